What follows belongs to an exercise in optimizing a design on an open flow for small area, a short achievable clock period and few clock cycles; a production flow would make more cautious choices. At most, simulation tests tie the RTL to the original design; equivalence was not proved. Order is by start time. A run may have started before the one above it ended, and the first run may already hold edits. Some runs may be left out. An edit can pass the tests and still lose a function that they never use. The RTL of runs 7 to 9 and 16 was laid out without a check of its function.

## flow/run.sh

```bash
#!/bin/bash
# synth_recipe.tcl (not shown) runs the flow's synth.tcl, then flattens the netlist and writes it again
# the make line also repeats each setting of config.mk as NAME=value (left out here)
make -C /OpenROAD-flow-scripts/flow DESIGN_CONFIG=/design/flow/config.mk WORK_HOME=/design/flow/orfs CLKGATE_MAP_FILE= SYNTH_SCRIPT=/design/flow/synth_recipe.tcl finish
```

## flow/config.mk

```make
export PLATFORM = sky130hd
export DESIGN_NAME = calc_ops
export DESIGN_NICKNAME = calc_ops
export VERILOG_FILES = /design/flow/design.v
export SDC_FILE = /design/flow/constraint.sdc
export NUM_CORES = 4
export LEC_CHECK = 0
export CAP_MARGIN = 20
export CORE_MARGIN = 2
export CORE_UTILIZATION = 40
export SLEW_MARGIN = 20
```

## flow/constraint.sdc

```tcl
create_clock -name core_clock -period 11.0 [get_ports {clk}]
set_input_delay 2.2000 -clock core_clock [delete_from_list [all_inputs] [get_ports {clk}]]
set_output_delay 2.2000 -clock core_clock [all_outputs]
set_load 0.01 [all_outputs]
```

## flow/design.v

```verilog
module adder (
    input                               clk,
    input                               rst,
    input [RAH_PACKET_WIDTH-1:0]        a,
    input                               empty,
    output reg [RAH_PACKET_WIDTH-1:0]   c,
    output reg                          rden,
    output reg                          wren
);
parameter RAH_PACKET_WIDTH = 48;
localparam IDLE = 2'd0;
localparam NEXT = 2'd1;
localparam LB = 2'd2;
localparam ADD = 2'd3;
reg [RAH_PACKET_WIDTH-1:0] da;
reg [RAH_PACKET_WIDTH-1:0] db;
reg r_wait;
reg [1:0] state;
always @(posedge clk) begin
    if (rst) begin
        state <= IDLE;
        r_wait <= 0;
        rden <= 0;
        wren <= 0;
    end else
    case(state)
        IDLE:begin
            wren <= 0;
            if (~empty) begin
               rden <= 1;
               state <= NEXT;
            end else begin
               rden <= 0;
            end
        end
        NEXT:begin
            if (r_wait) begin
                da <= a;
                rden <= 0;
                state <= LB;
                r_wait <= 0;
            end else begin
                r_wait <= ~r_wait;
            end
        end
        LB: begin
            db <= a;
            rden <= 0;
            state <= ADD;
        end
        ADD: begin
            c <= da + db;
            wren <= 1;
            state <= IDLE;
        end
    endcase
end
endmodule
module shift (
    input                               clk,
    input                               rst,
    input [RAH_PACKET_WIDTH-1:0]        a,
    input                               empty,
    output reg [RAH_PACKET_WIDTH-1:0]   c,
    output reg                          rden,
    output reg                          wren
);
parameter RAH_PACKET_WIDTH = 48;
localparam IDLE = 2'd0;
localparam NEXT = 2'd1;
localparam LB = 2'd2;
localparam ADD = 2'd3;
reg [RAH_PACKET_WIDTH-1:0] da;
reg [RAH_PACKET_WIDTH-1:0] db;
reg r_wait;
reg [1:0] state;
always @(posedge clk) begin
    if (rst) begin
        state <= IDLE;
        r_wait <= 0;
        rden <= 0;
        wren <= 0;
    end else
    case (state)
        IDLE: begin
            wren <= 0;
            rden <= 0;
            if (!empty) begin
               rden <= 1;
               state <= NEXT;
            end
        end
        NEXT: begin
            if (r_wait) begin
                da <= a;
                rden <= 0;
                state <= LB;
                r_wait <= 0;
            end else begin
                r_wait <= ~r_wait;
            end
        end
        LB: begin
            db <= a;
            rden <= 0;
            state <= ADD;
        end
        ADD: begin
            c <= (da << db);
            wren <= 1;
            state <= IDLE;
        end
    endcase
end
endmodule
module mul (
    input                               clk,
    input                               rst,
    input [RAH_PACKET_WIDTH-1:0]        a,
    input                               empty,
    output reg [RAH_PACKET_WIDTH-1:0]   c,
    output reg                          rden,
    output reg                          wren
);
parameter RAH_PACKET_WIDTH = 48;
localparam IDLE = 3'd0;
localparam NEXT = 3'd1;
localparam LB = 3'd2;
localparam ADD = 3'd3;
localparam WRITE = 3'd4;
reg [RAH_PACKET_WIDTH-1:0] da;
reg [RAH_PACKET_WIDTH-1:0] db;
reg [(2*RAH_PACKET_WIDTH)-1:0] temp_a;
reg r_wait;
reg [1:0] i;
reg [2:0] state;
always @(posedge clk) begin
    if (rst) begin
        state <= IDLE;
        r_wait <= 0;
        i <= 2'd2;
        rden <= 0;
        wren <= 0;
    end else
    case(state)
        IDLE: begin
            wren <= 0;
            rden <= 0;
            if (~empty) begin
               rden <= 1;
               state <= NEXT;
            end
        end
        NEXT: begin
            if (r_wait) begin
                da <= a;
                rden <= 0;
                state <= LB;
                r_wait <= 0;
            end else begin
                r_wait <= ~r_wait;
            end
        end
        LB: begin
            db <= a;
            rden <= 0;
            state <= ADD;
        end
        ADD: begin
            temp_a <= da * db;
            state <= WRITE;
        end
        WRITE: begin
            c <= temp_a[(i * 48) - 1 -: 48];
            wren <= 1;
            if (i == 1) begin
                state <= IDLE;
                i <= 2'd2;
            end else begin
                i <= i - 1;
            end
        end
    endcase
end
endmodule
module calc_ops (
    input           clk,
    input           rst,
    input  [47:0]   add_a,
    input           add_empty,
    output          add_rden,
    output [47:0]   add_c,
    output          add_wren,
    input  [47:0]   shl_a,
    input           shl_empty,
    output          shl_rden,
    output [47:0]   shl_c,
    output          shl_wren,
    input  [47:0]   mul_a,
    input           mul_empty,
    output          mul_rden,
    output [47:0]   mul_c,
    output          mul_wren
);
adder #(
    .RAH_PACKET_WIDTH(48)
) u_adder (
    .clk    (clk),
    .rst    (rst),
    .a      (add_a),
    .empty  (add_empty),
    .c      (add_c),
    .rden   (add_rden),
    .wren   (add_wren)
);
shift #(
    .RAH_PACKET_WIDTH(48)
) u_shift (
    .clk    (clk),
    .rst    (rst),
    .a      (shl_a),
    .empty  (shl_empty),
    .c      (shl_c),
    .rden   (shl_rden),
    .wren   (shl_wren)
);
mul #(
    .RAH_PACKET_WIDTH(48)
) u_mul (
    .clk    (clk),
    .rst    (rst),
    .a      (mul_a),
    .empty  (mul_empty),
    .c      (mul_c),
    .rden   (mul_rden),
    .wren   (mul_wren)
);
endmodule
```

==> results of run 1 <==
cell usage in the layout (no fill, tap or decap), drive strengths merged, types with 7 or more instances in the layout:
master,instances
a211oi,29
a21o,82
a21oi,232
a221oi,9
a31oi,28
a41oi,7
and2,1008
and3,26
buf,183
bufinv,8
clkbuf,87
clkdlybuf4s50,297
clkinv,30
dfxtp,18
edfxtp,528
fa,2113
ha,492
inv,2169
mux2,12
mux2i,105
mux4,31
nand2,1469
nand2b,16
nand3,34
nand4,35
nor2,234
nor2b,30
nor3,40
nor4,17
o211ai,13
o21a,13
o21ai,119
o21bai,24
o31ai,7
or3,10
xnor2,87
xor2,50
logic make-up (layout without fill, tap and decap cells):
kind of cell	Yosys count	in the layout	synth area share, %
buffers and inverters	2761	2777	10.8
AOI/OAI and AO/OA	625	625	4.21
other	0	3	0
xor gates and xnor gates	137	137	1.25
adders and majority gates	2605	2605	50.3
and+or+nand+nor	2937	2937	14.6
muxes	148	148	1.96
DFF	546	546	16.8
area by class of cell:
cell class | instances | area (µm²)
antenna | 3 | 7.51
clock inverter | 45 | 604
inverter | 2165 | 8130
fill | 22900 | 135000
multi-input combinational | 6452 | 69700
clock buffer | 87 | 1870
tap | 3185 | 3990
timing repair buffer | 480 | 4520
sequential | 546 | 16200
worst paths after layout:
path	start	end	slack, ns	cells past startpoint
worst max-delay path	u_mul.db[8]	u_mul.temp_a[94]	0.70	28
worst min-delay path	u_adder.rden	u_adder.rden	0.48	2
worst min register to register	u_adder.rden	u_adder.rden	0.48	2
worst max register to register	u_mul.db[8]	u_mul.temp_a[94]	0.70	28
routing by layer:
| layer | up-vias | routed length, µm | part of all wire (%) | GRT usage (%) |
|---|---|---|---|---|
| met4 | 0 | 12900 | 4.6 | 9.49 |
| met3 | 562 | 15900 | 5.6 | 2.81 |
| met1 | 35600 | 112000 | 40 | 30.2 |
| met2 | 2307 | 141000 | 50 | 40.8 |
| met5 | - | 0 | 0 | 0 |
| li1 | 28900 | - | - | - |
flip-flops by register name (all words and copies together) (netlist names), 2 cells and up:
signal and cells:
u_mul.db 48, u_adder.da 48, u_shift.db 48, u_mul.state 3, u_mul.temp_a 96, u_adder.db 48, u_adder.state 2, u_adder.c 48
u_mul.da 48, u_shift.state 2, u_mul.i 2, u_mul.c 48, u_shift.c 48, u_shift.da 48
critical path, delay by kind of cell (launching register included):
family,cells,cell delay (ns)
adders and majority gates,10,4.89
AOI/OAI and AO/OA,9,2.45
DFF,1,1.15
buffers and inverters,6,0.72
and+or+nand+nor,2,0.67
xor gates and xnor gates,1,0.15
per-stage QoR:
step / worst slack [ns] / area [µm²] / hold slack [ns]
floorplan: 2.62 / 96300 / 0.463
global placement: 0.883 / 102000 / 0.460
detailed placement: 0.753 / 102000 / 0.478
CTS: 0.684 / 105000 / 0.488
global route: 0.188 / 105000 / 0.525
finish: 0.697 / 105000 / 0.480
==> flow_summary_export.csv, run 1 <==
group,metric,value,unit
die,dieArea,245000,µm²
die,fp.dieH,495,µm
clock_tree,clockRootBuffer,"clkbuf_16",
synthesis,synth-seq-cells,546,
final_layout,nets,12500,
clock_tree,post_cts_buffers,0,
detailed_routing,routedWlPerCell,21.8,µm
min_path,hold_class,"reg -> reg",
synthesis,netlist_instances,9759,
sta,period_minus_slack,10.30,ns
sta,maxSlewHeadroom,19.8,%
synthesis,seq_area_frac_synth,16.8,%
placed_design,gp_congestion,0.929,
detailed_routing,drtPass1Iterations,6,
clock_tree,path_clk_slew,0.07,ns
synthesis,synth_edf_count,528,
sta,tightest_slew,1.20,ns
synthesis,synth_nets,12500,
placed_design,place_hpwl,231000,µm
grt,grt-ovfl-total,0,
clock_tree,clk_latency,0.71,ns
detailed_routing,viasPerCell,5.20,
final_layout,synthToLayoutAreaGrowth,9.12,%
clock_tree,cts_max_level,3,
synthesis,avgSynthCellArea,9.87,µm²
critical_path,end_kind,"flip-flop",
synthesis,synth_area_leaders,"fa_1, edfxtp_1, inv_1, and2_1, ha_1",
die,rows,180,
detailed_routing,drc,0,
placed_design,dp_cells,12800,
grt,grt_pass1_wl,442000,µm
sta,tns,0,ns
sta,min_period_over_period,93.7,%
final_layout,finalNonFillerCells,13000,
detailed_routing,routed_wl,282000,µm
critical_path,cp_common_cell,"fa_1",
synthesis,synth_top_cell_area_share,43.9,%
clock_tree,cts_buffer_depth,3,
grt,grtUsageTotal,23.6,%
synthesis,yosysWarnings,3,
clock_tree,cts_resized,0,
critical_path,cpPeakStageDelay,1.15,ns
critical_path,cp-start-kind,"flip-flop",
grt,grt_pass1_vias,74600,
sta,max_freq,97.1,MHz
grt,antenna_found_initial,8,
critical_path,path_max_fanout,27,
die,fp.coreArea,240000,µm²
synthesis,syn_area,96300,µm²
critical_path,critical_path_arrival,10.74,ns
grt,grt_max_degree,73,
detailed_routing,detail-route-antenna-nets,0,
die,ios,299,
sta,report.final.slew_viol_count,0,
synthesis,yosys_most_used_dff,"edfxtp_1",
die,die_w,495,µm
final_layout,layout-drive-gt1-share,3.87,%
sta,final-hold-violation-count,0,
synthesis,synth_top_cells_by_count,"inv_1, fa_1, nand2_1",
clock_tree,cts_tree,"built",
sta,finalSetupViolCount,0,
clock_tree,cts_sinks,546,
run_status,status,"finished clean",
critical_path,worstSetupPathType,"reg -> reg",
synthesis,async_flop_share,0,%
final_layout,final_util,43.8,%
job,maxCapViolations,0,
clock_tree,cts_buffers,72,
synthesis,ys_types,88,
sta,skew,0.0613,ns
detailed_routing,drtIter0Drc,4223,
critical_path,slowest_stage,"edfxtp_1",
placed_design,io_buffers,298,
die,initial_core_util,40.1,%
critical_path,crit_required,11.44,ns
synthesis,yosysMostFrequentCell,"inv_1",
synthesis,synthDominantAreaCellType,"fa_1",
detailed_routing,vias,67400,
clock_tree,cts_hold_buf,0,
sta,grt_setup_unrepaired,"no",
Testbench counts, summed over its fixed seeds: cycles 12,726.
Power of run 1 is not shown: the default activity estimate is doubtful for this run.
==> inputs of run 2 (changes only) <==
==> flow/design.v (replaced) <==
module adder (
    input  [55:0] a,
    input  [55:0] b,
    input         ci,
    output [55:0] sum
);
    assign sum = a + b + {55'd0, ci};
endmodule
module shift (
    input  [47:0] a,
    input  [47:0] b,
    output [47:0] c
);
    wire big = (|b[47:6]) | (b[5] & b[4]);
    assign c = big ? 48'd0 : (a << b[5:0]);
endmodule
module mul (
    input  [47:0] x,         
    input  [9:0]  yd,        
    input         it0,       
    input         negp,      
    input  [51:0] s,
    input  [51:0] c,
    output [51:0] s_n,       
    output [51:0] c_n,
    output [7:0]  sb,        
    output [7:0]  cb,
    output        negp_n
);
    function [2:0] benc(input y2, input y1, input y0);
        benc = {y2 & ~(y1 & y0),                        
                (y2 & ~y1 & ~y0) | (~y2 & y1 & y0),     
                y1 ^ y0};                               
    endfunction
    function [49:0] brow(input [2:0] e, input [47:0] xx);
        brow = {~e[2], ({49{e[0]}} & {1'b0, xx} | {49{e[1]}} & {xx, 1'b0}) ^ {49{e[2]}}};
    endfunction
    wire [2:0] e0 = benc(yd[1], yd[0], 1'b0);
    wire [2:0] e1 = benc(yd[3], yd[2], yd[1]);
    wire [2:0] e2 = benc(yd[5], yd[4], yd[3]);
    wire [2:0] e3 = benc(yd[7], yd[6], yd[5]);
    wire [2:0] e4 = benc(yd[9], yd[8], yd[7]);
    wire [49:0] r0 = brow(e0, x);
    wire [49:0] r1 = brow(e1, x);
    wire [49:0] r2 = brow(e2, x);
    wire [49:0] r3 = brow(e3, x);
    wire [49:0] r4 = brow(e4, x);
    wire [51:0] a_s = it0 ? {2'b00, r0} : s;
    wire [51:0] b_s = it0 ? (52'd3 << 49) : c;
    wire nb0 = it0 ? e0[2] : negp;
    wire n1 = e1[2];
    wire n2 = e2[2];
    wire n3 = e3[2];
    assign negp_n = e4[2];
    wire hs0;
    wire hc0;
    wire hs1;
    wire hc1;
    wire fs2;
    wire fc2;
    wire hs3;
    wire hc3;
    wire fs4;
    wire fc4;
    wire hs5;
    wire hc5;
    wire fs6;
    wire fc6;
    wire fs7;
    wire fc7;
    wire fs8;
    wire fc8;
    wire fs9;
    wire fc9;
    wire fs10;
    wire fc10;
    wire fs11;
    wire fc11;
    wire fs12;
    wire fc12;
    wire fs13;
    wire fc13;
    wire fs14;
    wire fc14;
    wire fs15;
    wire fc15;
    wire fs16;
    wire fc16;
    wire fs17;
    wire fc17;
    wire fs18;
    wire fc18;
    wire fs19;
    wire fc19;
    wire fs20;
    wire fc20;
    wire fs21;
    wire fc21;
    wire fs22;
    wire fc22;
    wire fs23;
    wire fc23;
    wire fs24;
    wire fc24;
    wire fs25;
    wire fc25;
    wire fs26;
    wire fc26;
    wire fs27;
    wire fc27;
    wire fs28;
    wire fc28;
    wire fs29;
    wire fc29;
    wire fs30;
    wire fc30;
    wire fs31;
    wire fc31;
    wire fs32;
    wire fc32;
    wire fs33;
    wire fc33;
    wire fs34;
    wire fc34;
    wire fs35;
    wire fc35;
    wire fs36;
    wire fc36;
    wire fs37;
    wire fc37;
    wire fs38;
    wire fc38;
    wire fs39;
    wire fc39;
    wire fs40;
    wire fc40;
    wire fs41;
    wire fc41;
    wire fs42;
    wire fc42;
    wire fs43;
    wire fc43;
    wire fs44;
    wire fc44;
    wire fs45;
    wire fc45;
    wire fs46;
    wire fc46;
    wire fs47;
    wire fc47;
    wire fs48;
    wire fc48;
    wire fs49;
    wire fc49;
    wire fs50;
    wire fc50;
    wire fs51;
    wire fc51;
    wire fs52;
    wire fc52;
    wire fs53;
    wire fc53;
    wire fs54;
    wire fc54;
    wire fs55;
    wire fc55;
    wire fs56;
    wire fc56;
    wire fs57;
    wire fc57;
    wire fs58;
    wire fc58;
    wire fs59;
    wire fc59;
    wire fs60;
    wire fc60;
    wire fs61;
    wire fc61;
    wire fs62;
    wire fc62;
    wire fs63;
    wire fc63;
    wire fs64;
    wire fc64;
    wire fs65;
    wire fc65;
    wire fs66;
    wire fc66;
    wire fs67;
    wire fc67;
    wire fs68;
    wire fc68;
    wire fs69;
    wire fc69;
    wire fs70;
    wire fc70;
    wire fs71;
    wire fc71;
    wire fs72;
    wire fc72;
    wire fs73;
    wire fc73;
    wire fs74;
    wire fc74;
    wire fs75;
    wire fc75;
    wire fs76;
    wire fc76;
    wire fs77;
    wire fc77;
    wire fs78;
    wire fc78;
    wire fs79;
    wire fc79;
    wire fs80;
    wire fc80;
    wire fs81;
    wire fc81;
    wire fs82;
    wire fc82;
    wire fs83;
    wire fc83;
    wire fs84;
    wire fc84;
    wire fs85;
    wire fc85;
    wire fs86;
    wire fc86;
    wire fs87;
    wire fc87;
    wire fs88;
    wire fc88;
    wire fs89;
    wire fc89;
    wire fs90;
    wire fc90;
    wire fs91;
    wire fc91;
    wire fs92;
    wire fc92;
    wire fs93;
    wire fc93;
    wire fs94;
    wire fc94;
    wire hs95;
    wire hc95;
    wire hs96;
    wire hc96;
    wire fs97;
    wire fc97;
    wire fs98;
    wire fc98;
    wire fs99;
    wire fc99;
    wire fs100;
    wire fc100;
    wire fs101;
    wire fc101;
    wire fs102;
    wire fc102;
    wire fs103;
    wire fc103;
    wire fs104;
    wire fc104;
    wire fs105;
    wire fc105;
    wire fs106;
    wire fc106;
    wire fs107;
    wire fc107;
    wire fs108;
    wire fc108;
    wire fs109;
    wire fc109;
    wire fs110;
    wire fc110;
    wire fs111;
    wire fc111;
    wire fs112;
    wire fc112;
    wire fs113;
    wire fc113;
    wire fs114;
    wire fc114;
    wire fs115;
    wire fc115;
    wire fs116;
    wire fc116;
    wire fs117;
    wire fc117;
    wire fs118;
    wire fc118;
    wire fs119;
    wire fc119;
    wire fs120;
    wire fc120;
    wire fs121;
    wire fc121;
    wire fs122;
    wire fc122;
    wire fs123;
    wire fc123;
    wire fs124;
    wire fc124;
    wire fs125;
    wire fc125;
    wire fs126;
    wire fc126;
    wire fs127;
    wire fc127;
    wire fs128;
    wire fc128;
    wire fs129;
    wire fc129;
    wire fs130;
    wire fc130;
    wire fs131;
    wire fc131;
    wire fs132;
    wire fc132;
    wire fs133;
    wire fc133;
    wire fs134;
    wire fc134;
    wire fs135;
    wire fc135;
    wire fs136;
    wire fc136;
    wire fs137;
    wire fc137;
    wire fs138;
    wire fc138;
    wire fs139;
    wire fc139;
    wire fs140;
    wire fc140;
    wire fs141;
    wire fc141;
    wire fs142;
    wire fc142;
    wire fs143;
    wire fc143;
    wire fs144;
    wire fc144;
    wire fs145;
    wire fc145;
    wire fs146;
    wire fc146;
    wire hs147;
    wire hc147;
    wire hs148;
    wire hc148;
    wire hs149;
    wire hc149;
    wire fs150;
    wire fc150;
    wire fs151;
    wire fc151;
    wire fs152;
    wire fc152;
    wire fs153;
    wire fc153;
    wire fs154;
    wire fc154;
    wire fs155;
    wire fc155;
    wire fs156;
    wire fc156;
    wire fs157;
    wire fc157;
    wire fs158;
    wire fc158;
    wire fs159;
    wire fc159;
    wire fs160;
    wire fc160;
    wire fs161;
    wire fc161;
    wire fs162;
    wire fc162;
    wire fs163;
    wire fc163;
    wire fs164;
    wire fc164;
    wire fs165;
    wire fc165;
    wire fs166;
    wire fc166;
    wire fs167;
    wire fc167;
    wire fs168;
    wire fc168;
    wire fs169;
    wire fc169;
    wire fs170;
    wire fc170;
    wire fs171;
    wire fc171;
    wire fs172;
    wire fc172;
    wire fs173;
    wire fc173;
    wire fs174;
    wire fc174;
    wire fs175;
    wire fc175;
    wire fs176;
    wire fc176;
    wire fs177;
    wire fc177;
    wire fs178;
    wire fc178;
    wire fs179;
    wire fc179;
    wire fs180;
    wire fc180;
    wire fs181;
    wire fc181;
    wire fs182;
    wire fc182;
    wire fs183;
    wire fc183;
    wire fs184;
    wire fc184;
    wire fs185;
    wire fc185;
    wire fs186;
    wire fc186;
    wire fs187;
    wire fc187;
    wire fs188;
    wire fc188;
    wire fs189;
    wire fc189;
    wire fs190;
    wire fc190;
    wire fs191;
    wire fc191;
    wire fs192;
    wire fc192;
    wire fs193;
    wire fc193;
    wire fs194;
    wire fc194;
    wire fs195;
    wire fc195;
    wire fs196;
    wire fc196;
    wire fs197;
    wire fc197;
    wire fs198;
    wire fc198;
    wire fs199;
    wire fc199;
    wire fs200;
    wire fc200;
    wire fs201;
    wire fc201;
    wire fs202;
    wire fc202;
    wire fs203;
    wire fc203;
    wire hs204;
    wire hc204;
    assign hs0 = a_s[4] ^ b_s[4];
    assign hc0 = a_s[4] & b_s[4];
    assign hs1 = a_s[5] ^ b_s[5];
    assign hc1 = a_s[5] & b_s[5];
    assign fs2 = a_s[6] ^ b_s[6] ^ n3;
    assign fc2 = (a_s[6] & b_s[6]) | (a_s[6] & n3) | (b_s[6] & n3);
    assign hs3 = r1[4] ^ r2[2];
    assign hc3 = r1[4] & r2[2];
    assign fs4 = a_s[7] ^ b_s[7] ^ r1[5];
    assign fc4 = (a_s[7] & b_s[7]) | (a_s[7] & r1[5]) | (b_s[7] & r1[5]);
    assign hs5 = r2[3] ^ r3[1];
    assign hc5 = r2[3] & r3[1];
    assign fs6 = a_s[8] ^ b_s[8] ^ r1[6];
    assign fc6 = (a_s[8] & b_s[8]) | (a_s[8] & r1[6]) | (b_s[8] & r1[6]);
    assign fs7 = r2[4] ^ r3[2] ^ r4[0];
    assign fc7 = (r2[4] & r3[2]) | (r2[4] & r4[0]) | (r3[2] & r4[0]);
    assign fs8 = a_s[9] ^ b_s[9] ^ r1[7];
    assign fc8 = (a_s[9] & b_s[9]) | (a_s[9] & r1[7]) | (b_s[9] & r1[7]);
    assign fs9 = r2[5] ^ r3[3] ^ r4[1];
    assign fc9 = (r2[5] & r3[3]) | (r2[5] & r4[1]) | (r3[3] & r4[1]);
    assign fs10 = a_s[10] ^ b_s[10] ^ r1[8];
    assign fc10 = (a_s[10] & b_s[10]) | (a_s[10] & r1[8]) | (b_s[10] & r1[8]);
    assign fs11 = r2[6] ^ r3[4] ^ r4[2];
    assign fc11 = (r2[6] & r3[4]) | (r2[6] & r4[2]) | (r3[4] & r4[2]);
    assign fs12 = a_s[11] ^ b_s[11] ^ r1[9];
    assign fc12 = (a_s[11] & b_s[11]) | (a_s[11] & r1[9]) | (b_s[11] & r1[9]);
    assign fs13 = r2[7] ^ r3[5] ^ r4[3];
    assign fc13 = (r2[7] & r3[5]) | (r2[7] & r4[3]) | (r3[5] & r4[3]);
    assign fs14 = a_s[12] ^ b_s[12] ^ r1[10];
    assign fc14 = (a_s[12] & b_s[12]) | (a_s[12] & r1[10]) | (b_s[12] & r1[10]);
    assign fs15 = r2[8] ^ r3[6] ^ r4[4];
    assign fc15 = (r2[8] & r3[6]) | (r2[8] & r4[4]) | (r3[6] & r4[4]);
    assign fs16 = a_s[13] ^ b_s[13] ^ r1[11];
    assign fc16 = (a_s[13] & b_s[13]) | (a_s[13] & r1[11]) | (b_s[13] & r1[11]);
    assign fs17 = r2[9] ^ r3[7] ^ r4[5];
    assign fc17 = (r2[9] & r3[7]) | (r2[9] & r4[5]) | (r3[7] & r4[5]);
    assign fs18 = a_s[14] ^ b_s[14] ^ r1[12];
    assign fc18 = (a_s[14] & b_s[14]) | (a_s[14] & r1[12]) | (b_s[14] & r1[12]);
    assign fs19 = r2[10] ^ r3[8] ^ r4[6];
    assign fc19 = (r2[10] & r3[8]) | (r2[10] & r4[6]) | (r3[8] & r4[6]);
    assign fs20 = a_s[15] ^ b_s[15] ^ r1[13];
    assign fc20 = (a_s[15] & b_s[15]) | (a_s[15] & r1[13]) | (b_s[15] & r1[13]);
    assign fs21 = r2[11] ^ r3[9] ^ r4[7];
    assign fc21 = (r2[11] & r3[9]) | (r2[11] & r4[7]) | (r3[9] & r4[7]);
    assign fs22 = a_s[16] ^ b_s[16] ^ r1[14];
    assign fc22 = (a_s[16] & b_s[16]) | (a_s[16] & r1[14]) | (b_s[16] & r1[14]);
    assign fs23 = r2[12] ^ r3[10] ^ r4[8];
    assign fc23 = (r2[12] & r3[10]) | (r2[12] & r4[8]) | (r3[10] & r4[8]);
    assign fs24 = a_s[17] ^ b_s[17] ^ r1[15];
    assign fc24 = (a_s[17] & b_s[17]) | (a_s[17] & r1[15]) | (b_s[17] & r1[15]);
    assign fs25 = r2[13] ^ r3[11] ^ r4[9];
    assign fc25 = (r2[13] & r3[11]) | (r2[13] & r4[9]) | (r3[11] & r4[9]);
    assign fs26 = a_s[18] ^ b_s[18] ^ r1[16];
    assign fc26 = (a_s[18] & b_s[18]) | (a_s[18] & r1[16]) | (b_s[18] & r1[16]);
    assign fs27 = r2[14] ^ r3[12] ^ r4[10];
    assign fc27 = (r2[14] & r3[12]) | (r2[14] & r4[10]) | (r3[12] & r4[10]);
    assign fs28 = a_s[19] ^ b_s[19] ^ r1[17];
    assign fc28 = (a_s[19] & b_s[19]) | (a_s[19] & r1[17]) | (b_s[19] & r1[17]);
    assign fs29 = r2[15] ^ r3[13] ^ r4[11];
    assign fc29 = (r2[15] & r3[13]) | (r2[15] & r4[11]) | (r3[13] & r4[11]);
    assign fs30 = a_s[20] ^ b_s[20] ^ r1[18];
    assign fc30 = (a_s[20] & b_s[20]) | (a_s[20] & r1[18]) | (b_s[20] & r1[18]);
    assign fs31 = r2[16] ^ r3[14] ^ r4[12];
    assign fc31 = (r2[16] & r3[14]) | (r2[16] & r4[12]) | (r3[14] & r4[12]);
    assign fs32 = a_s[21] ^ b_s[21] ^ r1[19];
    assign fc32 = (a_s[21] & b_s[21]) | (a_s[21] & r1[19]) | (b_s[21] & r1[19]);
    assign fs33 = r2[17] ^ r3[15] ^ r4[13];
    assign fc33 = (r2[17] & r3[15]) | (r2[17] & r4[13]) | (r3[15] & r4[13]);
    assign fs34 = a_s[22] ^ b_s[22] ^ r1[20];
    assign fc34 = (a_s[22] & b_s[22]) | (a_s[22] & r1[20]) | (b_s[22] & r1[20]);
    assign fs35 = r2[18] ^ r3[16] ^ r4[14];
    assign fc35 = (r2[18] & r3[16]) | (r2[18] & r4[14]) | (r3[16] & r4[14]);
    assign fs36 = a_s[23] ^ b_s[23] ^ r1[21];
    assign fc36 = (a_s[23] & b_s[23]) | (a_s[23] & r1[21]) | (b_s[23] & r1[21]);
    assign fs37 = r2[19] ^ r3[17] ^ r4[15];
    assign fc37 = (r2[19] & r3[17]) | (r2[19] & r4[15]) | (r3[17] & r4[15]);
    assign fs38 = a_s[24] ^ b_s[24] ^ r1[22];
    assign fc38 = (a_s[24] & b_s[24]) | (a_s[24] & r1[22]) | (b_s[24] & r1[22]);
    assign fs39 = r2[20] ^ r3[18] ^ r4[16];
    assign fc39 = (r2[20] & r3[18]) | (r2[20] & r4[16]) | (r3[18] & r4[16]);
    assign fs40 = a_s[25] ^ b_s[25] ^ r1[23];
    assign fc40 = (a_s[25] & b_s[25]) | (a_s[25] & r1[23]) | (b_s[25] & r1[23]);
    assign fs41 = r2[21] ^ r3[19] ^ r4[17];
    assign fc41 = (r2[21] & r3[19]) | (r2[21] & r4[17]) | (r3[19] & r4[17]);
    assign fs42 = a_s[26] ^ b_s[26] ^ r1[24];
    assign fc42 = (a_s[26] & b_s[26]) | (a_s[26] & r1[24]) | (b_s[26] & r1[24]);
    assign fs43 = r2[22] ^ r3[20] ^ r4[18];
    assign fc43 = (r2[22] & r3[20]) | (r2[22] & r4[18]) | (r3[20] & r4[18]);
    assign fs44 = a_s[27] ^ b_s[27] ^ r1[25];
    assign fc44 = (a_s[27] & b_s[27]) | (a_s[27] & r1[25]) | (b_s[27] & r1[25]);
    assign fs45 = r2[23] ^ r3[21] ^ r4[19];
    assign fc45 = (r2[23] & r3[21]) | (r2[23] & r4[19]) | (r3[21] & r4[19]);
    assign fs46 = a_s[28] ^ b_s[28] ^ r1[26];
    assign fc46 = (a_s[28] & b_s[28]) | (a_s[28] & r1[26]) | (b_s[28] & r1[26]);
    assign fs47 = r2[24] ^ r3[22] ^ r4[20];
    assign fc47 = (r2[24] & r3[22]) | (r2[24] & r4[20]) | (r3[22] & r4[20]);
    assign fs48 = a_s[29] ^ b_s[29] ^ r1[27];
    assign fc48 = (a_s[29] & b_s[29]) | (a_s[29] & r1[27]) | (b_s[29] & r1[27]);
    assign fs49 = r2[25] ^ r3[23] ^ r4[21];
    assign fc49 = (r2[25] & r3[23]) | (r2[25] & r4[21]) | (r3[23] & r4[21]);
    assign fs50 = a_s[30] ^ b_s[30] ^ r1[28];
    assign fc50 = (a_s[30] & b_s[30]) | (a_s[30] & r1[28]) | (b_s[30] & r1[28]);
    assign fs51 = r2[26] ^ r3[24] ^ r4[22];
    assign fc51 = (r2[26] & r3[24]) | (r2[26] & r4[22]) | (r3[24] & r4[22]);
    assign fs52 = a_s[31] ^ b_s[31] ^ r1[29];
    assign fc52 = (a_s[31] & b_s[31]) | (a_s[31] & r1[29]) | (b_s[31] & r1[29]);
    assign fs53 = r2[27] ^ r3[25] ^ r4[23];
    assign fc53 = (r2[27] & r3[25]) | (r2[27] & r4[23]) | (r3[25] & r4[23]);
    assign fs54 = a_s[32] ^ b_s[32] ^ r1[30];
    assign fc54 = (a_s[32] & b_s[32]) | (a_s[32] & r1[30]) | (b_s[32] & r1[30]);
    assign fs55 = r2[28] ^ r3[26] ^ r4[24];
    assign fc55 = (r2[28] & r3[26]) | (r2[28] & r4[24]) | (r3[26] & r4[24]);
    assign fs56 = a_s[33] ^ b_s[33] ^ r1[31];
    assign fc56 = (a_s[33] & b_s[33]) | (a_s[33] & r1[31]) | (b_s[33] & r1[31]);
    assign fs57 = r2[29] ^ r3[27] ^ r4[25];
    assign fc57 = (r2[29] & r3[27]) | (r2[29] & r4[25]) | (r3[27] & r4[25]);
    assign fs58 = a_s[34] ^ b_s[34] ^ r1[32];
    assign fc58 = (a_s[34] & b_s[34]) | (a_s[34] & r1[32]) | (b_s[34] & r1[32]);
    assign fs59 = r2[30] ^ r3[28] ^ r4[26];
    assign fc59 = (r2[30] & r3[28]) | (r2[30] & r4[26]) | (r3[28] & r4[26]);
    assign fs60 = a_s[35] ^ b_s[35] ^ r1[33];
    assign fc60 = (a_s[35] & b_s[35]) | (a_s[35] & r1[33]) | (b_s[35] & r1[33]);
    assign fs61 = r2[31] ^ r3[29] ^ r4[27];
    assign fc61 = (r2[31] & r3[29]) | (r2[31] & r4[27]) | (r3[29] & r4[27]);
    assign fs62 = a_s[36] ^ b_s[36] ^ r1[34];
    assign fc62 = (a_s[36] & b_s[36]) | (a_s[36] & r1[34]) | (b_s[36] & r1[34]);
    assign fs63 = r2[32] ^ r3[30] ^ r4[28];
    assign fc63 = (r2[32] & r3[30]) | (r2[32] & r4[28]) | (r3[30] & r4[28]);
    assign fs64 = a_s[37] ^ b_s[37] ^ r1[35];
    assign fc64 = (a_s[37] & b_s[37]) | (a_s[37] & r1[35]) | (b_s[37] & r1[35]);
    assign fs65 = r2[33] ^ r3[31] ^ r4[29];
    assign fc65 = (r2[33] & r3[31]) | (r2[33] & r4[29]) | (r3[31] & r4[29]);
    assign fs66 = a_s[38] ^ b_s[38] ^ r1[36];
    assign fc66 = (a_s[38] & b_s[38]) | (a_s[38] & r1[36]) | (b_s[38] & r1[36]);
    assign fs67 = r2[34] ^ r3[32] ^ r4[30];
    assign fc67 = (r2[34] & r3[32]) | (r2[34] & r4[30]) | (r3[32] & r4[30]);
    assign fs68 = a_s[39] ^ b_s[39] ^ r1[37];
    assign fc68 = (a_s[39] & b_s[39]) | (a_s[39] & r1[37]) | (b_s[39] & r1[37]);
    assign fs69 = r2[35] ^ r3[33] ^ r4[31];
    assign fc69 = (r2[35] & r3[33]) | (r2[35] & r4[31]) | (r3[33] & r4[31]);
    assign fs70 = a_s[40] ^ b_s[40] ^ r1[38];
    assign fc70 = (a_s[40] & b_s[40]) | (a_s[40] & r1[38]) | (b_s[40] & r1[38]);
    assign fs71 = r2[36] ^ r3[34] ^ r4[32];
    assign fc71 = (r2[36] & r3[34]) | (r2[36] & r4[32]) | (r3[34] & r4[32]);
    assign fs72 = a_s[41] ^ b_s[41] ^ r1[39];
    assign fc72 = (a_s[41] & b_s[41]) | (a_s[41] & r1[39]) | (b_s[41] & r1[39]);
    assign fs73 = r2[37] ^ r3[35] ^ r4[33];
    assign fc73 = (r2[37] & r3[35]) | (r2[37] & r4[33]) | (r3[35] & r4[33]);
    assign fs74 = a_s[42] ^ b_s[42] ^ r1[40];
    assign fc74 = (a_s[42] & b_s[42]) | (a_s[42] & r1[40]) | (b_s[42] & r1[40]);
    assign fs75 = r2[38] ^ r3[36] ^ r4[34];
    assign fc75 = (r2[38] & r3[36]) | (r2[38] & r4[34]) | (r3[36] & r4[34]);
    assign fs76 = a_s[43] ^ b_s[43] ^ r1[41];
    assign fc76 = (a_s[43] & b_s[43]) | (a_s[43] & r1[41]) | (b_s[43] & r1[41]);
    assign fs77 = r2[39] ^ r3[37] ^ r4[35];
    assign fc77 = (r2[39] & r3[37]) | (r2[39] & r4[35]) | (r3[37] & r4[35]);
    assign fs78 = a_s[44] ^ b_s[44] ^ r1[42];
    assign fc78 = (a_s[44] & b_s[44]) | (a_s[44] & r1[42]) | (b_s[44] & r1[42]);
    assign fs79 = r2[40] ^ r3[38] ^ r4[36];
    assign fc79 = (r2[40] & r3[38]) | (r2[40] & r4[36]) | (r3[38] & r4[36]);
    assign fs80 = a_s[45] ^ b_s[45] ^ r1[43];
    assign fc80 = (a_s[45] & b_s[45]) | (a_s[45] & r1[43]) | (b_s[45] & r1[43]);
    assign fs81 = r2[41] ^ r3[39] ^ r4[37];
    assign fc81 = (r2[41] & r3[39]) | (r2[41] & r4[37]) | (r3[39] & r4[37]);
    assign fs82 = a_s[46] ^ b_s[46] ^ r1[44];
    assign fc82 = (a_s[46] & b_s[46]) | (a_s[46] & r1[44]) | (b_s[46] & r1[44]);
    assign fs83 = r2[42] ^ r3[40] ^ r4[38];
    assign fc83 = (r2[42] & r3[40]) | (r2[42] & r4[38]) | (r3[40] & r4[38]);
    assign fs84 = a_s[47] ^ b_s[47] ^ r1[45];
    assign fc84 = (a_s[47] & b_s[47]) | (a_s[47] & r1[45]) | (b_s[47] & r1[45]);
    assign fs85 = r2[43] ^ r3[41] ^ r4[39];
    assign fc85 = (r2[43] & r3[41]) | (r2[43] & r4[39]) | (r3[41] & r4[39]);
    assign fs86 = a_s[48] ^ b_s[48] ^ r1[46];
    assign fc86 = (a_s[48] & b_s[48]) | (a_s[48] & r1[46]) | (b_s[48] & r1[46]);
    assign fs87 = r2[44] ^ r3[42] ^ r4[40];
    assign fc87 = (r2[44] & r3[42]) | (r2[44] & r4[40]) | (r3[42] & r4[40]);
    assign fs88 = a_s[49] ^ b_s[49] ^ r1[47];
    assign fc88 = (a_s[49] & b_s[49]) | (a_s[49] & r1[47]) | (b_s[49] & r1[47]);
    assign fs89 = r2[45] ^ r3[43] ^ r4[41];
    assign fc89 = (r2[45] & r3[43]) | (r2[45] & r4[41]) | (r3[43] & r4[41]);
    assign fs90 = a_s[50] ^ b_s[50] ^ r1[48];
    assign fc90 = (a_s[50] & b_s[50]) | (a_s[50] & r1[48]) | (b_s[50] & r1[48]);
    assign fs91 = r2[46] ^ r3[44] ^ r4[42];
    assign fc91 = (r2[46] & r3[44]) | (r2[46] & r4[42]) | (r3[44] & r4[42]);
    assign fs92 = a_s[51] ^ b_s[51] ^ r1[49];
    assign fc92 = (a_s[51] & b_s[51]) | (a_s[51] & r1[49]) | (b_s[51] & r1[49]);
    assign fs93 = r2[47] ^ r3[45] ^ r4[43];
    assign fc93 = (r2[47] & r3[45]) | (r2[47] & r4[43]) | (r3[45] & r4[43]);
    assign fs94 = 1'b1 ^ r2[48] ^ r3[46];
    assign fc94 = (1'b1 & r2[48]) | (1'b1 & r3[46]) | (r2[48] & r3[46]);
    assign hs95 = a_s[2] ^ b_s[2];
    assign hc95 = a_s[2] & b_s[2];
    assign hs96 = a_s[3] ^ b_s[3];
    assign hc96 = a_s[3] & b_s[3];
    assign fs97 = n2 ^ hs0 ^ r1[2];
    assign fc97 = (n2 & hs0) | (n2 & r1[2]) | (hs0 & r1[2]);
    assign fs98 = hc0 ^ hs1 ^ r1[3];
    assign fc98 = (hc0 & hs1) | (hc0 & r1[3]) | (hs1 & r1[3]);
    assign fs99 = hc1 ^ r3[0] ^ fs2;
    assign fc99 = (hc1 & r3[0]) | (hc1 & fs2) | (r3[0] & fs2);
    assign fs100 = fc2 ^ hc3 ^ hs5;
    assign fc100 = (fc2 & hc3) | (fc2 & hs5) | (hc3 & hs5);
    assign fs101 = hc5 ^ fc4 ^ fs6;
    assign fc101 = (hc5 & fc4) | (hc5 & fs6) | (fc4 & fs6);
    assign fs102 = fc6 ^ fc7 ^ fs8;
    assign fc102 = (fc6 & fc7) | (fc6 & fs8) | (fc7 & fs8);
    assign fs103 = fc8 ^ fc9 ^ fs10;
    assign fc103 = (fc8 & fc9) | (fc8 & fs10) | (fc9 & fs10);
    assign fs104 = fc10 ^ fc11 ^ fs12;
    assign fc104 = (fc10 & fc11) | (fc10 & fs12) | (fc11 & fs12);
    assign fs105 = fc12 ^ fc13 ^ fs14;
    assign fc105 = (fc12 & fc13) | (fc12 & fs14) | (fc13 & fs14);
    assign fs106 = fc14 ^ fc15 ^ fs16;
    assign fc106 = (fc14 & fc15) | (fc14 & fs16) | (fc15 & fs16);
    assign fs107 = fc16 ^ fc17 ^ fs18;
    assign fc107 = (fc16 & fc17) | (fc16 & fs18) | (fc17 & fs18);
    assign fs108 = fc18 ^ fc19 ^ fs20;
    assign fc108 = (fc18 & fc19) | (fc18 & fs20) | (fc19 & fs20);
    assign fs109 = fc20 ^ fc21 ^ fs22;
    assign fc109 = (fc20 & fc21) | (fc20 & fs22) | (fc21 & fs22);
    assign fs110 = fc22 ^ fc23 ^ fs24;
    assign fc110 = (fc22 & fc23) | (fc22 & fs24) | (fc23 & fs24);
    assign fs111 = fc24 ^ fc25 ^ fs26;
    assign fc111 = (fc24 & fc25) | (fc24 & fs26) | (fc25 & fs26);
    assign fs112 = fc26 ^ fc27 ^ fs28;
    assign fc112 = (fc26 & fc27) | (fc26 & fs28) | (fc27 & fs28);
    assign fs113 = fc28 ^ fc29 ^ fs30;
    assign fc113 = (fc28 & fc29) | (fc28 & fs30) | (fc29 & fs30);
    assign fs114 = fc30 ^ fc31 ^ fs32;
    assign fc114 = (fc30 & fc31) | (fc30 & fs32) | (fc31 & fs32);
    assign fs115 = fc32 ^ fc33 ^ fs34;
    assign fc115 = (fc32 & fc33) | (fc32 & fs34) | (fc33 & fs34);
    assign fs116 = fc34 ^ fc35 ^ fs36;
    assign fc116 = (fc34 & fc35) | (fc34 & fs36) | (fc35 & fs36);
    assign fs117 = fc36 ^ fc37 ^ fs38;
    assign fc117 = (fc36 & fc37) | (fc36 & fs38) | (fc37 & fs38);
    assign fs118 = fc38 ^ fc39 ^ fs40;
    assign fc118 = (fc38 & fc39) | (fc38 & fs40) | (fc39 & fs40);
    assign fs119 = fc40 ^ fc41 ^ fs42;
    assign fc119 = (fc40 & fc41) | (fc40 & fs42) | (fc41 & fs42);
    assign fs120 = fc42 ^ fc43 ^ fs44;
    assign fc120 = (fc42 & fc43) | (fc42 & fs44) | (fc43 & fs44);
    assign fs121 = fc44 ^ fc45 ^ fs46;
    assign fc121 = (fc44 & fc45) | (fc44 & fs46) | (fc45 & fs46);
    assign fs122 = fc46 ^ fc47 ^ fs48;
    assign fc122 = (fc46 & fc47) | (fc46 & fs48) | (fc47 & fs48);
    assign fs123 = fc48 ^ fc49 ^ fs50;
    assign fc123 = (fc48 & fc49) | (fc48 & fs50) | (fc49 & fs50);
    assign fs124 = fc50 ^ fc51 ^ fs52;
    assign fc124 = (fc50 & fc51) | (fc50 & fs52) | (fc51 & fs52);
    assign fs125 = fc52 ^ fc53 ^ fs54;
    assign fc125 = (fc52 & fc53) | (fc52 & fs54) | (fc53 & fs54);
    assign fs126 = fc54 ^ fc55 ^ fs56;
    assign fc126 = (fc54 & fc55) | (fc54 & fs56) | (fc55 & fs56);
    assign fs127 = fc56 ^ fc57 ^ fs58;
    assign fc127 = (fc56 & fc57) | (fc56 & fs58) | (fc57 & fs58);
    assign fs128 = fc58 ^ fc59 ^ fs60;
    assign fc128 = (fc58 & fc59) | (fc58 & fs60) | (fc59 & fs60);
    assign fs129 = fc60 ^ fc61 ^ fs62;
    assign fc129 = (fc60 & fc61) | (fc60 & fs62) | (fc61 & fs62);
    assign fs130 = fc62 ^ fc63 ^ fs64;
    assign fc130 = (fc62 & fc63) | (fc62 & fs64) | (fc63 & fs64);
    assign fs131 = fc64 ^ fc65 ^ fs66;
    assign fc131 = (fc64 & fc65) | (fc64 & fs66) | (fc65 & fs66);
    assign fs132 = fc66 ^ fc67 ^ fs68;
    assign fc132 = (fc66 & fc67) | (fc66 & fs68) | (fc67 & fs68);
    assign fs133 = fc68 ^ fc69 ^ fs70;
    assign fc133 = (fc68 & fc69) | (fc68 & fs70) | (fc69 & fs70);
    assign fs134 = fc70 ^ fc71 ^ fs72;
    assign fc134 = (fc70 & fc71) | (fc70 & fs72) | (fc71 & fs72);
    assign fs135 = fc72 ^ fc73 ^ fs74;
    assign fc135 = (fc72 & fc73) | (fc72 & fs74) | (fc73 & fs74);
    assign fs136 = fc74 ^ fc75 ^ fs76;
    assign fc136 = (fc74 & fc75) | (fc74 & fs76) | (fc75 & fs76);
    assign fs137 = fc76 ^ fc77 ^ fs78;
    assign fc137 = (fc76 & fc77) | (fc76 & fs78) | (fc77 & fs78);
    assign fs138 = fc78 ^ fc79 ^ fs80;
    assign fc138 = (fc78 & fc79) | (fc78 & fs80) | (fc79 & fs80);
    assign fs139 = fc80 ^ fc81 ^ fs82;
    assign fc139 = (fc80 & fc81) | (fc80 & fs82) | (fc81 & fs82);
    assign fs140 = fc82 ^ fc83 ^ fs84;
    assign fc140 = (fc82 & fc83) | (fc82 & fs84) | (fc83 & fs84);
    assign fs141 = fc84 ^ fc85 ^ fs86;
    assign fc141 = (fc84 & fc85) | (fc84 & fs86) | (fc85 & fs86);
    assign fs142 = fc86 ^ fc87 ^ fs88;
    assign fc142 = (fc86 & fc87) | (fc86 & fs88) | (fc87 & fs88);
    assign fs143 = fc88 ^ fc89 ^ fs90;
    assign fc143 = (fc88 & fc89) | (fc88 & fs90) | (fc89 & fs90);
    assign fs144 = fc90 ^ fc91 ^ fs92;
    assign fc144 = (fc90 & fc91) | (fc90 & fs92) | (fc91 & fs92);
    assign fs145 = r4[44] ^ fc92 ^ fc93;
    assign fc145 = (r4[44] & fc92) | (r4[44] & fc93) | (fc92 & fc93);
    assign fs146 = r2[49] ^ r3[47] ^ r4[45];
    assign fc146 = (r2[49] & r3[47]) | (r2[49] & r4[45]) | (r3[47] & r4[45]);
    assign hs147 = 1'b1 ^ r3[48];
    assign hc147 = 1'b1 & r3[48];
    assign hs148 = a_s[0] ^ b_s[0];
    assign hc148 = a_s[0] & b_s[0];
    assign hs149 = a_s[1] ^ b_s[1];
    assign hc149 = a_s[1] & b_s[1];
    assign fs150 = n1 ^ hs95 ^ r1[0];
    assign fc150 = (n1 & hs95) | (n1 & r1[0]) | (hs95 & r1[0]);
    assign fs151 = hc95 ^ hs96 ^ r1[1];
    assign fc151 = (hc95 & hs96) | (hc95 & r1[1]) | (hs96 & r1[1]);
    assign fs152 = hc96 ^ r2[0] ^ fs97;
    assign fc152 = (hc96 & r2[0]) | (hc96 & fs97) | (r2[0] & fs97);
    assign fs153 = r2[1] ^ fc97 ^ fs98;
    assign fc153 = (r2[1] & fc97) | (r2[1] & fs98) | (fc97 & fs98);
    assign fs154 = hs3 ^ fc98 ^ fs99;
    assign fc154 = (hs3 & fc98) | (hs3 & fs99) | (fc98 & fs99);
    assign fs155 = fs4 ^ fc99 ^ fs100;
    assign fc155 = (fs4 & fc99) | (fs4 & fs100) | (fc99 & fs100);
    assign fs156 = fs7 ^ fc100 ^ fs101;
    assign fc156 = (fs7 & fc100) | (fs7 & fs101) | (fc100 & fs101);
    assign fs157 = fs9 ^ fc101 ^ fs102;
    assign fc157 = (fs9 & fc101) | (fs9 & fs102) | (fc101 & fs102);
    assign fs158 = fs11 ^ fc102 ^ fs103;
    assign fc158 = (fs11 & fc102) | (fs11 & fs103) | (fc102 & fs103);
    assign fs159 = fs13 ^ fc103 ^ fs104;
    assign fc159 = (fs13 & fc103) | (fs13 & fs104) | (fc103 & fs104);
    assign fs160 = fs15 ^ fc104 ^ fs105;
    assign fc160 = (fs15 & fc104) | (fs15 & fs105) | (fc104 & fs105);
    assign fs161 = fs17 ^ fc105 ^ fs106;
    assign fc161 = (fs17 & fc105) | (fs17 & fs106) | (fc105 & fs106);
    assign fs162 = fs19 ^ fc106 ^ fs107;
    assign fc162 = (fs19 & fc106) | (fs19 & fs107) | (fc106 & fs107);
    assign fs163 = fs21 ^ fc107 ^ fs108;
    assign fc163 = (fs21 & fc107) | (fs21 & fs108) | (fc107 & fs108);
    assign fs164 = fs23 ^ fc108 ^ fs109;
    assign fc164 = (fs23 & fc108) | (fs23 & fs109) | (fc108 & fs109);
    assign fs165 = fs25 ^ fc109 ^ fs110;
    assign fc165 = (fs25 & fc109) | (fs25 & fs110) | (fc109 & fs110);
    assign fs166 = fs27 ^ fc110 ^ fs111;
    assign fc166 = (fs27 & fc110) | (fs27 & fs111) | (fc110 & fs111);
    assign fs167 = fs29 ^ fc111 ^ fs112;
    assign fc167 = (fs29 & fc111) | (fs29 & fs112) | (fc111 & fs112);
    assign fs168 = fs31 ^ fc112 ^ fs113;
    assign fc168 = (fs31 & fc112) | (fs31 & fs113) | (fc112 & fs113);
    assign fs169 = fs33 ^ fc113 ^ fs114;
    assign fc169 = (fs33 & fc113) | (fs33 & fs114) | (fc113 & fs114);
    assign fs170 = fs35 ^ fc114 ^ fs115;
    assign fc170 = (fs35 & fc114) | (fs35 & fs115) | (fc114 & fs115);
    assign fs171 = fs37 ^ fc115 ^ fs116;
    assign fc171 = (fs37 & fc115) | (fs37 & fs116) | (fc115 & fs116);
    assign fs172 = fs39 ^ fc116 ^ fs117;
    assign fc172 = (fs39 & fc116) | (fs39 & fs117) | (fc116 & fs117);
    assign fs173 = fs41 ^ fc117 ^ fs118;
    assign fc173 = (fs41 & fc117) | (fs41 & fs118) | (fc117 & fs118);
    assign fs174 = fs43 ^ fc118 ^ fs119;
    assign fc174 = (fs43 & fc118) | (fs43 & fs119) | (fc118 & fs119);
    assign fs175 = fs45 ^ fc119 ^ fs120;
    assign fc175 = (fs45 & fc119) | (fs45 & fs120) | (fc119 & fs120);
    assign fs176 = fs47 ^ fc120 ^ fs121;
    assign fc176 = (fs47 & fc120) | (fs47 & fs121) | (fc120 & fs121);
    assign fs177 = fs49 ^ fc121 ^ fs122;
    assign fc177 = (fs49 & fc121) | (fs49 & fs122) | (fc121 & fs122);
    assign fs178 = fs51 ^ fc122 ^ fs123;
    assign fc178 = (fs51 & fc122) | (fs51 & fs123) | (fc122 & fs123);
    assign fs179 = fs53 ^ fc123 ^ fs124;
    assign fc179 = (fs53 & fc123) | (fs53 & fs124) | (fc123 & fs124);
    assign fs180 = fs55 ^ fc124 ^ fs125;
    assign fc180 = (fs55 & fc124) | (fs55 & fs125) | (fc124 & fs125);
    assign fs181 = fs57 ^ fc125 ^ fs126;
    assign fc181 = (fs57 & fc125) | (fs57 & fs126) | (fc125 & fs126);
    assign fs182 = fs59 ^ fc126 ^ fs127;
    assign fc182 = (fs59 & fc126) | (fs59 & fs127) | (fc126 & fs127);
    assign fs183 = fs61 ^ fc127 ^ fs128;
    assign fc183 = (fs61 & fc127) | (fs61 & fs128) | (fc127 & fs128);
    assign fs184 = fs63 ^ fc128 ^ fs129;
    assign fc184 = (fs63 & fc128) | (fs63 & fs129) | (fc128 & fs129);
    assign fs185 = fs65 ^ fc129 ^ fs130;
    assign fc185 = (fs65 & fc129) | (fs65 & fs130) | (fc129 & fs130);
    assign fs186 = fs67 ^ fc130 ^ fs131;
    assign fc186 = (fs67 & fc130) | (fs67 & fs131) | (fc130 & fs131);
    assign fs187 = fs69 ^ fc131 ^ fs132;
    assign fc187 = (fs69 & fc131) | (fs69 & fs132) | (fc131 & fs132);
    assign fs188 = fs71 ^ fc132 ^ fs133;
    assign fc188 = (fs71 & fc132) | (fs71 & fs133) | (fc132 & fs133);
    assign fs189 = fs73 ^ fc133 ^ fs134;
    assign fc189 = (fs73 & fc133) | (fs73 & fs134) | (fc133 & fs134);
    assign fs190 = fs75 ^ fc134 ^ fs135;
    assign fc190 = (fs75 & fc134) | (fs75 & fs135) | (fc134 & fs135);
    assign fs191 = fs77 ^ fc135 ^ fs136;
    assign fc191 = (fs77 & fc135) | (fs77 & fs136) | (fc135 & fs136);
    assign fs192 = fs79 ^ fc136 ^ fs137;
    assign fc192 = (fs79 & fc136) | (fs79 & fs137) | (fc136 & fs137);
    assign fs193 = fs81 ^ fc137 ^ fs138;
    assign fc193 = (fs81 & fc137) | (fs81 & fs138) | (fc137 & fs138);
    assign fs194 = fs83 ^ fc138 ^ fs139;
    assign fc194 = (fs83 & fc138) | (fs83 & fs139) | (fc138 & fs139);
    assign fs195 = fs85 ^ fc139 ^ fs140;
    assign fc195 = (fs85 & fc139) | (fs85 & fs140) | (fc139 & fs140);
    assign fs196 = fs87 ^ fc140 ^ fs141;
    assign fc196 = (fs87 & fc140) | (fs87 & fs141) | (fc140 & fs141);
    assign fs197 = fs89 ^ fc141 ^ fs142;
    assign fc197 = (fs89 & fc141) | (fs89 & fs142) | (fc141 & fs142);
    assign fs198 = fs91 ^ fc142 ^ fs143;
    assign fc198 = (fs91 & fc142) | (fs91 & fs143) | (fc142 & fs143);
    assign fs199 = fs93 ^ fc143 ^ fs144;
    assign fc199 = (fs93 & fc143) | (fs93 & fs144) | (fc143 & fs144);
    assign fs200 = fs94 ^ fc144 ^ fs145;
    assign fc200 = (fs94 & fc144) | (fs94 & fs145) | (fc144 & fs145);
    assign fs201 = fc94 ^ fs146 ^ fc145;
    assign fc201 = (fc94 & fs146) | (fc94 & fc145) | (fs146 & fc145);
    assign fs202 = r4[46] ^ hs147 ^ fc146;
    assign fc202 = (r4[46] & hs147) | (r4[46] & fc146) | (hs147 & fc146);
    assign fs203 = r3[49] ^ r4[47] ^ hc147;
    assign fc203 = (r3[49] & r4[47]) | (r3[49] & hc147) | (r4[47] & hc147);
    assign hs204 = 1'b1 ^ r4[48];
    assign hc204 = 1'b1 & r4[48];
    wire [59:0] so = {1'b0, 1'b1, r4[49], hs204, fs203, fs202, fc200, fc199, fc198, fc197, fc196, fc195, fc194, fc193, fc192, fc191, fc190, fc189, fc188, fc187, fc186, fc185, fc184, fc183, fc182, fc181, fc180, fc179, fc178, fc177, fc176, fc175, fc174, fc173, fc172, fc171, fc170, fc169, fc168, fc167, fc166, fc165, fc164, fc163, fc162, fc161, fc160, fc159, fc158, fc157, fc156, fc155, fc154, fc153, fc152, fc151, fc150, hc149, hc148, nb0};
    wire [59:0] co = {1'b0, 1'b0, hc204, fc203, fc202, fc201, fs201, fs200, fs199, fs198, fs197, fs196, fs195, fs194, fs193, fs192, fs191, fs190, fs189, fs188, fs187, fs186, fs185, fs184, fs183, fs182, fs181, fs180, fs179, fs178, fs177, fs176, fs175, fs174, fs173, fs172, fs171, fs170, fs169, fs168, fs167, fs166, fs165, fs164, fs163, fs162, fs161, fs160, fs159, fs158, fs157, fs156, fs155, fs154, fs153, fs152, fs151, fs150, hs149, hs148};
    assign s_n = so[59:8];
    assign c_n = co[59:8];
    assign sb = so[7:0];
    assign cb = co[7:0];
endmodule
module calc_ops (
    input           clk,
    input           rst,
    input  [47:0]   add_a,
    input           add_empty,
    output          add_rden,
    output [47:0]   add_c,
    output          add_wren,
    input  [47:0]   shl_a,
    input           shl_empty,
    output          shl_rden,
    output [47:0]   shl_c,
    output          shl_wren,
    input  [47:0]   mul_a,
    input           mul_empty,
    output          mul_rden,
    output [47:0]   mul_c,
    output          mul_wren
);
reg        st_idle, st_capx, st_capy, st_exec, st_iter, st_hi, st_lo;
reg  [2:0] cur;          
reg  [2:0] last;         
reg  [2:0] pend;         
reg  [2:0] rden;
reg  [2:0] wren;
reg  [2:0] it;           
wire [2:0] empty = {mul_empty, shl_empty, add_empty};
wire [2:0] popx = rden & ~empty & ~({3{st_capx}} & cur);
wire [2:0] req  = pend | popx;
wire [2:0] g_after0 = req[1] ? 3'b010 : req[2] ? 3'b100 : req[0] ? 3'b001 : 3'b000;
wire [2:0] g_after1 = req[2] ? 3'b100 : req[0] ? 3'b001 : req[1] ? 3'b010 : 3'b000;
wire [2:0] g_after2 = req[0] ? 3'b001 : req[1] ? 3'b010 : req[2] ? 3'b100 : 3'b000;
wire [2:0] gsel = last[0] ? g_after0 : last[1] ? g_after1 : g_after2;
wire [2:0] grant = st_idle ? gsel : 3'b000;
wire       go = |grant;
wire       it_last = (it == 3'd5);
always @(posedge clk) begin
    if (rst) begin
        st_idle <= 1'b1;
        st_capx <= 1'b0;
        st_capy <= 1'b0;
        st_exec <= 1'b0;
        st_iter <= 1'b0;
        st_hi   <= 1'b0;
        st_lo   <= 1'b0;
        cur     <= 3'b000;
        last    <= 3'b100;
        pend    <= 3'b000;
        rden    <= 3'b111;
        wren    <= 3'b000;
        it      <= 3'd0;
    end else begin
        st_idle <= (st_idle & ~go) | st_exec | st_lo;
        st_capx <= go;
        st_capy <= st_capx;
        st_exec <= st_capy & ~cur[2];
        st_iter <= (st_capy & cur[2]) | (st_iter & ~it_last);
        st_hi   <= st_iter & it_last;
        st_lo   <= st_hi;
        it      <= st_iter ? it + 3'd1 : 3'd0;
        if (go) begin
            cur  <= grant;
            last <= grant;
        end
        pend <= (pend | popx) & ~grant;
        rden <= ~((pend | popx) & ~grant);
        wren <= cur & {3{st_exec | st_hi | st_lo}};
    end
end
assign add_rden = rden[0];
assign shl_rden = rden[1];
assign mul_rden = rden[2];
assign add_wren = wren[0];
assign shl_wren = wren[1];
assign mul_wren = wren[2];
wire [47:0] a_sel = ({48{cur[0]}} & add_a) | ({48{cur[1]}} & shl_a) | ({48{cur[2]}} & mul_a);
reg  [47:0] x;           
reg  [47:0] y;           
reg  [51:0] s, c;        
reg  [7:0]  sb, cb;      
reg         cy;          
reg         negp;
reg  [47:0] acc;         
wire [51:0] s_n, c_n;
wire [7:0]  sb_n, cb_n;
wire        negp_n;
mul u_mul (
    .x      (x),
    .yd     (y[9:0]),
    .it0    (it == 3'd0),
    .negp   (negp),
    .s      (s),
    .c      (c),
    .s_n    (s_n),
    .c_n    (c_n),
    .sb     (sb_n),
    .cb     (cb_n),
    .negp_n (negp_n)
);
wire        is_add = cur[0];
wire [55:0] sum;
adder u_adder (
    .a   (is_add ? {y, 8'd0} : {s[47:0], sb}),
    .b   (is_add ? {x, 8'd0} : {c[47:0], cb}),
    .ci  (~is_add & cy),
    .sum (sum)
);
wire [8:0] lo_byte = {1'b0, sb} + {1'b0, cb} + {8'd0, cy};
wire [47:0] shl_res;
shift u_shift (
    .a (x),
    .b (y),
    .c (shl_res)
);
always @(posedge clk) begin
    if (st_capx)
        x <= a_sel;
    if (st_capy)
        y <= a_sel;
    else
        y <= {(st_iter & (it == 3'd0)) ? 8'd0 : lo_byte[7:0], y[47:8]};
    s    <= s_n;
    c    <= c_n;
    sb   <= sb_n;
    cb   <= cb_n;
    negp <= negp_n;
    cy   <= (st_iter & (it == 3'd0)) ? 1'b0 : lo_byte[8];
    if (st_lo)
        acc <= y;
    else if (st_exec & cur[1])
        acc <= shl_res;
    else
        acc <= sum[55:8];
end
assign add_c = acc;
assign shl_c = acc;
assign mul_c = acc;
endmodule
==> flow_summary_export.csv, run 2 <==
group,metric,value,unit
clock_tree,cts_sinks,284,
critical_path,regToRegStartpoint,"cur[0]",
clock_tree,cts_buffer_depth,3,
synthesis,synth_edf_count,48,
critical_path,worstSetupPathType,"reg -> reg",
synthesis,syn_area,26500,µm²
critical_path,critical_path_arrival,5.55,ns
sta,max_freq,196,MHz
placed_design,place_hpwl,72500,µm
grt,grt_pass1_wl,149000,µm
clock_tree,clk_latency,0.57,ns
clock_tree,clockRootBuffer,"clkbuf_16",
synthesis,async_flop_share,0,%
sta,skew,0.0310,ns
sta,period_minus_slack,5.11,ns
grt,grt_max_degree,85,
clock_tree,cts_max_level,2,
min_path,min-delay-start,"negp",
final_layout,nets,3451,
clock_tree,cts_buffers,36,
detailed_routing,drc,0,
synthesis,synth_area_leaders,"dfxtp_1, fa_1, xor2_1, a22oi_1, edfxtp_1",
die,rows,94,
die,initial_core_util,40.4,%
critical_path,cp-start-kind,"flip-flop",
die,fp.coreArea,65700,µm²
sta,grt_setup_unrepaired,"no",
sta,maxSlewHeadroom,29.0,%
die,die_w,262,µm
sta,tightest_slew,1.06,ns
grt,antenna_found_initial,1,
sta,tns,0,ns
sta,fin_ws,5.89,ns
min_path,hold_path_end,"sb[0]",
placed_design,dp_slack,6.01,ns
final_layout,final_cell_area,30500,µm²
grt,grt-ovfl-total,0,
placed_design,placed_area,29200,µm²
clock_tree,path_clk_slew,0.06,ns
critical_path,r2r-end,"acc[45]",
sta,finalSetupViolCount,0,
synthesis,synth_top_cell_area_share,17.8,%
run_status,status,"finished clean",
detailed_routing,drtPass1Iterations,7,
grt,grt_pass1_vias,23500,
sta,final-hold-violation-count,0,
detailed_routing,vias,23300,
synthesis,ys_types,73,
clock_tree,cts_resized,0,
critical_path,slowest_stage,"buf_4",
synthesis,seq_area_frac_synth,23.2,%
detailed_routing,routedWlPerCell,25.4,µm
sta,min_period_over_period,46.4,%
detailed_routing,drtIter0Drc,2351,
critical_path,r2r_slack,5.89,ns
critical_path,path_max_fanout,76,
min_path,whs_path_depth,2,
sta,report.final.slew_viol_count,0,
sta,whs,0.430,ns
critical_path,crit_chain,"buf_4 > mux2_2 > ha_1 > nand2_1 > nor2_1 > a221oi_2 > o22ai_2 > a21oi_4 > o31ai_4 > a31oi_4 > o31ai_1 > xnor2_1 > o21ai_1",
die,fp.dieH,262,µm
final_layout,layout-drive-gt1-share,8.67,%
die,dieArea,68400,µm²
synthesis,yosysWarnings,2,
synthesis,synth_top_cells_by_count,"a21oi_1, dfxtp_1, inv_1",
critical_path,rr_worst_depth,13,
critical_path,end_kind,"flip-flop",
synthesis,synth_nets,3438,
die,ios,299,
clock_tree,cts_tree,"built",
detailed_routing,detail-route-antenna-nets,0,
final_layout,reg_top3,"c x50, s x50",
final_layout,final_common_cell,"clkdlybuf4s50_1",
synthesis,synth-seq-cells,284,
final_layout,final_cell_mix,"clkdlybuf4s50_1, a21oi_1, inv_1",
clock_tree,cts_hold_buf,0,
critical_path,crit_required,11.44,ns
synthesis,netlist_instances,3019,
grt,grtUsageTotal,28.9,%
final_layout,synthToLayoutAreaGrowth,14.9,%
clock_tree,post_cts_buffers,0,
min_path,hold_class,"reg -> reg",
synthesis,avgSynthCellArea,8.79,µm²
placed_design,gp_congestion,0.946,
job,maxCapViolations,0,
placed_design,io_buffers,298,
detailed_routing,viasPerCell,5.93,
critical_path,cpPeakStageDelay,0.85,ns
detailed_routing,routed_wl,99800,µm
synthesis,synthDominantAreaCellType,"dfxtp_1",
synthesis,yosysMostFrequentCell,"a21oi_1",
synthesis,yosys_most_used_dff,"dfxtp_1",
run 2: metrics by stage:
stage,std cells,utilization [%]
detailed placement,3856,44.4
CTS,3920,46.3
floorplan,3019,-
global placement,3856,44.4
finish,3923,46.4
global route,3922,46.4
run 2: cell type report:
cell class	count	area (µm²)
well taps	864	1080
clock inverters	18	196
flip-flops and latches	284	6190
diodes	1	2.50
fillers	6183	35300
multi-input cells	2138	17800
inverters	239	897
clock buffers	46	1030
repair buffers	333	3270
run 2: cell families after synthesis:
family,share of synthesized area (%)
xor+xnor,9.80
compound gates,19.5
buf+inv,9.92
fa+ha+maj,18.1
mux,9.40
simple gates,10.0
flops,23.2
run 2: how the worst max path moves through the flow:
stage / startpoint / to / slack (ns) / depth (start not counted)
2_1_floorplan: y[0] / acc[30] / 7.10 / 16
3_3_place_gp: cur[0] / acc[45] / 6.12 / 13
3_5_place_dp: cur[0] / acc[45] / 6.01 / 13
4_1_cts: cur[0] / acc[45] / 5.98 / 13
5_1_grt: cur[0] / acc[36] / 5.76 / 13
6_report: cur[0] / acc[45] / 5.89 / 13
run 2: critical path, delay by kind of cell (launching register included):
kind	cells	cell delay [ns]
buf+inv	1	0.85
simple gates	2	0.33
compound gates	7	1.96
mux	1	0.42
flops	1	0.72
fa+ha+maj	1	0.47
xor+xnor	1	0.14
run 2: per-layer routing:
layer	share of wire (%)	GRT usage, %	vias up
met4	4.0	11.3	0
met3	7.7	3.95	204
met2	47	47.4	1174
li1	-	-	10400
met5	0	0	-
met1	42	38.5	11500
Testbench counts for the RTL of run 2, summed over its fixed seeds: cycles 13,821.
Power of run 2 is left out: the tool's default activity adds up to more than one toggle a clock period on the data nets, which glitch-free logic cannot reach.
==> inputs of run 3 (changes only) <==
--- a/flow/design.v
+++ b/flow/design.v
@@ -18,3 +18,3 @@
     input  [47:0] x,         
-    input  [9:0]  yd,        
+    input  [14:0] bd,        
     input         it0,       
@@ -29,7 +29,2 @@
 );
-    function [2:0] benc(input y2, input y1, input y0);
-        benc = {y2 & ~(y1 & y0),                        
-                (y2 & ~y1 & ~y0) | (~y2 & y1 & y0),     
-                y1 ^ y0};                               
-    endfunction
     function [49:0] brow(input [2:0] e, input [47:0] xx);
@@ -37,7 +32,7 @@
     endfunction
-    wire [2:0] e0 = benc(yd[1], yd[0], 1'b0);
-    wire [2:0] e1 = benc(yd[3], yd[2], yd[1]);
-    wire [2:0] e2 = benc(yd[5], yd[4], yd[3]);
-    wire [2:0] e3 = benc(yd[7], yd[6], yd[5]);
-    wire [2:0] e4 = benc(yd[9], yd[8], yd[7]);
+    wire [2:0] e0 = bd[2:0];
+    wire [2:0] e1 = bd[5:3];
+    wire [2:0] e2 = bd[8:6];
+    wire [2:0] e3 = bd[11:9];
+    wire [2:0] e4 = bd[14:12];
     wire [49:0] r0 = brow(e0, x);
@@ -963,3 +958,15 @@
 reg         negp;
+reg  [14:0] bd;          
+reg         it0;         
+reg         sel_sh;      
 reg  [47:0] acc;         
+function [2:0] benc(input y2, input y1, input y0);
+    benc = {y2 & ~(y1 & y0),
+            (y2 & ~y1 & ~y0) | (~y2 & y1 & y0),
+            y1 ^ y0};
+endfunction
+function [14:0] bdig(input [9:0] v);
+    bdig = {benc(v[9], v[8], v[7]), benc(v[7], v[6], v[5]), benc(v[5], v[4], v[3]),
+            benc(v[3], v[2], v[1]), benc(v[1], v[0], 1'b0)};
+endfunction
 wire [51:0] s_n, c_n;
@@ -969,4 +976,4 @@
     .x      (x),
-    .yd     (y[9:0]),
-    .it0    (it == 3'd0),
+    .bd     (bd),
+    .it0    (it0),
     .negp   (negp),
@@ -980,8 +987,7 @@
 );
-wire        is_add = cur[0];
 wire [55:0] sum;
 adder u_adder (
-    .a   (is_add ? {y, 8'd0} : {s[47:0], sb}),
-    .b   (is_add ? {x, 8'd0} : {c[47:0], cb}),
-    .ci  (~is_add & cy),
+    .a   ({s[47:0], sb}),
+    .b   ({c[47:0], cb}),
+    .ci  (cy),
     .sum (sum)
@@ -998,15 +1004,25 @@
         x <= a_sel;
-    if (st_capy)
-        y <= a_sel;
-    else
-        y <= {(st_iter & (it == 3'd0)) ? 8'd0 : lo_byte[7:0], y[47:8]};
-    s    <= s_n;
-    c    <= c_n;
-    sb   <= sb_n;
-    cb   <= cb_n;
-    negp <= negp_n;
-    cy   <= (st_iter & (it == 3'd0)) ? 1'b0 : lo_byte[8];
+    if (st_capy) begin
+        y  <= a_sel;
+        bd <= bdig(a_sel[9:0]);
+        s  <= {4'd0, a_sel};
+        c  <= {4'd0, x};
+        sb <= 8'd0;
+        cb <= 8'd0;
+        cy <= 1'b0;
+    end else begin
+        y  <= {it0 ? 8'd0 : lo_byte[7:0], y[47:8]};
+        bd <= bdig(y[17:8]);
+        s  <= s_n;
+        c  <= c_n;
+        sb <= sb_n;
+        cb <= cb_n;
+        cy <= it0 ? 1'b0 : lo_byte[8];
+    end
+    negp   <= negp_n;
+    it0    <= st_capy;
+    sel_sh <= st_capy & cur[1];
     if (st_lo)
         acc <= y;
-    else if (st_exec & cur[1])
+    else if (sel_sh)
         acc <= shl_res;
==> flow_summary_export.csv, run 3 <==
group,metric,value,unit
sta,report.final.slew_viol_count,0,
grt,use_met1,41.4,%
critical_path,worstSetupPathType,"reg -> reg",
min_path,whs_path_depth,1,
synthesis,netlist_instances,2924,
detailed_routing,detail-route-antenna-nets,0,
sta,final-hold-violation-count,0,
clock_tree,path_clk_slew,0.06,ns
sta,max_freq,232,MHz
grt,grt_max_degree,76,
critical_path,crit_required,11.46,ns
synthesis,synth_nets,3338,
synthesis,yosys_most_used_dff,"dfxtp_1",
placed_design,dp_slack,6.57,ns
synthesis,syn_area,26800,µm²
critical_path,cp-endpoint,"c[40]",
critical_path,startpoint,"bd[2]",
critical_path,r2r-end,"c[40]",
synthesis,yosysWarnings,2,
sta,skew,0.0248,ns
sta,maxSlewHeadroom,25.8,%
clock_tree,cts_hold_buf,0,
synthesis,avgSynthCellArea,9.18,µm²
grt,grt_pass1_wl,155000,µm
synthesis,ys_types,82,
sta,tns,0,ns
synthesis,synth-seq-cells,300,
synthesis,synthDominantAreaCellType,"dfxtp_1",
synthesis,synth_top_cell_area_share,18.8,%
critical_path,path_max_fanout,52,
placed_design,gp_congestion,0.962,
clock_tree,clockRootBuffer,"clkbuf_16",
critical_path,end_kind,"flip-flop",
critical_path,rr_worst_depth,10,
grt,grt_pass1_vias,23200,
job,maxCapViolations,0,
detailed_routing,drc,0,
synthesis,async_flop_share,0,%
critical_path,regToRegStartpoint,"bd[2]",
final_layout,final_util,46.5,%
critical_path,r2r_slack,6.69,ns
detailed_routing,drtPass1Iterations,6,
final_layout,synthToLayoutAreaGrowth,14.6,%
final_layout,layout-drive-gt1-share,8.56,%
die,ios,299,
grt,grtUsageTotal,29.3,%
clock_tree,post_cts_buffers,0,
grt,top_usage_layer,"met2",
sta,grt_setup_unrepaired,"no",
die,fp.coreArea,66100,µm²
die,initial_core_util,40.6,%
synthesis,seq_area_frac_synth,24.2,%
detailed_routing,routed_wl,103000,µm
die,die_w,263,µm
placed_design,place_hpwl,75700,µm
final_layout,final_common_cell,"clkdlybuf4s50_1",
grt,grt-ovfl-total,0,
sta,fin_ws,6.69,ns
clock_tree,clk_latency,0.58,ns
placed_design,io_buffers,298,
clock_tree,cts_resized,0,
clock_tree,cts_buffer_depth,3,
detailed_routing,vias,23300,
grt,antenna_found_initial,3,
final_layout,largest_register,"s",
critical_path,cp-start-kind,"flip-flop",
die,dieArea,69200,µm²
sta,period_minus_slack,4.31,ns
detailed_routing,viasPerCell,6.07,
final_layout,final_cell_mix,"clkdlybuf4s50_1, a22oi_1, nand2_1",
run_status,status,"finished clean",
synthesis,yosysMostFrequentCell,"a22oi_1",
die,rows,94,
final_layout,largest_reg_flops,51,
min_path,hold_class,"reg -> reg",
synthesis,synth_edf_count,48,
detailed_routing,drtIter0Drc,2514,
grt,use_met3,5.53,%
synthesis,synth_top_cells_by_count,"a22oi_1, dfxtp_1, nand2_1",
clock_tree,cts_max_level,2,
sta,finalSetupViolCount,0,
sta,tightest_slew,1.11,ns
clock_tree,cts_tree,"built",
final_layout,reg_top3,"s x51, c x50",
grt,grt_use_met2,45.9,%
detailed_routing,routedWlPerCell,26.9,µm
sta,min_period_over_period,39.2,%
clock_tree,cts_sinks,300,
synthesis,synth_area_leaders,"dfxtp_1, fa_1, xnor2_1, a22oi_1, edfxtp_1",
final_layout,nets,3365,
critical_path,critical_path_arrival,4.77,ns
die,fp.dieH,263,µm
clock_tree,cts_buffers,36,
run 3: cell types whose count changed after synthesis, moves of 24 or more:
| cell | change |
|---|---|
| xnor2_1 | +135 |
| o21a_1 | +79 |
| a22oi_1 | +48 |
| a21o_1 | -24 |
| xor2_1 | -141 |
| nand2b_1 | +34 |
| a21oi_1 | -138 |
| nor3b_1 | -40 |
| inv_1 | -58 |
| nand2_1 | +73 |
| nor2_1 | -106 |
run 3: worst min path at each step:
stage	start	end	slack (ns)
after floorplan	bd[14]	negp	0.33
after global placement	st_lo	st_idle	0.42
after detailed placement	st_lo	st_idle	0.44
after CTS	st_lo	st_idle	0.45
after global routing	negp	sb[0]	0.48
final	st_lo	st_idle	0.45
run 3: layout make-up:
class                   count  area [µm²]
flip-flops and latches    300        6520
diodes                      1        2.50
multi-input cells        2095       17900
inverters                 181         679
well taps                 864        1080
clock buffers              51        1100
clock inverters            15         156
repair buffers            337        3280
fillers                  6248       35400
run 3: critical path, cell delays in order (launching register included):
cell and delay (ns):
dfxtp_4 0.87, buf_4 0.75, inv_1 0.32, xnor2_1 0.21
nand2_1 0.06, o21ai_0 0.11, fa_1 0.52, inv_1 0.06
fa_1 0.51, fa_1 0.48, mux2_2 0.27
run 3: logic make-up after synthesis:
| logic type | count (synthesis) | synth area share, % |
|---|---|---|
| compound gates | 771 | 20.0 |
| buf+inv | 529 | 9.02 |
| simple gates | 573 | 9.79 |
| mux | 195 | 9.83 |
| flops | 300 | 24.2 |
| fa+ha+maj | 265 | 17.7 |
| xor+xnor | 291 | 9.50 |
run 3: routing by layer:
metal  wire length [µm]  up-vias  part of all wire, %
li1                   -    10200                    -
met1              44600    11700                   43
met2              46700     1241                   45
met3               9480      161                  9.2
met4               2560        4                  2.5
met5                 27        -                0.026
run 3: through the flow:
stage	cells	cell area (µm²)	hold slack, ns
finish	3844	30700	0.452
global route	3843	30700	0.484
CTS	3842	30700	0.452
detailed placement	3776	29500	0.436
global placement	3776	29500	0.418
floorplan	2924	26800	0.329
Testbench counts for the RTL of run 3, summed over its fixed seeds: cycles 13,821.
Power of run 3 is left out for the same reason.
==> inputs of run 4 (changes only) <==
==> flow/flow/run.sh (new file) <==
#!/bin/bash
# Own layout flow: the standard ORFS flow, with the port buffers made of
# sky130_fd_sc_hd__buf_2 and timing repair aimed below the clock period (the
# SDC and the clock period are unchanged).  make's full output goes to
# flow_make.log; ORFS keeps each step's log under orfs/logs.
set -euo pipefail
MARGIN=${MARGIN:-7.5}
bash standard.sh \
  "BUFFER_PORTS_ARGS=-buffer_cell sky130_fd_sc_hd__buf_2" \
  "SETUP_SLACK_MARGIN=$MARGIN" \
  finish > flow_make.log 2>&1
==> flow/standard.sh (new file) <==
#!/bin/bash
# synth_recipe.tcl (not shown) runs the flow's synth.tcl, then flattens the netlist and writes it again
# the make line also repeats each setting of config.mk as NAME=value (left out here)
make -C /OpenROAD-flow-scripts/flow DESIGN_CONFIG=/design/flow/config.mk WORK_HOME=/design/flow/orfs CLKGATE_MAP_FILE= SYNTH_SCRIPT=/design/flow/synth_recipe.tcl "${@:-finish}"
removed: flow/run.sh
==> flow_summary_export.csv, run 4 <==
group,metric,value,unit
run_status,status,"finished clean",
synthesis,seq_area_frac_synth,24.2,%
placed_design,gp_congestion,1.03,
synthesis,synth_xor_area_share,9.50,%
detailed_routing,drc,0,
die,ios,299,
die,dieArea,69200,µm²
sta,max_freq,279,MHz
clock_tree,clockRootBuffer,"clkbuf_16",
synthesis,yosysMostFrequentCell,"a22oi_1",
clock_tree,cts_buffer_depth,3,
sta,finalSetupViolCount,0,
grt,antenna_found_initial,6,
synthesis,avgSynthCellArea,9.18,µm²
synthesis,synth_area_leaders,"dfxtp_1, fa_1, xnor2_1, a22oi_1, edfxtp_1",
synthesis,synth.mux.area_fraction,9.83,%
critical_path,path_max_fanout,27,
clock_tree,cts_hold_buf,0,
final_layout,synthToLayoutAreaGrowth,10.3,%
sta,grt_setup_unrepaired,"yes",
synthesis,synthSimpleGateAreaFrac,9.79,%
synthesis,async_flop_share,0,%
critical_path,end_kind,"flip-flop",
sta,maxSlewHeadroom,26.5,%
sta,period_minus_slack,3.58,ns
sta,tightest_slew,1.10,ns
grt,grt_pass1_vias,22800,
die,initial_core_util,40.6,%
sta,skew,0.0268,ns
grt,grt_max_degree,79,
critical_path,crit_family,"simple AND/OR/NAND/NOR gates",
critical_path,crit_chain,"buf_4 > inv_1 > nor4_1 > nand4_1 > or3_1 > nor2_2 > nand2_1 > o22ai_1 > nor2_1 > a21oi_1",
grt,grt_pass1_wl,153000,µm
detailed_routing,vias,23900,
sta,final-hold-violation-count,0,
detailed_routing,drtIter0Drc,3204,
final_layout,reg_top3,"s x51, c x50",
critical_path,worstSetupPathType,"reg -> reg",
clock_tree,cts_sinks,300,
synthesis,yosys_most_used_dff,"dfxtp_1",
final_layout,final_util,44.8,%
synthesis,synth_nets,3338,
die,rows,94,
final_layout,final_cell_mix,"buf_2, a22oi_1, nand2_1",
synthesis,synth_top_cell_area_share,18.8,%
final_layout,layout-drive-gt1-share,19.4,%
sta,min_period_over_period,32.5,%
placed_design,io_buffers,298,
critical_path,cpPeakStageDelay,0.52,ns
die,die_w,263,µm
synthesis,ys_types,82,
grt,grtUsageTotal,28.9,%
job,maxCapViolations,0,
die,fp.dieH,263,µm
synthesis,synth_top_cells_by_count,"a22oi_1, dfxtp_1, nand2_1",
detailed_routing,routed_wl,104000,µm
clock_tree,cts_max_level,2,
critical_path,critical_path_arrival,3.98,ns
synthesis,synthAdderAreaFrac,17.7,%
die,fp.coreArea,66100,µm²
critical_path,slowest_stage,"a21oi_1",
detailed_routing,detail-route-antenna-nets,0,
synthesis,yosysWarnings,2,
synthesis,syn_area,26800,µm²
critical_path,cp-start-kind,"flip-flop",
sta,report.final.slew_viol_count,0,
min_path,hold_class,"reg -> reg",
clock_tree,cts_buffers,37,
clock_tree,cts_tree,"built",
final_layout,largest_reg_flops,51,
final_layout,nets,3389,
final_layout,final_common_cell,"buf_2",
synthesis,netlist_instances,2924,
sta,tns,0,ns
synthesis,synth_edf_count,48,
final_layout,fill_cells,6282,
final_layout,largest_register,"s",
critical_path,crit_required,11.40,ns
clock_tree,path_clk_slew,0.06,ns
synthesis,synth-compound-area-share,20.0,%
synthesis,synthDominantAreaCellType,"dfxtp_1",
placed_design,place_hpwl,74300,µm
detailed_routing,drtPass1Iterations,11,
grt,grt-ovfl-total,0,
synthesis,synth_top_family_by_area,"compound AO/OA/AOI/OAI gates",
detailed_routing,routedWlPerCell,26.8,µm
critical_path,cp_num_buf_inv,2,
synthesis,synth-seq-cells,300,
detailed_routing,viasPerCell,6.16,
clock_tree,clk_latency,0.57,ns
run 4: layer usage:
| layer | part of all wire (%) | GRT usage [%] | wire length (µm) | up-vias |
|---|---|---|---|---|
| li1 | - | - | - | 10300 |
| met1 | 42 | 41.2 | 43300 | 11800 |
| met2 | 45 | 44.5 | 46200 | 1559 |
| met3 | 9.9 | 4.62 | 10300 | 186 |
| met4 | 3.8 | 9.92 | 3900 | 2 |
| met5 | 0.013 | 0 | 13 | - |
run 4: repair_timing:
| action | in CTS | in global routing |
|---|---|---|
| buffers inserted | 6 | 22 |
| resized for setup | 19 | 19 |
| setup endpoints to repair | 135 | 52 |
| gates cloned | 0 | 1 |
| pin swaps | 1 | 2 |
run 4: logic make-up after synthesis:
kind of cell | count (synthesis)
muxes | 195
DFF | 300
and+or+nand+nor | 573
buffers and inverters | 529
AOI/OAI and AO/OA | 771
adders and majority gates | 265
xor gates and xnor gates | 291
run 4: per-stage QoR:
| stage | std cells | area, µm² | setup slack (ns) | hold WS [ns] |
|---|---|---|---|---|
| finish | 3869 | 29600 | 7.42 | 0.450 |
| global route | 3868 | 29600 | 7.39 | 0.472 |
| CTS | 3845 | 29300 | 7.51 | 0.450 |
| detailed placement | 3771 | 27900 | 6.65 | 0.436 |
| global placement | 3770 | 27900 | 6.62 | 0.422 |
| floorplan | 2924 | 26900 | 7.41 | 0.329 |
run 4: worst register-to-register path, delay by kind of cell (launching register included):
family	cells	cell delay (ns)
compound gates	2	0.73
simple gates	6	1.90
buf+inv	2	0.48
flops	1	0.31
run 4: final cells by class:
| type | count | area (µm²) | share of cell area, % |
|---|---|---|---|
| Multi-Input combinational cell | 2095 | 18000 | 60.9 |
| Sequential cell | 300 | 6520 | 22.0 |
| Timing Repair Buffer | 360 | 2110 | 7.14 |
| Tap cell | 864 | 1080 | 3.65 |
| Clock buffer | 58 | 1050 | 3.56 |
| Inverter | 181 | 679 | 2.30 |
| Clock inverter | 10 | 133 | 0.448 |
| Antenna cell | 1 | 2.50 | 0.00845 |
run 4: final timing paths:
path	startpoint	to	slack, ns	cells after the start
setup / recovery	sel_sh	acc[2]	7.42	10
hold / removal	st_exec	st_idle	0.45	1
setup reg to reg	sel_sh	acc[2]	7.42	10
hold reg to reg	st_exec	st_idle	0.45	1
Power of run 4 is left out for the same reason.
==> inputs of run 5 (changes only) <==
--- a/flow/flow/run.sh
+++ b/flow/flow/run.sh
@@ -6,3 +6,3 @@
 set -euo pipefail
-MARGIN=${MARGIN:-7.5}
+MARGIN=${MARGIN:-8.0}
 bash standard.sh \
==> flow_summary_export.csv, run 5 <==
group,metric,value,unit
critical_path,rr_worst_depth,13,
grt,use_met3,7.71,%
grt,grt-ovfl-total,0,
detailed_routing,routed_wl,120000,µm
detailed_routing,vias,25600,
sta,finalSetupViolCount,0,
critical_path,path_max_fanout,3,
die,rows,94,
sta,report.final.slew_viol_count,0,
detailed_routing,viasPerCell,6.27,
synthesis,synthDominantAreaCellType,"dfxtp_1",
critical_path,crit_family,"flip-flops",
sta,maxSlewHeadroom,24.0,%
final_layout,synthToLayoutAreaGrowth,28.8,%
sta,grt_setup_unrepaired,"yes",
min_path,whs_path_depth,1,
detailed_routing,detail-route-antenna-nets,0,
critical_path,cp_num_buf_inv,1,
die,ios,299,
final_layout,largest_register,"s",
critical_path,regToRegStartpoint,"cy",
sta,min_period_over_period,30.5,%
min_path,min-delay-start,"it[0]",
detailed_routing,drtIter0Drc,3069,
synthesis,ys_types,82,
critical_path,cpPeakStageDelay,0.43,ns
synthesis,synth_edf_count,48,
synthesis,synth_nets,3338,
critical_path,crit_required,8.80,ns
synthesis,yosysMostFrequentCell,"a22oi_1",
synthesis,synth_top_cells_by_count,"a22oi_1, dfxtp_1, nand2_1",
detailed_routing,drc,0,
final_layout,final_cell_mix,"nand2_1, xnor2_1, a22oi_1",
clock_tree,cts_buffers,39,
detailed_routing,drtPass1Iterations,7,
sta,final-hold-violation-count,0,
final_layout,nets,3595,
critical_path,end_kind,"output pin",
die,fp.dieH,263,µm
synthesis,synth-seq-cells,300,
critical_path,cp-start-kind,"flip-flop",
final_layout,largest_reg_flops,51,
synthesis,netlist_instances,2924,
critical_path,crit_chain,"buf_6",
critical_path,critical_path_arrival,1.15,ns
synthesis,syn_area,26800,µm²
die,die_w,263,µm
grt,top_usage_layer,"met2",
grt,grt_use_met2,50.4,%
die,initial_core_util,40.6,%
clock_tree,cts_tree,"built",
final_layout,final_util,52.3,%
critical_path,slowest_stage,"dfxtp_4",
placed_design,gp_congestion,0.974,
critical_path,worstSetupPathType,"reg -> out",
min_path,hold_class,"reg -> reg",
clock_tree,cts_sinks,300,
critical_path,r2r-end,"acc[46]",
grt,use_met1,43.8,%
synthesis,synth_area_leaders,"dfxtp_1, fa_1, xnor2_1, a22oi_1, edfxtp_1",
clock_tree,path_clk_slew,0.06,ns
grt,grtUsageTotal,32.7,%
synthesis,async_flop_share,0,%
clock_tree,cts_hold_buf,0,
grt,antenna_found_initial,4,
grt,grt_max_degree,74,
synthesis,yosys_most_used_dff,"dfxtp_1",
clock_tree,cts_max_level,2,
final_layout,reg_top3,"s x51, c x50",
detailed_routing,routedWlPerCell,29.5,µm
die,fp.coreArea,66100,µm²
sta,skew,0.0335,ns
min_path,hold_path_end,"it[0]",
synthesis,seq_area_frac_synth,24.2,%
die,dieArea,69200,µm²
grt,grt_pass1_wl,169000,µm
placed_design,io_buffers,298,
sta,max_freq,298,MHz
placed_design,place_hpwl,79000,µm
sta,tightest_slew,1.14,ns
critical_path,startpoint,"acc[43]",
final_layout,layout-drive-gt1-share,33.3,%
clock_tree,clk_latency,0.59,ns
synthesis,avgSynthCellArea,9.18,µm²
synthesis,yosysWarnings,2,
synthesis,synth_top_cell_area_share,18.8,%
clock_tree,cts_buffer_depth,3,
sta,tns,0,ns
final_layout,final_common_cell,"nand2_1",
critical_path,r2r_slack,7.78,ns
run_status,status,"finished clean",
final_layout,fill_cells,5835,
sta,period_minus_slack,3.35,ns
job,maxCapViolations,0,
grt,grt_pass1_vias,24900,
clock_tree,clockRootBuffer,"clkbuf_16",
==> run 5: worst max-delay path by stage <==
| stage | end | cells past startpoint |
|---|---|---|
| finish | mul_c[43] | 1 |
| global route | mul_c[43] | 1 |
| CTS | shl_c[43] | 1 |
| detailed placement | c[40] | 10 |
| global placement | c[40] | 10 |
| floorplan | bd[14] | 5 |
==> run 5: cell families (layout without fill, tap and decap cells) <==
family / count (synthesis) / count (layout) / share of synthesized area [%]
buf+inv: 529 / 817 / 9.02
flops: 300 / 300 / 24.2
xor+xnor: 291 / 291 / 9.50
fa+ha+maj: 265 / 265 / 17.7
compound gates: 771 / 771 / 20.0
simple gates: 573 / 573 / 9.79
other cells: 0 / 3 / 0
mux: 195 / 195 / 9.83
==> run 5: final cells by class <==
cell class / instances / area, µm² / area share [%]
diodes: 3 / 7.51 / 0.0217
clock inverters: 20 / 200 / 0.579
repair buffers: 564 / 5600 / 16.2
flip-flops and latches: 300 / 6720 / 19.4
multi-input cells: 2095 / 19200 / 55.5
well taps: 864 / 1080 / 3.13
clock buffers: 52 / 1070 / 3.11
inverters: 181 / 689 / 1.99
==> run 5: what timing repair did <==
item,in CTS,in global routing
endpoints found under the hold margin,0,0
gates cloned,7,10
setup endpoints to repair,320,262
pin swaps,61,82
buffers inserted,176,36
resized for setup,376,157
==> run 5: through the flow <==
step           setup slack [ns]  area (µm²)  cells  hold slack (ns)
2_1_floorplan              7.42       27400   2924            0.329
3_3_place_gp               6.77       28400   3774            0.431
3_5_place_dp               6.71       28400   3775            0.446
4_1_cts                    7.65       33400   4030            0.460
5_1_grt                    7.65       34600   4078            0.483
6_report                   7.65       34600   4079            0.461
==> run 5: per-layer routing <==
metal	routed length [µm]	part of all wire [%]	vias to the layer above
met2	52700	44	1768
li1	-	-	10700
met1	47000	39	12700
met4	6500	5.4	2
met5	13	0.011	-
met3	13900	12	341
Power of run 5 is left out for the same reason.
==> inputs of run 6 (changes only) <==
--- a/flow/flow/run.sh
+++ b/flow/flow/run.sh
@@ -6,5 +6,5 @@
 set -euo pipefail
-MARGIN=${MARGIN:-8.0}
+MARGIN=${MARGIN:-7.5}
 bash standard.sh \
-  "BUFFER_PORTS_ARGS=-buffer_cell sky130_fd_sc_hd__buf_2" \
+  "BUFFER_PORTS_ARGS=-buffer_cell sky130_fd_sc_hd__buf_1" \
   "SETUP_SLACK_MARGIN=$MARGIN" \
--- a/flow/config.mk
+++ b/flow/config.mk
@@ -10,2 +10,3 @@
 export CORE_UTILIZATION = 40
+export CTS_BUF_LIST = sky130_fd_sc_hd__clkbuf_8
 export SLEW_MARGIN = 20
==> flow_summary_export.csv, run 6 <==
group,metric,value,unit
run_status,status,"finished clean",
sta,fin_ws,7.49,ns
die,ios,299,
final_layout,reg_top3,"s x51, c x50",
die,dieArea,69200,µm²
detailed_routing,routed_wl,107000,µm
critical_path,cp-start-kind,"flip-flop",
grt,grt_pass1_vias,23300,
final_layout,regArea,6550,µm²
die,initial_core_util,40.6,%
clock_tree,cts_tree,"built",
die,die_w,263,µm
placed_design,io_buffers,298,
die,fp.coreArea,66100,µm²
sta,max_freq,285,MHz
synthesis,syn_area,26800,µm²
synthesis,synth-seq-cells,300,
synthesis,yosysWarnings,2,
placed_design,dp_slack,6.64,ns
sta,min_period_over_period,31.9,%
synthesis,seq_area_frac_synth,24.2,%
final_layout,fill_cells,6566,
clock_tree,cts_buffer_depth,3,
clock_tree,clk_latency,0.73,ns
synthesis,synthSimpleGateAreaFrac,9.79,%
critical_path,end_kind,"flip-flop",
synthesis,yosys_most_used_dff,"dfxtp_1",
synthesis,synthDominantAreaCellType,"dfxtp_1",
sta,skew,0.0536,ns
placed_design,gp_congestion,0.969,
detailed_routing,viasPerCell,6.15,
final_layout,layout-drive-gt1-share,10.6,%
synthesis,avgSynthCellArea,9.18,µm²
grt,grt_pass1_wl,157000,µm
min_path,hold_class,"reg -> reg",
synthesis,async_flop_share,0,%
synthesis,synth_xor_area_share,9.50,%
job,maxCapViolations,0,
detailed_routing,detail-route-antenna-nets,0,
synthesis,synth_top_cells_by_count,"a22oi_1, dfxtp_1, nand2_1",
grt,grt_max_degree,69,
critical_path,crit_required,11.55,ns
sta,report.final.slew_viol_count,0,
final_layout,multi_input_area,18000,µm²
sta,period_minus_slack,3.51,ns
sta,maxSlewHeadroom,22.9,%
synthesis,synthAdderAreaFrac,17.7,%
synthesis,netlist_instances,2924,
sta,tightest_slew,1.16,ns
critical_path,critical_path_arrival,4.06,ns
sta,grt_setup_unrepaired,"yes",
final_layout,largest_reg_flops,51,
critical_path,path_max_fanout,7,
final_layout,synthToLayoutAreaGrowth,8.51,%
detailed_routing,drtPass1Iterations,10,
grt,antenna_found_initial,7,
grt,grt-ovfl-total,0,
final_layout,final_cell_mix,"buf_1, a22oi_1, nand2_1",
die,rows,94,
synthesis,synth.mux.area_fraction,9.83,%
clock_tree,clockRootBuffer,"clkbuf_8",
detailed_routing,drc,0,
clock_tree,cts_sinks,300,
synthesis,synth_top_cell_area_share,18.8,%
final_layout,nets,3395,
clock_tree,cts_max_level,2,
critical_path,worstSetupPathType,"reg -> reg",
detailed_routing,routedWlPerCell,27.6,µm
synthesis,synth-compound-area-share,20.0,%
clock_tree,cts_hold_buf,0,
synthesis,ys_types,82,
sta,finalSetupViolCount,0,
final_layout,largest_register,"s",
placed_design,place_hpwl,76400,µm
synthesis,synth_nets,3338,
clock_tree,cts_buffers,58,
grt,grtUsageTotal,30.0,%
die,fp.dieH,263,µm
synthesis,synth_top_family_by_area,"compound AO/OA/AOI/OAI gates",
synthesis,synth_edf_count,48,
clock_tree,path_clk_slew,0.06,ns
detailed_routing,drtIter0Drc,2892,
synthesis,synth_area_leaders,"dfxtp_1, fa_1, xnor2_1, a22oi_1, edfxtp_1",
sta,final-hold-violation-count,0,
sta,tns,0,ns
detailed_routing,vias,24000,
synthesis,yosysMostFrequentCell,"a22oi_1",
final_layout,final_common_cell,"buf_1",
-- run 6: logic make-up after synthesis --
logic type | after synthesis
buffers and inverters | 529
AO/OA/AOI/OAI | 771
XOR/XNOR | 291
multiplexers | 195
flip-flops | 300
AND/OR/NAND/NOR | 573
adder cells (fa/ha/maj) | 265
-- run 6: timing repair --
item / CTS / global route
buffers inserted: 4 / 9
endpoints found under the setup margin: 159 / 64
pin swaps: 1 / 3
gates resized for setup: 37 / 26
-- run 6: metal layers --
layer  wire (µm)  GRT usage [%]  share of wire (%)  vias up
met1       45700           42.2                 43    12000
met3       10300           5.90                9.6      216
li1            -              -                  -    10300
met4        3740           10.3                3.5        2
met2       47700           46.1                 44     1465
met5          11              0              0.010        -
-- run 6: worst paths after layout --
check | from | end | slack [ns] | depth (start not counted)
max | y[14] | acc[2] | 7.49 | 8
min | st_exec | st_idle | 0.44 | 1
max reg2reg | y[14] | acc[2] | 7.49 | 8
min reg2reg | st_exec | st_idle | 0.44 | 1
-- run 6: stage by stage --
stage	hold WS (ns)	instance area (µm²)	std cells	util, %
floorplan	0.329	26900	2924	-
global placement	0.419	27600	3769	41.7
detailed placement	0.427	27600	3770	41.7
CTS	0.440	28900	3882	43.7
global route	0.450	29100	3895	44.0
finish	0.444	29100	3898	44.1
-- run 6: final cells by class --
cell class                 instances  area share (%)
antenna                            5          0.0430
clock buffer                      69            3.26
clock inverter                    39           0.752
inverter                         181            2.33
multi-input combinational       2095            61.9
sequential                       300            22.5
tap                              864            3.71
timing repair buffer             345            5.47
-- run 6: worst max-delay path, cell delays in order (launching register included) --
cell,delay [ns]
dfxtp_1,0.41
nor4_2,0.53
nand4_1,0.42
or3_1,0.54
nor2_2,0.37
nand2_1,0.26
o22ai_1,0.22
nor2_1,0.06
a21oi_1,0.54
Power of run 6 is left out for the same reason.
==> inputs of run 7 (changes only) <==
--- a/flow/design.v
+++ b/flow/design.v
@@ -10,7 +10,6 @@
     input  [47:0] a,
-    input  [47:0] b,
+    input  [5:0]  b,
     output [47:0] c
 );
-    wire big = (|b[47:6]) | (b[5] & b[4]);
-    assign c = big ? 48'd0 : (a << b[5:0]);
+    assign c = a << b;
 endmodule
@@ -43,3 +42,3 @@
     wire [51:0] a_s = it0 ? {2'b00, r0} : s;
-    wire [51:0] b_s = it0 ? (52'd3 << 49) : c;
+    wire [51:0] b_s = c;        
     wire nb0 = it0 ? e0[2] : negp;
@@ -961,2 +960,4 @@
 reg         sel_sh;      
+reg         sel_lo;      
+reg         sel_sum;     
 reg  [47:0] acc;         
@@ -998,5 +999,6 @@
     .a (x),
-    .b (y),
+    .b (y[5:0]),
     .c (shl_res)
 );
+wire shl_big = (|a_sel[47:6]) | (a_sel[5] & a_sel[4]);    
 always @(posedge clk) begin
@@ -1008,3 +1010,3 @@
         s  <= {4'd0, a_sel};
-        c  <= {4'd0, x};
+        c  <= cur[2] ? (52'd3 << 49) : {4'd0, x};
         sb <= 8'd0;
@@ -1023,9 +1025,6 @@
     it0    <= st_capy;
-    sel_sh <= st_capy & cur[1];
-    if (st_lo)
-        acc <= y;
-    else if (sel_sh)
-        acc <= shl_res;
-    else
-        acc <= sum[55:8];
+    sel_sh  <= st_capy & cur[1] & ~shl_big;
+    sel_lo  <= st_hi;
+    sel_sum <= ~(st_capy & cur[1]) & ~st_hi;
+    acc <= ({48{sel_lo}} & y) | ({48{sel_sh}} & shl_res) | ({48{sel_sum}} & sum[55:8]);
 end
--- a/flow/flow/run.sh
+++ b/flow/flow/run.sh
@@ -2,3 +2,3 @@
 # Own layout flow: the standard ORFS flow, with the port buffers made of
-# sky130_fd_sc_hd__buf_2 and timing repair aimed below the clock period (the
+# sky130_fd_sc_hd__buf_1 and timing repair aimed below the clock period (the
 # SDC and the clock period are unchanged).  make's full output goes to
==> flow_summary_export.csv, run 7 <==
group,metric,value,unit
run_status,status,"finished clean",
min_path,hold_class,"reg -> reg",
clock_tree,clockRootBuffer,"clkbuf_8",
detailed_routing,met1_length,41200,µm
die,rows,94,
synthesis,synthSimpleGateAreaFrac,9.16,%
die,dieArea,68600,µm²
clock_tree,cts_sinks,303,
detailed_routing,viasPerCell,6.15,
synthesis,yosys_most_used_dff,"dfxtp_1",
final_layout,synthToLayoutAreaGrowth,10.6,%
detailed_routing,routedWlPerCell,27.2,µm
clock_tree,cts_buffer_depth,3,
synthesis,ys_types,80,
critical_path,critical_path_arrival,4.05,ns
detailed_routing,wl_met2,46600,µm
synthesis,synth-compound-area-share,21.5,%
sta,skew,0.0671,ns
synthesis,synthAdderAreaFrac,17.9,%
grt,grt_pass1_wl,155000,µm
final_layout,reg_top3,"c x51, s x51",
die,fp.dieH,262,µm
synthesis,synth_area_leaders,"dfxtp_1, fa_1, xnor2_1, a22oi_1, edfxtp_1",
sta,max_freq,284,MHz
detailed_routing,dr_wl_met3,15100,µm
synthesis,synthDominantAreaCellType,"dfxtp_1",
clock_tree,cts_buffers,58,
detailed_routing,dr.max_layer_used,"met4",
clock_tree,cts_max_level,2,
sta,period_minus_slack,3.53,ns
synthesis,async_flop_share,0,%
grt,grt_pass1_vias,23100,
clock_tree,path_clk_slew,0.06,ns
placed_design,place_hpwl,76200,µm
sta,maxSlewHeadroom,23.3,%
final_layout,fill_cells,6406,
critical_path,cp-start-kind,"flip-flop",
critical_path,path_max_fanout,7,
die,ios,299,
critical_path,crit_required,11.53,ns
final_layout,final_cell_mix,"buf_1, nand2_1, a22oi_1",
detailed_routing,vias,24100,
final_layout,layout-drive-gt1-share,9.93,%
synthesis,syn_area,26600,µm²
clock_tree,cts_hold_buf,0,
clock_tree,clk_latency,0.72,ns
placed_design,io_buffers,298,
synthesis,avgSynthCellArea,9.11,µm²
detailed_routing,drtIter0Drc,3045,
grt,grt_max_degree,77,
sta,final-hold-violation-count,0,
grt,antenna_found_initial,3,
detailed_routing,drc,0,
synthesis,yosysWarnings,2,
detailed_routing,drtPass1Iterations,9,
die,die_w,262,µm
sta,grt_setup_unrepaired,"yes",
synthesis,synth_nets,3335,
grt,grt-ovfl-total,0,
final_layout,final_util,44.7,%
sta,report.final.slew_viol_count,0,
grt,grtUsageTotal,30.5,%
synthesis,synth-seq-cells,303,
synthesis,synth_xor_area_share,9.71,%
sta,finalSetupViolCount,0,
detailed_routing,routed_wl,107000,µm
synthesis,netlist_instances,2920,
sta,tightest_slew,1.15,ns
sta,tns,0,ns
final_layout,final_common_cell,"buf_1",
synthesis,synth_top_cells_by_count,"a22oi_1, dfxtp_1, nand2_1",
synthesis,synth.mux.area_fraction,7.19,%
final_layout,nets,3417,
critical_path,worstSetupPathType,"reg -> reg",
sta,min_period_over_period,32.1,%
synthesis,synth_top_family_by_area,"compound AO/OA/AOI/OAI gates",
synthesis,yosysMostFrequentCell,"a22oi_1",
clock_tree,cts_tree,"built",
sta,whs,0.382,ns
critical_path,end_kind,"flip-flop",
synthesis,synth_edf_count,48,
detailed_routing,detail-route-antenna-nets,0,
synthesis,seq_area_frac_synth,24.6,%
die,initial_core_util,40.4,%
placed_design,gp_congestion,0.994,
synthesis,synth_top_cell_area_share,19.2,%
die,fp.coreArea,65900,µm²
job,maxCapViolations,0,
-- run 7: through the flow --
stage | setup WS, ns | cell area (µm²) | std cells
2_1_floorplan | 7.40 | 26700 | 2920
3_3_place_gp | 6.33 | 27400 | 3761
3_5_place_dp | 6.44 | 27400 | 3762
4_1_cts | 7.49 | 29000 | 3884
5_1_grt | 7.45 | 29400 | 3916
6_report | 7.47 | 29400 | 3916
-- run 7: logic make-up (layout without fill, tap and decap cells) --
kind of cell	count (synthesis)	in the layout
compound gates	792	792
xor+xnor	295	295
fa+ha+maj	266	266
buf+inv	584	715
flops	303	303
mux	143	143
other cells	0	1
simple gates	537	537
-- run 7: timing repair --
item,in CTS,in global routing
endpoints found under the setup margin,102,70
gates cloned,0,1
pin swaps,10,8
resized for setup,25,25
setup buffers,13,30
-- run 7: path summary, 6_finish.rpt --
kind / endpoint / slack (ns) / from / cells past startpoint
worst max register to register: acc[46] / 7.47 / s[22] / 11
worst min-delay path: sel_lo / 0.38 / st_hi / 0
worst max-delay path: acc[46] / 7.47 / s[22] / 11
worst min register to register: sel_lo / 0.38 / st_hi / 0
-- run 7: layer usage --
metal	up-vias	GRT usage (%)
met3	230	11.1
met2	1756	46.5
met1	11800	40.5
met4	0	9.04
met5	-	0
li1	10300	-
-- run 7: layout make-up --
type	count	area, µm²	share of cell area (%)
multi-input cells	2033	17700	60.0
flip-flops and latches	303	6570	22.3
repair buffers	377	1820	6.19
well taps	864	1080	3.67
clock buffers	74	1020	3.46
inverters	229	860	2.92
clock inverters	35	408	1.39
diodes	1	2.50	0.00850
-- run 7: critical path, stage by stage, from the launching register on --
cell and delay [ns]:
dfxtp_1 0.42, ha_2 0.50, nand4_4 0.16, nor4_2 0.41
nand4_1 0.21, nor3_4 0.40, o21ai_4 0.13, a2111oi_4 0.40
o31ai_1 0.14, a21oi_2 0.24, o21a_1 0.17, o211ai_1 0.14
Power of run 7 is left out for the same reason.
==> inputs of run 8 (changes only) <==
--- a/flow/flow/run.sh
+++ b/flow/flow/run.sh
@@ -6,3 +6,3 @@
 set -euo pipefail
-MARGIN=${MARGIN:-7.5}
+MARGIN=${MARGIN:-8.0}
 bash standard.sh \
--- a/flow/config.mk
+++ b/flow/config.mk
@@ -12 +12,2 @@
 export SLEW_MARGIN = 20
+export TNS_END_PERCENT = 0
==> flow_summary_export.csv, run 8 <==
group,metric,value,unit
detailed_routing,vias,24200,
clock_tree,cts_tree,"built",
clock_tree,path_clk_slew,0.06,ns
critical_path,worstSetupPathType,"reg -> reg",
job,maxCapViolations,0,
synthesis,seq_area_frac_synth,24.6,%
die,fp.dieH,262,µm
synthesis,synthAdderAreaFrac,17.9,%
sta,final-hold-violation-count,0,
clock_tree,cts_buffer_depth,3,
grt,top_usage_layer,"met2",
grt,use_met1,41.6,%
sta,max_freq,289,MHz
detailed_routing,drtPass1Iterations,8,
critical_path,crit_required,11.53,ns
final_layout,final_common_cell,"a22oi_1",
synthesis,synth_nets,3335,
synthesis,netlist_instances,2920,
synthesis,synth.mux.area_fraction,7.19,%
grt,grt_use_met2,46.8,%
die,dieArea,68600,µm²
sta,period_minus_slack,3.46,ns
grt,grt_pass1_vias,23800,
critical_path,cp-start-kind,"flip-flop",
synthesis,yosysWarnings,2,
min_path,hold_class,"reg -> reg",
detailed_routing,routed_wl,108000,µm
final_layout,fill_cells,6531,
critical_path,slowest_stage,"a221oi_4",
detailed_routing,routedWlPerCell,27.6,µm
final_layout,layout-drive-gt1-share,11.8,%
clock_tree,clockRootBuffer,"clkbuf_8",
synthesis,async_flop_share,0,%
detailed_routing,drtIter0Drc,3158,
die,initial_core_util,40.4,%
grt,antenna_found_initial,3,
synthesis,synthSimpleGateAreaFrac,9.16,%
synthesis,synth_xor_area_share,9.71,%
critical_path,cp_num_buf_inv,0,
sta,min_period_over_period,31.4,%
grt,grt-ovfl-total,0,
synthesis,yosys_most_used_dff,"dfxtp_1",
die,die_w,262,µm
sta,tns,0,ns
critical_path,crit_family,"compound AO/OA/AOI/OAI gates",
run_status,status,"finished clean",
die,ios,299,
synthesis,synth_edf_count,48,
detailed_routing,detail-route-antenna-nets,0,
synthesis,yosysMostFrequentCell,"a22oi_1",
detailed_routing,viasPerCell,6.17,
clock_tree,cts_max_level,2,
grt,grt_pass1_wl,158000,µm
synthesis,avgSynthCellArea,9.11,µm²
placed_design,io_buffers,298,
sta,grt_setup_unrepaired,"yes",
placed_design,gp_congestion,0.971,
sta,maxSlewHeadroom,34.6,%
sta,tightest_slew,0.981,ns
clock_tree,cts_hold_buf,0,
final_layout,synthToLayoutAreaGrowth,10.4,%
synthesis,synth_area_leaders,"dfxtp_1, fa_1, xnor2_1, a22oi_1, edfxtp_1",
grt,grt_max_degree,78,
die,fp.coreArea,65900,µm²
die,rows,94,
clock_tree,clk_latency,0.70,ns
final_layout,nets,3420,
sta,skew,0.0422,ns
synthesis,synthDominantAreaCellType,"dfxtp_1",
critical_path,crit_chain,"ha_1 > a21oi_1 > o21ai_1 > a31oi_1 > o31ai_2 > a221oi_4 > o2111ai_2 > nand3_1 > and3_1 > o21a_1 > o211ai_1",
synthesis,synth_top_family_by_area,"compound AO/OA/AOI/OAI gates",
synthesis,synth-compound-area-share,21.5,%
synthesis,ys_types,80,
synthesis,synth_top_cell_area_share,19.2,%
synthesis,syn_area,26600,µm²
placed_design,place_hpwl,78500,µm
synthesis,synth-seq-cells,303,
clock_tree,cts_buffers,58,
final_layout,final_cell_mix,"a22oi_1, nand2_1, inv_1",
synthesis,synth_top_cells_by_count,"a22oi_1, dfxtp_1, nand2_1",
critical_path,critical_path_arrival,3.99,ns
clock_tree,cts_sinks,303,
critical_path,path_max_fanout,8,
critical_path,end_kind,"flip-flop",
grt,use_met3,10.6,%
detailed_routing,drc,0,
sta,finalSetupViolCount,0,
grt,grtUsageTotal,31.1,%
critical_path,cpPeakStageDelay,0.56,ns
sta,report.final.slew_viol_count,0,
final_layout,reg_top3,"c x51, s x51",
==> run 8: cell counts after synthesis <==
No cell type changed its count.
==> run 8: final timing paths <==
kind	startpoint	endpoint	slack (ns)	cells past startpoint
min reg2reg	st_hi	sel_lo	0.42	0
min	st_hi	sel_lo	0.42	0
max reg2reg	c[0]	acc[47]	7.54	11
max	c[0]	acc[47]	7.54	11
==> run 8: kinds of logic after synthesis <==
family                   count (synthesis)
flip-flops                             303
multiplexers                           143
XOR/XNOR                               295
adder cells (fa/ha/maj)                266
AND/OR/NAND/NOR                        537
AO/OA/AOI/OAI                          792
buffers and inverters                  584
==> run 8: cell type report <==
type	instances	area [µm²]	share of cell area, %
Timing Repair Buffer	380	2000	6.81
Clock inverter	42	323	1.10
Clock buffer	66	908	3.09
Antenna cell	3	7.51	0.0255
Multi-Input combinational cell	2033	17600	60.0
Inverter	229	863	2.94
Tap cell	864	1080	3.68
Sequential cell	303	6580	22.4
==> run 8: layer usage <==
layer  wire (µm)  part of all wire [%]
met1       42700                    39
met2       46300                    43
met3       14700                    14
met4        4440                   4.1
met5          14                 0.013
==> run 8: repair_timing <==
item / in CTS / in global routing
pin swaps: 21 / 9
gates resized for setup: 62 / 67
setup buffers: 31 / 15
endpoints found under the hold margin: 0 / 0
setup endpoints to repair: 314 / 308
==> run 8: per-stage QoR <==
| step | std cells | area (µm²) | worst slack (ns) | utilization, % | hold slack, ns |
|---|---|---|---|---|---|
| final | 3920 | 29400 | 7.54 | 44.6 | 0.420 |
| after global routing | 3918 | 29400 | 7.53 | 44.6 | 0.453 |
| after CTS | 3902 | 29100 | 7.56 | 44.1 | 0.436 |
| after detailed placement | 3763 | 27300 | 6.67 | 41.5 | 0.425 |
| after global placement | 3760 | 27300 | 6.00 | 41.5 | 0.428 |
| after floorplan | 2920 | 26600 | 7.40 | - | 0.329 |
Power of run 8 is left out for the same reason.
==> inputs of run 9 (changes only) <==
==> flow/flow/run.sh (replaced) <==
#!/bin/bash
# Own layout flow: the standard ORFS flow, with the port buffers made of
# sky130_fd_sc_hd__buf_1, a clock tree of fewer, larger leaf clusters and
# timing repair aimed below the clock period (the SDC and the clock period
# are unchanged).  make's full output goes to flow_make.log; ORFS keeps each
# step's log under orfs/logs.
set -euo pipefail
MARGIN=${MARGIN:-7.8}
bash standard.sh \
  "BUFFER_PORTS_ARGS=-buffer_cell sky130_fd_sc_hd__buf_1" \
  "CTS_ARGS=-sink_clustering_enable -repair_clock_nets -sink_clustering_size 30 -sink_clustering_max_diameter 100 -buf_list sky130_fd_sc_hd__clkbuf_16 -dont_use_dummy_load" \
  "SETUP_SLACK_MARGIN=$MARGIN" \
  finish > flow_make.log 2>&1
--- a/flow/config.mk
+++ b/flow/config.mk
@@ -10,4 +10,3 @@
 export CORE_UTILIZATION = 40
-export CTS_BUF_LIST = sky130_fd_sc_hd__clkbuf_8
 export SLEW_MARGIN = 20
-export TNS_END_PERCENT = 0
+export TNS_END_PERCENT = 5
==> flow_summary_export.csv, run 9 <==
group,metric,value,unit
synthesis,synth-compound-area-share,21.5,%
grt,grt_pass1_wl,156000,µm
synthesis,synth_xor_area_share,9.71,%
run_status,status,"finished clean",
grt,grtUsageTotal,30.7,%
final_layout,nets,3433,
clock_tree,cts_sinks,303,
die,die_w,262,µm
die,fp.coreArea,65900,µm²
sta,tns,0,ns
die,rows,94,
detailed_routing,detail-route-antenna-nets,0,
synthesis,yosysWarnings,2,
critical_path,critical_path_arrival,3.89,ns
detailed_routing,routed_wl,107000,µm
synthesis,synth_top_cell_area_share,19.2,%
synthesis,yosysMostFrequentCell,"a22oi_1",
critical_path,path_max_fanout,15,
sta,tightest_slew,1.05,ns
placed_design,place_hpwl,77900,µm
clock_tree,cts_max_level,1,
placed_design,io_buffers,298,
job,maxCapViolations,0,
grt,grt-ovfl-total,0,
synthesis,synthDominantAreaCellType,"dfxtp_1",
sta,finalSetupViolCount,0,
synthesis,synthAdderAreaFrac,17.9,%
clock_tree,cts_buffers,20,
detailed_routing,vias,23900,
synthesis,synth_edf_count,48,
critical_path,cp-start-kind,"flip-flop",
detailed_routing,drtIter0Drc,3261,
sta,final-hold-violation-count,0,
clock_tree,clk_latency,0.58,ns
detailed_routing,drc,0,
detailed_routing,routedWlPerCell,27.7,µm
synthesis,synth_top_cells_by_count,"a22oi_1, dfxtp_1, nand2_1",
sta,report.final.slew_viol_count,0,
final_layout,reg_top3,"c x51, s x51",
sta,skew,0.0616,ns
final_layout,layout-drive-gt1-share,9.98,%
die,initial_core_util,40.4,%
critical_path,end_kind,"flip-flop",
synthesis,synth_top_family_by_area,"compound AO/OA/AOI/OAI gates",
critical_path,crit_required,11.50,ns
synthesis,synthSimpleGateAreaFrac,9.16,%
synthesis,avgSynthCellArea,9.11,µm²
final_layout,fill_cells,6422,
detailed_routing,viasPerCell,6.16,
die,fp.dieH,262,µm
synthesis,ys_types,80,
die,dieArea,68600,µm²
synthesis,synth_area_leaders,"dfxtp_1, fa_1, xnor2_1, a22oi_1, edfxtp_1",
synthesis,syn_area,26600,µm²
clock_tree,cts_buffer_depth,3,
synthesis,netlist_instances,2920,
synthesis,synth-seq-cells,303,
clock_tree,cts_tree,"built",
die,ios,299,
clock_tree,cts_hold_buf,0,
final_layout,final_common_cell,"buf_1",
synthesis,seq_area_frac_synth,24.6,%
clock_tree,path_clk_slew,0.11,ns
grt,antenna_found_initial,0,
critical_path,worstSetupPathType,"reg -> reg",
sta,maxSlewHeadroom,30.2,%
final_layout,synthToLayoutAreaGrowth,10.1,%
min_path,whs_path_depth,0,
synthesis,synth_nets,3335,
sta,max_freq,295,MHz
final_layout,multi_input_area,17800,µm²
min_path,hold_class,"reg -> reg",
grt,grt_max_degree,85,
clock_tree,clockRootBuffer,"clkbuf_16",
placed_design,gp_congestion,0.978,
sta,min_period_over_period,30.8,%
synthesis,yosys_most_used_dff,"dfxtp_1",
final_layout,regArea,6580,µm²
sta,period_minus_slack,3.39,ns
grt,grt_pass1_vias,23000,
critical_path,rr_worst_depth,9,
final_layout,final_cell_mix,"buf_1, a22oi_1, nand2_1",
detailed_routing,drtPass1Iterations,7,
synthesis,async_flop_share,0,%
synthesis,synth.mux.area_fraction,7.19,%
sta,grt_setup_unrepaired,"yes",
==> run 9: repair_timing <==
item / 4_1_cts / 5_1_grt
resized for setup: 57 / 50
setup endpoints to repair: 304 / 277
hold endpoints to repair: 0 / 0
setup buffers: 52 / 45
cloned: 1 / 0
pin swaps: 35 / 32
==> run 9: per-stage QoR <==
stage                     cells  hold slack [ns]  util (%)  setup slack (ns)  instance area (µm²)
after global placement     3760            0.369      41.5              6.37                27300
after CTS                  3835            0.391      43.5              7.58                28600
final                      3881            0.392      44.5              7.61                29300
after detailed placement   3762            0.379      41.5              6.67                27300
after floorplan            2920            0.329         -              7.40                26700
after global routing       3880            0.408      44.5              7.49                29300
==> run 9: path summary, 6_finish.rpt <==
kind	slack (ns)	endpoint	from
worst max-delay path	7.61	c[33]	x[40]
worst min-delay path	0.39	sel_lo	st_hi
worst max register to register	7.61	c[33]	x[40]
worst min register to register	0.39	sel_lo	st_hi
==> run 9: kinds of logic (layout without fill, tap and decap cells) <==
logic type / after synthesis / after routing
XOR/XNOR: 295 / 295
flip-flops: 303 / 303
other: 0 / 1
multiplexers: 143 / 143
adder cells (fa/ha/maj): 266 / 266
buffers and inverters: 584 / 680
AND/OR/NAND/NOR: 537 / 537
AO/OA/AOI/OAI: 792 / 792
==> run 9: final cells by class <==
type	instances	share of cell area, %
sequential	303	22.5
timing repair buffer	431	8.38
tap	864	3.69
antenna	1	0.00854
multi-input combinational	2033	60.8
clock buffer	20	1.71
inverter	229	2.97
==> run 9: worst max-delay path, stage by stage, from the launching register on <==
cell and delay [ns]:
edfxtp_1 0.85, a22oi_1 0.22, xnor2_1 0.26, mux2i_1 0.16, fa_1 0.50, inv_1 0.07, fa_1 0.52, fa_1 0.55
inv_1 0.04, o21ai_0 0.13
==> run 9: routing by layer <==
layer  global-route usage [%]  share of wire (%)  vias to the layer above
li1                         -                  -                    10300
met1                     41.8                 39                    11800
met2                     47.1                 44                     1617
met3                     9.59                 13                      203
met4                     8.15                3.3                        2
met5                     1.04              0.096                        -
Power of run 9 is left out for the same reason.
==> inputs of run 10 (changes only) <==
--- a/flow/design.v
+++ b/flow/design.v
@@ -17,4 +17,3 @@
     input  [47:0] x,         
-    input  [14:0] bd,        
-    input         it0,       
+    input  [11:0] bd,        
     input         negp,      
@@ -31,8 +30,6 @@
     endfunction
-    wire [2:0] e0 = bd[2:0];
-    wire [2:0] e1 = bd[5:3];
-    wire [2:0] e2 = bd[8:6];
-    wire [2:0] e3 = bd[11:9];
-    wire [2:0] e4 = bd[14:12];
-    wire [49:0] r0 = brow(e0, x);
+    wire [2:0] e1 = bd[2:0];
+    wire [2:0] e2 = bd[5:3];
+    wire [2:0] e3 = bd[8:6];
+    wire [2:0] e4 = bd[11:9];
     wire [49:0] r1 = brow(e1, x);
@@ -41,5 +38,5 @@
     wire [49:0] r4 = brow(e4, x);
-    wire [51:0] a_s = it0 ? {2'b00, r0} : s;
-    wire [51:0] b_s = c;        
-    wire nb0 = it0 ? e0[2] : negp;
+    wire [51:0] a_s = s;
+    wire [51:0] b_s = c;
+    wire nb0 = negp;
     wire n1 = e1[2];
@@ -957,3 +954,3 @@
 reg         negp;
-reg  [14:0] bd;          
+reg  [11:0] bd;          
 reg         it0;         
@@ -968,5 +965,5 @@
 endfunction
-function [14:0] bdig(input [9:0] v);
+function [11:0] bdig(input [9:0] v);
     bdig = {benc(v[9], v[8], v[7]), benc(v[7], v[6], v[5]), benc(v[5], v[4], v[3]),
-            benc(v[3], v[2], v[1]), benc(v[1], v[0], 1'b0)};
+            benc(v[3], v[2], v[1])};
 endfunction
@@ -978,3 +975,2 @@
     .bd     (bd),
-    .it0    (it0),
     .negp   (negp),
@@ -1009,4 +1005,6 @@
         bd <= bdig(a_sel[9:0]);
-        s  <= {4'd0, a_sel};
-        c  <= cur[2] ? (52'd3 << 49) : {4'd0, x};
+        s  <= cur[2] ? {4'd0, x & {48{a_sel[0]}}} : {4'd0, a_sel};
+        c  <= cur[2] ? {~a_sel[1], a_sel[1], a_sel[1], ~x & {48{a_sel[1]}}, a_sel[1]}
+                     : {4'd0, x};
+        negp <= a_sel[1];
         sb <= 8'd0;
@@ -1022,4 +1020,4 @@
         cy <= it0 ? 1'b0 : lo_byte[8];
+        negp <= negp_n;
     end
-    negp   <= negp_n;
     it0    <= st_capy;
==> flow/flow/run.sh (replaced) <==
#!/bin/bash
# Own layout flow: the standard ORFS flow, with the port buffers made of
# sky130_fd_sc_hd__buf_1 and timing repair aimed below the clock period (the
# SDC and the clock period are unchanged).  make's full output goes to
# flow_make.log; ORFS keeps each step's log under orfs/logs.
set -euo pipefail
MARGIN=${MARGIN:-8.0}
bash standard.sh \
  "BUFFER_PORTS_ARGS=-buffer_cell sky130_fd_sc_hd__buf_1" \
  "SETUP_SLACK_MARGIN=$MARGIN" \
  finish > flow_make.log 2>&1
--- a/flow/config.mk
+++ b/flow/config.mk
@@ -10,3 +10,4 @@
 export CORE_UTILIZATION = 40
+export CTS_BUF_LIST = sky130_fd_sc_hd__clkbuf_8
 export SLEW_MARGIN = 20
-export TNS_END_PERCENT = 5
+export TNS_END_PERCENT = 0
==> flow_summary_export.csv, run 10 <==
group,metric,value,unit
synthesis,seq_area_frac_synth,25.6,%
detailed_routing,routedWlPerCell,28.9,µm
final_layout,largest_register,"c",
critical_path,cp_common_cell,"fa_1",
final_layout,nets,3365,
synthesis,netlist_instances,2893,
synthesis,yosys_most_used_dff,"dfxtp_1",
sta,period_minus_slack,3.46,ns
sta,tightest_slew,1.18,ns
die,die_w,257,µm
final_layout,final_util,44.4,%
synthesis,synthDominantAreaCellType,"dfxtp_1",
synthesis,synth-seq-cells,303,
clock_tree,cts_buffer_depth,3,
final_layout,synthToLayoutAreaGrowth,9.63,%
synthesis,synth_nets,3306,
min_path,hold_class,"reg -> reg",
sta,min_period_over_period,31.5,%
sta,report.final.slew_viol_count,0,
grt,grt_pass1_wl,161000,µm
clock_tree,path_clk_slew,0.08,ns
synthesis,synth_edf_count,48,
synthesis,yosysMostFrequentCell,"nor2_1",
detailed_routing,vias,24000,
detailed_routing,viasPerCell,6.24,
synthesis,synth_top_cell_area_share,20.0,%
critical_path,end_kind,"flip-flop",
grt,grt_pass1_vias,23100,
sta,finalSetupViolCount,0,
die,ios,299,
sta,tns,0,ns
placed_design,gp_congestion,1.04,
critical_path,path_max_fanout,48,
synthesis,syn_area,25600,µm²
detailed_routing,routed_wl,111000,µm
synthesis,avgSynthCellArea,8.83,µm²
grt,antenna_found_initial,4,
sta,max_freq,289,MHz
clock_tree,cts_tree,"built",
sta,final-hold-violation-count,0,
sta,skew,0.0308,ns
die,fp.dieH,257,µm
detailed_routing,drc,0,
clock_tree,cts_sinks,303,
detailed_routing,detail-route-antenna-nets,0,
synthesis,yosysWarnings,2,
synthesis,synth_area_leaders,"dfxtp_1, fa_1, xnor2_1, a22oi_1, edfxtp_1",
synthesis,async_flop_share,0,%
die,fp.coreArea,63100,µm²
critical_path,worstSetupPathType,"reg -> reg",
final_layout,reg_top3,"c x52, s x51",
final_layout,largest_reg_flops,52,
detailed_routing,drtPass1Iterations,9,
sta,grt_setup_unrepaired,"yes",
die,rows,92,
grt,grt_max_degree,96,
sta,fin_ws,7.54,ns
die,initial_core_util,40.5,%
final_layout,fill_cells,6229,
synthesis,synth_top_cells_by_count,"nor2_1, dfxtp_1, clkbuf_1",
critical_path,crit_required,11.56,ns
critical_path,cp-start-kind,"flip-flop",
run_status,status,"finished clean",
clock_tree,cts_buffers,56,
critical_path,cpPeakStageDelay,0.61,ns
detailed_routing,drtIter0Drc,3280,
sta,maxSlewHeadroom,21.6,%
placed_design,place_hpwl,80400,µm
placed_design,io_buffers,298,
critical_path,crit_family,"adder cells",
final_layout,final_common_cell,"nor2_1",
final_layout,final_cell_mix,"nor2_1, buf_1, dfxtp_1",
grt,grtUsageTotal,32.9,%
critical_path,critical_path_arrival,4.02,ns
final_layout,layout-drive-gt1-share,10.0,%
clock_tree,clockRootBuffer,"clkbuf_8",
synthesis,ys_types,71,
critical_path,slowest_stage,"buf_4",
critical_path,cp_num_buf_inv,1,
job,maxCapViolations,0,
clock_tree,cts_max_level,2,
clock_tree,clk_latency,0.70,ns
critical_path,crit_chain,"buf_4 > a22oi_1 > xnor2_1 > fa_1 > fa_1 > fa_1 > nor2_1 > a21oi_1",
grt,grt-ovfl-total,0,
die,dieArea,65900,µm²
placed_design,dp_slack,6.66,ns
## run 10: changes by cell type in the layout (fill, tap and decap cells not counted), moves of 56 or more
cell,delta
nor2_1,+182
a21oi_1,+119
inv_1,-102
o21a_1,-73
clkbuf_8,+66
a22oi_1,-56
## run 10: layout make-up
type	count	area, µm²	share of cell area (%)
Antenna cell	3	7.51	0.0268
Clock buffer	67	922	3.29
Timing Repair Buffer	371	1810	6.46
Sequential cell	303	6630	23.7
Multi-Input combinational cell	2116	17000	60.5
Timing Repair inverter	1	5.00	0.0179
Inverter	103	390	1.39
Tap cell	846	1060	3.78
Clock inverter	38	236	0.844
## run 10: worst paths after layout
kind              start     end  slack [ns]  cells past startpoint
setup / recovery  bd[6]   c[14]        7.54                      8
hold / removal    st_hi  sel_lo        0.39                      0
setup reg to reg  bd[6]   c[14]        7.54                      8
hold reg to reg   st_hi  sel_lo        0.39                      0
## run 10: cell families after synthesis
| kind of cell | count (synthesis) | share of synthesized area, % |
|---|---|---|
| compound gates | 811 | 21.3 |
| xor+xnor | 243 | 8.33 |
| simple gates | 657 | 10.9 |
| flops | 303 | 25.6 |
| buf+inv | 474 | 8.46 |
| fa+ha+maj | 264 | 18.7 |
| mux | 141 | 6.76 |
## run 10: per-stage QoR
| stage | hold slack [ns] | std cells | cell area, µm² |
|---|---|---|---|
| final | 0.389 | 3848 | 28000 |
| after global routing | 0.406 | 3845 | 28000 |
| after CTS | 0.397 | 3839 | 27900 |
| after detailed placement | 0.386 | 3730 | 26500 |
| after global placement | 0.382 | 3727 | 26400 |
| after floorplan | 0.329 | 2893 | 25600 |
## run 10: layer usage
metal / vias to the layer above / track usage, % / part of all wire [%]
met1: 11900 / 43.7 / 40
li1: 10300 / - / -
met5: - / 0 / 0.025
met4: 4 / 12.5 / 4.2
met2: 1606 / 50.1 / 44
met3: 253 / 9.93 / 12
## run 10: repair_timing
item / in CTS / in global routing
hold buffers: 0 / 0
endpoints found under the hold margin: 0 / 0
pin swaps: 5 / 8
gates resized for setup: 91 / 30
gates cloned: 1 / 0
buffers inserted: 3 / 5
setup endpoints to repair: 303 / 312
Testbench counts for the RTL of run 10, summed over its fixed seeds: cycles 13,821.
Power of run 10 is left out for the same reason.
==> inputs of run 11 (changes only) <==
==> flow/flow/run.sh (replaced) <==
#!/bin/bash
# Own layout flow: the standard ORFS flow, with the port buffers made of
# sky130_fd_sc_hd__buf_1, a clock tree of fewer, larger leaf clusters and
# timing repair aimed below the clock period (the SDC and the clock period
# are unchanged).  make's full output goes to flow_make.log; ORFS keeps each
# step's log under orfs/logs.
set -euo pipefail
MARGIN=${MARGIN:-8.0}
bash standard.sh \
  "BUFFER_PORTS_ARGS=-buffer_cell sky130_fd_sc_hd__buf_1" \
  "CTS_ARGS=-sink_clustering_enable -repair_clock_nets -sink_clustering_size 20 -sink_clustering_max_diameter 80 -buf_list sky130_fd_sc_hd__clkbuf_16 -dont_use_dummy_load" \
  "SETUP_SLACK_MARGIN=$MARGIN" \
  finish > flow_make.log 2>&1
--- a/flow/config.mk
+++ b/flow/config.mk
@@ -10,3 +10,2 @@
 export CORE_UTILIZATION = 40
-export CTS_BUF_LIST = sky130_fd_sc_hd__clkbuf_8
 export SLEW_MARGIN = 20
==> flow_summary_export.csv, run 11 <==
group,metric,value,unit
run_status,status,"finished clean",
final_layout,layout-drive-gt1-share,8.77,%
critical_path,crit_required,11.45,ns
critical_path,cp-start-kind,"flip-flop",
clock_tree,clk_latency,0.60,ns
detailed_routing,routedWlPerCell,29.5,µm
synthesis,synthDominantAreaCellType,"dfxtp_1",
clock_tree,path_clk_slew,0.08,ns
synthesis,synth_area_leaders,"dfxtp_1, fa_1, xnor2_1, a22oi_1, edfxtp_1",
final_layout,reg_top3,"c x52, s x51",
sta,fin_ws,7.57,ns
synthesis,async_flop_share,0,%
final_layout,fill_cells,6247,
placed_design,gp_congestion,1.04,
final_layout,final_cell_mix,"nor2_1, buf_1, dfxtp_1",
clock_tree,cts_buffers,27,
synthesis,synth_nets,3306,
placed_design,io_buffers,298,
min_path,min-delay-start,"st_hi",
synthesis,yosysMostFrequentCell,"nor2_1",
synthesis,avgSynthCellArea,8.83,µm²
synthesis,synth_top_cells_by_count,"nor2_1, dfxtp_1, clkbuf_1",
critical_path,critical_path_arrival,3.88,ns
grt,antenna_found_initial,3,
sta,report.final.slew_viol_count,0,
critical_path,worstSetupPathType,"reg -> reg",
die,die_w,257,µm
sta,min_period_over_period,31.2,%
clock_tree,cts_buffer_depth,3,
synthesis,ys_types,71,
detailed_routing,drtIter0Drc,3559,
final_layout,largest_register,"c",
die,ios,299,
detailed_routing,drc,0,
clock_tree,cts_max_level,1,
critical_path,path_max_fanout,49,
die,initial_core_util,40.5,%
sta,max_freq,292,MHz
sta,period_minus_slack,3.43,ns
min_path,hold_path_end,"sel_lo",
final_layout,final_common_cell,"nor2_1",
grt,grt_pass1_wl,162000,µm
grt,grt_pass1_vias,23000,
critical_path,rr_worst_depth,8,
grt,grt-ovfl-total,0,
grt,grt_max_degree,96,
synthesis,synth_top_cell_area_share,20.0,%
clock_tree,clockRootBuffer,"clkbuf_16",
sta,tns,0,ns
placed_design,dp_slack,6.66,ns
detailed_routing,viasPerCell,6.34,
detailed_routing,detail-route-antenna-nets,0,
min_path,whs_path_depth,0,
detailed_routing,drtPass1Iterations,9,
grt,grtUsageTotal,32.8,%
synthesis,netlist_instances,2893,
clock_tree,cts_hold_buf,0,
final_layout,nets,3356,
die,rows,92,
sta,finalSetupViolCount,0,
synthesis,synth_edf_count,48,
synthesis,seq_area_frac_synth,25.6,%
placed_design,place_hpwl,80400,µm
synthesis,yosys_most_used_dff,"dfxtp_1",
synthesis,yosysWarnings,2,
final_layout,synthToLayoutAreaGrowth,8.46,%
final_layout,largest_reg_flops,52,
critical_path,regToRegStartpoint,"bd[0]",
sta,tightest_slew,1.16,ns
die,fp.dieH,257,µm
job,maxCapViolations,0,
detailed_routing,vias,24000,
min_path,hold_class,"reg -> reg",
synthesis,syn_area,25600,µm²
die,dieArea,65900,µm²
die,fp.coreArea,63100,µm²
critical_path,end_kind,"flip-flop",
sta,maxSlewHeadroom,22.8,%
clock_tree,cts_sinks,303,
detailed_routing,routed_wl,112000,µm
critical_path,r2r_slack,7.57,ns
sta,grt_setup_unrepaired,"yes",
sta,final-hold-violation-count,0,
critical_path,r2r-end,"c[2]",
sta,skew,0.0551,ns
synthesis,synth-seq-cells,303,
clock_tree,cts_tree,"built",
-- run 11: logic make-up after synthesis --
family | synth area share, %
multiplexers | 6.76
AND/OR/NAND/NOR | 10.9
buffers and inverters | 8.46
XOR/XNOR | 8.33
adder cells (fa/ha/maj) | 18.7
flip-flops | 25.6
AO/OA/AOI/OAI | 21.3
-- run 11: per-layer routing --
| metal | share of wire, % | track usage, % | vias up | wire (µm) |
|---|---|---|---|---|
| li1 | - | - | 10200 | - |
| met4 | 4.5 | 12.5 | 4 | 5000 |
| met2 | 44 | 50.0 | 1582 | 48800 |
| met1 | 39 | 43.9 | 12000 | 44200 |
| met3 | 12 | 9.64 | 282 | 13900 |
| met5 | 0.025 | 0 | - | 28 |
-- run 11: worst max-delay path by stage --
stage	slack, ns	end	cells after the start	startpoint
global route	7.55	acc[44]	12	c[2]
detailed placement	6.66	bd[0]	6	mul_a[1]
finish	7.57	c[2]	8	bd[0]
floorplan	7.35	bd[9]	4	mul_a[7]
global placement	6.75	bd[0]	6	mul_a[1]
CTS	7.64	acc[38]	12	cy
-- run 11: through the flow --
step                area (µm²)  utilization, %  std cells  hold WS [ns]
detailed placement       26500            42.0       3730         0.386
floorplan                25600               -       2893         0.329
global route             27700            43.9       3787         0.410
finish                   27700            43.9       3789         0.395
CTS                      27600            43.7       3781         0.400
global placement         26400            41.9       3727         0.382
-- run 11: cell type report --
class,count,area [µm²],area share (%)
Multi-Input combinational cell,2116,17000,61.4
Sequential cell,303,6630,23.9
Timing Repair Buffer,391,1940,7.00
Tap cell,846,1060,3.82
Clock buffer,27,676,2.44
Inverter,103,390,1.41
Timing Repair inverter,1,5.00,0.0181
Antenna cell,2,5.00,0.0181
-- run 11: repair_timing --
action,4_1_cts,5_1_grt
buffers inserted,22,5
gates resized for setup,97,21
pin swaps,16,11
endpoints found under the setup margin,317,316
gates cloned,2,1
-- run 11: critical path: stages (launching register included) --
cell and delay, ns:
dfxtp_2 0.33, buf_6 0.46, a22oi_1 0.21, xnor2_1 0.24
fa_1 0.53, fa_1 0.55, fa_1 0.55, nor2_1 0.04
a21oi_1 0.36
Power of run 11 is left out for the same reason.
==> inputs of run 12 (changes only) <==
--- a/flow/config.mk
+++ b/flow/config.mk
@@ -7,2 +7,3 @@
 export LEC_CHECK = 0
+export ABC_AREA = 1
 export CAP_MARGIN = 20
==> flow_summary_export.csv, run 12 <==
group,metric,value,unit
run_status,status,"finished clean",
synthesis,synth_top_cells_by_count,"nand2_1, nand3_1, inv_1",
synthesis,synth_top_cell_area_share,18.6,%
die,dieArea,70600,µm²
grt,grt_pass1_vias,25900,
clock_tree,cts_max_level,1,
synthesis,synthDominantAreaCellType,"dfxtp_1",
final_layout,final_cell_mix,"nand2_1, nand3_1, inv_1",
sta,skew,0.0415,ns
clock_tree,clockRootBuffer,"clkbuf_16",
synthesis,yosys_most_used_dff,"dfxtp_1",
min_path,whs_path_depth,2,
sta,maxSlewHeadroom,35.0,%
grt,grt_pass1_wl,176000,µm
final_layout,layout-drive-gt1-share,9.26,%
detailed_routing,drtPass1Iterations,8,
grt,antenna_found_initial,12,
critical_path,worstSetupPathType,"reg -> reg",
critical_path,crit_family,"buffers and inverters",
critical_path,path_max_fanout,49,
final_layout,regArea,6610,µm²
detailed_routing,routed_wl,122000,µm
clock_tree,cts_sinks,303,
die,rows,95,
min_path,hold_class,"reg -> reg",
die,initial_core_util,40.6,%
synthesis,ys_types,51,
detailed_routing,drtIter0Drc,3960,
placed_design,io_buffers,298,
die,ios,299,
final_layout,multi_input_area,17600,µm²
critical_path,cp-start-kind,"flip-flop",
final_layout,largest_reg_flops,52,
die,fp.dieH,266,µm
sta,grt_setup_unrepaired,"yes",
final_layout,largest_register,"c",
critical_path,r2r-end,"acc[14]",
synthesis,syn_area,27400,µm²
sta,finalSetupViolCount,0,
critical_path,r2r_slack,7.70,ns
detailed_routing,detail-route-antenna-nets,0,
critical_path,cp_num_buf_inv,2,
detailed_routing,viasPerCell,5.83,
clock_tree,cts_buffer_depth,3,
critical_path,regToRegStartpoint,"y[0]",
synthesis,netlist_instances,3863,
critical_path,end_kind,"flip-flop",
synthesis,avgSynthCellArea,7.09,µm²
clock_tree,cts_tree,"built",
detailed_routing,routedWlPerCell,25.2,µm
clock_tree,cts_hold_buf,0,
clock_tree,clk_latency,0.58,ns
critical_path,rr_worst_depth,10,
synthesis,yosysWarnings,2,
sta,tightest_slew,0.975,ns
sta,period_minus_slack,3.30,ns
final_layout,final_cell_area,29600,µm²
synthesis,synth_nets,4276,
placed_design,placed_area,28300,µm²
placed_design,gp_congestion,1.08,
placed_design,place_hpwl,95100,µm
placed_design,dp_slack,7.15,ns
job,maxCapViolations,0,
grt,grt-ovfl-total,0,
min_path,min-delay-start,"negp",
final_layout,final_common_cell,"nand2_1",
clock_tree,path_clk_slew,0.09,ns
sta,max_freq,303,MHz
grt,grtUsageTotal,33.8,%
critical_path,cpPeakStageDelay,0.54,ns
sta,min_period_over_period,30.0,%
critical_path,cp_common_cell,"nand3_1",
detailed_routing,vias,28300,
synthesis,yosysMostFrequentCell,"nand2_1",
sta,final-hold-violation-count,0,
clock_tree,cts_buffers,23,
die,die_w,266,µm
synthesis,synth_area_leaders,"dfxtp_1, nand2_1, fa_1, nand3_1, xor2_1",
sta,tns,0,ns
detailed_routing,drc,0,
synthesis,synth-seq-cells,303,
grt,grt_max_degree,86,
final_layout,synthToLayoutAreaGrowth,8.23,%
synthesis,seq_area_frac_synth,23.9,%
critical_path,slowest_stage,"inv_2",
synthesis,async_flop_share,0,%
sta,whs,0.411,ns
final_layout,reg_top3,"c x52, s x51",
synthesis,synth_edf_count,48,
sta,report.final.slew_viol_count,0,
sta,fin_ws,7.70,ns
final_layout,fill_cells,7068,
critical_path,crit_required,11.36,ns
final_layout,nets,4388,
min_path,hold_path_end,"sb[0]",
die,fp.coreArea,67500,µm²
critical_path,crit_chain,"buf_4 > inv_2 > nand2_1 > nand3_1 > nand3_1 > nand3_1 > nand3_1 > nor2_1 > a21oi_1 > o21ai_0",
critical_path,critical_path_arrival,3.66,ns
-- run 12: routing by layer --
layer	track usage (%)	part of all wire (%)
met5	0	0.040
met1	45.4	39
met2	50.7	43
met3	6.66	11
met4	19.1	7.2
-- run 12: stage by stage --
step / util, % / instances
detailed placement: 41.9 / 4776
finish: 43.9 / 4847
floorplan: - / 3863
global route: 43.9 / 4846
CTS: 43.3 / 4816
global placement: 41.9 / 4776
-- run 12: worst max-delay path by stage --
stage	from	to	slack, ns	cells after the start
floorplan	mul_empty	st_capx	7.96	9
global placement	bd[9]	s[8]	7.07	8
detailed placement	bd[9]	s[8]	7.15	8
CTS	acc[6]	shl_c[6]	7.70	1
global route	x[22]	c[16]	7.69	8
finish	y[0]	acc[14]	7.70	10
-- run 12: worst min-delay path, cell delays in order, from the launching register on --
cell and delay [ns]:
dfxtp_1 0.31, inv_1 0.04, nor2_1 0.03
-- run 12: timing repair --
item | CTS | global route
setup endpoints to repair | 252 | 268
pin swaps | 1 | 1
setup buffers | 17 | 28
gates resized for setup | 149 | 88
gates cloned | 0 | 2
-- run 12: area by class of cell --
type	instances	area share, %
antenna	1	0.00844
clock buffer	23	1.94
inverter	437	6.02
multi-input combinational	2830	59.4
sequential	303	22.3
tap	873	3.69
timing repair buffer	378	6.60
timing repair inverter	2	0.0338
-- run 12: cells by family (layout without fill, tap and decap cells) --
logic type      count (synthesis)  count (layout)  share of synthesized area, %
other cells                     0               1                             0
compound gates                451             451                          10.6
fa+ha+maj                     264             264                          17.4
xor+xnor                      199             199                          6.36
flops                         303             303                          23.9
buf+inv                       730             840                          12.0
simple gates                 1916            1916                          29.7
Power of run 12 is left out for the same reason.
==> inputs of run 13 (changes only) <==
--- a/flow/config.mk
+++ b/flow/config.mk
@@ -7,6 +7,5 @@
 export LEC_CHECK = 0
-export ABC_AREA = 1
 export CAP_MARGIN = 20
 export CORE_MARGIN = 2
-export CORE_UTILIZATION = 40
+export CORE_UTILIZATION = 60
 export SLEW_MARGIN = 20
==> flow_summary_export.csv, run 13 <==
group,metric,value,unit
synthesis,netlist_instances,2893,
critical_path,end_kind,"flip-flop",
detailed_routing,viasPerCell,6.94,
detailed_routing,routed_wl,99700,µm
synthesis,seq_area_frac_synth,25.6,%
placed_design,place_hpwl,70100,µm
critical_path,r2r_slack,7.58,ns
synthesis,synth.mux.area_fraction,6.76,%
clock_tree,clk_latency,0.58,ns
detailed_routing,drc,0,
clock_tree,cts_tree,"built",
synthesis,synth_nets,3306,
clock_tree,path_clk_slew,0.08,ns
final_layout,fill_cells,3561,
detailed_routing,vias,24100,
detailed_routing,routedWlPerCell,28.7,µm
die,ios,299,
grt,antenna_found_initial,6,
die,dieArea,44300,µm²
final_layout,n_antenna_cell,0,
critical_path,worstSetupPathType,"reg -> reg",
die,rows,75,
grt,grt_pass1_wl,147000,µm
final_layout,multi_input_area,17000,µm²
synthesis,yosysWarnings,2,
synthesis,synth_top_family_by_area,"compound AO/OA/AOI/OAI gates",
final_layout,reg_top3,"c x52, s x51",
synthesis,yosysMostFrequentCell,"nor2_1",
synthesis,synthAdderAreaFrac,18.7,%
clock_tree,cts_sinks,303,
grt,grt_pass1_vias,22700,
final_layout,largest_reg_flops,52,
sta,tns,0,ns
sta,maxSlewHeadroom,20.6,%
clock_tree,clockRootBuffer,"clkbuf_16",
sta,period_minus_slack,3.42,ns
sta,final-hold-violation-count,0,
placed_design,io_buffers,298,
grt,grt_use_met2,66.4,%
synthesis,synth_top_cells_by_count,"nor2_1, dfxtp_1, clkbuf_1",
final_layout,largest_register,"c",
grt,top_usage_layer,"met2",
clock_tree,cts_buffer_depth,3,
die,fp.coreArea,42000,µm²
detailed_routing,drtPass1Iterations,9,
critical_path,path_max_fanout,14,
sta,max_freq,292,MHz
grt,grt-ovfl-total,0,
critical_path,crit_required,11.48,ns
synthesis,synth_xor_area_share,8.33,%
final_layout,final_util,64.8,%
final_layout,regArea,6630,µm²
sta,min_period_over_period,31.1,%
synthesis,avgSynthCellArea,8.83,µm²
final_layout,synthToLayoutAreaGrowth,6.51,%
job,maxCapViolations,0,
detailed_routing,drtIter0Drc,4045,
final_layout,final_common_cell,"nor2_1",
grt,use_met3,9.76,%
synthesis,synth-seq-cells,303,
grt,use_met1,60.7,%
synthesis,syn_area,25600,µm²
final_layout,nets,3345,
die,fp.dieH,210,µm
final_layout,final_cell_mix,"nor2_1, buf_1, dfxtp_1",
clock_tree,cts_buffers,22,
sta,skew,0.0604,ns
synthesis,synthDominantAreaCellType,"dfxtp_1",
sta,finalSetupViolCount,0,
synthesis,ys_types,71,
grt,grt_max_degree,94,
sta,grt_setup_unrepaired,"yes",
sta,tightest_slew,1.19,ns
synthesis,synth_area_leaders,"dfxtp_1, fa_1, xnor2_1, a22oi_1, edfxtp_1",
grt,grtUsageTotal,44.4,%
detailed_routing,detail-route-antenna-nets,0,
final_layout,layout-drive-gt1-share,7.92,%
synthesis,synth-compound-area-share,21.3,%
critical_path,cp-start-kind,"flip-flop",
clock_tree,cts_max_level,1,
synthesis,async_flop_share,0,%
final_layout,finalNonFillerCells,3469,
synthesis,synth_top_cell_area_share,20.0,%
sta,report.final.slew_viol_count,0,
synthesis,yosys_most_used_dff,"dfxtp_1",
die,initial_core_util,60.8,%
critical_path,critical_path_arrival,3.90,ns
placed_design,dp_cells,3422,
min_path,hold_class,"reg -> reg",
run_status,status,"finished clean",
synthesis,synthSimpleGateAreaFrac,10.9,%
placed_design,gp_congestion,1.03,
synthesis,synth_edf_count,48,
die,die_w,210,µm
==> run 13: cell types whose count changed in the layout (fill, tap and decap cells not counted), sizes merged, moves of 104 or more <==
cell,delta
nor2,+140
mux2i,+104
nand2,-933
nand3,-501
xnor2,+210
xor2,-166
inv,-283
o22ai,-181
a22oi,+193
a21oi,+151
==> run 13: timing repair <==
item / 4_1_cts / 5_1_grt
gates resized for setup: 99 / 10
pin swaps: 22 / 7
hold buffers: 0 / 0
setup buffers: 20 / 4
gates cloned: 1 / 0
endpoints found under the setup margin: 314 / 319
==> run 13: routing by layer <==
metal / share of wire [%] / routed length (µm) / vias up
met5: 0.052 / 52 / -
met4: 6.5 / 6440 / 8
met3: 13 / 13300 / 348
met2: 42 / 42400 / 1990
met1: 38 / 37500 / 11500
li1: - / - / 10200
==> run 13: layout make-up <==
type	count	share of cell area [%]
Inverter	103	1.42
Tap cell	539	2.48
Clock buffer	22	2.02
Timing Repair Buffer	386	7.24
Sequential cell	303	24.4
Multi-Input combinational cell	2116	62.5
==> run 13: kinds of logic (layout without fill, tap and decap cells) <==
group,count (synthesis),after routing
mux,141,141
buf+inv,474,511
fa+ha+maj,264,264
flops,303,303
simple gates,657,657
compound gates,811,811
xor+xnor,243,243
==> run 13: worst paths after layout <==
kind	start	end	cells past startpoint
max reg2reg	x[4]	acc[47]	8
min	st_hi	sel_lo	0
min reg2reg	st_hi	sel_lo	0
max	x[4]	acc[47]	8
==> run 13: metrics by stage <==
stage,instance area [µm²],worst slack [ns],hold slack [ns]
floorplan,25600,7.35,0.329
global placement,26100,6.75,0.392
detailed placement,26100,6.66,0.396
CTS,27100,7.66,0.410
global route,27200,7.54,0.429
finish,27200,7.58,0.406
==> run 13: critical path, cell delays in order (launching register included) <==
cell and delay (ns):
edfxtp_1 0.70, mux4_2 0.63, mux2i_2 0.45, nand2_1 0.12, nand2_1 0.26, o22ai_1 0.13
a222oi_1 0.47, o311ai_2 0.32, buf_4 0.24
Power of run 13 is left out for the same reason.
==> inputs of run 14 (changes only) <==
--- a/flow/flow/run.sh
+++ b/flow/flow/run.sh
@@ -7,3 +7,3 @@
 set -euo pipefail
-MARGIN=${MARGIN:-8.0}
+MARGIN=${MARGIN:-7.75}
 bash standard.sh \
--- a/flow/config.mk
+++ b/flow/config.mk
@@ -9,4 +9,3 @@
 export CORE_MARGIN = 2
-export CORE_UTILIZATION = 60
+export CORE_UTILIZATION = 40
 export SLEW_MARGIN = 20
-export TNS_END_PERCENT = 0
==> flow_summary_export.csv, run 14 <==
group,metric,value,unit
sta,whs,0.396,ns
detailed_routing,drtIter0Drc,2999,
synthesis,avgSynthCellArea,8.83,µm²
sta,tns,0,ns
grt,use_met3,4.94,%
synthesis,synth_top_cells_by_count,"nor2_1, dfxtp_1, clkbuf_1",
final_layout,fill_cells,5991,
sta,tightest_slew,1.15,ns
synthesis,synth_edf_count,48,
synthesis,synth_top_cell_area_share,20.0,%
job,maxCapViolations,0,
synthesis,synth-seq-cells,303,
synthesis,synth_nets,3306,
final_layout,reg_top3,"c x52, s x51",
die,fp.coreArea,63100,µm²
placed_design,io_buffers,298,
grt,grt-ovfl-total,0,
grt,use_met1,42.4,%
sta,grt_setup_unrepaired,"yes",
critical_path,end_kind,"flip-flop",
grt,grtUsageTotal,30.7,%
die,rows,92,
synthesis,syn_area,25600,µm²
detailed_routing,viasPerCell,6.23,
critical_path,cp-start-kind,"flip-flop",
sta,fin_ws,7.55,ns
final_layout,synthToLayoutAreaGrowth,15.8,%
placed_design,dp_cells,3725,
die,ios,299,
grt,grt_pass1_wl,153000,µm
sta,final-hold-violation-count,0,
final_layout,final_common_cell,"nor2_1",
placed_design,place_hpwl,73300,µm
sta,min_period_over_period,31.4,%
final_layout,final_cell_mix,"nor2_1, xnor2_1, a21oi_1",
final_layout,nets,3406,
detailed_routing,vias,23900,
synthesis,ys_types,71,
min_path,hold_class,"reg -> reg",
sta,skew,0.0725,ns
final_layout,largest_reg_flops,52,
grt,grt_pass1_vias,22800,
detailed_routing,drtPass1Iterations,8,
critical_path,r2r_slack,7.55,ns
clock_tree,cts_tree,"built",
clock_tree,cts_buffer_depth,3,
placed_design,dp_slack,6.62,ns
sta,maxSlewHeadroom,23.2,%
run_status,status,"finished clean",
detailed_routing,routedWlPerCell,27.8,µm
synthesis,yosysWarnings,2,
synthesis,synth_area_leaders,"dfxtp_1, fa_1, xnor2_1, a22oi_1, edfxtp_1",
clock_tree,clk_latency,0.62,ns
synthesis,yosys_most_used_dff,"dfxtp_1",
clock_tree,path_clk_slew,0.09,ns
clock_tree,clockRootBuffer,"clkbuf_16",
die,initial_core_util,40.5,%
clock_tree,cts_buffers,27,
synthesis,async_flop_share,0,%
synthesis,seq_area_frac_synth,25.6,%
sta,report.final.slew_viol_count,0,
clock_tree,cts_max_level,1,
critical_path,critical_path_arrival,3.89,ns
die,fp.dieH,257,µm
placed_design,gp_congestion,0.976,
detailed_routing,detail-route-antenna-nets,0,
critical_path,crit_required,11.44,ns
final_layout,finalNonFillerCells,3838,
final_layout,largest_register,"c",
synthesis,synthDominantAreaCellType,"dfxtp_1",
critical_path,path_max_fanout,3,
synthesis,yosysMostFrequentCell,"nor2_1",
detailed_routing,routed_wl,107000,µm
grt,top_usage_layer,"met2",
grt,grt_use_met2,48.4,%
synthesis,netlist_instances,2893,
sta,period_minus_slack,3.45,ns
clock_tree,cts_sinks,303,
die,dieArea,65900,µm²
final_layout,layout-drive-gt1-share,16.9,%
critical_path,worstSetupPathType,"reg -> reg",
grt,grt_max_degree,97,
grt,antenna_found_initial,2,
detailed_routing,drc,0,
die,die_w,257,µm
sta,finalSetupViolCount,0,
sta,max_freq,290,MHz
-- run 14: changes by cell type in the layout (fill, tap and decap cells not counted), sizes merged --
cell    delta
diode      +1
clkbuf    +11
buf       +51
bufbuf     -1
-- run 14: cell families (layout without fill, tap and decap cells) --
| kind of cell | after synthesis | after routing | synth area share, % |
|---|---|---|---|
| AO/OA/AOI/OAI | 811 | 811 | 21.3 |
| XOR/XNOR | 243 | 243 | 8.33 |
| adder cells (fa/ha/maj) | 264 | 264 | 18.7 |
| buffers and inverters | 474 | 572 | 8.46 |
| flip-flops | 303 | 303 | 25.6 |
| multiplexers | 141 | 141 | 6.76 |
| other | 0 | 1 | 0 |
| AND/OR/NAND/NOR | 657 | 657 | 10.9 |
-- run 14: per-stage QoR --
stage          util [%]  area, µm²
3_5_place_dp       41.9      26400
4_1_cts            45.3      28600
5_1_grt            46.9      29600
2_1_floorplan         -      25600
6_report           46.9      29600
3_3_place_gp       41.9      26400
-- run 14: final timing paths --
path         cells past startpoint  start      end
max                             12  sb[0]  acc[30]
min                              0  st_hi   sel_lo
min reg2reg                      0  st_hi   sel_lo
max reg2reg                     12  sb[0]  acc[30]
-- run 14: timing repair --
action                                  in CTS  in global routing
endpoints found under the setup margin     252                200
setup buffers                               22                 60
resized for setup                          406                103
pin swaps                                   28                 34
cloned                                       0                  2
hold buffers                                 0                  0
-- run 14: cell type report --
cell class              count  area, µm²  share of cell area, %
flip-flops and latches    303       6740                   22.8
well taps                 846       1060                   3.58
inverters                 103        389                   1.31
multi-input cells        2116      17300                   58.4
clock buffers              27        676                   2.28
repair buffers            442       3430                   11.6
diodes                      1       2.50                0.00846
-- run 14: metal layers --
| metal | wire length (µm) | up-vias | part of all wire [%] |
|---|---|---|---|
| met5 | 0 | - | 0 |
| met4 | 4860 | 0 | 4.6 |
| met3 | 10300 | 244 | 9.7 |
| met2 | 47700 | 1526 | 45 |
| met1 | 43800 | 11800 | 41 |
| li1 | - | 10300 | - |
-- run 14: worst max-delay path, cell delays in order, from the launching register on --
cell and delay (ns):
dfxtp_2 0.33, fa_2 0.40, fa_2 0.37, a211oi_2 0.26, nor2_2 0.08, a21oi_4 0.22, o221a_4 0.22, nor3_4 0.06
o41a_1 0.43, a21oi_2 0.17, xnor2_1 0.07, a222oi_1 0.56, inv_1 0.12
Power of run 14 is left out for the same reason.
==> inputs of run 15 (changes only) <==
--- a/flow/flow/run.sh
+++ b/flow/flow/run.sh
@@ -7,3 +7,3 @@
 set -euo pipefail
-MARGIN=${MARGIN:-7.75}
+MARGIN=${MARGIN:-8.0}
 bash standard.sh \
--- a/flow/config.mk
+++ b/flow/config.mk
@@ -7,5 +7,7 @@
 export LEC_CHECK = 0
+export ABC_CLOCK_PERIOD_IN_PS = 2800
 export CAP_MARGIN = 20
 export CORE_MARGIN = 2
-export CORE_UTILIZATION = 40
+export CORE_UTILIZATION = 60
 export SLEW_MARGIN = 20
+export TNS_END_PERCENT = 0
==> flow_summary_export.csv, run 15 <==
group,metric,value,unit
run_status,status,"finished clean",
sta,skew,0.0604,ns
critical_path,worstSetupPathType,"reg -> reg",
synthesis,netlist_instances,2893,
final_layout,synthToLayoutAreaGrowth,6.51,%
sta,max_freq,292,MHz
synthesis,avgSynthCellArea,8.83,µm²
die,die_w,210,µm
sta,report.final.slew_viol_count,0,
critical_path,path_max_fanout,14,
synthesis,synth_area_leaders,"dfxtp_1, fa_1, xnor2_1, a22oi_1, edfxtp_1",
final_layout,final_cell_mix,"nor2_1, buf_1, dfxtp_1",
critical_path,cp-start-kind,"flip-flop",
final_layout,largest_reg_flops,52,
synthesis,yosys_most_used_dff,"dfxtp_1",
critical_path,end_kind,"flip-flop",
synthesis,seq_area_frac_synth,25.6,%
final_layout,n_antenna_cell,0,
synthesis,ys_types,71,
detailed_routing,detail-route-antenna-nets,0,
die,ios,299,
grt,grtUsageTotal,44.4,%
die,fp.dieH,210,µm
synthesis,synth_nets,3306,
final_layout,reg_top3,"c x52, s x51",
critical_path,r2r-end,"acc[47]",
clock_tree,cts_sinks,303,
placed_design,gp_congestion,1.03,
critical_path,cp-endpoint,"acc[47]",
detailed_routing,drc,0,
grt,grt-ovfl-total,0,
critical_path,rr_worst_depth,8,
synthesis,async_flop_share,0,%
critical_path,cpPeakStageDelay,0.70,ns
clock_tree,cts_buffer_depth,3,
placed_design,io_buffers,298,
sta,finalSetupViolCount,0,
clock_tree,cts_max_level,1,
critical_path,critical_path_arrival,3.90,ns
grt,grt_max_degree,94,
grt,grt_pass1_vias,22700,
clock_tree,clk_latency,0.58,ns
sta,min_period_over_period,31.1,%
critical_path,crit_chain,"mux4_2 > mux2i_2 > nand2_1 > nand2_1 > o22ai_1 > a222oi_1 > o311ai_2 > buf_4",
detailed_routing,viasPerCell,6.94,
detailed_routing,routed_wl,99700,µm
final_layout,final_util,64.8,%
job,maxCapViolations,0,
die,initial_core_util,60.8,%
grt,grt_pass1_wl,147000,µm
synthesis,syn_area,25600,µm²
critical_path,slowest_stage,"edfxtp_1",
critical_path,r2r_slack,7.58,ns
clock_tree,cts_hold_buf,0,
detailed_routing,vias,24100,
sta,tightest_slew,1.19,ns
final_layout,layout-drive-gt1-share,7.92,%
critical_path,cp_common_cell,"nand2_1",
detailed_routing,drtIter0Drc,4045,
synthesis,yosysMostFrequentCell,"nor2_1",
sta,maxSlewHeadroom,20.6,%
final_layout,final_common_cell,"nor2_1",
min_path,hold_class,"reg -> reg",
detailed_routing,routedWlPerCell,28.7,µm
grt,antenna_found_initial,6,
final_layout,largest_register,"c",
synthesis,synth_edf_count,48,
synthesis,synthDominantAreaCellType,"dfxtp_1",
critical_path,regToRegStartpoint,"x[4]",
clock_tree,path_clk_slew,0.08,ns
synthesis,synth_top_cell_area_share,20.0,%
detailed_routing,drtPass1Iterations,9,
critical_path,crit_required,11.48,ns
synthesis,synth_top_cells_by_count,"nor2_1, dfxtp_1, clkbuf_1",
die,fp.coreArea,42000,µm²
final_layout,nets,3345,
synthesis,yosysWarnings,2,
clock_tree,clockRootBuffer,"clkbuf_16",
sta,period_minus_slack,3.42,ns
synthesis,synth-seq-cells,303,
critical_path,startpoint,"x[4]",
die,dieArea,44300,µm²
sta,final-hold-violation-count,0,
sta,tns,0,ns
clock_tree,cts_tree,"built",
clock_tree,cts_buffers,22,
sta,grt_setup_unrepaired,"yes",
die,rows,75,
placed_design,place_hpwl,70100,µm
[run 15: cell types whose count changed in the layout (fill, tap and decap cells not counted), sizes merged]
cell	delta
buf	-51
bufbuf	+1
clkbuf	-11
diode	-1
[run 15: kinds of logic after synthesis]
group                    Yosys count  share of synthesized area (%)
adder cells (fa/ha/maj)          264                           18.7
AND/OR/NAND/NOR                  657                           10.9
flip-flops                       303                           25.6
buffers and inverters            474                           8.46
AO/OA/AOI/OAI                    811                           21.3
XOR/XNOR                         243                           8.33
multiplexers                     141                           6.76
[run 15: metal layers]
metal | up-vias | part of all wire [%] | wire (µm) | global-route usage, %
li1 | 10200 | - | - | -
met1 | 11500 | 38 | 37500 | 60.7
met2 | 1990 | 42 | 42400 | 66.4
met3 | 348 | 13 | 13300 | 9.76
met4 | 8 | 6.5 | 6440 | 22.9
met5 | - | 0.052 | 52 | 0
[run 15: per-stage QoR]
step | setup slack, ns | area [µm²] | instances | hold slack, ns
2_1_floorplan | 7.35 | 25600 | 2893 | 0.329
3_3_place_gp | 6.75 | 26100 | 3419 | 0.392
3_5_place_dp | 6.66 | 26100 | 3422 | 0.396
4_1_cts | 7.66 | 27100 | 3465 | 0.410
5_1_grt | 7.54 | 27200 | 3469 | 0.429
6_report | 7.58 | 27200 | 3469 | 0.406
[run 15: critical path, delay by kind of cell (launching register included)]
family / cells / cell delay [ns]
mux: 2 / 1.08
buf+inv: 1 / 0.24
compound gates: 3 / 0.92
simple gates: 2 / 0.38
flops: 1 / 0.70
[run 15: area by class of cell]
cell class,instances,area (µm²)
multi-input cells,2116,17000
repair buffers,386,1970
fillers,3561,14800
flip-flops and latches,303,6630
well taps,539,674
clock buffers,22,551
inverters,103,387
[run 15: worst min-delay path by stage]
| stage | from | endpoint | slack, ns | cells after the start |
|---|---|---|---|---|
| finish | st_hi | sel_lo | 0.41 | 0 |
| CTS | st_hi | sel_lo | 0.41 | 0 |
| floorplan | st_capy | it0 | 0.33 | 0 |
| global placement | st_hi | sel_lo | 0.39 | 0 |
| detailed placement | st_hi | sel_lo | 0.40 | 0 |
| global route | st_hi | sel_lo | 0.43 | 0 |
[run 15: what timing repair did]
item	4_1_cts	5_1_grt
resized for setup	99	10
setup endpoints to repair	314	319
buffers inserted	20	4
gates cloned	1	0
pin swaps	22	7
Power of run 15 is left out for the same reason.
==> inputs of run 16 (changes only) <==
--- a/flow/design.v
+++ b/flow/design.v
@@ -10,6 +10,12 @@
     input  [47:0] a,
-    input  [5:0]  b,
+    input  [3:0]  o1,
+    input  [3:0]  o2,
+    input  [2:0]  o3,
     output [47:0] c
 );
-    assign c = a << b;
+    wire [47:0] t1 = ({48{o1[0]}} & a)        | ({48{o1[1]}} & (a << 1)) |
+                     ({48{o1[2]}} & (a << 2)) | ({48{o1[3]}} & (a << 3));
+    wire [47:0] t2 = ({48{o2[0]}} & t1)        | ({48{o2[1]}} & (t1 << 4)) |
+                     ({48{o2[2]}} & (t1 << 8)) | ({48{o2[3]}} & (t1 << 12));
+    assign c = ({48{o3[0]}} & t2) | ({48{o3[1]}} & (t2 << 16)) | ({48{o3[2]}} & (t2 << 32));
 endmodule
@@ -956,3 +962,5 @@
 reg         it0;         
-reg         sel_sh;      
+reg  [3:0]  sh_o1;       
+reg  [3:0]  sh_o2;       
+reg  [2:0]  sh_o3;       
 reg         sel_lo;      
@@ -994,7 +1002,10 @@
 shift u_shift (
-    .a (x),
-    .b (y[5:0]),
-    .c (shl_res)
+    .a  (x),
+    .o1 (sh_o1),
+    .o2 (sh_o2),
+    .o3 (sh_o3),
+    .c  (shl_res)
 );
 wire shl_big = (|a_sel[47:6]) | (a_sel[5] & a_sel[4]);    
+wire shl_go  = st_capy & cur[1] & ~shl_big;
 always @(posedge clk) begin
@@ -1023,6 +1034,8 @@
     it0    <= st_capy;
-    sel_sh  <= st_capy & cur[1] & ~shl_big;
+    sh_o1 <= {a_sel[1:0] == 2'd3, a_sel[1:0] == 2'd2, a_sel[1:0] == 2'd1, a_sel[1:0] == 2'd0};
+    sh_o2 <= {a_sel[3:2] == 2'd3, a_sel[3:2] == 2'd2, a_sel[3:2] == 2'd1, a_sel[3:2] == 2'd0};
+    sh_o3 <= {3{shl_go}} & {a_sel[5:4] == 2'd2, a_sel[5:4] == 2'd1, a_sel[5:4] == 2'd0};
     sel_lo  <= st_hi;
     sel_sum <= ~(st_capy & cur[1]) & ~st_hi;
-    acc <= ({48{sel_lo}} & y) | ({48{sel_sh}} & shl_res) | ({48{sel_sum}} & sum[55:8]);
+    acc <= ({48{sel_lo}} & y) | shl_res | ({48{sel_sum}} & sum[55:8]);
 end
--- a/flow/config.mk
+++ b/flow/config.mk
@@ -7,3 +7,2 @@
 export LEC_CHECK = 0
-export ABC_CLOCK_PERIOD_IN_PS = 2800
 export CAP_MARGIN = 20
==> flow_summary_export.csv, run 16 <==
group,metric,value,unit
run_status,status,"finished clean",
synthesis,netlist_instances,2899,
min_path,hold_path_end,"cy",
detailed_routing,routed_wl,101000,µm
job,maxCapViolations,0,
sta,min_period_over_period,31.9,%
min_path,min-delay-start,"it0",
final_layout,fill_cells,3560,
sta,period_minus_slack,3.51,ns
clock_tree,cts_buffers,23,
clock_tree,cts_buffer_depth,3,
final_layout,largest_reg_flops,52,
sta,fin_ws,7.49,ns
final_layout,nets,3350,
die,rows,75,
synthesis,yosysMostFrequentCell,"a22oi_1",
sta,report.final.slew_viol_count,0,
sta,tns,0,ns
synthesis,avgSynthCellArea,8.83,µm²
synthesis,yosys_most_used_dff,"dfxtp_1",
sta,grt_setup_unrepaired,"yes",
synthesis,syn_area,25600,µm²
clock_tree,cts_max_level,1,
detailed_routing,viasPerCell,7.07,
placed_design,io_buffers,298,
synthesis,synth_area_leaders,"dfxtp_1, fa_1, a22oi_1, xnor2_1, edfxtp_1",
detailed_routing,vias,24600,
sta,tightest_slew,1.16,ns
synthesis,synth_nets,3312,
critical_path,crit_required,11.39,ns
synthesis,ys_types,85,
detailed_routing,detail-route-antenna-nets,0,
detailed_routing,drtPass1Iterations,13,
placed_design,dp_slack,6.70,ns
critical_path,r2r_slack,7.49,ns
critical_path,r2r-end,"acc[40]",
synthesis,synth_top_cell_area_share,20.7,%
min_path,whs_path_depth,1,
clock_tree,cts_sinks,313,
grt,grt_pass1_vias,22900,
synthesis,async_flop_share,0,%
synthesis,seq_area_frac_synth,26.4,%
sta,final-hold-violation-count,0,
placed_design,gp_congestion,1.05,
critical_path,regToRegStartpoint,"cy",
final_layout,finalNonFillerCells,3477,
critical_path,path_max_fanout,4,
grt,grtUsageTotal,44.8,%
final_layout,largest_register,"c",
critical_path,critical_path_arrival,3.90,ns
placed_design,dp_cells,3410,
detailed_routing,drc,0,
sta,max_freq,285,MHz
grt,grt-ovfl-total,0,
synthesis,synth_top_cells_by_count,"a22oi_1, nor2_1, dfxtp_1",
synthesis,synthDominantAreaCellType,"dfxtp_1",
final_layout,layout-drive-gt1-share,6.47,%
final_layout,final_cell_mix,"a22oi_1, nor2_1, buf_1",
critical_path,end_kind,"flip-flop",
synthesis,yosysWarnings,2,
final_layout,reg_top3,"c x52, s x51",
die,fp.coreArea,42000,µm²
final_layout,final_cell_area,27100,µm²
clock_tree,path_clk_slew,0.08,ns
final_layout,synthToLayoutAreaGrowth,5.91,%
critical_path,rr_worst_depth,11,
sta,finalSetupViolCount,0,
final_layout,final_common_cell,"a22oi_1",
grt,grt_max_degree,101,
synthesis,synth-seq-cells,313,
die,ios,299,
grt,grt_pass1_wl,149000,µm
detailed_routing,drtIter0Drc,4088,
detailed_routing,routedWlPerCell,29.0,µm
sta,skew,0.0655,ns
placed_design,placed_area,26000,µm²
die,fp.dieH,211,µm
critical_path,worstSetupPathType,"reg -> reg",
placed_design,place_hpwl,72600,µm
synthesis,synth_edf_count,48,
min_path,hold_class,"reg -> reg",
die,die_w,211,µm
die,initial_core_util,60.9,%
die,dieArea,44300,µm²
clock_tree,clk_latency,0.60,ns
clock_tree,cts_tree,"built",
critical_path,cp-start-kind,"flip-flop",
sta,maxSlewHeadroom,22.9,%
clock_tree,clockRootBuffer,"clkbuf_16",
grt,antenna_found_initial,4,
-- run 16: changes by cell type after synthesis, sizes merged, moves of 11 or more --
cell / change
clkbuf: +21
nor2: -11
o21ai: -25
mux4: -24
o221ai: -12
mux2i: -58
a21oi: -22
nand2: -17
a22oi: +163
o22ai: -14
buf: -13
-- run 16: cells by family after synthesis --
| logic type | after synthesis | synth area share [%] |
|---|---|---|
| AOI/OAI and AO/OA | 928 | 25.7 |
| buffers and inverters | 472 | 8.39 |
| adders and majority gates | 264 | 18.6 |
| muxes | 50 | 1.97 |
| and+or+nand+nor | 629 | 10.6 |
| DFF | 313 | 26.4 |
| xor gates and xnor gates | 243 | 8.31 |
-- run 16: cell type report --
type / count / area (µm²) / area share [%]
flip-flops and latches: 313 / 6780 / 25.0
well taps: 539 / 674 / 2.49
repair buffers: 392 / 1890 / 6.98
inverters: 93 / 352 / 1.30
diodes: 3 / 7.51 / 0.0277
clock buffers: 23 / 576 / 2.12
multi-input cells: 2114 / 16800 / 62.1
-- run 16: per-stage QoR --
stage	utilization, %	hold WS [ns]
6_report	64.5	0.430
4_1_cts	64.0	0.431
2_1_floorplan	-	0.359
3_3_place_gp	61.8	0.415
5_1_grt	64.5	0.444
3_5_place_dp	61.9	0.426
-- run 16: critical path, cell delays in order (launching register included) --
cell and delay, ns:
dfxtp_2 0.33, fa_2 0.39, fa_2 0.37, a211oi_4 0.24
o21ai_2 0.12, a21oi_1 0.25, o21ai_2 0.19, a31oi_4 0.35
o31ai_4 0.15, a31oi_2 0.32, xor2_1 0.11, o21ai_0 0.46
-- run 16: timing repair --
action                     4_1_cts  5_1_grt
hold buffers                     0        0
setup endpoints to repair      306      301
pin swaps                       20       17
buffers inserted                29       11
gates resized for setup         30       19
-- run 16: worst max path at each step --
stage	from	end	slack, ns	depth (start not counted)
final	cy	acc[40]	7.49	11
after detailed placement	mul_a[1]	bd[0]	6.70	7
after global routing	cy	acc[42]	7.57	13
after CTS	sb[0]	acc[42]	7.64	13
after floorplan	mul_a[7]	bd[9]	7.38	4
after global placement	mul_a[37]	sh_o3[0]	6.66	6
-- run 16: metal layers --
layer  GRT usage (%)  vias up  share of wire, %
met3            11.3      377                14
met4            28.7        4               8.2
met5               0        -             0.025
met2            63.3     2046                41
li1                -    10400                 -
met1            60.9    11800                37
Power of run 16 is left out for the same reason.
==> inputs of run 17 (changes only) <==
--- a/flow/design.v
+++ b/flow/design.v
@@ -24,2 +24,3 @@
     input  [11:0] bd,        
+    input  [11:0] bdn,       
     input         negp,      
@@ -33,4 +34,9 @@
 );
-    function [49:0] brow(input [2:0] e, input [47:0] xx);
-        brow = {~e[2], ({49{e[0]}} & {1'b0, xx} | {49{e[1]}} & {xx, 1'b0}) ^ {49{e[2]}}};
+    function [49:0] brow(input [2:0] e, input [2:0] eh, input [47:0] xx);
+        reg [49:0] lo, hi;
+        begin
+            lo = {~e[2],  ({49{e[0]}}  & {1'b0, xx} | {49{e[1]}}  & {xx, 1'b0}) ^ {49{e[2]}}};
+            hi = {~eh[2], ({49{eh[0]}} & {1'b0, xx} | {49{eh[1]}} & {xx, 1'b0}) ^ {49{eh[2]}}};
+            brow = {hi[49:25], lo[24:0]};
+        end
     endfunction
@@ -40,6 +46,7 @@
     wire [2:0] e4 = bd[11:9];
-    wire [49:0] r1 = brow(e1, x);
-    wire [49:0] r2 = brow(e2, x);
-    wire [49:0] r3 = brow(e3, x);
-    wire [49:0] r4 = brow(e4, x);
+    wire [11:0] bh = ~bdn;
+    wire [49:0] r1 = brow(e1, bh[2:0], x);
+    wire [49:0] r2 = brow(e2, bh[5:3], x);
+    wire [49:0] r3 = brow(e3, bh[8:6], x);
+    wire [49:0] r4 = brow(e4, bh[11:9], x);
     wire [51:0] a_s = s;
@@ -961,2 +968,3 @@
 reg  [11:0] bd;          
+reg  [11:0] bdn;         
 reg         it0;         
@@ -983,2 +991,3 @@
     .bd     (bd),
+    .bdn    (bdn),
     .negp   (negp),
@@ -1016,2 +1025,3 @@
         bd <= bdig(a_sel[9:0]);
+        bdn <= ~bdig(a_sel[9:0]);
         s  <= cur[2] ? {4'd0, x & {48{a_sel[0]}}} : {4'd0, a_sel};
@@ -1026,2 +1036,3 @@
         bd <= bdig(y[17:8]);
+        bdn <= ~bdig(y[17:8]);
         s  <= s_n;
==> flow_summary_export.csv, run 17 <==
group,metric,value,unit
run_status,status,"finished clean",
grt,grt_pass1_vias,23600,
critical_path,critical_path_arrival,3.74,ns
detailed_routing,drtPass1Iterations,11,
clock_tree,clockRootBuffer,"clkbuf_16",
clock_tree,cts_hold_buf,0,
synthesis,yosysWarnings,2,
grt,grtUsageTotal,45.0,%
clock_tree,cts_buffers,25,
detailed_routing,routed_wl,102000,µm
grt,grt_pass1_wl,149000,µm
synthesis,avgSynthCellArea,8.81,µm²
min_path,whs_path_depth,1,
final_layout,largest_register,"c",
critical_path,cp-start-kind,"primary input",
synthesis,async_flop_share,0,%
synthesis,synth_top_cells_by_count,"nor2_1, a22oi_1, dfxtp_1",
detailed_routing,viasPerCell,7.06,
clock_tree,cts_buffer_depth,3,
clock_tree,cts_max_level,1,
job,maxCapViolations,0,
final_layout,synthToLayoutAreaGrowth,9.55,%
grt,grt-ovfl-total,0,
final_layout,fill_cells,3462,
final_layout,final_cell_mix,"nor2_1, a22oi_1, dfxtp_1",
sta,final-hold-violation-count,0,
sta,grt_setup_unrepaired,"yes",
placed_design,dp_slack,6.48,ns
grt,antenna_found_initial,3,
critical_path,crit_required,11.47,ns
detailed_routing,drtIter0Drc,4623,
die,rows,75,
detailed_routing,detail-route-antenna-nets,0,
critical_path,crit_chain,"buf_1 > a22oi_1 > and2_1 > inv_2 > buf_6 > a31oi_1 > a21oi_1",
min_path,min-delay-start,"negp",
critical_path,r2r_slack,7.76,ns
synthesis,synth_edf_count,48,
synthesis,netlist_instances,2905,
sta,finalSetupViolCount,0,
detailed_routing,wl_met2,42200,µm
synthesis,synth_area_leaders,"dfxtp_1, fa_1, a22oi_1, xnor2_1, edfxtp_1",
synthesis,seq_area_frac_synth,27.3,%
critical_path,rr_worst_depth,12,
sta,report.final.slew_viol_count,0,
clock_tree,cts_tree,"built",
sta,fin_ws,7.73,ns
placed_design,io_buffers,298,
detailed_routing,vias,25300,
detailed_routing,dr_wl_met3,18200,µm
die,fp.dieH,211,µm
clock_tree,clk_latency,0.60,ns
critical_path,slowest_stage,"buf_6",
die,die_w,211,µm
detailed_routing,dr.max_layer_used,"met5",
final_layout,final_common_cell,"nor2_1",
synthesis,yosys_most_used_dff,"dfxtp_1",
synthesis,synth-seq-cells,325,
final_layout,largest_reg_flops,52,
detailed_routing,drc,0,
die,dieArea,44300,µm²
synthesis,synth_nets,3318,
critical_path,path_max_fanout,48,
critical_path,end_kind,"flip-flop",
clock_tree,cts_sinks,325,
sta,max_freq,306,MHz
critical_path,cpPeakStageDelay,0.39,ns
synthesis,synth_top_cell_area_share,21.7,%
placed_design,gp_congestion,1.04,
critical_path,r2r-end,"acc[44]",
sta,maxSlewHeadroom,28.2,%
synthesis,ys_types,86,
critical_path,regToRegStartpoint,"s[17]",
synthesis,yosysMostFrequentCell,"nor2_1",
die,ios,299,
detailed_routing,routedWlPerCell,28.4,µm
detailed_routing,met1_length,37300,µm
final_layout,layout-drive-gt1-share,12.6,%
final_layout,reg_top3,"c x52, s x51",
die,fp.coreArea,42000,µm²
critical_path,worstSetupPathType,"in -> reg",
min_path,hold_class,"reg -> reg",
synthesis,syn_area,25600,µm²
synthesis,synthDominantAreaCellType,"dfxtp_1",
sta,tns,0,ns
final_layout,nets,3454,
sta,min_period_over_period,29.7,%
sta,skew,0.0945,ns
placed_design,place_hpwl,73800,µm
die,initial_core_util,60.9,%
sta,period_minus_slack,3.27,ns
grt,grt_max_degree,100,
min_path,hold_path_end,"sb[0]",
sta,tightest_slew,1.08,ns
clock_tree,path_clk_slew,0.08,ns
## run 17: worst max path at each step
stage / start / endpoint / slack (ns) / depth (start not counted)
final: add_a[0] / s[3] / 7.73 / 7
after global routing: acc[7] / mul_c[7] / 7.70 / 1
after CTS: rden[2] / mul_rden / 7.75 / 1
after detailed placement: mul_a[1] / bdn[2] / 6.48 / 10
after global placement: mul_a[1] / bdn[2] / 6.49 / 10
after floorplan: mul_a[5] / bdn[8] / 7.17 / 6
## run 17: kinds of logic (layout without fill, tap and decap cells)
logic type	Yosys count	after routing	share of synthesized area [%]
AO/OA/AOI/OAI	933	933	25.5
AND/OR/NAND/NOR	630	630	10.6
buffers and inverters	480	614	8.48
flip-flops	325	325	27.3
adder cells (fa/ha/maj)	264	264	18.6
XOR/XNOR	245	245	8.38
multiplexers	28	28	1.11
other	0	6	0
## run 17: worst max-delay path, delay by kind of cell
kind / cells / cell delay, ns
simple gates: 1 / 0.34
buf+inv: 3 / 0.66
compound gates: 3 / 0.48
## run 17: final cells by class
cell class / instances / area, µm² / area share [%]
Antenna cell: 6 / 15.0 / 0.0535
Clock buffer: 25 / 626 / 2.23
Inverter: 136 / 582 / 2.07
Multi-Input combinational cell: 2100 / 16600 / 59.1
Sequential cell: 325 / 7040 / 25.1
Tap cell: 539 / 674 / 2.40
Timing Repair Buffer: 452 / 2530 / 9.03
Timing Repair inverter: 1 / 5.00 / 0.0178
## run 17: timing repair
action	in CTS	in global routing
gates resized for setup	127	55
setup endpoints to repair	309	303
pin swaps	34	12
setup buffers	60	49
gates cloned	1	1
## run 17: through the flow
step                cell area, µm²  hold slack [ns]  util [%]  cells
finish                       28000            0.439      66.7   3584
global route                 28000            0.465      66.7   3580
floorplan                    25600            0.359         -   2905
detailed placement           26100            0.420      62.0   3442
global placement             26100            0.428      62.0   3441
CTS                          27400            0.439      65.2   3528
## run 17: routing by layer
layer	vias up	GRT usage, %
li1	10600	-
met1	12200	59.2
met2	2257	65.4
met3	325	21.0
met4	2	14.2
met5	-	2.00
Testbench counts for the RTL of run 17, summed over its fixed seeds: cycles 13,821.
Power of run 17 is left out for the same reason.
==> inputs of run 18 (changes only) <==
--- a/flow/design.v
+++ b/flow/design.v
@@ -6,3 +6,4 @@
 );
-    assign sum = a + b + {55'd0, ci};
+    wire [56:0] t = {a, 1'b1} + {b, ci};
+    assign sum = t[56:1];
 endmodule
@@ -1008,3 +1009,4 @@
 );
-wire [8:0] lo_byte = {1'b0, sb} + {1'b0, cb} + {8'd0, cy};
+wire [9:0] lo_t = {1'b0, sb, 1'b1} + {1'b0, cb, cy};
+wire [8:0] lo_byte = lo_t[9:1];    
 wire [47:0] shl_res;
==> flow_summary_export.csv, run 18 <==
group,metric,value,unit
run_status,status,"finished clean",
synthesis,synth_xor_area_share,8.09,%
detailed_routing,drc,0,
critical_path,regToRegStartpoint,"s[20]",
detailed_routing,drtIter0Drc,4292,
synthesis,synthSimpleGateAreaFrac,11.1,%
sta,tightest_slew,1.10,ns
min_path,hold_class,"reg -> reg",
synthesis,seq_area_frac_synth,27.0,%
sta,tns,0,ns
critical_path,end_kind,"flip-flop",
final_layout,final_common_cell,"nor2_1",
sta,grt_setup_unrepaired,"yes",
synthesis,async_flop_share,0,%
critical_path,crit_required,11.51,ns
synthesis,synth-seq-cells,325,
sta,min_period_over_period,29.9,%
detailed_routing,routedWlPerCell,28.8,µm
sta,max_freq,304,MHz
clock_tree,cts_buffer_depth,3,
die,die_w,212,µm
synthesis,synth_top_family_by_area,"compound AO/OA/AOI/OAI gates",
synthesis,synthDominantAreaCellType,"dfxtp_1",
final_layout,final_cell_area,28100,µm²
critical_path,cpPeakStageDelay,0.47,ns
synthesis,synth.mux.area_fraction,1.14,%
detailed_routing,viasPerCell,7.09,
grt,grt_pass1_vias,23800,
clock_tree,path_clk_slew,0.08,ns
placed_design,placed_area,26300,µm²
synthesis,yosys_most_used_dff,"dfxtp_1",
clock_tree,cts_sinks,325,
final_layout,largest_reg_flops,52,
die,initial_core_util,60.4,%
synthesis,ys_types,79,
grt,grt_max_degree,123,
sta,finalSetupViolCount,0,
synthesis,netlist_instances,2972,
synthesis,synth_area_leaders,"dfxtp_1, fa_1, a22oi_1, xnor2_1, edfxtp_1",
detailed_routing,routed_wl,104000,µm
synthesis,yosysWarnings,2,
critical_path,worstSetupPathType,"in -> reg",
die,rows,76,
grt,antenna_found_initial,4,
final_layout,final_util,65.6,%
die,fp.dieH,212,µm
grt,grt_pass1_wl,151000,µm
synthesis,synth_top_cell_area_share,21.4,%
synthesis,synth-compound-area-share,25.8,%
final_layout,nets,3487,
critical_path,crit_chain,"buf_1 > a22oi_1 > nand2_1 > nor4_1 > nand4_1 > nor3_1",
die,ios,299,
final_layout,reg_top3,"c x52, s x51",
synthesis,yosysMostFrequentCell,"nor2_1",
sta,final-hold-violation-count,0,
min_path,min-delay-start,"st_hi",
sta,report.final.slew_viol_count,0,
critical_path,startpoint,"mul_a[47]",
placed_design,gp_congestion,1.03,
final_layout,synthToLayoutAreaGrowth,8.58,%
critical_path,crit_family,"simple AND/OR/NAND/NOR gates",
die,dieArea,44800,µm²
synthesis,synth_top_cells_by_count,"nor2_1, a22oi_1, dfxtp_1",
sta,skew,0.0449,ns
detailed_routing,vias,25700,
critical_path,path_max_fanout,4,
placed_design,io_buffers,298,
grt,grtUsageTotal,45.4,%
critical_path,cp-start-kind,"primary input",
synthesis,synth_nets,3384,
final_layout,final_cell_mix,"nor2_1, a22oi_1, xnor2_1",
grt,grt-ovfl-total,0,
synthesis,synth_edf_count,48,
clock_tree,clockRootBuffer,"clkbuf_16",
job,maxCapViolations,0,
placed_design,place_hpwl,75300,µm
synthesis,syn_area,25900,µm²
final_layout,layout-drive-gt1-share,13.5,%
clock_tree,cts_buffers,25,
sta,maxSlewHeadroom,27.0,%
die,fp.coreArea,42800,µm²
critical_path,slowest_stage,"nor4_1",
clock_tree,cts_max_level,1,
synthesis,synthAdderAreaFrac,18.3,%
detailed_routing,detail-route-antenna-nets,0,
sta,period_minus_slack,3.29,ns
critical_path,critical_path_arrival,3.79,ns
clock_tree,cts_tree,"built",
final_layout,largest_register,"c",
clock_tree,clk_latency,0.60,ns
critical_path,cp_num_buf_inv,1,
detailed_routing,drtPass1Iterations,14,
synthesis,avgSynthCellArea,8.70,µm²
[run 18: cell count changes after synthesis, moves of 4 or more]
cell and delta:
or3_1 +9, o21ai_0 +19, buf_1 +10, o21a_1 +8
nor3_1 +8, a211oi_1 +5, o21ai_1 -6, buf_2 +4
a21oi_1 +7, a221oi_1 -4, nor4_1 +4, inv_1 -6
nor3b_1 +5, nand2_1 -4
[run 18: timing repair]
item,4_1_cts,5_1_grt
resized for setup,116,135
hold buffers,0,0
setup buffers,47,39
pin swaps,28,8
gates cloned,1,1
setup endpoints to repair,292,307
[run 18: cell families (layout without fill, tap and decap cells)]
logic type | count (synthesis) | count (layout)
XOR/XNOR | 239 | 239
multiplexers | 29 | 29
buffers and inverters | 486 | 587
other | 0 | 4
AO/OA/AOI/OAI | 973 | 973
adder cells (fa/ha/maj) | 264 | 264
AND/OR/NAND/NOR | 656 | 656
flip-flops | 325 | 325
[run 18: per-stage QoR]
stage / setup slack (ns) / cells / hold WS (ns)
CTS: 7.71 / 3579 / 0.417
floorplan: 7.29 / 2972 / 0.359
detailed placement: 6.50 / 3506 / 0.406
global placement: 6.49 / 3506 / 0.386
finish: 7.71 / 3623 / 0.420
global route: 7.66 / 3619 / 0.423
[run 18: worst reg2reg max path, stage by stage (launching register included)]
cell and delay [ns]:
dfxtp_1 0.58, ha_1 0.41, a21o_1 0.22, a21o_1 0.17, a21oi_1 0.39, o211ai_1 0.25
o21a_1 0.35, nor3b_1 0.28, xor2_1 0.28, o211ai_1 0.17
[run 18: area by class of cell]
type / count / area, µm²
Antenna cell: 4 / 10.0
Clock buffer: 25 / 626
Fill cell: 3596 / 14700
Inverter: 131 / 546
Multi-Input combinational cell: 2161 / 16700
Sequential cell: 325 / 7080
Tap cell: 546 / 683
Timing Repair Buffer: 430 / 2400
Timing Repair inverter: 1 / 5.00
[run 18: metal layers]
| metal | wire length, µm | vias to the layer above | global-route usage [%] |
|---|---|---|---|
| li1 | - | 10800 | - |
| met4 | 4720 | 2 | 15.7 |
| met5 | 10 | - | 0 |
| met1 | 36800 | 12200 | 58.0 |
| met3 | 19700 | 367 | 23.4 |
| met2 | 43100 | 2319 | 65.9 |
[run 18: final timing paths]
check / end / slack, ns / depth (start not counted)
min: sel_lo / 0.42 / 0
min reg2reg: sel_lo / 0.42 / 0
max: sh_o3[0] / 7.71 / 6
max reg2reg: acc[35] / 7.72 / 9
Testbench counts for the RTL of run 18, summed over its fixed seeds: cycles 13,821.
Power of run 18 is left out for the same reason.
==> inputs of run 19 (changes only) <==
--- a/flow/design.v
+++ b/flow/design.v
@@ -1013,3 +1013,3 @@
 shift u_shift (
-    .a  (x),
+    .a  (c[47:0]),
     .o1 (sh_o1),
==> flow_summary_export.csv, run 19 <==
group,metric,value,unit
die,ios,299,
clock_tree,cts_tree,"built",
synthesis,synth_top_cells_by_count,"nor2_1, dfxtp_1, a22oi_1",
synthesis,yosysWarnings,2,
grt,grt_pass1_vias,23200,
grt,grt-ovfl-total,0,
final_layout,final_cell_area,27800,µm²
critical_path,cp-start-kind,"primary input",
clock_tree,clk_latency,0.58,ns
sta,grt_setup_unrepaired,"yes",
final_layout,fill_cells,3475,
final_layout,layout-drive-gt1-share,12.1,%
sta,maxSlewHeadroom,28.4,%
sta,max_freq,303,MHz
job,maxCapViolations,0,
critical_path,regToRegStartpoint,"s[12]",
detailed_routing,viasPerCell,6.96,
grt,grtUsageTotal,43.3,%
sta,report.final.slew_viol_count,0,
synthesis,synth_top_cell_area_share,21.7,%
run_status,status,"finished clean",
synthesis,seq_area_frac_synth,27.3,%
sta,min_period_over_period,30.0,%
critical_path,crit_family,"simple AND/OR/NAND/NOR gates",
clock_tree,cts_sinks,325,
grt,use_met1,56.2,%
synthesis,avgSynthCellArea,8.70,µm²
critical_path,end_kind,"flip-flop",
final_layout,synthToLayoutAreaGrowth,8.55,%
sta,tns,0,ns
grt,use_met3,18.4,%
min_path,whs_path_depth,0,
synthesis,ys_types,70,
final_layout,reg_top3,"c x52, s x51",
placed_design,gp_congestion,0.994,
critical_path,crit_chain,"buf_1 > a222oi_1 > nand2_1 > nor4_1 > nand4_1 > nor3_1",
placed_design,placed_area,26000,µm²
synthesis,synth-seq-cells,325,
detailed_routing,routed_wl,98400,µm
synthesis,synth_area_leaders,"dfxtp_1, fa_1, a22oi_1, xnor2_1, edfxtp_1",
clock_tree,cts_max_level,1,
min_path,hold_class,"reg -> reg",
detailed_routing,detail-route-antenna-nets,0,
detailed_routing,drc,0,
clock_tree,path_clk_slew,0.08,ns
critical_path,cpPeakStageDelay,0.72,ns
placed_design,place_hpwl,70900,µm
synthesis,synth_edf_count,48,
die,dieArea,44300,µm²
detailed_routing,vias,24800,
sta,finalSetupViolCount,0,
detailed_routing,routedWlPerCell,27.6,µm
critical_path,cp_num_buf_inv,1,
final_layout,largest_reg_flops,52,
critical_path,path_max_fanout,4,
critical_path,rr_worst_depth,12,
grt,antenna_found_initial,7,
critical_path,r2r-end,"acc[39]",
critical_path,cp.depth,6,
sta,period_minus_slack,3.30,ns
critical_path,slowest_stage,"a222oi_1",
die,fp.dieH,211,µm
synthesis,yosysMostFrequentCell,"nor2_1",
sta,skew,0.0558,ns
placed_design,dp_cells,3460,
grt,grt_use_met2,64.9,%
final_layout,final_common_cell,"nor2_1",
final_layout,nets,3432,
critical_path,worstSetupPathType,"in -> reg",
grt,top_usage_layer,"met2",
clock_tree,clockRootBuffer,"clkbuf_16",
synthesis,netlist_instances,2943,
critical_path,critical_path_arrival,3.80,ns
min_path,min-delay-start,"st_hi",
die,fp.coreArea,42000,µm²
final_layout,largest_register,"c",
synthesis,syn_area,25600,µm²
critical_path,crit_required,11.50,ns
grt,grt_max_degree,201,
die,die_w,211,µm
critical_path,r2r_slack,7.77,ns
final_layout,finalNonFillerCells,3561,
clock_tree,cts_buffer_depth,3,
sta,final-hold-violation-count,0,
min_path,hold_path_end,"sel_lo",
sta,tightest_slew,1.07,ns
grt,grt_pass1_wl,144000,µm
detailed_routing,drtPass1Iterations,10,
die,initial_core_util,60.9,%
final_layout,final_cell_mix,"nor2_1, a22oi_1, xnor2_1",
detailed_routing,drtIter0Drc,4223,
synthesis,synth_nets,3355,
synthesis,async_flop_share,0,%
placed_design,io_buffers,298,
synthesis,yosys_most_used_dff,"dfxtp_1",
clock_tree,cts_buffers,24,
synthesis,synthDominantAreaCellType,"dfxtp_1",
die,rows,75,
## run 19: cell count changes after synthesis, sizes merged, moves of 9 or more
cell | before | now
clkbuf | 210 | 226
buf | 145 | 131
a221oi | 4 | 13
a222oi | 74 | 65
nor3 | 26 | 17
xnor2 | 218 | 227
## run 19: worst max-delay path by stage
stage,from,end
after floorplan,mul_a[4],bdn[5]
after global placement,mul_a[1],bdn[2]
final,mul_a[37],sh_o3[0]
after CTS,acc[41],add_c[41]
after detailed placement,mul_a[1],bdn[2]
after global routing,c[0],acc[46]
## run 19: worst reg2reg max path: cells and delay by family (launching register included)
kind | cells | cell delay (ns)
compound gates | 10 | 1.98
flops | 1 | 0.44
fa+ha+maj | 1 | 0.38
simple gates | 1 | 0.31
## run 19: cells by family (layout without fill, tap and decap cells)
family | Yosys count | after routing | share of synthesized area (%)
AOI/OAI and AO/OA | 964 | 964 | 25.6
xor gates and xnor gates | 246 | 246 | 8.42
adders and majority gates | 264 | 264 | 18.5
buffers and inverters | 488 | 563 | 8.61
DFF | 325 | 325 | 27.3
muxes | 27 | 27 | 1.08
other | 0 | 4 | 0
and+or+nand+nor | 629 | 629 | 10.5
## run 19: metal layers
layer / vias to the layer above / routed length [µm]
met1: 11900 / 35400
met3: 297 / 16400
met2: 2054 / 42300
met4: 6 / 4310
met5: - / 35
li1: 10600 / -
## run 19: what timing repair did
item | 4_1_cts | 5_1_grt
gates cloned | 2 | 0
endpoints found under the setup margin | 312 | 306
resized for setup | 188 | 51
pin swaps | 36 | 21
hold buffers | 0 | 0
setup buffers | 47 | 24
## run 19: cell type report
cell class | count | area (µm²) | share of cell area, %
tap | 539 | 674 | 2.43
clock buffer | 24 | 601 | 2.16
timing repair buffer | 408 | 2180 | 7.84
sequential | 325 | 7090 | 25.5
antenna | 4 | 10.0 | 0.0360
multi-input combinational | 2130 | 16700 | 60.2
inverter | 131 | 504 | 1.81
## run 19: stage by stage
stage	utilization (%)	setup WS (ns)	hold slack, ns
after floorplan	-	7.34	0.329
after global placement	61.8	6.59	0.381
after detailed placement	61.8	6.57	0.390
after CTS	65.2	7.75	0.406
after global routing	66.1	7.66	0.415
final	66.1	7.70	0.400
Testbench counts for the RTL of run 19, summed over its fixed seeds: cycles 13,821.
Power of run 19 is left out for the same reason.
==> inputs of run 20 (changes only) <==
--- a/flow/config.mk
+++ b/flow/config.mk
@@ -9,3 +9,3 @@
 export CORE_MARGIN = 2
-export CORE_UTILIZATION = 60
+export CORE_UTILIZATION = 50
 export SLEW_MARGIN = 20
==> flow_summary_export.csv, run 20 <==
group,metric,value,unit
clock_tree,clockRootBuffer,"clkbuf_16",
die,dieArea,53000,µm²
die,fp.coreArea,50400,µm²
critical_path,crit_required,11.51,ns
die,die_w,230,µm
critical_path,critical_path_arrival,3.83,ns
run_status,status,"finished clean",
critical_path,end_kind,"flip-flop",
detailed_routing,routed_wl,104000,µm
detailed_routing,routedWlPerCell,28.2,µm
sta,max_freq,301,MHz
sta,grt_setup_unrepaired,"yes",
detailed_routing,drc,0,
detailed_routing,drtPass1Iterations,10,
final_layout,final_util,55.2,%
min_path,hold_class,"reg -> reg",
min_path,whs_path_depth,0,
grt,grt_pass1_wl,152000,µm
sta,maxSlewHeadroom,32.3,%
synthesis,synth_nets,3355,
sta,period_minus_slack,3.32,ns
placed_design,io_buffers,298,
clock_tree,path_clk_slew,0.09,ns
grt,grt_max_degree,201,
synthesis,synthDominantAreaCellType,"dfxtp_1",
sta,whs,0.386,ns
sta,tightest_slew,1.01,ns
clock_tree,cts_max_level,1,
sta,skew,0.0453,ns
detailed_routing,detail-route-antenna-nets,0,
synthesis,ys_types,70,
final_layout,final_cell_mix,"nor2_1, buf_1, a22oi_1",
critical_path,worstSetupPathType,"in -> reg",
sta,tns,0,ns
die,ios,299,
clock_tree,cts_hold_buf,0,
synthesis,avgSynthCellArea,8.70,µm²
final_layout,largest_register,"c",
job,maxCapViolations,0,
clock_tree,cts_buffers,25,
synthesis,synth_area_leaders,"dfxtp_1, fa_1, a22oi_1, xnor2_1, edfxtp_1",
synthesis,async_flop_share,0,%
clock_tree,cts_sinks,325,
final_layout,synthToLayoutAreaGrowth,8.62,%
critical_path,rr_worst_depth,11,
detailed_routing,drtIter0Drc,3393,
detailed_routing,vias,24400,
die,fp.dieH,230,µm
grt,grtUsageTotal,38.4,%
synthesis,synth_top_cell_area_share,21.7,%
synthesis,yosysWarnings,2,
synthesis,seq_area_frac_synth,27.3,%
clock_tree,cts_buffer_depth,3,
min_path,hold_path_end,"sel_lo",
final_layout,nets,3431,
synthesis,yosys_most_used_dff,"dfxtp_1",
critical_path,regToRegStartpoint,"c[4]",
final_layout,reg_top3,"c x52, s x51",
synthesis,synth-seq-cells,325,
synthesis,synth_top_cells_by_count,"nor2_1, dfxtp_1, a22oi_1",
synthesis,netlist_instances,2943,
grt,grt-ovfl-total,0,
critical_path,cp-start-kind,"primary input",
sta,min_period_over_period,30.2,%
final_layout,layout-drive-gt1-share,8.29,%
sta,final-hold-violation-count,0,
sta,report.final.slew_viol_count,0,
critical_path,path_max_fanout,4,
placed_design,gp_congestion,0.969,
final_layout,final_common_cell,"nor2_1",
sta,finalSetupViolCount,0,
critical_path,r2r-end,"acc[34]",
clock_tree,clk_latency,0.59,ns
grt,antenna_found_initial,8,
synthesis,yosysMostFrequentCell,"nor2_1",
detailed_routing,viasPerCell,6.60,
synthesis,synth_edf_count,48,
grt,grt_pass1_vias,23000,
min_path,min-delay-start,"st_hi",
critical_path,r2r_slack,7.69,ns
synthesis,syn_area,25600,µm²
die,rows,82,
die,initial_core_util,50.8,%
placed_design,place_hpwl,75100,µm
clock_tree,cts_tree,"built",
final_layout,largest_reg_flops,52,
[run 20: kinds of logic (layout without fill, tap and decap cells)]
group,Yosys count,after routing,synth area share [%]
other,0,4,0
buffers and inverters,488,562,8.61
AO/OA/AOI/OAI,964,964,25.6
multiplexers,27,27,1.08
XOR/XNOR,246,246,8.42
adder cells (fa/ha/maj),264,264,18.5
AND/OR/NAND/NOR,629,629,10.5
flip-flops,325,325,27.3
[run 20: worst max path at each step]
stage               from  endpoint  cells after the start
4_1_cts          rden[0]  add_rden                      1
2_1_floorplan   mul_a[4]    bdn[5]                      6
6_report        mul_a[6]  sh_o3[2]                      7
5_1_grt            sb[3]   acc[44]                     14
3_5_place_dp   mul_a[28]  sh_o3[0]                      6
3_3_place_gp   mul_a[12]  sh_o3[2]                      6
[run 20: layout make-up]
type                    instances  area, µm²
clock buffers                  25        626
repair buffers                406       2010
well taps                     672        841
multi-input cells            2130      16800
diodes                          4       10.0
inverters                     131        494
flip-flops and latches        325       7060
fillers                      4673      22600
[run 20: metal layers]
| layer | part of all wire, % | global-route usage (%) | vias to the layer above |
|---|---|---|---|
| met5 | 0.14 | 0 | - |
| met4 | 3.4 | 11.5 | 8 |
| met3 | 14 | 12.9 | 190 |
| met2 | 43 | 57.7 | 1607 |
| met1 | 39 | 52.2 | 12000 |
| li1 | - | - | 10600 |
[run 20: per-stage QoR]
step | instance area, µm² | setup WS, ns | instances
floorplan | 25600 | 7.34 | 2943
global placement | 26200 | 6.60 | 3599
detailed placement | 26200 | 6.72 | 3602
CTS | 27500 | 7.70 | 3674
global route | 27800 | 7.62 | 3690
finish | 27800 | 7.68 | 3693
[run 20: what timing repair did]
| action | in CTS | in global routing |
|---|---|---|
| endpoints found under the setup margin | 326 | 317 |
| cloned | 0 | 1 |
| buffers inserted | 47 | 14 |
| endpoints found under the hold margin | 0 | 0 |
| resized for setup | 76 | 43 |
| pin swaps | 36 | 23 |
[run 20: worst max-delay path, cell delays in order]
cell and delay [ns]:
buf_1 0.11, a222oi_1 0.34, buf_4 0.23, nand4_1 0.16
nor4_4 0.35, nand4_1 0.24, nor3_1 0.20
Power of run 20 is left out for the same reason.
==> inputs of run 21 (changes only) <==
--- a/flow/design.v
+++ b/flow/design.v
@@ -974,2 +974,3 @@
 reg  [2:0]  sh_o3;       
+reg         sh_bh, sh_bl;    
 reg         sel_lo;      
@@ -1016,7 +1017,6 @@
     .o2 (sh_o2),
-    .o3 (sh_o3),
+    .o3 (sh_o3 & {3{~(sh_bh | sh_bl)}}),    
     .c  (shl_res)
 );
-wire shl_big = (|a_sel[47:6]) | (a_sel[5] & a_sel[4]);    
-wire shl_go  = st_capy & cur[1] & ~shl_big;
+wire shl_go = st_capy & cur[1];
 always @(posedge clk) begin
@@ -1050,2 +1050,4 @@
     sh_o3 <= {3{shl_go}} & {a_sel[5:4] == 2'd2, a_sel[5:4] == 2'd1, a_sel[5:4] == 2'd0};
+    sh_bh <= |a_sel[47:27];
+    sh_bl <= |a_sel[26:6];
     sel_lo  <= st_hi;
--- a/flow/config.mk
+++ b/flow/config.mk
@@ -9,3 +9,3 @@
 export CORE_MARGIN = 2
-export CORE_UTILIZATION = 50
+export CORE_UTILIZATION = 60
 export SLEW_MARGIN = 20
==> flow_summary_export.csv, run 21 <==
group,metric,value,unit
run_status,status,"finished clean",
die,fp.dieH,212,µm
synthesis,synthDominantAreaCellType,"dfxtp_1",
sta,final-hold-violation-count,0,
min_path,whs_path_depth,0,
detailed_routing,vias,24400,
clock_tree,path_clk_slew,0.09,ns
clock_tree,cts_tree,"built",
final_layout,final_util,63.0,%
final_layout,finalNonFillerCells,3521,
detailed_routing,drtPass1Iterations,8,
die,dieArea,44700,µm²
final_layout,synthToLayoutAreaGrowth,4.28,%
sta,grt_setup_unrepaired,"yes",
clock_tree,cts_hold_buf,0,
sta,tns,0,ns
synthesis,ys_types,76,
synthesis,yosysMostFrequentCell,"nor2_1",
grt,grt_pass1_wl,143000,µm
critical_path,crit_required,11.48,ns
critical_path,cp-start-kind,"flip-flop",
synthesis,synth-seq-cells,327,
final_layout,largest_register,"c",
synthesis,synth_nets,3377,
sta,skew,0.0550,ns
die,ios,299,
synthesis,synth_top_cells_by_count,"nor2_1, dfxtp_1, a22oi_1",
final_layout,fill_cells,3746,
synthesis,synth_area_leaders,"dfxtp_1, fa_1, xnor2_1, a22oi_1, edfxtp_1",
final_layout,reg_top3,"c x52, s x51",
sta,fin_ws,7.49,ns
critical_path,critical_path_arrival,3.99,ns
sta,finalSetupViolCount,0,
critical_path,end_kind,"flip-flop",
synthesis,synth_top_cell_area_share,21.6,%
detailed_routing,drc,0,
clock_tree,clk_latency,0.60,ns
synthesis,avgSynthCellArea,8.72,µm²
sta,tightest_slew,1.20,ns
clock_tree,cts_buffer_depth,3,
synthesis,syn_area,25800,µm²
die,fp.coreArea,42800,µm²
synthesis,async_flop_share,0,%
sta,period_minus_slack,3.51,ns
detailed_routing,routedWlPerCell,27.6,µm
placed_design,gp_congestion,1.01,
die,rows,76,
die,initial_core_util,60.4,%
detailed_routing,detail-route-antenna-nets,0,
placed_design,io_buffers,298,
sta,maxSlewHeadroom,19.9,%
job,maxCapViolations,0,
sta,report.final.slew_viol_count,0,
critical_path,rr_worst_depth,7,
final_layout,largest_reg_flops,52,
sta,max_freq,285,MHz
placed_design,dp_slack,6.76,ns
synthesis,synth_edf_count,48,
final_layout,final_common_cell,"nor2_1",
final_layout,layout-drive-gt1-share,4.00,%
detailed_routing,drtIter0Drc,3791,
clock_tree,cts_max_level,1,
detailed_routing,routed_wl,97100,µm
clock_tree,clockRootBuffer,"clkbuf_16",
critical_path,worstSetupPathType,"reg -> reg",
final_layout,final_cell_mix,"nor2_1, buf_1, dfxtp_1",
synthesis,yosys_most_used_dff,"dfxtp_1",
critical_path,path_max_fanout,24,
die,die_w,212,µm
grt,antenna_found_initial,2,
synthesis,yosysWarnings,2,
min_path,hold_class,"reg -> reg",
detailed_routing,viasPerCell,6.93,
synthesis,seq_area_frac_synth,27.2,%
clock_tree,cts_sinks,327,
placed_design,place_hpwl,71100,µm
grt,grtUsageTotal,42.6,%
placed_design,dp_cells,3486,
sta,min_period_over_period,31.9,%
grt,grt-ovfl-total,0,
grt,grt_max_degree,109,
grt,grt_pass1_vias,22900,
final_layout,nets,3388,
synthesis,netlist_instances,2965,
clock_tree,cts_buffers,25,
-- run 21: cell types whose count changed in the layout (fill, tap and decap cells not counted), moves of 15 or more --
cell	change
a22oi_1	-16
o21ai_0	-15
nand2_1	-27
dfxtp_2	-18
buf_4	-50
dfxtp_1	+26
a21oi_1	+25
-- run 21: path summary, 6_finish.rpt --
path	start	to	slack (ns)
hold / removal	st_hi	sel_lo	0.40
setup reg to reg	bd[1]	c[4]	7.49
setup / recovery	bd[1]	c[4]	7.49
hold reg to reg	st_hi	sel_lo	0.40
-- run 21: through the flow --
stage / hold WS, ns / area (µm²)
after floorplan: 0.359 / 25800
after global placement: 0.384 / 26200
after detailed placement: 0.385 / 26200
after CTS: 0.399 / 26900
after global routing: 0.418 / 26900
final: 0.400 / 26900
-- run 21: critical path, stage by stage, from the launching register on --
cell	delay, ns
dfxtp_1	1.09
a22oi_1	0.22
xnor2_1	0.24
fa_1	0.47
fa_1	0.53
fa_1	0.56
nor2_1	0.05
a21oi_1	0.25
-- run 21: cell type report --
| cell class | instances | area (µm²) | area share, % |
|---|---|---|---|
| inverters | 130 | 488 | 1.81 |
| diodes | 1 | 2.50 | 0.00929 |
| multi-input cells | 2145 | 16600 | 61.6 |
| flip-flops and latches | 327 | 7060 | 26.2 |
| clock buffers | 25 | 626 | 2.32 |
| well taps | 546 | 683 | 2.54 |
| repair buffers | 347 | 1490 | 5.52 |
-- run 21: logic make-up (layout without fill, tap and decap cells) --
kind of cell             count (synthesis)  in the layout  share of synthesized area, %
multiplexers                            30             30                          1.19
other                                    0              1                             0
AND/OR/NAND/NOR                        629            629                          10.6
buffers and inverters                  493            502                          8.71
AO/OA/AOI/OAI                          975            975                          25.6
flip-flops                             327            327                          27.2
XOR/XNOR                               247            247                          8.37
adder cells (fa/ha/maj)                264            264                          18.3
-- run 21: routing by layer --
metal	up-vias	part of all wire, %	track usage (%)
met2	1883	42	63.0
met3	264	16	17.4
li1	10500	-	-
met5	-	0.024	0
met1	11700	38	56.8
met4	4	3.9	13.9
-- run 21: repair_timing --
action	4_1_cts	5_1_grt
buffers inserted	4	5
setup endpoints to repair	304	324
gates resized for setup	7	11
pin swaps	5	5
Testbench counts for the RTL of run 21, summed over its fixed seeds: cycles 13,821.
Power of run 21 is left out for the same reason.
==> inputs of run 22 (changes only) <==
--- a/flow/design.v
+++ b/flow/design.v
@@ -27,2 +27,4 @@
     input         negp,      
+    input         it0,       
+    input  [1:0]  y01,       
     input  [51:0] s,
@@ -52,5 +54,5 @@
     wire [49:0] r4 = brow(e4, bh[11:9], x);
-    wire [51:0] a_s = s;
-    wire [51:0] b_s = c;
-    wire nb0 = negp;
+    wire [51:0] a_s = it0 ? {4'd0, x & {48{y01[0]}}} : s;
+    wire [51:0] b_s = it0 ? {~y01[1], y01[1], y01[1], ~x & {48{y01[1]}}, y01[1]} : c;
+    wire nb0 = it0 ? y01[1] : negp;
     wire n1 = e1[2];
@@ -994,2 +996,4 @@
     .bdn    (bdn),
+    .it0    (it0),
+    .y01    (y[1:0]),
     .negp   (negp),
@@ -1028,6 +1032,4 @@
         bdn <= ~bdig(a_sel[9:0]);
-        s  <= cur[2] ? {4'd0, x & {48{a_sel[0]}}} : {4'd0, a_sel};
-        c  <= cur[2] ? {~a_sel[1], a_sel[1], a_sel[1], ~x & {48{a_sel[1]}}, a_sel[1]}
-                     : {4'd0, x};
-        negp <= a_sel[1];
+        s  <= {4'd0, a_sel};
+        c  <= {4'd0, x};
         sb <= 8'd0;
@@ -1044,4 +1046,4 @@
         cy <= it0 ? 1'b0 : lo_byte[8];
-        negp <= negp_n;
     end
+    negp <= negp_n;
     it0    <= st_capy;
==> flow_summary_export.csv, run 22 <==
group,metric,value,unit
run_status,status,"finished clean",
synthesis,async_flop_share,0,%
detailed_routing,wl_met2,43200,µm
critical_path,cp-start-kind,"primary input",
synthesis,synthDominantAreaCellType,"dfxtp_1",
final_layout,finalNonFillerCells,3518,
sta,maxSlewHeadroom,22.5,%
final_layout,largest_register,"s",
sta,report.final.slew_viol_count,0,
clock_tree,clk_latency,0.62,ns
synthesis,synth_edf_count,48,
synthesis,synth_nets,3291,
die,dieArea,45000,µm²
detailed_routing,dr.max_layer_used,"met5",
min_path,hold_class,"reg -> reg",
synthesis,syn_area,26000,µm²
detailed_routing,vias,24100,
detailed_routing,viasPerCell,6.86,
critical_path,worstSetupPathType,"in -> reg",
synthesis,ys_types,86,
sta,tightest_slew,1.16,ns
final_layout,synthToLayoutAreaGrowth,8.06,%
critical_path,slowest_stage,"a222oi_1",
synthesis,yosys_most_used_dff,"dfxtp_1",
detailed_routing,routedWlPerCell,27.9,µm
sta,max_freq,307,MHz
synthesis,synth_area_leaders,"dfxtp_1, fa_1, a22oi_1, xnor2_1, edfxtp_1",
sta,finalSetupViolCount,0,
die,fp.coreArea,42900,µm²
sta,grt_setup_unrepaired,"yes",
placed_design,dp_cells,3450,
sta,tns,0,ns
grt,grt_pass1_vias,22900,
detailed_routing,detail-route-antenna-nets,0,
clock_tree,clockRootBuffer,"clkbuf_16",
sta,min_period_over_period,29.6,%
detailed_routing,dr_wl_met3,15600,µm
placed_design,io_buffers,298,
final_layout,fill_cells,3566,
detailed_routing,drc,0,
critical_path,crit_chain,"buf_1 > a222oi_1 > nand4_1 > nor4_1 > nand2_1",
placed_design,place_hpwl,71900,µm
clock_tree,path_clk_slew,0.08,ns
clock_tree,cts_buffers,25,
final_layout,largest_reg_flops,51,
synthesis,synth-seq-cells,325,
die,rows,76,
critical_path,path_max_fanout,3,
job,maxCapViolations,0,
clock_tree,cts_tree,"built",
synthesis,synth_top_cell_area_share,21.3,%
synthesis,yosysWarnings,2,
critical_path,end_kind,"flip-flop",
die,initial_core_util,60.6,%
sta,skew,0.102,ns
final_layout,reg_top3,"s x51, c x50",
synthesis,seq_area_frac_synth,26.9,%
grt,grtUsageTotal,43.0,%
detailed_routing,drtIter0Drc,3844,
final_layout,nets,3350,
final_layout,layout-drive-gt1-share,14.6,%
grt,antenna_found_initial,4,
synthesis,avgSynthCellArea,9.03,µm²
die,fp.dieH,212,µm
clock_tree,cts_max_level,1,
critical_path,critical_path_arrival,3.75,ns
die,ios,299,
sta,final-hold-violation-count,0,
clock_tree,cts_sinks,325,
grt,grt-ovfl-total,0,
clock_tree,cts_buffer_depth,3,
detailed_routing,drtPass1Iterations,10,
critical_path,crit_required,11.49,ns
detailed_routing,routed_wl,98300,µm
synthesis,yosysMostFrequentCell,"a22oi_1",
placed_design,gp_congestion,1.01,
sta,period_minus_slack,3.26,ns
die,die_w,212,µm
final_layout,final_cell_mix,"a22oi_1, dfxtp_1, nand2_1",
final_layout,n_antenna_cell,0,
detailed_routing,met1_length,35500,µm
grt,grt_max_degree,89,
grt,grt_pass1_wl,144000,µm
critical_path,cpPeakStageDelay,0.98,ns
final_layout,final_common_cell,"a22oi_1",
synthesis,synth_top_cells_by_count,"a22oi_1, dfxtp_1, nand2_1",
synthesis,netlist_instances,2876,
run 22: path summary, 6_finish.rpt:
path,cells after the start,from,end,slack (ns)
max,5,mul_a[28],sh_bh,7.74
min,1,st_lo,st_idle,0.44
max reg2reg,12,c[17],acc[45],7.75
min reg2reg,1,st_lo,st_idle,0.44
run 22: kinds of logic (layout without fill, tap and decap cells):
kind of cell    after synthesis  after routing  share of synthesized area [%]
mux                          56             56                           2.42
flops                       325            325                           26.9
simple gates                497            498                           8.65
fa+ha+maj                   266            266                           18.3
compound gates              945            945                           25.8
buf+inv                     540            596                           9.60
xor+xnor                    247            247                           8.33
run 22: final cells by class:
class	count	area, µm²	area share [%]
clock buffer	25	626	2.23
inverter	204	773	2.75
multi-input combinational	2012	16900	60.3
sequential	325	7110	25.3
tap	585	732	2.61
timing repair buffer	367	1890	6.74
run 22: metal layers:
layer  track usage [%]  up-vias
li1                  -    10300
met4              14.7        6
met2              65.9     1898
met3              16.3      291
met1              55.8    11700
met5                 0        -
run 22: worst max-delay path, delay by kind of cell:
kind,cells,cell delay [ns]
AOI/OAI and AO/OA,1,0.98
buffers and inverters,1,0.07
and+or+nand+nor,3,0.50
run 22: through the flow:
stage | instance area [µm²] | setup slack (ns) | util, % | hold WS, ns
after global placement | 26300 | 6.56 | 61.4 | 0.418
after global routing | 28100 | 7.58 | 65.5 | 0.447
after CTS | 27500 | 7.74 | 64.0 | 0.440
after floorplan | 26000 | 7.41 | - | 0.329
after detailed placement | 26300 | 6.92 | 61.4 | 0.425
final | 28100 | 7.74 | 65.5 | 0.437
run 22: repair_timing:
| item | CTS | global route |
|---|---|---|
| pin swaps | 17 | 28 |
| gates resized for setup | 156 | 147 |
| setup buffers | 16 | 25 |
| endpoints found under the setup margin | 324 | 322 |
| endpoints found under the hold margin | 0 | 0 |
| hold buffers | 0 | 0 |
| gates cloned | 1 | 1 |
Testbench counts for the RTL of run 22, summed over its fixed seeds: cycles 13,821.
Power of run 22 is left out for the same reason.

==> port drivers added, routing unchanged <==
The results above use ideal ports. As a check the final layouts listed here were re-extracted and re-timed, cells and wires unchanged.
Step 1, drivers: a clkbuf_16 drives clk and a buf_2 each remaining input, both assumed.
Step 2 times the ports against the registers' clock, not the clock port: input delays grow and output delays shrink by t, the midpoint of the rising clock arrivals with the driver on.
Three values: ideal ports, drivers, drivers and shift; two values: the first two.
run	t (ns)	slack for setup (ns)	latest minus earliest clock arrival (ns)	worst register clock-pin slew, ns
run 1	0.753	0.697 / 0.697 / 0.697	0.069 / 0.070	0.08 / 0.08
run 2	0.619	5.892 / 5.892 / 5.892	0.031 / 0.031	0.08 / 0.08
run 3	0.627	6.689 / 6.689 / 6.563	0.025 / 0.025	0.06 / 0.06
run 4	0.625	7.420 / 7.420 / 7.161	0.027 / 0.027	0.06 / 0.06
run 5	0.631	7.647 / 7.588 / 7.438	0.034 / 0.034	0.07 / 0.07
run 6	0.758	7.487 / 7.458 / 6.947	0.054 / 0.054	0.08 / 0.08
run 7	0.748	7.474 / 7.474 / 6.858	0.067 / 0.067	0.07 / 0.07
run 8	0.742	7.543 / 7.535 / 6.939	0.043 / 0.043	0.07 / 0.07
run 9	0.617	7.611 / 7.594 / 7.152	0.072 / 0.073	0.12 / 0.12
run 10	0.748	7.537 / 7.475 / 6.887	0.031 / 0.031	0.08 / 0.08
run 11	0.641	7.573 / 7.559 / 7.039	0.055 / 0.055	0.09 / 0.09
run 12	0.620	7.699 / 7.650 / 7.221	0.041 / 0.042	0.09 / 0.09
run 13	0.613	7.575 / 7.575 / 7.003	0.061 / 0.061	0.09 / 0.09
run 14	0.645	7.547 / 7.547 / 7.132	0.073 / 0.073	0.09 / 0.09
run 15	0.613	7.575 / 7.575 / 7.003	0.061 / 0.061	0.09 / 0.09
run 16	0.627	7.490 / 7.490 / 7.074	0.067 / 0.067	0.09 / 0.09
run 17	0.617	7.733 / 7.693 / 7.151	0.095 / 0.095	0.09 / 0.09
run 18	0.639	7.714 / 7.657 / 7.111	0.049 / 0.048	0.09 / 0.09
run 19	0.615	7.702 / 7.701 / 7.125	0.056 / 0.056	0.09 / 0.09
run 20	0.628	7.683 / 7.641 / 7.094	0.047 / 0.046	0.09 / 0.09
run 21	0.635	7.492 / 7.492 / 6.900	0.057 / 0.057	0.09 / 0.09
run 22	0.624	7.744 / 7.691 / 7.157	0.102 / 0.102	0.09 / 0.09
After both steps setup and hold are still met in every run listed. The setup slack of run 10, which loses most, moves by -0.062 ns with the drivers and by -0.650 ns with both steps.
